What follows belongs to an exercise in optimizing a design on an open flow for small area; a production flow would make more cautious choices.
Where RTL was checked, it was by simulation tests only, not by an equivalence proof against the original.
The runs stand in the order in which they began. Some may have run side by side, so a run need not build on the results above it, and the first need not be the original design.
Some runs may be left out. An edit can pass the tests and still lose a function that they never use.
Only the layout flow was run in runs 1, 4 and 5; the RTL was not checked for function there.
Power and IR drop assume default switching activity.

==> design.v <==
module clk_1s(clk,rst,CP);
input clk,rst;
output reg CP;
reg [27:0]count1s;
parameter  T1=28'd11999999;
always @(posedge clk or negedge rst)
 if (!rst)
	     begin
	     count1s<=28'd0;
	     CP<=1'b0;
	     end
	else  if (count1s==T1)
				begin
				CP<=~CP;
				count1s<=28'd0;
				end
			else  count1s<=count1s+28'b1;
endmodule
module clk_1us(clk,rst,CP,tick);
input clk,rst;
output reg CP;
output tick;
reg [7:0]count1us;
parameter  T1=7'd11;
assign tick = (count1us==T1) && !CP;
always @(posedge clk or negedge rst)
 if (!rst)
       begin
	     count1us<=7'd0;
	     CP<=1'b0;
		 end
	else  if (count1us==T1)
				begin
				CP<=~CP;
				count1us<=7'd0;
				end
			else
			   begin
			   count1us<=count1us+7'b1;
 			end
endmodule
module clk_1ms(clk,rst,CP,tick);
input clk,rst;
output reg CP;
output tick;
reg [27:0]count1ms;
parameter  T1=28'd11999;
assign tick = (count1ms==T1) && !CP;
always @(posedge clk or negedge rst)
 if (!rst)
	     begin
	     count1ms<=28'd0;
	     CP<=1'b0;
	     end
	else  if (count1ms==T1)
				begin
				CP<=~CP;
				count1ms<=28'd0;
				end
			else  count1ms<=count1ms+28'b1;
endmodule
module ds18b20_test(clk,rst,ce,ds_in,ds_out,ds_oe,data,Flag_CmdSET);
input clk;
input rst;
input ce;
input ds_in;
output reg ds_out;
output reg ds_oe;		
output	reg [11:0]data;
output   reg Flag_CmdSET;
reg	[19:0]tempre_temp;
parameter state_0  = 0;
parameter state_1  = 1;
parameter state_2  = 2;  
parameter state_3  = 3;
parameter state_4  = 4;
parameter state_5  = 5;
parameter state_6  = 6;
parameter state_7  = 7;
parameter state_8  = 8;
parameter state_9  = 9;
parameter state_10  = 10;
parameter state_11  = 11;
parameter state_12  = 12;
parameter state_13  = 13;
parameter state_14  = 14;
parameter state_15  = 15;
parameter state_16  = 16;
parameter state_17  = 17;
reg Flag_Rst;         		
reg [4:0] Rststate;       
reg [10:0] CountRstStep;   
task Rst_DS18B20;				
	begin
	 case(Rststate)
	 state_0 :          
			 begin
			  Flag_Rst <= 0;       
			  begin ds_out <= 1; ds_oe <= 1'b1; end       
			  CountRstStep <= 0;		  
			  Rststate <= state_1;
			 end 
	 state_1 :
			 begin
			  begin ds_out <= 0; ds_oe <= 1'b1; end       
			  if(CountRstStep > 600)     
				  begin
					CountRstStep <= 0;    
					Rststate <= state_2;    
				    begin ds_out <= 1; ds_oe <= 1'b1; end      
				  end 
			  else 
				  begin   
					CountRstStep <= CountRstStep + 1'b1; 
					Rststate <= state_1;   
				  end
			 end 
	 state_2 :         
			 begin
				  if(CountRstStep > 60)    
					  begin
						CountRstStep <= 0;    
						Rststate <= state_3;
					  end
				  else
					  begin
						CountRstStep <= CountRstStep +1'b1;
						Rststate <= state_2;   
					  end  
			 end
	 state_3 :
			 begin
			  ds_oe <= 1'b0;       
			  Rststate <= state_4;
			 end
	 state_4 :
			 begin
				  if(CountRstStep > 6) 
					  begin
						CountRstStep <= 0;   
						Rststate <= state_5;
					  end
				  else
					  begin
						CountRstStep <= CountRstStep +1'b1;
						Rststate <= state_4; 
					  end  
			 end
	 state_5 :
			 begin
				  if(ds_in == 1'b0)     
						  begin
							CountRstStep <= 0;
							Rststate <= state_6;    
						  end
				  else
						begin
						CountRstStep <= 0;
						Rststate <= state_9;   
						end
			 end
	 state_6 :
		begin
			if(CountRstStep == 240)			
				  begin
					CountRstStep <= 0;
					Rststate <= state_7;  
				  end
			  else
				  begin
					CountRstStep <= CountRstStep + 1'b1;
					Rststate <= state_6;  
				  end
		end
	 state_7 :
			 begin
			  if(ds_in == 1'b1)
				  begin
					Rststate <= state_8;  
				  end
			  else
				  begin
					Rststate <= state_0;  
				  end
			 end 
	 state_8 :
			 begin
			  Flag_Rst <= 1;      
			  CountRstStep <= 0;
			  begin ds_out <= 1'b1; ds_oe <= 1'b1; end
			  Rststate <= state_0;     
			 end
	state_9 :
			 begin
				if(CountRstStep > 300)
					begin
					 CountRstStep <= 0;
					 Rststate <= state_0;
					end
				else
					begin
					 CountRstStep <= CountRstStep + 1'b1;
					 Rststate <= state_9;
					end 
			end
	 default :
			 begin
			  CountRstStep <= 0;
			  Rststate <= state_0;      
			 end 
	 endcase
	end
endtask 
reg[4:0] i;     				
reg Flag_Write;       		
reg[4:0] WrState;       	
task Write_DS18B20;			
	input [7:0] dcmd;       
	reg	[7:0] indcmd;
	begin	
		 case(WrState)
			 state_0 :
				 begin
					Flag_Write <= 0;      
					WrState <= state_1; 
					indcmd <= dcmd;
					begin ds_out <= 1'b1; ds_oe <= 1'b1; end	
					i <= 0; 
				 end
			 state_1 :
				 begin 
					if(i < 8)
						begin
							wBit_DS18B20(dcmd[i]); 
							if(Flag_wBit)  
								begin
								 i <= i + 1'b1;      
								end
							WrState <= state_1;    
					  end
				  else         
						begin
						WrState <= state_2;    
						i <= 5'd0;
						end 
				 end
			 state_2 :
				begin
				begin ds_out <= 1'b1; ds_oe <= 1'b1; end
				WrState <= state_3;
				end
			 state_3 :
				begin
				WrState <= state_4;
				end
			state_4:
				 begin
				  Flag_Write <= 1'b1;      
				  indcmd <= 0;
				  WrState <= state_0;
				 end
			 default :
				 begin
					Flag_Write <= 1'b0;
					WrState<=state_0;
					Flag_Write <= 1'b0;
				 end
		 endcase
	end
endtask 
reg Flag_wBit;         		
reg[4:0] WriteBitstate;    
reg[7:0] CountWbitStep;    
task wBit_DS18B20;			
input wiBit;          
	begin 
		 case(WriteBitstate)
		 state_0 :
			 begin
			  Flag_wBit <= 1'b0;      
			  begin ds_out <= 1'b0; ds_oe <= 1'b1; end       			  
			  CountWbitStep <= 8'd0;
			  WriteBitstate <= state_1;
			 end 
		 state_1 :
			 begin
			  if(CountWbitStep>15)
				begin
				  CountWbitStep<=8'd0;
				  WriteBitstate <= state_2;
				end
			  else
				begin
					CountWbitStep<=CountWbitStep+1'b1;
					WriteBitstate <= state_1;
				end
			 end 
		 state_2 :
			 begin
				if(wiBit)
					begin
					begin ds_out <= 1; ds_oe <= 1'b1; end
					WriteBitstate <= state_3;
					end
				else
					begin
					begin ds_out <= 0; ds_oe <= 1'b1; end
					WriteBitstate <= state_3;
					end
			 end
		 state_3 :
				begin
				  if(CountWbitStep >= 60)     
					  begin
						CountWbitStep <= 0;
						WriteBitstate <= state_4;
					  end
				  else
					  begin
						CountWbitStep <= CountWbitStep + 1'b1; 
						WriteBitstate <= state_3;
					  end				  
				end 
		 state_4 :
			 begin
			 begin ds_out <= 1; ds_oe <= 1'b1; end
			 WriteBitstate <= state_5;
			 end
		 state_5 :
			 begin
			  if(CountWbitStep >= 3)     
				  begin
					CountWbitStep <= 0;
					WriteBitstate <= state_6;
				  end
			  else
				  begin
					CountWbitStep <= CountWbitStep + 1'b1;
					WriteBitstate <= state_5;
				  end
			 end 
		 state_6 :         
			 begin
			  Flag_wBit <= 1;    
			  CountWbitStep <= 0;
			  WriteBitstate <= state_0;
			 end
		 default :
			 begin
			  Flag_wBit <= 0;
			  CountWbitStep <= 0;
			  WriteBitstate <= state_0; 
			 end 
		endcase
	end
endtask
reg[3:0] j;
reg[7:0] ResultDS18B20; 	
reg Flag_Read;         		
reg [15:0] Readstate;      
task Read_DS18B20;					
	begin
		 case(Readstate)
			 state_0 :
				 begin
				  Flag_Read <= 0;      
				  Readstate <= state_1;
				  j <= 0;
				 end
			 state_1 :
				 begin
					  rBit_DS18B20;
					  if(Flag_rBit)
						  begin
								if(temp)
								begin
								ResultDS18B20 = ResultDS18B20 | 8'b10000000;
								end
								if(j < 7)
									begin
									 ResultDS18B20 = ResultDS18B20 >> 1; 
									 j <= j + 1'b1;
									 Readstate <= state_1;
									end 
								else
									begin
									 Readstate <= state_2;   
									 j <= 0;
									end   
						  end
					  else Readstate <= state_1;  
				 end
			 state_2 : 
				 begin
				  Flag_Read <= 1;       
				  Readstate <= state_0;
				 end
			 default : 
				 begin
				  Flag_Read <= 0;
				  Readstate <= state_0;
				 end
		 endcase
	end 
endtask  
reg Flag_rBit,temp;       
reg[15:0] ReadBitstate;   
reg[15:0] CountRbitStep;    
task rBit_DS18B20;			
	begin
		 case(ReadBitstate)
				 state_0 :
					 begin
					  Flag_rBit <= 1'b0;      
					  begin ds_out <= 1'b0; ds_oe <= 1'b1; end      
					  CountRbitStep <= 16'd0;
					  ReadBitstate <= state_1;
					 end
				 state_1 :
					 begin
						if(CountRbitStep >= 2)   
							begin
							begin ds_out <= 1'b1; ds_oe <= 1'b1; end     
							CountRbitStep <= 0;		
							ReadBitstate <= state_2;			
							end
						else
							begin
							CountRbitStep <= CountRbitStep + 1'b1;	
							ReadBitstate <= state_1;
							end  
					 end
				state_2 :
					 begin
					 if(CountRbitStep >= 4)     
							begin	
							ds_oe <= 1'b0;     
							CountRbitStep <= 16'd0; 			
							ReadBitstate <= state_3;
							end
						else
							begin
							CountRbitStep <= CountRbitStep + 1'b1;		
							ReadBitstate <= state_2;
							end  
					 end
				state_3 :
					 begin
						  if(CountRbitStep >= 2)     
							  begin
							  if(ds_in)				
								begin
									temp <= 1'b1;    
									data<=data+1'b1;	
									end
								else 
									begin
									temp <= 1'b0;      
								end
								CountRbitStep <= 16'd0;
								ReadBitstate <= state_4;
							  end
						  else
								  begin
									CountRbitStep <= CountRbitStep + 1'b1;		
									ReadBitstate <= state_3;   
								  end
					 end
				state_4 :
					 begin
					  if(CountRbitStep >= 60)     
						  begin
							CountRbitStep <= 16'd0;
							ReadBitstate <= state_5; 
						  end
					  else
						  begin
							CountRbitStep <= CountRbitStep + 1'b1;
							ReadBitstate <= state_4; 
						  end     
					 end
				state_5 :
					 begin
					  begin ds_out <= 1'b1; ds_oe <= 1'b1; end            
					  Flag_rBit <= 1'b1;       
					  CountRbitStep <= 16'd0;
					  ReadBitstate <= state_0; 
					 end
				default :
					 begin
					  Flag_rBit <= 1'b0;
					  CountRbitStep <= 16'd0;
					  ReadBitstate <= state_0;  
					 end
		 endcase
	end 
endtask 
reg [15:0] CmdSETstate;
reg [15:0] Count65535;
reg [3:0] Count12;
reg [7:0] Resultl,Resulth;
reg	[15:0]Result_all;
task CmdSETDS18B20;			
	begin
		 case(CmdSETstate)			 			 
		 state_0 :
			 begin
			  Flag_CmdSET <= 0;
			  Rst_DS18B20;
			  if(!Flag_Rst)	  
				  begin
				  CmdSETstate <= state_0;
				  end			  
			  else 
				begin
				CmdSETstate <= state_1;
				end
			 end
		 state_1 :
			 begin
			  Write_DS18B20(8'hCC);
			  if(!Flag_Write)CmdSETstate <= state_1;
			  else CmdSETstate <= state_2;
			 end
		 state_2 : 
			 begin
			  Write_DS18B20(8'h44);
			  if(!Flag_Write)CmdSETstate <= state_2;
			  else CmdSETstate <= state_3;
			 end
		 state_3 :														
		 begin														
			  if(Count65535 == 16'd249)									
				  begin
					Count65535 <= 0;
					CmdSETstate <= state_4;
				  end
			  else
				  begin
					Count65535 <= Count65535 + 1'b1;
					CmdSETstate <= state_3;
				  end    
			 end
		 state_4 :
			 begin
			  if(Count12 == 13)
				  begin
					Count12 <= 0;
					CmdSETstate <= state_5;
				  end
			  else
			  begin
				Count12 <= Count12 + 1'b1;
				CmdSETstate <= state_3;
			  end   
			 end  
		 state_5 :
			 begin
				Rst_DS18B20;
				if(!Flag_Rst)
					CmdSETstate <= state_5;
				else 
					begin
					CmdSETstate <= state_6;
					end
			 end		 
		 state_6 :
			 begin
			  Write_DS18B20(8'hcc);
			  if(!Flag_Write)CmdSETstate <= state_6;
			  else CmdSETstate <= state_7;
			 end 
		 state_7 : 
			 begin
				Write_DS18B20(8'hbe);
			  if(!Flag_Write)CmdSETstate <= state_7;
			  else CmdSETstate <= state_8;
			 end 
		 state_8 :
			 begin		
			  Read_DS18B20;
			  if(!Flag_Read)CmdSETstate <= state_8;
			  else
				  begin
					Resultl = ResultDS18B20;
				   ResultDS18B20 <= 8'b00000000;
					CmdSETstate <= state_9;
				  end 
			 end  
		 state_9 :
			 begin
			  Read_DS18B20;
			  if(!Flag_Read)CmdSETstate <= state_9;
			  else
			  begin
				Resulth = ResultDS18B20;
				ResultDS18B20 <= 8'b00000000;
				CmdSETstate <= state_10;
			  end 
			 end  
		 state_10 :
			 begin
			  Result_all=Resulth;
			  Result_all=Result_all<<8;
			  Result_all=Result_all|Resultl;
			  tempre_temp=Result_all;
			  tempre_temp=tempre_temp*10;		
			  data<=tempre_temp/16;
			  CmdSETstate <= state_11;
			 end 
		 state_11 : 
			 begin
			  Flag_CmdSET <= 1;
			  CmdSETstate <= state_0;
			 end
		 default :
			 begin
			  Flag_CmdSET <= 0;
			  CmdSETstate <= state_0; 
			 end
		 endcase
	end
endtask
always@(posedge clk or negedge rst)
begin
	if(!rst)
	begin
		data <= 12'd0;
		tempre_temp <= 20'd0;
		Flag_Rst <= 1'b0;
		Rststate <= 5'd0;
		CountRstStep <= 11'd0;
		i <= 5'd0;
		Flag_Write <= 1'b0;
		WrState <= 5'd0;
		Flag_wBit <= 1'b0;
		WriteBitstate <= 5'd0;
		CountWbitStep <= 8'd0;
		j <= 4'd0;
		ResultDS18B20 <= 8'd0;
		Flag_Read <= 1'b0;
		Readstate <= 16'd0;
		Flag_rBit <= 1'b0;
		temp <= 1'b0;
		ReadBitstate <= 16'd0;
		CountRbitStep <= 16'd0;
		CmdSETstate <= 16'd0;
		Count65535 <= 16'd0;
		Count12 <= 4'd0;
		Resultl <= 8'd0;
		Resulth <= 8'd0;
		Result_all <= 16'd0;
		Flag_CmdSET <= 1'b0;
		ds_out <= 1'b1;
		ds_oe <= 1'b0;
	end
	else if(ce)
	CmdSETDS18B20;
end
endmodule
module key_rc(clk,rst,ce,key1,key2,key3,key1_out,key2_out,key3_out);
input		clk;
input		rst;
input		ce;				
input		key1;
input		key2;
input		key3;
output	reg	key1_out;
output	reg	key2_out;
output	reg	key3_out;
parameter state_0  = 0;
parameter state_1  = 1;
parameter state_2  = 2;
parameter state_3  = 3;
parameter state_4  = 4;
parameter state_5  = 5;
parameter state_6  = 6;
parameter state_7  = 7;
parameter state_8  = 8;
parameter state_9  = 9;
reg	[3:0]key_state;  
reg	[7:0]key_count;
reg	[2:0]key_value;
always @(posedge clk or negedge rst)
	if(!rst)
	begin
		key1_out<=1'b0;
		key2_out<=1'b0;
		key3_out<=1'b0;
		key_state<=4'd0;
		key_count<=8'd0;
		key_value<=3'd0;
	end
	else if(ce)
	begin
		case(key_state)
		 state_0 :          
				 begin
				 if(key1&key2&key3)
						key_state<=state_0;
					 else					 
						key_state<=state_1;
				 end 
		 state_1 :
				 begin
					if(key_count > 20) 
						begin
						 key_count <= 0;
						 key_state <= state_2;
						end
					else
						begin
						 key_count <= key_count + 1'b1;			
						 key_state <= state_1;
						end 
				 end 
		 state_2 :         
				 begin
					if(key1&key2&key3)   
						key_state<=state_0;
					 else					 
						key_state<=state_3;
				 end
		 state_3 :
				 begin
					if		 ((!key1)&key2&key3)
						key_value<=2'd1;
					else if(key1&(!key2)&key3)
						key_value<=2'd2;
					else if(key1&key2&(!key3))
						key_value<=2'd3;
					key_state<=state_4;
				 end
		 state_4 :					
				begin
					if(!(key1&key2&key3)) 
							key_state<=state_4;
					else					 
							key_state<=state_5;
				end
		state_5 :
				 begin
					if		 (1==key_value)
						key1_out<=1'b1;
					else if(2==key_value)
						key2_out<=1'b1;
					else if(3==key_value)
						key3_out<=1'b1;
					key_value<=2'd0;			
					key_state<=state_6;
				 end
		state_6 :
				 begin
					key_state<=state_7;		
				 end
		state_7 :
				 begin
					if(key_count > 2)
						begin
						 key_count <= 0;
						 key_state <= state_8;
						end
					else
						begin
						 key_count <= key_count + 1'b1;
						 key_state <= state_7;
						end 
				end
		 state_8 :
				 begin
						key1_out<=1'b0;
						key2_out<=1'b0;
						key3_out<=1'b0;
						key_state<=state_9;
				 end
		 state_9 :
				 begin
					key_state<=state_0;
				 end	
		default :
				 begin
					key_state<=state_0;  
				 end 
		endcase
	end
endmodule 
module	data_change(clk,rst,key1_in,key2_in,key3_in,data_warn,show_flag,flash_flag);
input	clk;
input	rst;
input	key1_in;
input	key2_in;
input	key3_in;
output	reg [11:0]data_warn;
output	reg show_flag;
output	reg	[2:0]flash_flag;
wire	ev3 = key3_in &&(!key1_in);
wire	ev1 = key1_in &&(!key3_in);
reg	ev3_d, ev2_d, ev1_d;
wire	rise3 = ev3 && !ev3_d;
wire	rise2 = key2_in && !ev2_d;
wire	rise1 = ev1 && !ev1_d;
always @(posedge clk or negedge rst)
	if(!rst)
		begin
		ev3_d<=1'b0;
		ev2_d<=1'b0;
		ev1_d<=1'b0;
		end
	else
		begin
		ev3_d<=ev3;
		ev2_d<=key2_in;
		ev1_d<=ev1;
		end
always @(posedge clk or negedge rst)
	if(!rst)
	show_flag<=1'b0;
	else if(rise3)
	begin
	show_flag<=~show_flag;
	end
always @(posedge clk or negedge rst)
	if(!rst)
	data_warn<=12'd200;
	else if(rise2)
	begin
	if(show_flag)
		begin
		case(flash_flag)
		2'd0:
				begin
					if(data_warn%10==9)
						data_warn<=data_warn-12'd9;
					else
					data_warn<=data_warn+12'd1;
				end
			2'd1:
				begin
					if(data_warn/10%10==9)
						data_warn<=data_warn-12'd90;
					else
					data_warn<=data_warn+12'd10;
				end
			2'd2:
				begin
					if(data_warn/100==9)
						data_warn<=data_warn-12'd900;
					else
					data_warn<=data_warn+12'd100;
				end
			endcase
		end
	end
always @(posedge clk or negedge rst)
	if(!rst)
	flash_flag<=3'b0;
	else if(rise1)
	begin
	if(show_flag)
		begin
			begin
			if(flash_flag==2)
			flash_flag<=3'b0;
			else
			flash_flag<=flash_flag+3'd1;
			end
		end
	end
endmodule
module led_show(clk,rst,ce,flash_flag,show_flag,clk_1ms,cs,data_warn,data_show,data,sta_p1,sta_p2,p_data,i_data,d_data,pid_show,pid_lock);
input		clk;
input		rst;
input		ce;
input		clk_1ms;			
input		show_flag;		
input		[2:0]flash_flag;
input		[11:0]data_show;			
input		[11:0]data_warn;	
input    [9:0]p_data;
input    [9:0]i_data;
input    [9:0]d_data;
input    [1:0]pid_show;		
output	reg[3:0]cs;			
output	reg[7:0]data;		
output   reg[7:0]sta_p1;
output   reg[7:0]sta_p2;
output   reg pid_lock;
parameter	SEG_NUM0	=8'hC0,		
				SEG_NUM1	=8'hF9,		
				SEG_NUM2	=8'hA4,	
				SEG_NUM3	=8'hB0,	
				SEG_NUM4	=8'h99,	
				SEG_NUM5	=8'h92,	
				SEG_NUM6	=8'h82,	
				SEG_NUM7	=8'hF8,	
				SEG_NUM8	=8'h80,	
				SEG_NUM9	=8'h90,	
				SEG_DU   =8'hFF,	
				SEG_C    =8'hFF,	
				SEG_P    =8'h8C,                                                                                          
				SEG_I    =8'hCF,  
				SEG_D    =8'hA1,  
				SEG_NULL =8'hFF;			
reg			[2:0]cs_count;			
reg			[3:0]data_in;			
reg			[9:0]flash_count;		
reg			flash_single_flag;
reg         [9:0]pid_count; 
reg         [3:0]sta_p1_in;
reg         [3:0]sta_p2_in;
reg         [7:0]data_dp;
always@(posedge clk or negedge rst)
	if(!rst)
	begin
		cs=4'd0;
		data=8'd0;
		sta_p1=8'd0;
		sta_p2=8'd0;
		pid_lock<=1'b0;
		cs_count<=3'd0;
		data_in=4'd0;
		flash_count<=10'd0;
		flash_single_flag<=1'b0;
		pid_count<=10'd0;
		sta_p1_in<=4'd0;
		sta_p2_in<=4'd0;
	end
	else if(ce)
	begin
	if(pid_show==2'b00 && pid_lock==1'b0)
		  begin
				if(!show_flag)		
					begin
						if(cs_count==2)
							cs_count<=0;
						else
							cs_count<=cs_count+8'd1;
						data_dp=data+8'h80;
						case(cs_count[2:0])
						3'd0:
							begin
							cs[3:0]=8'b0111;						
							data_in[3:0]=data_show/100;		
							if(data_in==0) 
							begin
								data_in=8'd10;
							end
							end 
						3'd1:			
							begin
							cs[3:0]=8'b1011;											
							data_in[3:0]=data_show/10%10;	
							end 
						3'd2:
							begin	
							cs[3:0]=8'b1101;						
							data_in[3:0]=data_show%10;		
							end
						default:data_in[3:0]=0;
						endcase
						case(data_in[3:0])
							8'd0:data[7:0]=SEG_NUM0;
							8'd1:data[7:0]=SEG_NUM1;
							8'd2:data[7:0]=SEG_NUM2;
							8'd3:data[7:0]=SEG_NUM3;
							8'd4:data[7:0]=SEG_NUM4;
							8'd5:data[7:0]=SEG_NUM5;
							8'd6:data[7:0]=SEG_NUM6;
							8'd7:data[7:0]=SEG_NUM7;
							8'd8:data[7:0]=SEG_NUM8;
							8'd9:data[7:0]=SEG_NUM9;
							8'd10:data[7:0]=SEG_NULL;
							default:data[7:0]=0;
						endcase
						if(cs_count==1)
							data=data_dp;
					end
				else					
					begin
						if(flash_count==10'd500)  
							begin
							flash_count<=0;
							flash_single_flag<=~flash_single_flag;
							end
						else
							flash_count<=flash_count+1'b1;
						case(cs_count[2:0])
						3'd0:
							begin
							if((flash_flag==2)&&(!flash_single_flag))
							cs[3:0]=8'b1111;
							else
							cs[3:0]=8'b0111;						
							data_in[3:0]=data_warn/100;		
							if(data_in==0) 
							begin
							   data_in=8'd10;
							end
							end 
						3'd1:			
							begin
							if((flash_flag==1)&&(!flash_single_flag))
							cs[3:0]=8'b1111;
							else
							cs[3:0]=8'b1011;												
							data_in[3:0]=data_warn/10%10;	
							end 
						3'd2:
							begin
							if((flash_flag==0)&&(!flash_single_flag))
							cs[3:0]=8'b1111;
							else
							cs[3:0]=8'b1101;						
							data_in[3:0]=data_warn%10;		
							end
						default:data_in[3:0]=0;
						endcase
						case(data_in[3:0])
							8'd0:data[7:0]=SEG_NUM0;
							8'd1:data[7:0]=SEG_NUM1;
							8'd2:data[7:0]=SEG_NUM2;
							8'd3:data[7:0]=SEG_NUM3;
							8'd4:data[7:0]=SEG_NUM4;
							8'd5:data[7:0]=SEG_NUM5;
							8'd6:data[7:0]=SEG_NUM6;
							8'd7:data[7:0]=SEG_NUM7;
							8'd8:data[7:0]=SEG_NUM8;
							8'd9:data[7:0]=SEG_NUM9;
							8'd10:data[7:0]=SEG_NULL;
							default:data[7:0]=0;
						endcase
						if(cs_count==2)
							cs_count<=0;
						else
							cs_count<=cs_count+8'd1;
				 		if(cs_count==1)
							data=data+8'h80;		
					end
					sta_p1[7:0]=SEG_DU;
					sta_p2[7:0]=SEG_C;
			end
	else 
		  begin
		   case(pid_show[1:0])
		   2'd1:
		      begin
		         cs[3:0]=8'b0111;					
				   data[7:0]=SEG_P;
				   sta_p1_in[3:0]<=p_data/10;
				   sta_p2_in[3:0]<=p_data%10;
		      end
		   2'd2:
		      begin
		         cs[3:0]=8'b0111;					
				   data[7:0]=SEG_I;
				   sta_p1_in[3:0]<=i_data/10;
				   sta_p2_in[3:0]<=i_data%10;
		      end
		   2'd3:
		      begin
		         cs[3:0]=8'b0111;					
				   data[7:0]=SEG_D;
				   sta_p1_in[3:0]<=d_data/10;
				   sta_p2_in[3:0]<=d_data%10;
		      end			
		   endcase
			case(sta_p1_in[3:0])
					8'd0:sta_p1[7:0]=SEG_NUM0;
					8'd1:sta_p1[7:0]=SEG_NUM1;
					8'd2:sta_p1[7:0]=SEG_NUM2;
					8'd3:sta_p1[7:0]=SEG_NUM3;
					8'd4:sta_p1[7:0]=SEG_NUM4;
					8'd5:sta_p1[7:0]=SEG_NUM5;
					8'd6:sta_p1[7:0]=SEG_NUM6;
					8'd7:sta_p1[7:0]=SEG_NUM7;
					8'd8:sta_p1[7:0]=SEG_NUM8;
					8'd9:sta_p1[7:0]=SEG_NUM9;
					default:sta_p1[7:0]=0;
				endcase
			case(sta_p2_in[3:0])
					8'd0:sta_p2[7:0]=SEG_NUM0;
					8'd1:sta_p2[7:0]=SEG_NUM1;
					8'd2:sta_p2[7:0]=SEG_NUM2;
					8'd3:sta_p2[7:0]=SEG_NUM3;
					8'd4:sta_p2[7:0]=SEG_NUM4;
					8'd5:sta_p2[7:0]=SEG_NUM5;
					8'd6:sta_p2[7:0]=SEG_NUM6;
					8'd7:sta_p2[7:0]=SEG_NUM7;
					8'd8:sta_p2[7:0]=SEG_NUM8;
					8'd9:sta_p2[7:0]=SEG_NUM9;
					default:sta_p2[7:0]=0;
				endcase
			if(pid_count==10'd1000)   
		   	begin
				   pid_count<=0;
					pid_lock<=0;
				end
			else
			   begin
					pid_count<=pid_count+1'b1;
					pid_lock<=1;
				end
		end	
	end		
endmodule
module work_unity(clk,rst,ce,data_changing,data_warn,ds_data,data_get_complete,p_para,i_para,d_para,heater_open,fan_open,work_c,high_len);
input clk;
input rst;
input ce;
input data_changing;  
input [11:0]data_warn;		
input	[11:0]ds_data;  		
input data_get_complete;	
input [9:0]p_para;			
input [9:0]i_para;
input [9:0]d_para;
output reg heater_open;   
output reg fan_open;      
output reg work_c;       
output reg signed[15:0]high_len;	
parameter state_0  = 0;
parameter state_1  = 1;
parameter state_2  = 2;
parameter state_3  = 3;
parameter state_4  = 4;
parameter state_5  = 5;
parameter state_6  = 6;
parameter state_7  = 7;
parameter state_8  = 8;
parameter state_9  = 9;
parameter state_10  = 10;
parameter state_11  = 11;
parameter state_12  = 12;
parameter state_13  = 13;
parameter state_14  = 14;
parameter state_15  = 15;
reg signed[15:0]hter_error;   
reg signed[15:0]hter_perror; 	
reg signed[15:0]hter_esum;    
reg signed[15:0]hter_d;
reg signed[15:0]hl;
reg [3:0]contCMD;
reg [15:0]Count20000;
reg [11:0]Count1000;
reg [3:0]Count50;
reg [11:0]cont_fin;
reg [3:0]judge;
always @(posedge clk or negedge rst)
begin
   if(!rst)
   begin
	    heater_open<=0;
	    fan_open<=0;
		 contCMD<=0;
		 work_c<=0;
		 hter_error=0;
		 hter_perror=0;
		 hter_esum=0;
		 hter_d=0;
		 high_len<=0;
		 judge<=0;
   end
   else if(!ce)
   begin
   end
   else if(!data_changing) 
	begin
      temp_cont;      
   end
	else					
	begin			
	    heater_open<=0;
		 contCMD<=0;
		 work_c<=0;
		 hter_error=0;
		 hter_perror=0;
		 hter_esum=0;
		 hter_d=0;
		 high_len<=0;
	end
end
task heater_get;
begin
	hter_perror=hter_error;
	if(data_warn>ds_data)
		hter_error=data_warn-ds_data;
	else
	   begin
		    hter_error=ds_data-data_warn;
          hter_error=hter_error*(-1);			 
		end
	if(hter_error<0)
	   begin
	      high_len<=0;
	   end
	else if(hter_error>0)
	      high_len<=1000;
			else
				begin	
				if(hter_error>=2)
					begin
						hter_esum=hter_error+hter_esum;
						end
				hter_d=hter_error-hter_perror;
				hl=hter_error*p_para+hter_esum*i_para/3+hter_d*d_para*100;
				if(hl>1000)
					begin
						hl=15'd1000;
					end
				else if(hl<0)
						begin	   
							hl=15'd0;
						end
				high_len<=hl;
			end
end
endtask
task temp_cont;
begin
      case(contCMD)
		state_0:
		begin
		   work_c<=0;
			fan_open<=0;
			if(data_warn>(ds_data+12'd10)||ds_data>(data_warn+12'd10)) contCMD<=state_1;
		end
		state_1:
		begin
		   work_c<=1;
		   if(ds_data==data_warn) contCMD<=state_2;
			heater_get;
		   if(ds_data>data_warn+1)
         begin		
 	   	   fan_open<=1;
				heater_open<=0;
         end
			else 
			    begin
			       fan_open<=0;
					 heater_open<=1;
			    end
		end
		state_2:
		begin
		   if(ds_data==data_warn)
			   begin
				   if(judge==16)
					   contCMD<=state_3;
					else
					   judge<=judge+1;
			   end
			else
			   begin
			      contCMD<=state_1;
			   end
		end
		state_3:
		begin
		   if(ds_data==data_warn)
			   begin
				   contCMD<=state_0;
					work_c<=0;
			   end
			else
			   begin
			      contCMD<=state_1;
			   end
		end
		endcase
end
endtask
endmodule 
module heatercontrol(clk,rst,ce,heater_open,high_len,heater_con);
input clk;
input rst;
input ce;
input heater_open;
input signed[15:0]high_len;
output reg heater_con;
reg [15:0]point_now;
always @(posedge clk or negedge rst)
begin
   if(!rst)
      begin
         heater_con<=1'b0;
         point_now<=16'd0;
      end
   else if(ce)
   begin
   if(heater_open==1)
      begin
	       if(point_now<high_len)
				begin
		        point_now<=point_now+16'd1;
		        heater_con<=1;
				end
	       else if(point_now<16'd1010)
		        begin
                 heater_con<=0;
				     point_now<=point_now+16'd1;
              end
		    else
	           begin
	              heater_con<=1;
				     point_now<=16'd0;
				  end
      end
	else
	   begin
			heater_con<=0;
	   end
   end
end
endmodule
module pid_parameter(clk,rst,ce,change_p,k_p,k_i,k_d,p_pa,i_pa,d_pa,pid_show);
input clk;
input rst;
input ce;
input change_p;
input k_p;
input k_i;
input k_d;
output reg [9:0]p_pa;
output reg [9:0]i_pa;
output reg [9:0]d_pa;
output reg [1:0]pid_show; 
parameter state_0  = 0;
parameter state_1  = 1;
parameter state_2  = 2;
parameter state_3  = 3;
parameter state_4  = 4;
parameter state_5  = 5;
parameter state_6  = 6;
parameter state_7  = 7;
parameter state_8  = 8;
parameter state_9  = 9;
reg	[3:0]key_state;
reg	[7:0]key_count;
reg	[2:0]key_value;
always @(posedge clk or negedge rst)
   if(!rst)
   begin
		p_pa<=10'd70;
		i_pa<=10'd10;
		d_pa<=10'd4;
		pid_show<=2'd0;
		key_state<=4'd0;
		key_count<=8'd0;
		key_value<=3'd0;
   end
   else if(ce && (~change_p))
   begin
		case(key_state)
		 state_0 :          
				 begin
					 if(k_p&k_i&k_d)
						key_state<=state_0;
					 else					
						key_state<=state_1;
				 end 
		 state_1 :
				 begin
					if(key_count > 20)
						begin
						 key_count <= 0;
						 key_state <= state_2;
						end
					else
						begin
						 key_count <= key_count + 1'b1;
						 key_state <= state_1;
						end 
				 end 
		 state_2 :         
				 begin
					if(k_p&k_i&k_d) 
						key_state<=state_0;
					 else					 
						key_state<=state_3;
				 end
		 state_3 :
				 begin
					if		 ((!k_p)&k_i&k_d)
						key_value<=2'd1;
					else if(k_p&(!k_i)&k_d)
						key_value<=2'd2;	
					else if(k_p&k_i&(!k_d))
						key_value<=2'd3;
					key_state<=state_4;
				 end
		 state_4 :						 
				begin
					if(!(k_p&k_i&k_d)) 
							key_state<=state_4;
					else					
							key_state<=state_5;
				end
		state_5 :
				 begin
					case(key_value[2:0])
					1:begin
					   if(p_pa==99)
						begin
						   p_pa<=0;
						end
    					p_pa<=p_pa+1;
						pid_show<=1;
					end
					2:begin
					   if(i_pa==99)
						begin
						   i_pa<=0;
						end
				   	i_pa<=i_pa+1;
						pid_show<=2;
					end
					3:begin
					   if(d_pa==99)
						begin
						   d_pa<=0;
						end
						d_pa<=d_pa+1;
					   pid_show<=3;
					end
	            endcase				
					key_value<=2'd0;	
					key_state<=state_6;
				 end
		state_6 :
				 begin
					key_state<=state_7;
				 end
		state_7 :
				 begin
					if(key_count > 20)
						begin
						 key_count <= 0;
						 key_state <= state_8;
						end
					else
						begin
						 key_count <= key_count + 1'b1;
						 key_state <= state_7;
						end 
				end
		 state_8 :
				 begin
				   pid_show<=0;
					key_state<=state_9;
				 end	
		 state_9 :
				 begin
					key_state<=state_0;
				 end	
		default :
				 begin
					key_state<=state_0;
				 end 
		endcase
	end
endmodule 
module Tempreture(clk,rst,ds_in,ds_out,ds_oe,led,cs,key1,key2,key3,key_p,key_i,key_d,static_p1,static_p2,work_status,show_flag_wire,heater_status,fan_status,heater_control,loopfin);
input		key1,key2,key3,key_p,key_i,key_d;
input		rst;
input		clk;
input		ds_in;
output	ds_out;
output	ds_oe;
output	[3:0]cs;
output	[7:0]led;
output   [7:0]static_p1;
output   [7:0]static_p2;
output   work_status;
output   show_flag_wire;
output   heater_status;
output   fan_status;
output  heater_control;
output loopfin;
wire clk_1ms_wire;
wire clk_1s_wire;
wire clk_1us_wire;
wire tick_1ms;
wire tick_1us;
wire [11:0]temp_data;
wire	[11:0]data_warn_wire;
wire	[2:0]flash_flag_wire;
wire key1_wire;
wire key2_wire;
wire key3_wire;
wire [15:0]mid_point;
wire [6:0]P_PARA;
wire [6:0]I_PARA;
wire [6:0]D_PARA;
wire [1:0]pid_show_wire;
wire pid_lock_wire;
reg loopfin_d;
always @(posedge clk or negedge rst)
	if(!rst)
		loopfin_d<=1'b0;
	else
		loopfin_d<=loopfin;
wire loopfin_rise = loopfin && !loopfin_d;
clk_1s U0(
			.clk(clk),
			.rst(rst),
			.CP(clk_1s_wire)
			);
clk_1us U1(
			.clk(clk),
			.rst(rst),
			.CP(clk_1us_wire),
			.tick(tick_1us)
			);
clk_1ms U2(
			.clk(clk),
			.rst(rst),
			.CP(clk_1ms_wire),
			.tick(tick_1ms)
			);
ds18b20_test U3(
				.clk(clk),
				.rst(rst),
				.ce(tick_1us),
				.ds_in(ds_in),
				.ds_out(ds_out),
				.ds_oe(ds_oe),
				.data(temp_data),
				.Flag_CmdSET(loopfin)
				);
key_rc	U4(
			.clk(clk),
			.rst(rst),
			.ce(tick_1ms),
			.key1(key1),
			.key2(key2),
			.key3(key3),
			.key1_out(key1_wire),
			.key2_out(key2_wire),
			.key3_out(key3_wire)
			);
data_change	U5(
				.clk(clk),
				.rst(rst),
				.key1_in(key1_wire),
				.key2_in(key2_wire),
				.key3_in(key3_wire),
				.data_warn(data_warn_wire),
				.show_flag(show_flag_wire),
				.flash_flag(flash_flag_wire)
				);
led_show	U6(
			.clk(clk),
			.rst(rst),
			.ce(tick_1ms),
			.flash_flag(flash_flag_wire),
			.show_flag(show_flag_wire),
			.clk_1ms(clk_1ms_wire),
			.cs(cs),
			.data_warn(data_warn_wire),
			.data_show(temp_data),
			.data(led),
			.sta_p1(static_p1),
			.sta_p2(static_p2),
			.p_data({3'b000,P_PARA}),
			.i_data({3'b000,I_PARA}),
			.d_data({3'b000,D_PARA}),
         .pid_show(pid_show_wire),
			.pid_lock(pid_lock_wire)
			);
work_unity U7(
			.clk(clk),
			.rst(rst),
			.ce(loopfin_rise),
			.data_changing(show_flag_wire),
			.data_warn(data_warn_wire),
			.ds_data(temp_data),
			.data_get_complete(loopfin),
			.p_para({3'b000,P_PARA}),
			.i_para({3'b000,I_PARA}),
			.d_para({3'b000,D_PARA}),
			.heater_open(heater_status),
			.fan_open(fan_status),
			.work_c(work_status),
			.high_len(mid_point)
			);
heatercontrol U8(
         .clk(clk),
			.rst(rst),
			.ce(tick_1us),
			.heater_open(heater_status),
			.high_len(mid_point),
			.heater_con(heater_control)
			);
wire [9:0]p_pa_full;
wire [9:0]i_pa_full;
wire [9:0]d_pa_full;
assign P_PARA = p_pa_full[6:0];
assign I_PARA = i_pa_full[6:0];
assign D_PARA = d_pa_full[6:0];
pid_parameter U9(
			.clk(clk),
			.rst(rst),
			.ce(tick_1ms),
			.change_p(show_flag_wire),
			.k_p(key_p),
			.k_i(key_i),
			.k_d(key_d),
			.p_pa(p_pa_full),
			.i_pa(i_pa_full),
			.d_pa(d_pa_full),
         .pid_show(pid_show_wire)
			);
endmodule
==> run.sh <==
#!/bin/bash
# synth_recipe.tcl (not shown) runs the flow's synth.tcl, then flattens the netlist and writes it again
# the make line also repeats each setting of config.mk as NAME=value (left out here)
make -C /OpenROAD-flow-scripts/flow DESIGN_CONFIG=/design/flow/config.mk WORK_HOME=/design/flow/orfs CLKGATE_MAP_FILE= SYNTH_SCRIPT=/design/flow/synth_recipe.tcl finish
==> config.mk <==
export PLATFORM = sky130hd
export DESIGN_NAME = Tempreture
export DESIGN_NICKNAME = Tempreture
export VERILOG_FILES = /design/flow/design.v
export SDC_FILE = /design/flow/constraint.sdc
export NUM_CORES = 4
export LEC_CHECK = 0
export CAP_MARGIN = 20
export CORE_MARGIN = 2
export CORE_UTILIZATION = 30
export SLEW_MARGIN = 20
==> constraint.sdc <==
create_clock -name core_clock -period 25.0 [get_ports {clk}]
set_input_delay 5.0000 -clock core_clock [delete_from_list [all_inputs] [get_ports {clk}]]
set_output_delay 5.0000 -clock core_clock [all_outputs]
set_load 0.01 [all_outputs]
==> flow_summary.ini, run 1 <==
[route]
ant_nets = 0
routed_wl_um = 140000
via_per_inst = 5.53
vias = 44700
drtIter0Drc = 3659
drcViolationCount = 0
firstDrtPassIters = 6
wl_per_cell_um = 17.4

[clocking]
cts_tree = yes
clkTransAtPathRegs_ps = 60
cts_hold_buf = 0
ctsLongestPathBuffers = 3
insertion_delay_ps = 620
htreeDepth = 2
cts_root_buf = clkbuf_16
clock-sinks = 367
numCtsBuffers = 44

[floorplanning]
chipHeight_um = 404
die_area_mm2 = 0.163
num_io_pins = 45
core_area_mm2 = 0.159
dieWidth_um = 404
num_rows = 146
start_util_pct = 30.2

[critical_path]
start_kind = flip-flop
slowest_stage = a2111oi_0
crit_path_end_kind = flip-flop
crit_family = compound AO/OA/AOI/OAI gates
crit_type = flip-flop to flip-flop
required_ps = 25530
cp_max_fo = 25
crit_buf_inv = 11
slowest_delay_ps = 990
arrival_ps = 23440

[yosys]
yosys_warnings = 11
ys.flop_type = dfrtp_1
synth-edff-count = 0
synth_seq_cells = 367
yosysSeqAreaShare_pct = 19.2
syn_avg_cell_area_um2 = 7.86
async_flop_share_pct = 100
synth_nets = 6651
synth_cells = 6096
synth_area_mm2 = 0.0479
ys_types = 131

[sta]
worst_pin_slew_ps = 1060
setup_viol = 0
slew_viol_final = 0
period_share_pct = 91.6
finalHoldViolCount = 0
rsz0062_at_grt = no
max_freq_ghz = 0.0437
fin_crit_ps = 22900
final.setup_skew_ps = 56.4
setup_tns_ps = 0
relSlewSlack_pct = 27.5

[place]
port_buffers = 44
dp_hpwl_um = 105000
place_congestion = 0.930

[finish]
nets = 6532
fillerInstances = 16600
syn_to_final_growth_pct = 8.72
n_antenna_cell = 0
final_layout_size_suffix_gt1_share_pct = 5.72

[grt]
grt_overflow = 0
antenna_found_initial = 1
grt_pass1_vias = 42500
track_usage_pct = 16.7
grt_max_degree = 79
grt_pass1_wl_um = 229000

[outcome]
status = complete, no violations

[min_path]
hold_class = flip-flop to flip-flop

[run]
drv_cap = 0
==> per-stage QoR <==
step           instances  area, um2  hold WS (ps)  utilization (%)  worst slack, ps
6_report            8084      52100           469             32.9             2100
5_1_grt             8084      52100           487             32.9             4.52
4_1_cts             8081      52000           476             32.8              788
3_5_place_dp        8000      50500           462             31.8              875
3_3_place_gp        8000      50400           457             31.8             1310
2_1_floorplan       6096      47900           381                -             3360
==> synth_stat cells (19+ instances only) <==
cell type,count,area [um2]
a21o_1,118,886
a31oi_1,89,557
nor2b_1,144,901
and3_1,70,438
mux2i_1,82,821
and2_1,134,838
fa_1,207,4140
o311ai_0,22,193
a211oi_1,47,353
a21oi_1,382,1910
or3_1,41,257
clkbuf_1,248,931
nand4_1,75,469
nand3_1,175,876
o31ai_1,65,488
mux2_2,30,338
nor2_1,469,1760
o21a_1,38,285
o21ai_0,436,2180
dfrtp_1,357,8930
nor3_1,143,716
o21bai_1,49,368
xor2_1,109,955
o21ai_1,23,115
buf_1,23,86.3
ha_1,339,4240
or4_1,21,158
nand2b_1,101,632
a22oi_1,30,225
nand2_1,643,2410
or2_2,19,119
a22o_1,35,307
inv_1,374,1400
o211ai_1,51,383
nor4_1,54,338
o2111ai_1,20,175
o22ai_1,36,225
xnor2_1,303,2650
a221oi_1,19,166
o221ai_1,20,175
a311oi_1,25,219
==> registers in the layout, indices dropped and copies added, names as in the netlist, 10 cells and up <==
register          cells
U2.count1ms          28
U3.Count65535        16
U3.CountRbitStep     16
U3.CountRstStep      11
U3.data              12
U5.data_warn         12
U6.flash_count       10
U6.pid_count         10
U7.high_len          15
U7.hter_error        14
U7.hter_esum         16
U8.point_now         16
==> final timing paths <==
check	end	cells past startpoint	slack, ps	startpoint
max in group asynchronous	U3.data[4]	3	18590	rst
max reg2reg	U7.high_len[8]	89	2100	U3.data[2]
min in group asynchronous	U2.count1ms[0]	1	4280	rst
max	U7.high_len[8]	89	2100	U3.data[2]
min reg2reg	U3.Count65535[15]	1	470	U3.Count65535[15]
min	U3.Count65535[15]	1	470	U3.Count65535[15]
==> metal layers <==
| layer | track usage (%) | wire, um | part of all wire (%) |
|---|---|---|---|
| met1 | 23.9 | 66300 | 47 |
| met2 | 27.2 | 64400 | 46 |
| met3 | 1.71 | 7410 | 5.3 |
| met4 | 3.33 | 2370 | 1.7 |
| met5 | 0 | 0 | 0 |
==> worst register-to-register path: cells and delay by family, from the launching register on <==
kind	cells	cell delay, ps
AO/OA/AOI/OAI	40	9940
adder cells (fa/ha/maj)	12	5210
AND/OR/NAND/NOR	15	3670
XOR/XNOR	9	1670
buffers and inverters	11	1060
multiplexers	2	930
flip-flops	1	350
==> cell type report <==
| class | instances | area, um2 | share of cell area (%) |
|---|---|---|---|
| clock buffer | 59 | 1230 | 2.36 |
| clock inverter | 22 | 338 | 0.648 |
| multi-input combinational | 5042 | 36200 | 69.4 |
| inverter | 386 | 1450 | 2.78 |
| tap | 2072 | 2590 | 4.97 |
| sequential | 367 | 9200 | 17.6 |
| timing repair buffer | 136 | 1140 | 2.19 |
==> what timing repair did <==
action | in CTS | in global routing
gates resized for setup | 0 | 9
setup buffers | 0 | 3
endpoints found under the setup margin | 0 | 10
endpoints found under the hold margin | 0 | 0
==> layout by cell type (no fill, tap or decap), drive strengths merged, types with 93 or more instances in the layout <==
| master | netlist | final |
|---|---|---|
| a21o | 118 | 118 |
| a21oi | 391 | 391 |
| and2 | 135 | 135 |
| buf | 52 | 93 |
| dfrtp | 357 | 357 |
| fa | 207 | 207 |
| ha | 339 | 339 |
| inv | 380 | 384 |
| nand2 | 648 | 648 |
| nand2b | 101 | 101 |
| nand3 | 176 | 176 |
| nor2 | 469 | 469 |
| nor2b | 144 | 144 |
| nor3 | 148 | 148 |
| o21ai | 464 | 464 |
| xnor2 | 308 | 308 |
| xor2 | 110 | 110 |
==> logic make-up (layout without fill, tap and decap cells) <==
logic type                 after synthesis  in the layout  share of synthesized area, %
AOI/OAI and AO/OA                     1763           1763                          24.6
xor gates and xnor gates               418            418                          7.73
adders and majority gates              564            564                          17.9
buffers and inverters                  687            603                          5.55
DFF                                    367            367                          19.2
muxes                                  113            113                          2.45
and+or+nand+nor                       2184           2184                          22.6
Power of run 1 is not shown: the default activity estimate is doubtful for this run.
==> run 2, diff against run 1 <==
==> design.v (replaced) <==
module clk_1us(clk,rst,cnt,half,tick);
input clk,rst;
output reg [3:0]cnt;
output reg half;
output tick;
assign tick = (cnt==4'd11) && !half;
always @(posedge clk or negedge rst)
	if (!rst)
		begin
		cnt<=4'd0;
		half<=1'b0;
		end
	else if (cnt==4'd11)
		begin
		half<=~half;
		cnt<=4'd0;
		end
	else
		cnt<=cnt+4'd1;
endmodule
module clk_1ms(clk,rst,p23,p0,tick,post);
input clk,rst;
input p23;
input p0;
output tick;
output post;
reg [9:0]cnt;
assign tick = p23 && (cnt==10'd0);
assign post = p0 && (cnt==10'd999);
always @(posedge clk or negedge rst)
	if (!rst)
		cnt<=10'd499;
	else if (p23)
		begin
		if (cnt==10'd0)
			cnt<=10'd999;
		else
			cnt<=cnt-10'd1;
		end
endmodule
module ds18b20_test(clk,rst,ce,ds_in,ds_out,ds_oe,data,Flag_CmdSET);
input clk;
input rst;
input ce;
input ds_in;
output reg ds_out;
output reg ds_oe;
output	reg [11:0]data;
output   reg Flag_CmdSET;
parameter state_0  = 0;
parameter state_1  = 1;
parameter state_2  = 2;
parameter state_3  = 3;
parameter state_4  = 4;
parameter state_5  = 5;
parameter state_6  = 6;
parameter state_7  = 7;
parameter state_8  = 8;
parameter state_9  = 9;
parameter state_10  = 10;
parameter state_11  = 11;
reg [11:0] cnt;
reg [12:0] sr;
reg b1, b2, cy;
wire [1:0] s5 = ds_in + b2 + cy;
reg Flag_Rst;
reg [3:0] Rststate;
task Rst_DS18B20;
	begin
	 case(Rststate)
	 state_0 :
			 begin
			  Flag_Rst <= 0;
			  ds_out <= 1; ds_oe <= 1'b1;
			  cnt <= 0;
			  Rststate <= state_1;
			 end
	 state_1 :
			 begin
			  ds_out <= 0; ds_oe <= 1'b1;
			  if(cnt > 600)
				  begin
					cnt <= 0;
					Rststate <= state_2;
					ds_out <= 1; ds_oe <= 1'b1;
				  end
			  else
				  begin
					cnt <= cnt + 1'b1;
					Rststate <= state_1;
				  end
			 end
	 state_2 :
			 begin
				  if(cnt > 60)
					  begin
						cnt <= 0;
						Rststate <= state_3;
					  end
				  else
					  begin
						cnt <= cnt +1'b1;
						Rststate <= state_2;
					  end
			 end
	 state_3 :
			 begin
			  ds_oe <= 1'b0;
			  Rststate <= state_4;
			 end
	 state_4 :
			 begin
				  if(cnt > 6)
					  begin
						cnt <= 0;
						Rststate <= state_5;
					  end
				  else
					  begin
						cnt <= cnt +1'b1;
						Rststate <= state_4;
					  end
			 end
	 state_5 :
			 begin
				  cnt <= 0;
				  if(ds_in == 1'b0)
						Rststate <= state_6;
				  else
						Rststate <= state_9;
			 end
	 state_6 :
		begin
			if(cnt == 240)
				  begin
					cnt <= 0;
					Rststate <= state_7;
				  end
			  else
				  begin
					cnt <= cnt + 1'b1;
					Rststate <= state_6;
				  end
		end
	 state_7 :
			 begin
			  if(ds_in == 1'b1)
					Rststate <= state_8;
			  else
					Rststate <= state_0;
			 end
	 state_8 :
			 begin
			  Flag_Rst <= 1;
			  cnt <= 0;
			  ds_out <= 1'b1; ds_oe <= 1'b1;
			  Rststate <= state_0;
			 end
	state_9 :
			 begin
				if(cnt > 300)
					begin
					 cnt <= 0;
					 Rststate <= state_0;
					end
				else
					begin
					 cnt <= cnt + 1'b1;
					 Rststate <= state_9;
					end
			end
	 default :
			 begin
			  cnt <= 0;
			  Rststate <= state_0;
			 end
	 endcase
	end
endtask
reg[3:0] i;
reg Flag_Write;
reg[2:0] WrState;
task Write_DS18B20;
	input [7:0] dcmd;
	begin
		 case(WrState)
			 state_0 :
				 begin
					Flag_Write <= 0;
					WrState <= state_1;
					ds_out <= 1'b1; ds_oe <= 1'b1;
					i <= 0;
				 end
			 state_1 :
				 begin
					if(!i[3])
						begin
							wBit_DS18B20(dcmd[i[2:0]]);
							if(Flag_wBit)
								i <= i + 1'b1;
							WrState <= state_1;
						end
					else
						begin
						WrState <= state_2;
						i <= 4'd0;
						end
				 end
			 state_2 :
				begin
				ds_out <= 1'b1; ds_oe <= 1'b1;
				WrState <= state_3;
				end
			 state_3 :
				begin
				WrState <= state_4;
				end
			state_4:
				 begin
				  Flag_Write <= 1'b1;
				  WrState <= state_0;
				 end
			 default :
				 begin
					Flag_Write <= 1'b0;
					WrState<=state_0;
				 end
		 endcase
	end
endtask
reg Flag_wBit;
reg[2:0] WriteBitstate;
task wBit_DS18B20;
input wiBit;
	begin
		 case(WriteBitstate)
		 state_0 :
			 begin
			  Flag_wBit <= 1'b0;
			  ds_out <= 1'b0; ds_oe <= 1'b1;
			  cnt <= 0;
			  WriteBitstate <= state_1;
			 end
		 state_1 :
			 begin
			  if(cnt>15)
				begin
				  cnt<=0;
				  WriteBitstate <= state_2;
				end
			  else
				begin
					cnt<=cnt+1'b1;
					WriteBitstate <= state_1;
				end
			 end
		 state_2 :
			 begin
				ds_out <= wiBit; ds_oe <= 1'b1;
				WriteBitstate <= state_3;
			 end
		 state_3 :
				begin
				  if(cnt >= 60)
					  begin
						cnt <= 0;
						WriteBitstate <= state_4;
					  end
				  else
					  begin
						cnt <= cnt + 1'b1;
						WriteBitstate <= state_3;
					  end
				end
		 state_4 :
			 begin
			 ds_out <= 1; ds_oe <= 1'b1;
			 WriteBitstate <= state_5;
			 end
		 state_5 :
			 begin
			  if(cnt >= 3)
				  begin
					cnt <= 0;
					WriteBitstate <= state_6;
				  end
			  else
				  begin
					cnt <= cnt + 1'b1;
					WriteBitstate <= state_5;
				  end
			 end
		 state_6 :
			 begin
			  Flag_wBit <= 1;
			  cnt <= 0;
			  WriteBitstate <= state_0;
			 end
		 default :
			 begin
			  Flag_wBit <= 0;
			  cnt <= 0;
			  WriteBitstate <= state_0;
			 end
		endcase
	end
endtask
reg[2:0] j;
reg Flag_Read;
reg [1:0] Readstate;
task Read_DS18B20;
	begin
		 case(Readstate)
			 state_0 :
				 begin
				  Flag_Read <= 0;
				  Readstate <= state_1;
				  j <= 0;
				 end
			 state_1 :
				 begin
					  rBit_DS18B20;
					  if(Flag_rBit)
						  begin
								if(j != 3'd7)
									begin
									 j <= j + 1'b1;
									 Readstate <= state_1;
									end
								else
									begin
									 Readstate <= state_2;
									 j <= 0;
									end
						  end
					  else Readstate <= state_1;
				 end
			 state_2 :
				 begin
				  Flag_Read <= 1;
				  Readstate <= state_0;
				 end
			 default :
				 begin
				  Flag_Read <= 0;
				  Readstate <= state_0;
				 end
		 endcase
	end
endtask
reg Flag_rBit;
reg[2:0] ReadBitstate;
task rBit_DS18B20;
	begin
		 case(ReadBitstate)
				 state_0 :
					 begin
					  Flag_rBit <= 1'b0;
					  ds_out <= 1'b0; ds_oe <= 1'b1;
					  cnt <= 0;
					  ReadBitstate <= state_1;
					 end
				 state_1 :
					 begin
						if(cnt >= 2)
							begin
							ds_out <= 1'b1; ds_oe <= 1'b1;
							cnt <= 0;
							ReadBitstate <= state_2;
							end
						else
							begin
							cnt <= cnt + 1'b1;
							ReadBitstate <= state_1;
							end
					 end
				state_2 :
					 begin
					 if(cnt >= 4)
							begin
							ds_oe <= 1'b0;
							cnt <= 0;
							ReadBitstate <= state_3;
							end
						else
							begin
							cnt <= cnt + 1'b1;
							ReadBitstate <= state_2;
							end
					 end
				state_3 :
					 begin
						  if(cnt >= 2)
							  begin
								sr <= {s5[0], sr[12:1]};
								b1 <= ds_in;
								b2 <= b1;
								cy <= s5[1];
								if(ds_in)
									data<=data+1'b1;
								cnt <= 0;
								ReadBitstate <= state_4;
							  end
						  else
								  begin
									cnt <= cnt + 1'b1;
									ReadBitstate <= state_3;
								  end
					 end
				state_4 :
					 begin
					  if(cnt >= 60)
						  begin
							cnt <= 0;
							ReadBitstate <= state_5;
						  end
					  else
						  begin
							cnt <= cnt + 1'b1;
							ReadBitstate <= state_4;
						  end
					 end
				state_5 :
					 begin
					  ds_out <= 1'b1; ds_oe <= 1'b1;
					  Flag_rBit <= 1'b1;
					  cnt <= 0;
					  ReadBitstate <= state_0;
					 end
				default :
					 begin
					  Flag_rBit <= 1'b0;
					  cnt <= 0;
					  ReadBitstate <= state_0;
					 end
		 endcase
	end
endtask
reg [3:0] CmdSETstate;
task CmdSETDS18B20;
	begin
		 case(CmdSETstate)
		 state_0 :
			 begin
			  Flag_CmdSET <= 0;
			  Rst_DS18B20;
			  if(Flag_Rst)
				CmdSETstate <= state_1;
			 end
		 state_1 :
			 begin
			  Write_DS18B20(8'hCC);
			  if(Flag_Write) CmdSETstate <= state_2;
			 end
		 state_2 :
			 begin
			  Write_DS18B20(8'h44);
			  if(Flag_Write) CmdSETstate <= state_3;
			 end
		 state_3 :
		 begin
			  if(cnt == 12'd3513)
				  begin
					cnt <= 0;
					CmdSETstate <= state_5;
				  end
			  else
					cnt <= cnt + 1'b1;
			 end
		 state_5 :
			 begin
				Rst_DS18B20;
				if(Flag_Rst)
					CmdSETstate <= state_6;
			 end
		 state_6 :
			 begin
			  Write_DS18B20(8'hcc);
			  if(Flag_Write) CmdSETstate <= state_7;
			 end
		 state_7 :
			 begin
				Write_DS18B20(8'hbe);
			  if(Flag_Write) CmdSETstate <= state_8;
			 end
		 state_8 :
			 begin
			  Read_DS18B20;
			  if(Flag_Read) CmdSETstate <= state_9;
			 end
		 state_9 :
			 begin
			  Read_DS18B20;
			  if(Flag_Read) CmdSETstate <= state_10;
			 end
		 state_10 :
			 begin
			  data<=sr[11:0];
			  b1<=1'b0;
			  b2<=1'b0;
			  cy<=1'b0;
			  CmdSETstate <= state_11;
			 end
		 state_11 :
			 begin
			  Flag_CmdSET <= 1;
			  CmdSETstate <= state_0;
			 end
		 default :
			 begin
			  Flag_CmdSET <= 0;
			  CmdSETstate <= state_0;
			 end
		 endcase
	end
endtask
always@(posedge clk or negedge rst)
begin
	if(!rst)
	begin
		data <= 12'd0;
		Flag_Rst <= 1'b0;
		Rststate <= 4'd0;
		cnt <= 12'd0;
		i <= 4'd0;
		Flag_Write <= 1'b0;
		WrState <= 3'd0;
		Flag_wBit <= 1'b0;
		WriteBitstate <= 3'd0;
		j <= 3'd0;
		sr <= 13'd0;
		b1 <= 1'b0;
		b2 <= 1'b0;
		cy <= 1'b0;
		Flag_Read <= 1'b0;
		Readstate <= 2'd0;
		Flag_rBit <= 1'b0;
		ReadBitstate <= 3'd0;
		CmdSETstate <= 4'd0;
		Flag_CmdSET <= 1'b0;
		ds_out <= 1'b1;
		ds_oe <= 1'b0;
	end
	else if(ce)
	CmdSETDS18B20;
end
endmodule
module key_rc(clk,rst,ce,post,key1,key2,key3,rise1,rise2,rise3);
input		clk;
input		rst;
input		ce;
input		post;
input		key1;
input		key2;
input		key3;
output	rise1;
output	rise2;
output	rise3;
reg	[3:0]key_state;
reg	[4:0]key_count;
reg	[1:0]key_value;
wire none = key1&key2&key3;
wire first6 = post && (key_state==4'd6);
assign rise1 = first6 && (key_value==2'd1);
assign rise2 = first6 && (key_value==2'd2);
assign rise3 = first6 && (key_value==2'd3);
always @(posedge clk or negedge rst)
	if(!rst)
	begin
		key_state<=4'd0;
		key_count<=5'd0;
		key_value<=2'd0;
	end
	else if(ce)
	begin
		case(key_state)
		4'd0: if(!none) key_state<=4'd1;
		4'd1:
			if(key_count > 20)
				begin
				 key_count <= 0;
				 key_state <= 4'd2;
				end
			else
				 key_count <= key_count + 1'b1;
		4'd2: key_state <= none ? 4'd0 : 4'd3;
		4'd3:
			begin
				if		 ((!key1)&key2&key3)
					key_value<=2'd1;
				else if(key1&(!key2)&key3)
					key_value<=2'd2;
				else if(key1&key2&(!key3))
					key_value<=2'd3;
				else
					key_value<=2'd0;
				key_state<=4'd4;
			end
		4'd4: if(none) key_state<=4'd5;
		4'd7:
			if(key_count > 2)
				begin
				 key_count <= 0;
				 key_state <= 4'd8;
				end
			else
				 key_count <= key_count + 1'b1;
		4'd9: key_state<=4'd0;
		default: key_state<=key_state+4'd1;
		endcase
	end
endmodule
module	data_change(clk,rst,rise1,rise2,rise3,dw_h,dw_t,dw_u,show_flag,flash_flag);
input	clk;
input	rst;
input	rise1;
input	rise2;
input	rise3;
output	reg [3:0]dw_h;
output	reg [3:0]dw_t;
output	reg [3:0]dw_u;
output	reg show_flag;
output	reg	[1:0]flash_flag;
always @(posedge clk or negedge rst)
	if(!rst)
	show_flag<=1'b0;
	else if(rise3)
	show_flag<=~show_flag;
always @(posedge clk or negedge rst)
	if(!rst)
		begin
		dw_h<=4'd2;
		dw_t<=4'd0;
		dw_u<=4'd0;
		end
	else if(rise2 && show_flag)
		case(flash_flag)
		2'd0: dw_u <= (dw_u==4'd9) ? 4'd0 : dw_u+4'd1;
		2'd1: dw_t <= (dw_t==4'd9) ? 4'd0 : dw_t+4'd1;
		2'd2: dw_h <= (dw_h==4'd9) ? 4'd0 : dw_h+4'd1;
		default: ;
		endcase
always @(posedge clk or negedge rst)
	if(!rst)
	flash_flag<=2'b0;
	else if(rise1 && show_flag)
	flash_flag <= (flash_flag==2'd2) ? 2'd0 : flash_flag+2'd1;
endmodule
module led_show(clk,rst,ce,ph_cnt,ph_half,flash_flag,show_flag,cs,dw_h,dw_t,dw_u,data_show,data,sta_p1,sta_p2,p_data,i_data,d_data,pid_show);
input		clk;
input		rst;
input		ce;
input		[3:0]ph_cnt;
input		ph_half;
input		show_flag;
input		[1:0]flash_flag;
input		[11:0]data_show;
input		[3:0]dw_h;
input		[3:0]dw_t;
input		[3:0]dw_u;
input    [6:0]p_data;
input    [6:0]i_data;
input    [6:0]d_data;
input    [1:0]pid_show;
output	reg[3:0]cs;
output	reg[7:0]data;
output   reg[7:0]sta_p1;
output   reg[7:0]sta_p2;
function [7:0] seg;
	input [3:0] v;
	case(v)
		4'd0:seg=8'hC0;
		4'd1:seg=8'hF9;
		4'd2:seg=8'hA4;
		4'd3:seg=8'hB0;
		4'd4:seg=8'h99;
		4'd5:seg=8'h92;
		4'd6:seg=8'h82;
		4'd7:seg=8'hF8;
		4'd8:seg=8'h80;
		4'd9:seg=8'h90;
		default:seg=8'h00;
	endcase
endfunction
reg			pid_lock;
reg			[1:0]cs_count;
reg			[8:0]flash_count;
reg			flash_single_flag;
reg         [9:0]pid_count;
reg         [3:0]sta_p1_in;
reg         [3:0]sta_p2_in;
wire pid_mode = (pid_show!=2'b00) || pid_lock;
wire [6:0] pid_sel = (pid_show==2'd1) ? p_data : (pid_show==2'd2) ? i_data : d_data;
wire [11:0] x = pid_mode ? {5'b00000,pid_sel} : data_show;
wire xb = x[4'd11-ph_cnt];
wire first = (ph_cnt==4'd0);
reg [3:0] r1, r2;
reg [2:0] q2;
wire [3:0] r1_in = first ? 4'd0 : r1;
wire [3:0] r2_in = first ? 4'd0 : r2;
wire [2:0] q2_in = first ? 3'd0 : q2;
wire [4:0] t1 = {r1_in,xb};
wire qb1 = (t1 >= 5'd10);
wire [3:0] r1_nx = qb1 ? t1-5'd10 : t1[3:0];
wire [4:0] t2 = {r2_in,qb1};
wire qb2 = (t2 >= 5'd10);
wire [3:0] r2_nx = qb2 ? t2-5'd10 : t2[3:0];
wire [3:0] q2_nx = {q2_in,qb2};
always @(posedge clk)
	begin
	r1 <= r1_nx;
	r2 <= r2_nx;
	q2 <= q2_nx[2:0];
	end
wire [3:0] t_u = r1_nx;
wire [3:0] t_h = q2_nx;
wire [3:0] pid_tens = r2_nx + (q2_nx[0] ? 4'd10 : 4'd0);
wire [3:0] hund = show_flag ? dw_h : t_h;
wire [7:0] seg_h = (hund==4'd0 || hund==4'd10) ? 8'hFF : seg(hund);
always@(posedge clk or negedge rst)
	if(!rst)
	begin
		cs<=4'd0;
		data<=8'd0;
		sta_p1<=8'd0;
		sta_p2<=8'd0;
		pid_lock<=1'b0;
		cs_count<=2'd0;
		flash_count<=9'd0;
		flash_single_flag<=1'b0;
		pid_count<=10'd0;
		sta_p1_in<=4'd0;
		sta_p2_in<=4'd0;
	end
	else if(ce)
	begin
	if(!pid_mode)
		begin
			cs_count <= (cs_count==2'd2) ? 2'd0 : cs_count+2'd1;
			if(show_flag)
				begin
				if(flash_count==9'd500)
					begin
					flash_count<=0;
					flash_single_flag<=~flash_single_flag;
					end
				else
					flash_count<=flash_count+1'b1;
				end
			case(cs_count)
			2'd0:
				begin
				cs <= (show_flag && flash_flag==2'd2 && !flash_single_flag) ? 4'b1111 : 4'b0111;
				data <= seg_h;
				end
			2'd1:
				begin
				cs <= (show_flag && flash_flag==2'd1 && !flash_single_flag) ? 4'b1111 : 4'b1011;
				data <= show_flag ? (seg(dw_t) ^ 8'h80) : (data ^ 8'h80);
				end
			default:
				begin
				cs <= (show_flag && flash_flag==2'd0 && !flash_single_flag) ? 4'b1111 : 4'b1101;
				data <= seg(show_flag ? dw_u : t_u);
				end
			endcase
			sta_p1<=8'hFF;
			sta_p2<=8'hFF;
		end
	else
		begin
		case(pid_show)
		2'd1: begin cs<=4'b0111; data<=8'h8C; end
		2'd2: begin cs<=4'b0111; data<=8'hCF; end
		2'd3: begin cs<=4'b0111; data<=8'hA1; end
		default: ;
		endcase
		if(pid_show!=2'd0)
			begin
			sta_p1_in<=pid_tens;
			sta_p2_in<=t_u;
			end
		sta_p1<=seg(sta_p1_in);
		sta_p2<=seg(sta_p2_in);
		if(pid_count==10'd1000)
			begin
			pid_count<=0;
			pid_lock<=0;
			end
		else
			begin
			pid_count<=pid_count+1'b1;
			pid_lock<=1;
			end
		end
	end
endmodule
module work_unity(clk,rst,ce,ph_cnt,ph_half,data_changing,dw_h,dw_t,dw_u,ds_data,d_para,heater_open,fan_open,work_c,hl4);
input clk;
input rst;
input ce;
input [3:0]ph_cnt;
input ph_half;
input data_changing;
input [3:0]dw_h;
input [3:0]dw_t;
input [3:0]dw_u;
input	[11:0]ds_data;
input [6:0]d_para;
output reg heater_open;
output reg fan_open;
output reg work_c;
output reg [7:0]hl4;
reg [1:0]contCMD;
reg [12:0]nerr;		 
wire [9:0] dw = dw_h*7'd100 + dw_t*4'd10 + dw_u;
wire [12:0] nd = {1'b0,ds_data} - {3'b000,dw};	 
wire nd_pos = !nd[12] && (nd != 13'd0);
wire eq = (nd == 13'd0);
wire hot = !nd[12] && (nd > 13'd1);
wire far = nd[12] ? (nd < 13'h1FF6) : (nd > 13'd10);
wire [11:0] m = d_para * 5'd25;
wire mb = m[4'd11-ph_cnt];
wire start = (ph_cnt==4'd0) && !ph_half;
reg [13:0] acc;
wire [13:0] addend = mb ? {nerr[12],nerr} : 14'd0;
always @(posedge clk)
	acc <= (start ? 14'd0 : {acc[12:0],1'b0}) + addend;
wire [7:0] hl_d = acc[13] ? 8'd0 : (acc > 14'd250) ? 8'd250 : acc[7:0];
always @(posedge clk or negedge rst)
begin
	if(!rst)
	begin
		heater_open<=0;
		fan_open<=0;
		contCMD<=0;
		work_c<=0;
		nerr<=0;
		hl4<=0;
	end
	else if(ce)
	begin
	if(!data_changing)
		case(contCMD)
		2'd0:
			begin
			work_c<=0;
			fan_open<=0;
			if(far) contCMD<=2'd1;
			end
		2'd1:
			begin
			work_c<=1;
			if(eq) contCMD<=2'd2;
			nerr<=nd;
			if(nd_pos)
				hl4<=0;
			else if(!eq)
				hl4<=8'd250;
			else
				hl4<=hl_d;
			fan_open<=hot;
			heater_open<=!hot;
			end
		2'd2:
			if(!eq) contCMD<=2'd1;
		default: ;
		endcase
	else
		begin
		heater_open<=0;
		contCMD<=0;
		work_c<=0;
		nerr<=0;
		hl4<=0;
		end
	end
end
endmodule
module heatercontrol(clk,rst,ce,heater_open,hl4,heater_con);
input clk;
input rst;
input ce;
input heater_open;
input [7:0]hl4;
output reg heater_con;
reg [9:0]point_now;
always @(posedge clk or negedge rst)
begin
   if(!rst)
      begin
         heater_con<=1'b0;
         point_now<=10'd0;
      end
   else if(ce)
   begin
   if(heater_open)
      begin
	       if(point_now[9:2]<hl4)
				begin
		        point_now<=point_now+10'd1;
		        heater_con<=1;
				end
	       else if(point_now<10'd1010)
		        begin
                 heater_con<=0;
				     point_now<=point_now+10'd1;
              end
		    else
	           begin
	              heater_con<=1;
				     point_now<=10'd0;
				  end
      end
	else
			heater_con<=0;
   end
end
endmodule
module pid_parameter(clk,rst,ce,change_p,k_p,k_i,k_d,p_pa,i_pa,d_pa,pid_show);
input clk;
input rst;
input ce;
input change_p;
input k_p;
input k_i;
input k_d;
output reg [6:0]p_pa;
output reg [6:0]i_pa;
output reg [6:0]d_pa;
output reg [1:0]pid_show;
reg	[3:0]key_state;
reg	[4:0]key_count;
reg	[1:0]key_value;
wire none = k_p&k_i&k_d;
always @(posedge clk or negedge rst)
   if(!rst)
   begin
		p_pa<=7'd70;
		i_pa<=7'd10;
		d_pa<=7'd4;
		pid_show<=2'd0;
		key_state<=4'd0;
		key_count<=5'd0;
		key_value<=2'd0;
   end
   else if(ce && (~change_p))
   begin
		case(key_state)
		4'd0: if(!none) key_state<=4'd1;
		4'd1:
			if(key_count > 20)
				begin
				 key_count <= 0;
				 key_state <= 4'd2;
				end
			else
				 key_count <= key_count + 1'b1;
		4'd2: key_state <= none ? 4'd0 : 4'd3;
		4'd3:
			begin
				if		 ((!k_p)&k_i&k_d)
					key_value<=2'd1;
				else if(k_p&(!k_i)&k_d)
					key_value<=2'd2;
				else if(k_p&k_i&(!k_d))
					key_value<=2'd3;
				key_state<=4'd4;
			end
		4'd4: if(none) key_state<=4'd5;
		4'd5:
			begin
				case(key_value)
				2'd1: begin p_pa<=p_pa+1'b1; pid_show<=2'd1; end
				2'd2: begin i_pa<=i_pa+1'b1; pid_show<=2'd2; end
				2'd3: begin d_pa<=d_pa+1'b1; pid_show<=2'd3; end
				default: ;
				endcase
				key_value<=2'd0;
				key_state<=4'd6;
			end
		4'd6: key_state<=4'd7;
		4'd7:
			if(key_count > 20)
				begin
				 key_count <= 0;
				 key_state <= 4'd8;
				end
			else
				 key_count <= key_count + 1'b1;
		4'd8:
			begin
				pid_show<=2'd0;
				key_state<=4'd9;
			end
		default: key_state<=4'd0;
		endcase
	end
endmodule
module Tempreture(clk,rst,ds_in,ds_out,ds_oe,led,cs,key1,key2,key3,key_p,key_i,key_d,static_p1,static_p2,work_status,show_flag_wire,heater_status,fan_status,heater_control,loopfin);
input		key1,key2,key3,key_p,key_i,key_d;
input		rst;
input		clk;
input		ds_in;
output	ds_out;
output	ds_oe;
output	[3:0]cs;
output	[7:0]led;
output   [7:0]static_p1;
output   [7:0]static_p2;
output   work_status;
output   show_flag_wire;
output   heater_status;
output   fan_status;
output  heater_control;
output loopfin;
wire [3:0]us_cnt;
wire us_half;
wire tick_1us;
wire tick_1ms;
wire [11:0]temp_data;
wire [3:0]dw_h, dw_t, dw_u;
wire [1:0]flash_flag_wire;
wire rise1, rise2, rise3;
wire post_1ms;
wire [7:0]hl4;
wire [6:0]P_PARA;
wire [6:0]I_PARA;
wire [6:0]D_PARA;
wire [1:0]pid_show_wire;
wire loopfin_rise = loopfin && us_half && (us_cnt==4'd0);
clk_1us U1(
			.clk(clk),
			.rst(rst),
			.cnt(us_cnt),
			.half(us_half),
			.tick(tick_1us)
			);
clk_1ms U2(
			.clk(clk),
			.rst(rst),
			.p23(us_half && (us_cnt==4'd11)),
			.p0(!us_half && (us_cnt==4'd0)),
			.tick(tick_1ms),
			.post(post_1ms)
			);
ds18b20_test U3(
				.clk(clk),
				.rst(rst),
				.ce(tick_1us),
				.ds_in(ds_in),
				.ds_out(ds_out),
				.ds_oe(ds_oe),
				.data(temp_data),
				.Flag_CmdSET(loopfin)
				);
key_rc	U4(
			.clk(clk),
			.rst(rst),
			.ce(tick_1ms),
			.post(post_1ms),
			.key1(key1),
			.key2(key2),
			.key3(key3),
			.rise1(rise1),
			.rise2(rise2),
			.rise3(rise3)
			);
data_change	U5(
				.clk(clk),
				.rst(rst),
				.rise1(rise1),
				.rise2(rise2),
				.rise3(rise3),
				.dw_h(dw_h),
				.dw_t(dw_t),
				.dw_u(dw_u),
				.show_flag(show_flag_wire),
				.flash_flag(flash_flag_wire)
				);
led_show	U6(
			.clk(clk),
			.rst(rst),
			.ce(tick_1ms),
			.ph_cnt(us_cnt),
			.ph_half(us_half),
			.flash_flag(flash_flag_wire),
			.show_flag(show_flag_wire),
			.cs(cs),
			.dw_h(dw_h),
			.dw_t(dw_t),
			.dw_u(dw_u),
			.data_show(temp_data),
			.data(led),
			.sta_p1(static_p1),
			.sta_p2(static_p2),
			.p_data(P_PARA),
			.i_data(I_PARA),
			.d_data(D_PARA),
			.pid_show(pid_show_wire)
			);
work_unity U7(
			.clk(clk),
			.rst(rst),
			.ce(loopfin_rise),
			.ph_cnt(us_cnt),
			.ph_half(us_half),
			.data_changing(show_flag_wire),
			.dw_h(dw_h),
			.dw_t(dw_t),
			.dw_u(dw_u),
			.ds_data(temp_data),
			.d_para(D_PARA),
			.heater_open(heater_status),
			.fan_open(fan_status),
			.work_c(work_status),
			.hl4(hl4)
			);
heatercontrol U8(
			.clk(clk),
			.rst(rst),
			.ce(tick_1us),
			.heater_open(heater_status),
			.hl4(hl4),
			.heater_con(heater_control)
			);
pid_parameter U9(
			.clk(clk),
			.rst(rst),
			.ce(tick_1ms),
			.change_p(show_flag_wire),
			.k_p(key_p),
			.k_i(key_i),
			.k_d(key_d),
			.p_pa(P_PARA),
			.i_pa(I_PARA),
			.d_pa(D_PARA),
			.pid_show(pid_show_wire)
			);
endmodule
--- a/config.mk
+++ b/config.mk
@@ -5,6 +5,7 @@
 export SDC_FILE = /design/flow/constraint.sdc
 export NUM_CORES = 4
 export LEC_CHECK = 0
+export ABC_AREA = 1
 export CAP_MARGIN = 20
 export CORE_MARGIN = 2
 export CORE_UTILIZATION = 30
==> run 2 against run 1 <==
  * Still clean
  * Global-route usage shrank 2.7 points
  * Sequential share of layout area grew 15 points
  * Register-to-register slack gained 17000 ps
  * Highest routed layer unchanged
  * Critical path type is now flip-flop to primary output
  * Sequential cell count shrank 97
  * Final cell count shrank 61%
  * Critical endpoint is now show_flag_wire
  * Count of clock-buffer cells in the layout shrank 9
  * Clock skew shrank 31 ps
  * Worst hold slack lost 39 ps
  * Synthesized cell count shrank 62%
  * First-iteration DRC count shrank 72%
  * Fmax grew to 3.4 times the previous value
  * Via count shrank 67%
==> flow_summary.ini, run 2 <==
[sta]
worst_pin_slew_ps = 959
rsz0062_at_grt = no
fin_crit_ps = 6770
fin_hold_ws_ps = 430
setup_tns_ps = 0
slew_viol_final = 0
setup_viol = 0
final.setup_skew_ps = 24.9
fin_ws_ps = 18230
period_share_pct = 27.1
max_freq_ghz = 0.148
finalHoldViolCount = 0
relSlewSlack_pct = 36.0

[route]
drtIter0Drc = 1022
vias = 15000
via_per_inst = 4.71
drcViolationCount = 0
firstDrtPassIters = 7
routed_wl_um = 42300
ant_nets = 0
wl_per_cell_um = 13.3

[grt]
grt_max_degree = 108
track_usage_pct = 14.0
antenna_found_initial = 0
grt_pass1_wl_um = 71400
grt_overflow = 0
grt_pass1_vias = 14400

[yosys]
yosysMostFrequentCell = inv_1
yosys.area.top_type_share_pct = 32.2
async_flop_share_pct = 90.7
synth_commonest_cells = inv_1, nand2_1, dfrtp_1
synth_area_leaders = dfrtp_1, ha_1, inv_1, nand2_1, o21ai_0
synth_area_mm2 = 0.0179
synth_cells = 2321
synth_area_leader_cell = dfrtp_1
synth_seq_cells = 270
ys.flop_type = dfrtp_1
yosysSeqAreaShare_pct = 37.2
synth-edff-count = 0
syn_avg_cell_area_um2 = 7.70
yosys_warnings = 9
ys_types = 69
synth_nets = 2485

[place]
place_congestion = 0.868
dp_slack_ps = 18240
place_area_mm2 = 0.0192
port_buffers = 44
dp_hpwl_um = 31400

[clocking]
clock-sinks = 270
post_cts_resized = 0
ctsLongestPathBuffers = 3
clkTransAtPathRegs_ps = 60
htreeDepth = 2
cts_tree = yes
numCtsBuffers = 35
cts_root_buf = clkbuf_16
cts_hold_buf = 0
insertion_delay_ps = 550
postCtsSetupBuffers = 0

[finish]
final_cell_mix = inv_1, nand2_1, dfrtp_1
n_antenna_cell = 0
final_layout_size_suffix_gt1_share_pct = 6.78
largest_reg_flops = 14
mostFrequentLayoutCell = inv_1
nets = 2540
reg.largest.list = U7.acc: 14 flops, U3.sr: 13 flops, U7.nerr: 13 flops
syn_to_final_growth_pct = 14.2
regMostFlops = U7.acc
final_area_mm2 = 0.0204
fillerInstances = 6095

[floorplanning]
start_util_pct = 30.3
num_io_pins = 45
core_area_mm2 = 0.0590
chipHeight_um = 248
dieWidth_um = 248
die_area_mm2 = 0.0616
num_rows = 89

[critical_path]
reg2reg_depth = 39
crit_family = buffers and inverters
crit_path_end_kind = primary output
slowest_delay_ps = 600
cp_max_fo = 20
slowest_stage = clkdlybuf4s50_1
required_ps = 20000
path_cells = buf_4, clkdlybuf4s50_1
arrival_ps = 1770
start_kind = flip-flop
crit_buf_inv = 2
cp_num_cells = 2
crit_type = flip-flop to primary output

[min_path]
hold_class = flip-flop to flip-flop
min_path_cells = 2

[run]
drv_cap = 0

[outcome]
status = complete, no violations
## run 2: metal layers
layer | GRT usage (%) | routed length (um)
met1 | 18.6 | 20100
met2 | 23.5 | 19600
met5 | 0 | 0
met3 | 2.25 | 1620
met4 | 3.82 | 951
## run 2: logic make-up after synthesis
family,count (synthesis),share of synthesized area (%)
AO/OA/AOI/OAI,447,14.7
flip-flops,270,37.2
AND/OR/NAND/NOR,921,23.1
adder cells (fa/ha/maj),155,11.3
XOR/XNOR,77,3.77
buffers and inverters,445,9.53
multiplexers,6,0.371
## run 2: per-stage QoR
| stage | cells | util [%] |
|---|---|---|
| floorplan | 2321 | - |
| global placement | 3112 | 32.5 |
| detailed placement | 3112 | 32.5 |
| CTS | 3176 | 34.6 |
| global route | 3176 | 34.6 |
| finish | 3176 | 34.6 |
## run 2: worst paths after layout
kind | from | end | slack [ps]
worst max-delay path | U5.show_flag | show_flag_wire | 18230
worst min-delay path | U6.q2[0] | U6.q2[1] | 430
worst max register to register | U9.d_pa[2] | U7.acc[13] | 18980
worst min register to register | U6.q2[0] | U6.q2[1] | 430
max in group asynchronous | rst | U4.key_count[2] | 18990
min in group asynchronous | rst | U9.key_state[0] | 4530
## run 2: area by class of cell
type | count | area, um2 | area share (%)
Clock buffer | 50 | 962 | 4.71
Inverter | 412 | 1550 | 7.58
Multi-Input combinational cell | 1606 | 9530 | 46.7
Sequential cell | 270 | 6650 | 32.6
Clock inverter | 14 | 264 | 1.29
Timing Repair Buffer | 51 | 498 | 2.44
Tap cell | 773 | 967 | 4.74
## run 2: worst register-to-register path, delay by kind of cell, from the launching register on
family	cells	cell delay (ps)
adder cells (fa/ha/maj)	6	2000
XOR/XNOR	1	150
buffers and inverters	5	240
AND/OR/NAND/NOR	18	1730
flip-flops	1	580
AO/OA/AOI/OAI	9	1240
Power of run 2 is not shown: the default activity estimate is doubtful for this run.
==> run 3, diff against run 2 <==
--- a/config.mk
+++ b/config.mk
@@ -8,5 +8,7 @@
 export ABC_AREA = 1
 export CAP_MARGIN = 20
 export CORE_MARGIN = 2
-export CORE_UTILIZATION = 30
+export CORE_UTILIZATION = 60
+export CTS_BUF_LIST = sky130_fd_sc_hd__clkbuf_4 sky130_fd_sc_hd__clkbuf_2
+export PLACE_DENSITY = 0.7
 export SLEW_MARGIN = 20
==> run 3 against run 2 <==
  * Critical path type unchanged
  * Critical endpoint is now ds_out
  * Routed wire length shrank 2.0%
  * Non-clock buffer count grew 1
  * Synthesized cell count is the same
==> flow_summary.ini, run 3 <==
[route]
drtIter0Drc = 909
met1_length_um = 19400
ant_nets = 0
vias = 15600
routed_wl_um = 41400
drcViolationCount = 0
wl_met3_um = 2040
firstDrtPassIters = 5
routed.top_layer = met5
via_per_inst = 5.44
route.met2.wl_um = 19000
wl_per_cell_um = 14.4

[sta]
slew_viol_final = 0
worst_pin_slew_ps = 988
period_share_pct = 27.0
relSlewSlack_pct = 34.1
rsz0062_at_grt = no
final.setup_skew_ps = 66.6
finalHoldViolCount = 0
max_freq_ghz = 0.148
setup_viol = 0
setup_tns_ps = 0
fin_crit_ps = 6740

[floorplanning]
dieWidth_um = 177
num_io_pins = 45
chipHeight_um = 177
die_area_mm2 = 0.0312
start_util_pct = 60.7
num_rows = 63
core_area_mm2 = 0.0295

[yosys]
yosys.area.top_type_share_pct = 32.2
async_flop_share_pct = 90.7
syn_avg_cell_area_um2 = 7.70
synth_nets = 2485
synth_area_leader_cell = dfrtp_1
synth_commonest_cells = inv_1, nand2_1, dfrtp_1
ys_types = 69
yosys_warnings = 9
synth_seq_cells = 270
yosysMostFrequentCell = inv_1
yosysSeqAreaShare_pct = 37.2
synth-edff-count = 0
synth_area_mm2 = 0.0179
synth_area_leaders = dfrtp_1, ha_1, inv_1, nand2_1, o21ai_0
ys.flop_type = dfrtp_1
synth_cells = 2321

[critical_path]
reg2reg_depth = 39
start_kind = flip-flop
cp_num_cells = 1
crit_path_end_kind = primary output
crit_family = flip-flops
crit_buf_inv = 1
slowest_delay_ps = 520
slowest_stage = dfstp_2
cp_max_fo = 2
arrival_ps = 1740
required_ps = 20000
crit_type = flip-flop to primary output
path_cells = clkdlybuf4s50_1

[grt]
track_usage_pct = 27.3
antenna_found_initial = 2
grt_pass1_vias = 15200
grt_pass1_wl_um = 70700
grt_max_degree = 118
grt_overflow = 0

[finish]
largest_reg_flops = 14
reg.largest.list = U7.acc: 14 flops, U3.sr: 13 flops, U7.nerr: 13 flops
multi_input_area_mm2 = 0.00953
seq_area_mm2 = 0.00665
regMostFlops = U7.acc
final_layout_size_suffix_gt1_share_pct = 9.52
final_cell_mix = inv_1, nand2_1, dfrtp_1
nets = 2581
fillerInstances = 2627
mostFrequentLayoutCell = inv_1
syn_to_final_growth_pct = 10.3

[clocking]
ctsLongestPathBuffers = 3
cts_hold_buf = 0
cts_root_buf = clkbuf_4
numCtsBuffers = 75
postCtsSetupBuffers = 0
htreeDepth = 3
cts_tree = yes
post_cts_resized = 0
clkTransAtPathRegs_ps = 70
insertion_delay_ps = 720
clock-sinks = 270

[run]
drv_cap = 0

[place]
place_congestion = 0.883
dp_hpwl_um = 30900
port_buffers = 44

[outcome]
status = complete, no violations

[min_path]
min_path_cells = 2
hold_class = flip-flop to flip-flop
## run 3: kinds of logic (layout without fill, tap and decap cells)
kind of cell / count (synthesis) / count (layout) / share of synthesized area [%]
simple gates: 921 / 921 / 23.1
compound gates: 447 / 447 / 14.7
buf+inv: 445 / 603 / 9.53
flops: 270 / 270 / 37.2
fa+ha+maj: 155 / 155 / 11.3
xor+xnor: 77 / 77 / 3.77
mux: 6 / 6 / 0.371
other cells: 0 / 3 / 0
## run 3: worst paths after layout
check | slack [ps] | start | endpoint
setup / recovery | 18260 | U3.ds_out | ds_out
hold / removal | 420 | U6.q2[0] | U6.q2[1]
setup reg to reg | 18960 | U9.d_pa[2] | U7.acc[13]
hold reg to reg | 420 | U6.q2[0] | U6.q2[1]
max in group asynchronous | 19190 | rst | U6.sta_p2_in[2]
min in group asynchronous | 4320 | rst | U6.sta_p2[7]
## run 3: stage by stage
| stage | instances | hold slack, ps | cell area (um2) | worst slack, ps | util [%] |
|---|---|---|---|---|---|
| CTS | 2869 | 412 | 19700 | 18210 | 66.9 |
| detailed placement | 2730 | 428 | 18700 | 18280 | 63.5 |
| floorplan | 2321 | 405 | 17900 | 19040 | - |
| finish | 2872 | 425 | 19700 | 18260 | 66.9 |
| global route | 2872 | 438 | 19700 | 18200 | 66.9 |
| global placement | 2730 | 418 | 18700 | 18340 | 63.5 |
## run 3: layer usage
layer | up-vias | track usage, %
met5 | - | 0
li1 | 7866 | -
met4 | 2 | 8.92
met1 | 7326 | 37.4
met3 | 81 | 4.60
met2 | 347 | 44.2
## run 3: layout make-up
| class | count | area share (%) |
|---|---|---|
| Antenna cell | 3 | 0.0381 |
| Clock buffer | 112 | 4.26 |
| Clock inverter | 27 | 0.793 |
| Inverter | 412 | 7.84 |
| Multi-Input combinational cell | 1606 | 48.3 |
| Sequential cell | 270 | 33.7 |
| Tap cell | 390 | 2.47 |
| Timing Repair Buffer | 52 | 2.56 |
## run 3: tightest hold or removal path, cell delays in order, from the launching register on
cell,delay (ps)
dfxtp_1,300
inv_1,60
nor2_1,40
Power of run 3 is not shown: the default activity estimate is doubtful for this run.
==> run 4, diff against run 3 <==
==> design.v (replaced) <==
module clk_1us(clk,rst,cnt,half,tick);
input clk,rst;
output reg [3:0]cnt;
output reg half;
output tick;
wire wrap = cnt[3] && cnt[1] && cnt[0];		 
assign tick = wrap && !half;
always @(posedge clk or negedge rst)
	if (!rst)
		begin
		cnt<=4'd0;
		half<=1'b0;
		end
	else
		begin
		half<=half^wrap;
		cnt<=wrap ? 4'd0 : {cnt[3]^(cnt[2]&cnt[1]&cnt[0]), cnt[2]^(cnt[1]&cnt[0]), cnt[1]^cnt[0], ~cnt[0]};
		end
endmodule
module clk_1ms(clk,rst,p23,p0,tick,post);
input clk,rst;
input p23;
input p0;
output tick;
output post;
reg [9:0]cnt;
reg [9:0]dec;
reg b;
integer k;
always @*
	begin
	b = p23;
	for (k=0;k<10;k=k+1)
		begin
		dec[k] = cnt[k]^b;
		b = b & ~cnt[k];
		end
	end
wire zero = (cnt==10'd0);
assign tick = p23 && zero;
assign post = p0 && ((cnt & 10'd999)==10'd999);
always @(posedge clk or negedge rst)
	if (!rst)
		cnt<=10'd499;
	else
		cnt<=tick ? 10'd999 : dec;
endmodule
module ds18b20_test(clk,rst,ce,ds_in,ds_out,ds_oe,data,Flag_CmdSET);
input clk;
input rst;
input ce;
input ds_in;
output reg ds_out;
output reg ds_oe;
output	reg [11:0]data;
output   reg Flag_CmdSET;
parameter state_0  = 0;
parameter state_1  = 1;
parameter state_2  = 2;
parameter state_3  = 3;
parameter state_4  = 4;
parameter state_5  = 5;
parameter state_6  = 6;
parameter state_7  = 7;
parameter state_8  = 8;
parameter state_9  = 9;
parameter state_10  = 10;
parameter state_11  = 11;
reg [11:0] cnt;
reg [12:0] sr;
reg b1, b2, cy;
wire s5_sum = ds_in ^ b2 ^ cy;
wire s5_cy = (ds_in & b2) | (cy & (ds_in ^ b2));
reg cnt_clr, cnt_inc;
reg i_clr, i_inc;
reg data_inc, data_load;
reg sample;
function has;		 
input [11:0] c;
input [11:0] k;
has = ((c & k) == k);
endfunction
reg Flag_Rst;
reg [3:0] Rststate;
task Rst_DS18B20;
	begin
	 case(Rststate)
	 state_0 :
			 begin
			  Flag_Rst <= 0;
			  ds_out <= 1; ds_oe <= 1'b1;
			  cnt_clr = 1;
			  Rststate <= state_1;
			 end
	 state_1 :
			 begin
			  ds_out <= 0; ds_oe <= 1'b1;
			  if(has(cnt,12'd601))
				  begin
					cnt_clr = 1;
					Rststate <= state_2;
					ds_out <= 1; ds_oe <= 1'b1;
				  end
			  else
					cnt_inc = 1;
			 end
	 state_2 :
			 begin
				  if(has(cnt,12'd61))
					  begin
						cnt_clr = 1;
						Rststate <= state_3;
					  end
				  else
						cnt_inc = 1;
			 end
	 state_3 :
			 begin
			  ds_oe <= 1'b0;
			  Rststate <= state_4;
			 end
	 state_4 :
			 begin
				  if(has(cnt,12'd7))
					  begin
						cnt_clr = 1;
						Rststate <= state_5;
					  end
				  else
						cnt_inc = 1;
			 end
	 state_5 :
			 begin
				  cnt_clr = 1;
				  if(ds_in == 1'b0)
						Rststate <= state_6;
				  else
						Rststate <= state_9;
			 end
	 state_6 :
		begin
			if(has(cnt,12'd240))
				  begin
					cnt_clr = 1;
					Rststate <= state_7;
				  end
			  else
					cnt_inc = 1;
		end
	 state_7 :
			 begin
			  if(ds_in == 1'b1)
					Rststate <= state_8;
			  else
					Rststate <= state_0;
			 end
	 state_8 :
			 begin
			  Flag_Rst <= 1;
			  cnt_clr = 1;
			  ds_out <= 1'b1; ds_oe <= 1'b1;
			  Rststate <= state_0;
			 end
	 default :	 
			 begin
				if(has(cnt,12'd301))
					begin
					 cnt_clr = 1;
					 Rststate <= state_0;
					end
				else
					 cnt_inc = 1;
			end
	 endcase
	end
endtask
reg[3:0] i;
reg Flag_Write;
reg[2:0] WrState;
task Write_DS18B20;
	input [7:0] dcmd;
	begin
		 case(WrState)
			 state_0 :
				 begin
					Flag_Write <= 0;
					WrState <= state_1;
					ds_out <= 1'b1; ds_oe <= 1'b1;
					i_clr = 1;
				 end
			 state_1 :
				 begin
					if(!i[3])
						begin
							wBit_DS18B20(dcmd[i[2:0]]);
							if(Flag_wBit)
								i_inc = 1;
						end
					else
						begin
						WrState <= state_2;
						i_clr = 1;
						end
				 end
			 state_2 :
				begin
				ds_out <= 1'b1; ds_oe <= 1'b1;
				WrState <= state_3;
				end
			 state_3 :
				begin
				WrState <= state_4;
				end
			default:	 
				 begin
				  Flag_Write <= 1'b1;
				  WrState <= state_0;
				 end
		 endcase
	end
endtask
reg Flag_wBit;
reg[2:0] WriteBitstate;
task wBit_DS18B20;
input wiBit;
	begin
		 case(WriteBitstate)
		 state_0 :
			 begin
			  Flag_wBit <= 1'b0;
			  ds_out <= 1'b0; ds_oe <= 1'b1;
			  cnt_clr = 1;
			  WriteBitstate <= state_1;
			 end
		 state_1 :
			 begin
			  if(has(cnt,12'd16))
				begin
				  cnt_clr = 1;
				  WriteBitstate <= state_2;
				end
			  else
					cnt_inc = 1;
			 end
		 state_2 :
			 begin
				ds_out <= wiBit; ds_oe <= 1'b1;
				WriteBitstate <= state_3;
			 end
		 state_3 :
				begin
				  if(has(cnt,12'd60))
					  begin
						cnt_clr = 1;
						WriteBitstate <= state_4;
					  end
				  else
						cnt_inc = 1;
				end
		 state_4 :
			 begin
			 ds_out <= 1; ds_oe <= 1'b1;
			 WriteBitstate <= state_5;
			 end
		 state_5 :
			 begin
			  if(has(cnt,12'd3))
				  begin
					cnt_clr = 1;
					WriteBitstate <= state_6;
				  end
			  else
					cnt_inc = 1;
			 end
		 default :	 
			 begin
			  Flag_wBit <= 1;
			  cnt_clr = 1;
			  WriteBitstate <= state_0;
			 end
		endcase
	end
endtask
reg Flag_Read;
reg [1:0] Readstate;
task Read_DS18B20;
	begin
		 case(Readstate)
			 state_0 :
				 begin
				  Flag_Read <= 0;
				  Readstate <= state_1;
				  i_clr = 1;
				 end
			 state_1 :
				 begin
					  rBit_DS18B20;
					  if(Flag_rBit)
						  begin
								if(i[2:0] != 3'd7)
									i_inc = 1;
								else
									begin
									 Readstate <= state_2;
									 i_clr = 1;
									end
						  end
				 end
			 default :	 
				 begin
				  Flag_Read <= 1;
				  Readstate <= state_0;
				 end
		 endcase
	end
endtask
reg Flag_rBit;
reg[2:0] ReadBitstate;
task rBit_DS18B20;
	begin
		 case(ReadBitstate)
				 state_0 :
					 begin
					  Flag_rBit <= 1'b0;
					  ds_out <= 1'b0; ds_oe <= 1'b1;
					  cnt_clr = 1;
					  ReadBitstate <= state_1;
					 end
				 state_1 :
					 begin
						if(has(cnt,12'd2))
							begin
							ds_out <= 1'b1; ds_oe <= 1'b1;
							cnt_clr = 1;
							ReadBitstate <= state_2;
							end
						else
							cnt_inc = 1;
					 end
				state_2 :
					 begin
					 if(has(cnt,12'd4))
							begin
							ds_oe <= 1'b0;
							cnt_clr = 1;
							ReadBitstate <= state_3;
							end
						else
							cnt_inc = 1;
					 end
				state_3 :
					 begin
						  if(has(cnt,12'd2))
							  begin
								sample = 1;
								data_inc = ds_in;
								cnt_clr = 1;
								ReadBitstate <= state_4;
							  end
						  else
								cnt_inc = 1;
					 end
				state_4 :
					 begin
					  if(has(cnt,12'd60))
						  begin
							cnt_clr = 1;
							ReadBitstate <= state_5;
						  end
					  else
							cnt_inc = 1;
					 end
				default :	 
					 begin
					  ds_out <= 1'b1; ds_oe <= 1'b1;
					  Flag_rBit <= 1'b1;
					  cnt_clr = 1;
					  ReadBitstate <= state_0;
					 end
		 endcase
	end
endtask
reg [3:0] CmdSETstate;
task CmdSETDS18B20;
	begin
		 case(CmdSETstate)
		 state_0 :
			 begin
			  Flag_CmdSET <= 0;
			  Rst_DS18B20;
			  if(Flag_Rst)
				CmdSETstate <= state_1;
			 end
		 state_1 :
			 begin
			  Write_DS18B20(8'hCC);
			  if(Flag_Write) CmdSETstate <= state_2;
			 end
		 state_2 :
			 begin
			  Write_DS18B20(8'h44);
			  if(Flag_Write) CmdSETstate <= state_3;
			 end
		 state_3 :
			 begin
			  if(has(cnt,12'd3513))
				  begin
					cnt_clr = 1;
					CmdSETstate <= state_5;
				  end
			  else
					cnt_inc = 1;
			 end
		 state_5 :
			 begin
				Rst_DS18B20;
				if(Flag_Rst)
					CmdSETstate <= state_6;
			 end
		 state_6 :
			 begin
			  Write_DS18B20(8'hcc);
			  if(Flag_Write) CmdSETstate <= state_7;
			 end
		 state_7 :
			 begin
				Write_DS18B20(8'hbe);
			  if(Flag_Write) CmdSETstate <= state_8;
			 end
		 state_8 :
			 begin
			  Read_DS18B20;
			  if(Flag_Read) CmdSETstate <= state_9;
			 end
		 state_9 :
			 begin
			  Read_DS18B20;
			  if(Flag_Read) CmdSETstate <= state_10;
			 end
		 state_10 :
			 begin
			  data_load = 1;
			  CmdSETstate <= state_11;
			 end
		 default :	 
			 begin
			  Flag_CmdSET <= 1;
			  CmdSETstate <= state_0;
			 end
		 endcase
	end
endtask
reg [11:0] cnt_nx;
reg [11:0] data_nx;
reg c;
integer k;
always@(posedge clk or negedge rst)
begin
	if(!rst)
	begin
		data <= 12'd0;
		Flag_Rst <= 1'b0;
		Rststate <= 4'd0;
		cnt <= 12'd0;
		i <= 4'd0;
		Flag_Write <= 1'b0;
		WrState <= 3'd0;
		Flag_wBit <= 1'b0;
		WriteBitstate <= 3'd0;
		Flag_Read <= 1'b0;
		Readstate <= 2'd0;
		Flag_rBit <= 1'b0;
		ReadBitstate <= 3'd0;
		CmdSETstate <= 4'd0;
		Flag_CmdSET <= 1'b0;
		ds_out <= 1'b1;
		ds_oe <= 1'b0;
		b1 <= 1'b0;
		b2 <= 1'b0;
		cy <= 1'b0;
	end
	else
	begin
		cnt_clr = 0; cnt_inc = 0;
		i_clr = 0; i_inc = 0;
		data_inc = 0; data_load = 0;
		sample = 0;
		if(ce)
			CmdSETDS18B20;
		c = cnt_inc;
		for (k=0;k<12;k=k+1)
			begin
			cnt_nx[k] = cnt[k]^c;
			c = c & cnt[k];
			end
		cnt <= cnt_clr ? 12'd0 : cnt_nx;
		if(i_clr)
			i <= 4'd0;
		else if(i_inc)
			i <= {i[3]^(i[2]&i[1]&i[0]), i[2]^(i[1]&i[0]), i[1]^i[0], ~i[0]};
		c = data_inc;
		for (k=0;k<12;k=k+1)
			begin
			data_nx[k] = data[k]^c;
			c = c & data[k];
			end
		data <= data_load ? sr[11:0] : data_nx;
		if(sample)
			begin
			b1 <= ds_in;
			b2 <= b1;
			cy <= s5_cy;
			end
		else if(data_load)
			begin
			b1 <= 1'b0;
			b2 <= 1'b0;
			cy <= 1'b0;
			end
	end
end
always@(posedge clk)
	if(ce && CmdSETstate[3] && !CmdSETstate[1] && Readstate==2'd1 && ReadBitstate==3'd3 && has(cnt,12'd2))
		sr <= {s5_sum, sr[12:1]};
endmodule
module key_rc(clk,rst,ce,post,key1,key2,key3,rise1,rise2,rise3);
input		clk;
input		rst;
input		ce;
input		post;
input		key1;
input		key2;
input		key3;
output	rise1;
output	rise2;
output	rise3;
reg	[5:0]pos;
reg	[1:0]key_value;
wire none = key1&key2&key3;
wire at0  = (pos==6'd0);
wire at23 = (pos==6'd23);
wire at24 = (pos==6'd24);
wire at25 = (pos==6'd25);
wire at27 = (pos==6'd27);
wire at33 = pos[5] & pos[0];		 
wire first6 = post && at27;
assign rise1 = first6 && (key_value==2'd1);
assign rise2 = first6 && (key_value==2'd2);
assign rise3 = first6 && (key_value==2'd3);
wire clr = ce && ((at23 && none) || at33);
wire adv = ce && !(at0 && none) && !(at25 && !none) && !(at23 && none) && !at33;
reg [5:0] pos_inc;
reg c;
integer k;
always @*
	begin
	c = adv;
	for (k=0;k<6;k=k+1)
		begin
		pos_inc[k] = pos[k]^c;
		c = c & pos[k];
		end
	end
always @(posedge clk or negedge rst)
	if(!rst)
	begin
		pos<=6'd0;
		key_value<=2'd0;
	end
	else
	begin
		pos <= clr ? 6'd0 : pos_inc;
		if(ce && at24)
			begin
			if		 ((!key1)&key2&key3)
				key_value<=2'd1;
			else if(key1&(!key2)&key3)
				key_value<=2'd2;
			else if(key1&key2&(!key3))
				key_value<=2'd3;
			else
				key_value<=2'd0;
			end
	end
endmodule
module	data_change(clk,rst,rise1,rise2,rise3,dw_h,dw_t,dw_u,show_flag,flash_flag);
input	clk;
input	rst;
input	rise1;
input	rise2;
input	rise3;
output	reg [3:0]dw_h;
output	reg [3:0]dw_t;
output	reg [3:0]dw_u;
output	reg show_flag;
output	reg	[1:0]flash_flag;
function [3:0] dnext;
input [3:0] d;
dnext = (d[3] & d[0]) ? 4'd0 : {d[3]^(d[2]&d[1]&d[0]), d[2]^(d[1]&d[0]), d[1]^d[0], ~d[0]};
endfunction
always @(posedge clk or negedge rst)
	if(!rst)
	show_flag<=1'b0;
	else if(rise3)
	show_flag<=~show_flag;
always @(posedge clk or negedge rst)
	if(!rst)
		begin
		dw_h<=4'd2;
		dw_t<=4'd0;
		dw_u<=4'd0;
		end
	else if(rise2 && show_flag)
		case(flash_flag)
		2'd0: dw_u <= dnext(dw_u);
		2'd1: dw_t <= dnext(dw_t);
		2'd2: dw_h <= dnext(dw_h);
		default: ;
		endcase
always @(posedge clk or negedge rst)
	if(!rst)
	flash_flag<=2'b0;
	else if(rise1 && show_flag)
	flash_flag <= {flash_flag[0], ~flash_flag[1] & ~flash_flag[0]};
endmodule
module led_show(clk,rst,ce,ph_cnt,flash_flag,show_flag,cs,dw_h,dw_t,dw_u,data_show,data,sta_p1,sta_p2,pid_sel,pid_show);
input		clk;
input		rst;
input		ce;
input		[3:0]ph_cnt;
input		show_flag;
input		[1:0]flash_flag;
input		[11:0]data_show;
input		[3:0]dw_h;
input		[3:0]dw_t;
input		[3:0]dw_u;
input    [6:0]pid_sel;
input    [1:0]pid_show;
output	reg[3:0]cs;
output	[7:0]data;
output   [7:0]sta_p1;
output   [7:0]sta_p2;
function [6:0] seg7;
	input [3:0] v;
	case(v)
		4'd0:seg7=7'h40;
		4'd1:seg7=7'h79;
		4'd2:seg7=7'h24;
		4'd3:seg7=7'h30;
		4'd4:seg7=7'h19;
		4'd5:seg7=7'h12;
		4'd6:seg7=7'h02;
		4'd7:seg7=7'h78;
		4'd9:seg7=7'h10;
		4'd10:seg7=7'h7F;
		4'd11:seg7=7'h0C;
		4'd12:seg7=7'h4F;
		4'd13:seg7=7'h21;
		default:seg7=7'h00;
	endcase
endfunction
function [7:0] seg8;
	input [3:0] v;
	case(v)
		4'd0:seg8=8'hC0;
		4'd1:seg8=8'hF9;
		4'd2:seg8=8'hA4;
		4'd3:seg8=8'hB0;
		4'd4:seg8=8'h99;
		4'd5:seg8=8'h92;
		4'd6:seg8=8'h82;
		4'd7:seg8=8'hF8;
		4'd8:seg8=8'h80;
		4'd9:seg8=8'h90;
		4'd15:seg8=8'hFF;
		default:seg8=8'h00;
	endcase
endfunction
reg			[3:0]led_code;
reg			led_b7;
reg			[3:0]p1_code;
reg			[3:0]p2_code;
reg			[1:0]cs_count;
reg			[8:0]flash_count;
reg			flash_single_flag;
reg         [9:0]pid_count;
reg         [3:0]sta_p1_in;
reg         [3:0]sta_p2_in;
assign data = {led_b7, seg7(led_code)};
assign sta_p1 = seg8(p1_code);
assign sta_p2 = seg8(p2_code);
wire pid_lock = (pid_count!=10'd0);
wire pid_mode = (pid_show!=2'b00) || pid_lock;
wire [11:0] x = pid_mode ? {5'b00000,pid_sel} : data_show;
wire xb = x[4'd11-ph_cnt];
wire first = (ph_cnt==4'd0);
reg [3:0] r1, r2;
reg [2:0] q2;
wire [3:0] r1_in = first ? 4'd0 : r1;
wire [3:0] r2_in = first ? 4'd0 : r2;
wire [2:0] q2_in = first ? 3'd0 : q2;
function [4:0] dstep;		 
input [3:0] r;
input b;
begin
	case(r)
	4'd5: dstep = {1'b1, 3'd0, b};
	4'd6: dstep = {1'b1, 3'd1, b};
	4'd7: dstep = {1'b1, 3'd2, b};
	4'd8: dstep = {1'b1, 3'd3, b};
	4'd9: dstep = {1'b1, 3'd4, b};
	default: dstep = {1'b0, r[2:0], b};
	endcase
end
endfunction
wire [4:0] st1 = dstep(r1_in, xb);
wire qb1 = st1[4];
wire [3:0] r1_nx = st1[3:0];
wire [4:0] st2 = dstep(r2_in, qb1);
wire qb2 = st2[4];
wire [3:0] r2_nx = st2[3:0];
wire [3:0] q2_nx = {q2_in,qb2};
always @(posedge clk)
	begin
	r1 <= r1_nx;
	r2 <= r2_nx;
	q2 <= q2_nx[2:0];
	end
wire [3:0] t_u = r1_nx;
wire [3:0] t_h = q2_nx;
wire [3:0] pid_tens = q2_nx[0] ? {1'b1, r2_nx[1], ~r2_nx[1], r2_nx[0]} : r2_nx;
wire [3:0] hund = show_flag ? dw_h : t_h;
wire hund_blank = (hund==4'd0 || hund==4'd10);
wire hund_digit = !hund[3] || (!hund[2] && !hund[1]);
wire flash_en = ce && !pid_mode && show_flag;
wire flash_wrap = ((flash_count & 9'd500)==9'd500);
wire pid_en = ce && pid_mode;
wire pid_wrap = ((pid_count & 10'd1000)==10'd1000);
reg [8:0] fc_inc;
reg [9:0] pc_inc;
reg c;
integer k;
always @*
	begin
	c = flash_en;
	for (k=0;k<9;k=k+1)
		begin
		fc_inc[k] = flash_count[k]^c;
		c = c & flash_count[k];
		end
	c = pid_en;
	for (k=0;k<10;k=k+1)
		begin
		pc_inc[k] = pid_count[k]^c;
		c = c & pid_count[k];
		end
	end
always@(posedge clk or negedge rst)
	if(!rst)
		begin
		flash_count<=9'd0;
		pid_count<=10'd0;
		end
	else
		begin
		flash_count <= (flash_en && flash_wrap) ? 9'd0 : fc_inc;
		pid_count <= (pid_en && pid_wrap) ? 10'd0 : pc_inc;
		end
always@(posedge clk or negedge rst)
	if(!rst)
	begin
		cs<=4'd0;
		led_code<=4'd8;
		led_b7<=1'b0;
		p1_code<=4'd10;
		p2_code<=4'd10;
		cs_count<=2'd0;
		flash_single_flag<=1'b0;
		sta_p1_in<=4'd0;
		sta_p2_in<=4'd0;
	end
	else if(ce)
	begin
	if(!pid_mode)
		begin
			cs_count <= {cs_count[0], ~cs_count[1] & ~cs_count[0]};
			if(show_flag)
				begin
				if(flash_wrap)
					flash_single_flag<=~flash_single_flag;
				end
			case(cs_count)
			2'd0:
				begin
				cs <= (show_flag && flash_flag==2'd2 && !flash_single_flag) ? 4'b1111 : 4'b0111;
				led_code <= hund_blank ? 4'd10 : hund_digit ? hund : 4'd8;
				led_b7 <= hund_blank || hund_digit;
				end
			2'd1:
				begin
				cs <= (show_flag && flash_flag==2'd1 && !flash_single_flag) ? 4'b1111 : 4'b1011;
				if(show_flag)
					begin
					led_code <= dw_t;
					led_b7 <= 1'b0;
					end
				else
					led_b7 <= ~led_b7;
				end
			default:
				begin
				cs <= (show_flag && flash_flag==2'd0 && !flash_single_flag) ? 4'b1111 : 4'b1101;
				led_code <= show_flag ? dw_u : t_u;
				led_b7 <= 1'b1;
				end
			endcase
			p1_code<=4'd15;
			p2_code<=4'd15;
		end
	else
		begin
		case(pid_show)
		2'd1: begin cs<=4'b0111; led_code<=4'd11; led_b7<=1'b1; end
		2'd2: begin cs<=4'b0111; led_code<=4'd12; led_b7<=1'b1; end
		2'd3: begin cs<=4'b0111; led_code<=4'd13; led_b7<=1'b1; end
		default: ;
		endcase
		if(pid_show!=2'd0)
			begin
			sta_p1_in<=pid_tens;
			sta_p2_in<=t_u;
			end
		p1_code<=sta_p1_in;
		p2_code<=sta_p2_in;
		end
	end
endmodule
module work_unity(clk,rst,ce,ph_cnt,ph_half,data_changing,dw_h,dw_t,dw_u,ds_data,d_para,heater_open,fan_open,work_c,hl4);
input clk;
input rst;
input ce;
input [3:0]ph_cnt;
input ph_half;
input data_changing;
input [3:0]dw_h;
input [3:0]dw_t;
input [3:0]dw_u;
input	[11:0]ds_data;
input [6:0]d_para;
output reg heater_open;
output reg fan_open;
output reg work_c;
output reg [7:0]hl4;
function [13:0] add14;
input [13:0] a;
input [13:0] b;
input ci;
reg c;
integer k;
begin
	c = ci;
	for (k=0;k<14;k=k+1)
		begin
		add14[k] = a[k]^b[k]^c;
		c = (a[k]&b[k]) | (c&(a[k]^b[k]));
		end
end
endfunction
reg [1:0]contCMD;
reg [12:0]nerr;		 
reg [9:0] h100;
always @*
	case(dw_h)
	4'd1: h100 = 10'd100;
	4'd2: h100 = 10'd200;
	4'd3: h100 = 10'd300;
	4'd4: h100 = 10'd400;
	4'd5: h100 = 10'd500;
	4'd6: h100 = 10'd600;
	4'd7: h100 = 10'd700;
	4'd8: h100 = 10'd800;
	4'd9: h100 = 10'd900;
	default: h100 = 10'd0;
	endcase
wire [13:0] tu = add14({7'd0,dw_t,3'b000}, {9'd0,dw_t,1'b0}, 1'b0);		 
wire [13:0] tu2 = add14(tu, {10'd0,dw_u}, 1'b0);					 
wire [13:0] dw = add14({4'd0,h100}, tu2, 1'b0);
wire [13:0] nd14 = add14({2'b00,ds_data}, ~dw, 1'b1);			 
wire [12:0] nd = nd14[12:0];		 
wire eq = (nd == 13'd0);
wire nd_pos = !nd[12] && !eq;
wire hot = !nd[12] && (|nd[11:1]);
wire ge11 = (|nd[11:4]) || (nd[3] && (nd[2] || (nd[1] && nd[0])));
wire ge_m10 = (&nd[11:4]) && (nd[3:0] >= 4'd6);	 
wire far = nd[12] ? !ge_m10 : ge11;
wire [13:0] d3 = add14({6'd0,d_para,1'b0}, {7'd0,d_para}, 1'b0);	 
wire [13:0] m14 = add14({d3[10:0],3'b000}, {7'd0,d_para}, 1'b0);	 
wire [11:0] m = m14[11:0];
wire mb = m[4'd11-ph_cnt];
wire start = (ph_cnt==4'd0) && !ph_half;
reg [13:0] acc;
wire [13:0] addend = mb ? {nerr[12],nerr} : 14'd0;
always @(posedge clk)
	acc <= add14(start ? 14'd0 : {acc[12:0],1'b0}, addend, 1'b0);
wire gt250 = (|acc[12:8]) || ((&acc[7:3]) && (acc[2] || (acc[1] && acc[0])));
wire [7:0] hl_d = acc[13] ? 8'd0 : gt250 ? 8'd250 : acc[7:0];
always @(posedge clk or negedge rst)
begin
	if(!rst)
	begin
		heater_open<=0;
		fan_open<=0;
		contCMD<=0;
		work_c<=0;
		nerr<=0;
		hl4<=0;
	end
	else if(ce)
	begin
	if(!data_changing)
		case(contCMD)
		2'd0:
			begin
			work_c<=0;
			fan_open<=0;
			if(far) contCMD<=2'd1;
			end
		2'd1:
			begin
			work_c<=1;
			if(eq) contCMD<=2'd2;
			nerr<=nd;
			if(nd_pos)
				hl4<=0;
			else if(!eq)
				hl4<=8'd250;
			else
				hl4<=hl_d;
			fan_open<=hot;
			heater_open<=!hot;
			end
		2'd2:
			if(!eq) contCMD<=2'd1;
		default: ;
		endcase
	else
		begin
		heater_open<=0;
		contCMD<=0;
		work_c<=0;
		nerr<=0;
		hl4<=0;
		end
	end
end
endmodule
module heatercontrol(clk,rst,ce,heater_open,hl4,heater_con);
input clk;
input rst;
input ce;
input heater_open;
input [7:0]hl4;
output reg heater_con;
reg [9:0]point_now;
reg lt;
reg [9:0] pn_inc;
reg c;
integer k;
always @*
	begin
	lt = 1'b0;		 
	for (k=0;k<8;k=k+1)
		lt = (~point_now[k+2] & hl4[k]) | (~(point_now[k+2]^hl4[k]) & lt);
	end
wire lt1010 = ((point_now & 10'd1010) != 10'd1010);
wire run = ce && heater_open;
wire step = lt || lt1010;
always @*
	begin
	c = run && step;
	for (k=0;k<10;k=k+1)
		begin
		pn_inc[k] = point_now[k]^c;
		c = c & point_now[k];
		end
	end
always @(posedge clk or negedge rst)
begin
   if(!rst)
      begin
         heater_con<=1'b0;
         point_now<=10'd0;
      end
   else
      begin
      point_now <= (run && !step) ? 10'd0 : pn_inc;
      if(ce)
         heater_con <= heater_open && (lt || !lt1010);
      end
end
endmodule
module pid_parameter(clk,rst,ce,change_p,k_p,k_i,k_d,d_pa,sel,pid_show);
input clk;
input rst;
input ce;
input change_p;
input k_p;
input k_i;
input k_d;
output reg [6:0]d_pa;
output [6:0]sel;
output [1:0]pid_show;
reg [6:0]p_pa;
reg [6:0]i_pa;
reg	[5:0]pos;
reg	[1:0]key_value;
wire none = k_p&k_i&k_d;
wire at0  = (pos==6'd0);
wire at23 = (pos==6'd23);
wire at24 = (pos==6'd24);
wire at25 = (pos==6'd25);
wire at26 = (pos==6'd26);
wire at51 = (pos==6'd51);
wire in6to8 = (pos>=6'd27) && (pos<=6'd50);
assign sel = (key_value==2'd1) ? p_pa : (key_value==2'd2) ? i_pa : d_pa;
assign pid_show = in6to8 ? key_value : 2'd0;
wire en = ce && !change_p;
wire clr = en && ((at23 && none) || at51);
wire adv = en && !(at0 && none) && !(at25 && !none) && !(at23 && none) && !at51;
reg [5:0] pos_inc;
reg [6:0] sel_inc;
reg c;
integer k;
always @*
	begin
	c = adv;
	for (k=0;k<6;k=k+1)
		begin
		pos_inc[k] = pos[k]^c;
		c = c & pos[k];
		end
	c = 1'b1;
	for (k=0;k<7;k=k+1)
		begin
		sel_inc[k] = sel[k]^c;
		c = c & sel[k];
		end
	end
always @(posedge clk or negedge rst)
   if(!rst)
   begin
		p_pa<=7'd70;
		i_pa<=7'd10;
		d_pa<=7'd4;
		pos<=6'd0;
		key_value<=2'd0;
   end
   else
   begin
		pos <= clr ? 6'd0 : pos_inc;
		if(en && at24)
			begin
			if		 ((!k_p)&k_i&k_d)
				key_value<=2'd1;
			else if(k_p&(!k_i)&k_d)
				key_value<=2'd2;
			else if(k_p&k_i&(!k_d))
				key_value<=2'd3;
			else
				key_value<=2'd0;
			end
		if(en && at26)
			case(key_value)
			2'd1: p_pa<=sel_inc;
			2'd2: i_pa<=sel_inc;
			2'd3: d_pa<=sel_inc;
			default: ;
			endcase
	end
endmodule
module Tempreture(clk,rst,ds_in,ds_out,ds_oe,led,cs,key1,key2,key3,key_p,key_i,key_d,static_p1,static_p2,work_status,show_flag_wire,heater_status,fan_status,heater_control,loopfin);
input		key1,key2,key3,key_p,key_i,key_d;
input		rst;
input		clk;
input		ds_in;
output	ds_out;
output	ds_oe;
output	[3:0]cs;
output	[7:0]led;
output   [7:0]static_p1;
output   [7:0]static_p2;
output   work_status;
output   show_flag_wire;
output   heater_status;
output   fan_status;
output  heater_control;
output loopfin;
wire [3:0]us_cnt;
wire us_half;
wire tick_1us;
wire tick_1ms;
wire [11:0]temp_data;
wire [3:0]dw_h, dw_t, dw_u;
wire [1:0]flash_flag_wire;
wire rise1, rise2, rise3;
wire post_1ms;
wire [7:0]hl4;
wire [6:0]PID_SEL;
wire [6:0]D_PARA;
wire [1:0]pid_show_wire;
wire loopfin_rise = loopfin && us_half && (us_cnt==4'd0);
clk_1us U1(
			.clk(clk),
			.rst(rst),
			.cnt(us_cnt),
			.half(us_half),
			.tick(tick_1us)
			);
clk_1ms U2(
			.clk(clk),
			.rst(rst),
			.p23(us_half && (us_cnt==4'd11)),
			.p0(!us_half && (us_cnt==4'd0)),
			.tick(tick_1ms),
			.post(post_1ms)
			);
ds18b20_test U3(
				.clk(clk),
				.rst(rst),
				.ce(tick_1us),
				.ds_in(ds_in),
				.ds_out(ds_out),
				.ds_oe(ds_oe),
				.data(temp_data),
				.Flag_CmdSET(loopfin)
				);
key_rc	U4(
			.clk(clk),
			.rst(rst),
			.ce(tick_1ms),
			.post(post_1ms),
			.key1(key1),
			.key2(key2),
			.key3(key3),
			.rise1(rise1),
			.rise2(rise2),
			.rise3(rise3)
			);
data_change	U5(
				.clk(clk),
				.rst(rst),
				.rise1(rise1),
				.rise2(rise2),
				.rise3(rise3),
				.dw_h(dw_h),
				.dw_t(dw_t),
				.dw_u(dw_u),
				.show_flag(show_flag_wire),
				.flash_flag(flash_flag_wire)
				);
led_show	U6(
			.clk(clk),
			.rst(rst),
			.ce(tick_1ms),
			.ph_cnt(us_cnt),
			.flash_flag(flash_flag_wire),
			.show_flag(show_flag_wire),
			.cs(cs),
			.dw_h(dw_h),
			.dw_t(dw_t),
			.dw_u(dw_u),
			.data_show(temp_data),
			.data(led),
			.sta_p1(static_p1),
			.sta_p2(static_p2),
			.pid_sel(PID_SEL),
			.pid_show(pid_show_wire)
			);
work_unity U7(
			.clk(clk),
			.rst(rst),
			.ce(loopfin_rise),
			.ph_cnt(us_cnt),
			.ph_half(us_half),
			.data_changing(show_flag_wire),
			.dw_h(dw_h),
			.dw_t(dw_t),
			.dw_u(dw_u),
			.ds_data(temp_data),
			.d_para(D_PARA),
			.heater_open(heater_status),
			.fan_open(fan_status),
			.work_c(work_status),
			.hl4(hl4)
			);
heatercontrol U8(
			.clk(clk),
			.rst(rst),
			.ce(tick_1us),
			.heater_open(heater_status),
			.hl4(hl4),
			.heater_con(heater_control)
			);
pid_parameter U9(
			.clk(clk),
			.rst(rst),
			.ce(tick_1ms),
			.change_p(show_flag_wire),
			.k_p(key_p),
			.k_i(key_i),
			.k_d(key_d),
			.d_pa(D_PARA),
			.sel(PID_SEL),
			.pid_show(pid_show_wire)
			);
endmodule
--- a/config.mk
+++ b/config.mk
@@ -9,6 +9,8 @@
 export CAP_MARGIN = 20
 export CORE_MARGIN = 2
 export CORE_UTILIZATION = 60
-export CTS_BUF_LIST = sky130_fd_sc_hd__clkbuf_4 sky130_fd_sc_hd__clkbuf_2
+export CTS_BUF_LIST = sky130_fd_sc_hd__clkbuf_4
+export CTS_CLUSTER_DIAMETER = 50
+export CTS_CLUSTER_SIZE = 8
 export PLACE_DENSITY = 0.7
 export SLEW_MARGIN = 20
==> run 4 against run 3 <==
  * Non-clock buffer count down 3
  * First-iteration DRC count down 15%
  * Critical path depth grew 31
  * Synthesized area fell by 17%
  * Via count shrank 25%
  * Final cell count is 23% lower
  * Clock skew decreased by 21 ps
  * Die area decreased by 16%
==> flow_summary.ini, run 4 <==
[route]
vias = 11700
wl_per_cell_um = 13.9
drtIter0Drc = 773
drcViolationCount = 0
firstDrtPassIters = 5
ant_nets = 0
via_per_inst = 5.27
routed_wl_um = 30800

[clocking]
postCtsSetupBuffers = 0
numCtsBuffers = 39
clock-sinks = 247
clkTransAtPathRegs_ps = 100
htreeDepth = 2
cts_root_buf = clkbuf_4
insertion_delay_ps = 650
cts_tree = yes
post_cts_resized = 0
cts_hold_buf = 0
ctsLongestPathBuffers = 3

[finish]
final_cell_mix = nand2_1, inv_1, dfrtp_1
reg.largest.list = U7.acc: 14 flops, U3.sr: 13 flops, U7.nerr: 13 flops
syn_to_final_growth_pct = 8.51
regMostFlops = U7.acc
largest_reg_flops = 14
mostFrequentLayoutCell = nand2_1
nets = 2050
final_layout_size_suffix_gt1_share_pct = 7.07
final_core_util_pct = 66.5
final_area_mm2 = 0.0162

[sta]
relSlewSlack_pct = 36.8
period_share_pct = 35.6
max_freq_ghz = 0.112
slew_viol_final = 0
finalHoldViolCount = 0
rsz0062_at_grt = no
worst_pin_slew_ps = 948
fin_crit_ps = 8890
setup_tns_ps = 0
setup_viol = 0
final.setup_skew_ps = 45.1

[floorplanning]
chipHeight_um = 162
dieWidth_um = 162
core_area_mm2 = 0.0243
die_area_mm2 = 0.0261
num_rows = 57
start_util_pct = 61.3
num_io_pins = 45

[grt]
grt_overflow = 0
antenna_found_initial = 1
track_usage_pct = 24.7
grt_pass1_wl_um = 53700
grt_pass1_vias = 11400
grt_max_degree = 77

[place]
port_buffers = 44
place_area_mm2 = 0.0156
place_congestion = 0.877
dp_hpwl_um = 23000

[yosys]
ys.flop_type = dfrtp_1
yosys.area.top_type_share_pct = 31.7
synth_area_leader_cell = dfrtp_1
synth-edff-count = 13
synth_commonest_cells = nand2_1, inv_1, dfrtp_1
async_flop_share_pct = 84.6
synth_area_mm2 = 0.0149
synth_seq_cells = 247
synth_nets = 1990
synth_area_leaders = dfrtp_1, ha_1, nand2_1, inv_1, fa_1
yosysMostFrequentCell = nand2_1
yosysSeqAreaShare_pct = 41.2
yosys_warnings = 9
ys_types = 62
synth_cells = 1804
syn_avg_cell_area_um2 = 8.26

[critical_path]
crit_type = flip-flop to flip-flop
required_ps = 25540
cp_max_fo = 11
setup.worst_path.start = U9.d_pa[2]
slowest_stage = dfstp_2
arrival_ps = 9430
crit_path_end_kind = flip-flop
slowest_delay_ps = 560
r2r-start = U9.d_pa[2]
start_kind = flip-flop
crit_top_cell = fa_1

[min_path]
hold_class = flip-flop to flip-flop
holdCritStartpoint = U6.q2[0]

[outcome]
status = complete, no violations

[run]
drv_cap = 0
-- run 4: per-stage QoR --
step           std cells  setup slack (ps)  hold slack, ps
5_1_grt             2220             15580             458
6_report            2220             16110             432
2_1_floorplan       1804             16450             400
3_5_place_dp        2147             16100             406
4_1_cts             2218             16100             433
3_3_place_gp        2147             16230             403
-- run 4: path summary, 6_finish.rpt --
| kind | end | slack (ps) | cells after the start |
|---|---|---|---|
| setup / recovery | U7.acc[13] | 16110 | 32 |
| setup reg to reg | U7.acc[13] | 16110 | 32 |
| hold / removal | U6.q2[1] | 430 | 2 |
| min in group asynchronous | U8.point_now[8] | 4340 | 1 |
| max in group asynchronous | U6.led_code[2] | 19210 | 2 |
| hold reg to reg | U6.q2[1] | 430 | 2 |
-- run 4: kinds of logic (layout without fill, tap and decap cells) --
group                      count (synthesis)  in the layout  synth area share [%]
other                                      0              2                     0
DFF                                      247            247                  41.2
buffers and inverters                    375            465                  9.69
AOI/OAI and AO/OA                        292            292                  10.9
adders and majority gates                177            177                  16.9
xor gates and xnor gates                  18             18                  1.06
and+or+nand+nor                          695            695                  20.2
-- run 4: final cells by class --
cell class,instances,area [um2]
antenna,2,5.00
timing repair buffer,49,482
clock buffer,64,480
tap,324,405
fill,2114,8150
clock inverter,7,33.8
inverter,345,1300
sequential,247,6150
multi-input combinational,1182,7320
-- run 4: routing by layer --
layer	track usage (%)	part of all wire, %	up-vias
met5	0	0	-
met4	5.40	1.6	0
met3	3.80	4.7	43
met2	40.3	46	226
met1	35.3	48	5480
li1	-	-	5952
-- run 4: critical path, delay by kind of cell, from the launching register on --
kind,cells,cell delay (ps)
DFF,1,560
and+or+nand+nor,3,430
xor gates and xnor gates,2,320
adders and majority gates,18,6570
buffers and inverters,7,700
AOI/OAI and AO/OA,2,220
Power of run 4 is not shown: the default activity estimate is doubtful for this run.
==> run 5, diff against run 4 <==
--- a/config.mk
+++ b/config.mk
@@ -9,8 +9,8 @@
 export CAP_MARGIN = 20
 export CORE_MARGIN = 2
 export CORE_UTILIZATION = 60
-export CTS_BUF_LIST = sky130_fd_sc_hd__clkbuf_4
-export CTS_CLUSTER_DIAMETER = 50
-export CTS_CLUSTER_SIZE = 8
+export CTS_BUF_LIST = sky130_fd_sc_hd__clkbuf_16
+export CTS_CLUSTER_DIAMETER = 80
+export CTS_CLUSTER_SIZE = 20
 export PLACE_DENSITY = 0.7
 export SLEW_MARGIN = 20
==> run 5 against run 4 <==
  * Worst hold slack gained 1.6 ps
  * Non-clock buffer count did not move
  * First-iteration DRC count decreased by 3.2%
  * Global-route usage shrank 0.38 points
  * Worst setup slack got worse by 54 ps
  * Register-to-register slack got worse by 50 ps
  * Critical path depth did not move
  * Routed wire length down 0.84%
  * Clock skew shrank 26 ps
  * Via count shrank 1.3%
  * Sequential share of layout area is 0.11 points higher
  * Cell area down 0.29%
  * Highest routed layer unchanged
==> flow_summary.ini, run 5 <==
[critical_path]
regToRegEndpoint = U7.acc[13]
r2r-start = U9.d_pa[2]
crit_end = U7.acc[13]
setup.worst_path.start = U9.d_pa[2]
crit_path_end_kind = flip-flop
crit_type = flip-flop to flip-flop
slowest_stage = dfstp_2
rrSetupSlack_ps = 16050
reg2reg_depth = 32
crit_top_cell = fa_1
cp_max_fo = 11
start_kind = flip-flop
arrival_ps = 9350
slowest_delay_ps = 560
required_ps = 25400

[finish]
largest_reg_flops = 14
n_antenna_cell = 0
reg.largest.list = U7.acc: 14 flops, U3.sr: 13 flops, U7.nerr: 13 flops
mostFrequentLayoutCell = nand2_1
regMostFlops = U7.acc
nets = 2027
multi_input_area_mm2 = 0.00732
final_core_util_pct = 66.3
fillerInstances = 2094
final_layout_size_suffix_gt1_share_pct = 4.59
syn_to_final_growth_pct = 8.20
seq_area_mm2 = 0.00615
final_cell_mix = nand2_1, inv_1, dfrtp_1

[clocking]
insertion_delay_ps = 500
ctsLongestPathBuffers = 3
post_cts_resized = 0
cts_tree = yes
cts_hold_buf = 0
postCtsSetupBuffers = 0
cts_root_buf = clkbuf_16
numCtsBuffers = 16
clkTransAtPathRegs_ps = 90
htreeDepth = 1
clock-sinks = 247

[grt]
grt_pass1_wl_um = 53100
antenna_found_initial = 0
grt_overflow = 0
grt_pass1_vias = 11200
grt_max_degree = 77
track_usage_pct = 24.3

[sta]
setup_tns_ps = 0
relSlewSlack_pct = 36.7
rsz0062_at_grt = no
worst_pin_slew_ps = 950
fin_crit_ps = 8950
max_freq_ghz = 0.112
final.setup_skew_ps = 19.5
period_share_pct = 35.8
slew_viol_final = 0
setup_viol = 0
fin_ws_ps = 16050
finalHoldViolCount = 0

[route]
drtIter0Drc = 748
via_per_inst = 5.31
routed_wl_um = 30500
firstDrtPassIters = 5
ant_nets = 0
wl_per_cell_um = 14.0
vias = 11500
drcViolationCount = 0

[yosys]
synth_commonest_cells = nand2_1, inv_1, dfrtp_1
ys_types = 62
synth_cells = 1804
syn_avg_cell_area_um2 = 8.26
yosysMostFrequentCell = nand2_1
async_flop_share_pct = 84.6
synth_area_mm2 = 0.0149
synth_nets = 1990
synth_seq_cells = 247
ys.flop_type = dfrtp_1
yosysSeqAreaShare_pct = 41.2
synth-edff-count = 13
yosys.area.top_type_share_pct = 31.7
yosys_warnings = 9
synth_area_leader_cell = dfrtp_1
synth_area_leaders = dfrtp_1, ha_1, nand2_1, inv_1, fa_1

[floorplanning]
dieWidth_um = 162
die_area_mm2 = 0.0261
core_area_mm2 = 0.0243
start_util_pct = 61.3
num_io_pins = 45
chipHeight_um = 162
num_rows = 57

[min_path]
hold_class = flip-flop to flip-flop
holdCritStartpoint = U6.q2[0]

[place]
dp_slack_ps = 16100
port_buffers = 44
place_congestion = 0.877
dp_hpwl_um = 23000

[outcome]
status = complete, no violations

[run]
drv_cap = 0
[run 5: through the flow]
| step | std cells | instance area, um2 | hold WS, ps |
|---|---|---|---|
| 2_1_floorplan | 1804 | 14900 | 400 |
| 6_report | 2175 | 16100 | 433 |
| 3_3_place_gp | 2147 | 15600 | 403 |
| 4_1_cts | 2175 | 16100 | 433 |
| 3_5_place_dp | 2147 | 15600 | 406 |
| 5_1_grt | 2175 | 16100 | 452 |
[run 5: how the worst min path moves through the flow]
stage                      endpoint  slack [ps]  cells past startpoint
after floorplan           U3.sr[11]         400                      0
after global placement    U3.sr[11]         400                      0
after detailed placement  U3.sr[11]         410                      0
after CTS                  U6.q2[1]         430                      2
after global routing      U3.sr[11]         450                      0
final                      U6.q2[1]         430                      2
[run 5: area by class of cell]
cell class | count | share of cell area [%]
flip-flops and latches | 247 | 38.1
clock buffers | 17 | 2.64
repair buffers | 49 | 2.99
multi-input cells | 1182 | 45.4
inverters | 345 | 8.06
well taps | 324 | 2.51
clock inverters | 11 | 0.295
[run 5: cells by family after synthesis]
logic type,Yosys count,synth area share (%)
buffers and inverters,375,9.69
DFF,247,41.2
xor gates and xnor gates,18,1.06
AOI/OAI and AO/OA,292,10.9
and+or+nand+nor,695,20.2
adders and majority gates,177,16.9
[run 5: critical path, delay by kind of cell (launching register included)]
kind,cells,cell delay [ps]
flip-flops,1,560
AO/OA/AOI/OAI,2,220
buffers and inverters,7,710
adder cells (fa/ha/maj),18,6620
AND/OR/NAND/NOR,3,410
XOR/XNOR,2,330
[run 5: per-layer routing]
layer / global-route usage (%) / up-vias / wire (um)
li1: - / 5869 / -
met1: 35.4 / 5459 / 14900
met2: 40.1 / 185 / 14000
met3: 2.85 / 34 / 1070
met4: 4.30 / 0 / 465
met5: 0 / - / 0
Power of run 5 is not shown: the default activity estimate is doubtful for this run.
==> run 6, diff against run 5 <==
--- a/design.v
+++ b/design.v
@@ -692,7 +692,22 @@
 wire pid_lock = (pid_count!=10'd0);
 wire pid_mode = (pid_show!=2'b00) || pid_lock;
 wire [11:0] x = pid_mode ? {5'b00000,pid_sel} : data_show;
-wire xb = x[4'd11-ph_cnt];
+reg xb;		 
+always @*
+	case(ph_cnt)
+	4'd0: xb = x[11];
+	4'd1: xb = x[10];
+	4'd2: xb = x[9];
+	4'd3: xb = x[8];
+	4'd4: xb = x[7];
+	4'd5: xb = x[6];
+	4'd6: xb = x[5];
+	4'd7: xb = x[4];
+	4'd8: xb = x[3];
+	4'd9: xb = x[2];
+	4'd10: xb = x[1];
+	default: xb = x[0];
+	endcase
 wire first = (ph_cnt==4'd0);
 reg [3:0] r1, r2;
 reg [2:0] q2;
@@ -896,7 +911,22 @@
 wire [13:0] d3 = add14({6'd0,d_para,1'b0}, {7'd0,d_para}, 1'b0);	 
 wire [13:0] m14 = add14({d3[10:0],3'b000}, {7'd0,d_para}, 1'b0);	 
 wire [11:0] m = m14[11:0];
-wire mb = m[4'd11-ph_cnt];
+reg mb;		 
+always @*
+	case(ph_cnt)
+	4'd0: mb = m[11];
+	4'd1: mb = m[10];
+	4'd2: mb = m[9];
+	4'd3: mb = m[8];
+	4'd4: mb = m[7];
+	4'd5: mb = m[6];
+	4'd6: mb = m[5];
+	4'd7: mb = m[4];
+	4'd8: mb = m[3];
+	4'd9: mb = m[2];
+	4'd10: mb = m[1];
+	default: mb = m[0];
+	endcase
 wire start = (ph_cnt==4'd0) && !ph_half;
 reg [13:0] acc;
 wire [13:0] addend = mb ? {nerr[12],nerr} : 14'd0;
==> run 6 against run 5 <==
  * Final cell count grew 0.37%
  * First-iteration DRC count decreased by 6.4%
  * Synthesized cell count grew 0.17%
  * Clock skew decreased by 7.0 ps
  * Synthesized area rose by 0.77%
  * Core utilization increased by 0.17 points
  * Critical path type unchanged
==> flow_summary.ini, run 6 <==
[outcome]
status = complete, no violations

[route]
drcViolationCount = 0
vias = 11500
via_per_inst = 5.26
drtIter0Drc = 700
wl_per_cell_um = 14.1
ant_nets = 0
firstDrtPassIters = 5
routed_wl_um = 30700

[finish]
mostFrequentLayoutCell = nand2_1
fillerInstances = 2091
reg.largest.list = U7.acc: 14 flops, U3.sr: 13 flops, U7.nerr: 13 flops
syn_to_final_growth_pct = 8.27
largest_reg_flops = 14
final_cell_mix = nand2_1, inv_1, dfrtp_1
n_antenna_cell = 0
final_layout_size_suffix_gt1_share_pct = 5.76
nets = 2035
regMostFlops = U7.acc

[critical_path]
crit_path_end_kind = flip-flop
crit_family = adder cells
regToRegEndpoint = U7.acc[13]
start_kind = flip-flop
crit_end = U7.acc[13]
required_ps = 25390
cp_max_fo = 12
crit_top_cell = fa_1
slowest_stage = fa_1
crit_type = flip-flop to flip-flop
crit_buf_inv = 4
reg2reg_depth = 32
r2r-start = U9.d_pa[0]
rrSetupSlack_ps = 16280
slowest_delay_ps = 480
setup.worst_path.start = U9.d_pa[0]
arrival_ps = 9110
cp_num_cells = 32

[floorplanning]
num_rows = 57
chipHeight_um = 162
core_area_mm2 = 0.0245
num_io_pins = 45
die_area_mm2 = 0.0263
start_util_pct = 61.4
dieWidth_um = 162

[sta]
worst_pin_slew_ps = 907
rsz0062_at_grt = no
finalHoldViolCount = 0
slew_viol_final = 0
max_freq_ghz = 0.115
setup_tns_ps = 0
fin_crit_ps = 8720
final.setup_skew_ps = 12.5
relSlewSlack_pct = 39.5
period_share_pct = 34.9
setup_viol = 0

[yosys]
synth_area_mm2 = 0.0150
synth_commonest_cells = nand2_1, inv_1, dfrtp_1
synth_area_leaders = dfrtp_1, ha_1, nand2_1, inv_1, fa_1
ys_types = 72
synth_nets = 1993
ys.flop_type = dfrtp_1
yosys_warnings = 9
yosysMostFrequentCell = nand2_1
synth_cells = 1807
synth-edff-count = 13
synth_seq_cells = 247
async_flop_share_pct = 84.6
yosys.area.top_type_share_pct = 31.5
syn_avg_cell_area_um2 = 8.31
yosysSeqAreaShare_pct = 40.9
synth_area_leader_cell = dfrtp_1

[clocking]
cts_hold_buf = 0
clkTransAtPathRegs_ps = 80
post_cts_resized = 0
cts_tree = yes
cts_root_buf = clkbuf_16
numCtsBuffers = 16
ctsLongestPathBuffers = 3
insertion_delay_ps = 500
htreeDepth = 1
postCtsSetupBuffers = 0
clock-sinks = 247

[place]
port_buffers = 44
place_congestion = 0.922
dp_hpwl_um = 23500

[grt]
grt_pass1_wl_um = 52900
grt_pass1_vias = 11300
track_usage_pct = 24.4
grt_max_degree = 80
grt_overflow = 0
antenna_found_initial = 0

[min_path]
hold_class = flip-flop to flip-flop
holdCritStartpoint = U3.sr[12]

[run]
drv_cap = 0
[run 6: cell count changes after synthesis, moves of 6 or more]
| cell | previous run | this run |
|---|---|---|
| a21oi_1 | 69 | 51 |
| o22ai_1 | 17 | 11 |
| nor2_1 | 168 | 149 |
| o21ai_1 | 13 | 1 |
| nand3_1 | 78 | 72 |
| o21ai_0 | 144 | 132 |
| nand2_1 | 344 | 402 |
[run 6: worst register-to-register path, delay by kind of cell (launching register included)]
family,cells,cell delay [ps]
compound gates,1,40
xor+xnor,2,310
fa+ha+maj,20,6920
buf+inv,4,270
flops,1,420
simple gates,5,640
[run 6: cells by family (layout without fill, tap and decap cells)]
| logic type | after synthesis | count (layout) | synth area share (%) |
|---|---|---|---|
| mux | 2 | 2 | 0.142 |
| buf+inv | 364 | 416 | 9.33 |
| xor+xnor | 18 | 18 | 1.10 |
| compound gates | 258 | 258 | 10.1 |
| flops | 247 | 247 | 40.9 |
| simple gates | 741 | 741 | 21.6 |
| fa+ha+maj | 177 | 177 | 16.8 |
[run 6: how the worst min path moves through the flow]
stage | endpoint | depth (start not counted)
3_3_place_gp | U3.sr[11] | 0
2_1_floorplan | U3.sr[11] | 0
3_5_place_dp | U3.sr[11] | 0
5_1_grt | U6.q2[2] | 2
6_report | U3.sr[11] | 0
4_1_cts | U6.q2[2] | 2
[run 6: through the flow]
step / cell area (um2) / hold WS (ps) / utilization, % / instances / setup WS [ps]
2_1_floorplan: 15000 / 400 / - / 1807 / 16860
6_report: 16300 / 433 / 66.5 / 2183 / 16280
4_1_cts: 16300 / 435 / 66.4 / 2183 / 16280
3_5_place_dp: 15800 / 407 / 64.5 / 2155 / 16280
5_1_grt: 16300 / 450 / 66.5 / 2183 / 15760
3_3_place_gp: 15800 / 409 / 64.5 / 2155 / 16480
[run 6: final cells by class]
class | count | area, um2 | area share [%]
flip-flops and latches | 247 | 6150 | 37.8
clock inverters | 11 | 43.8 | 0.269
inverters | 339 | 1280 | 7.86
well taps | 324 | 405 | 2.49
repair buffers | 49 | 485 | 2.99
multi-input cells | 1196 | 7470 | 46.0
clock buffers | 17 | 425 | 2.62
[run 6: routing by layer]
metal | part of all wire [%] | vias to the layer above | global-route usage [%]
met4 | 2.4 | 0 | 6.11
met2 | 47 | 181 | 42.0
met3 | 3.2 | 54 | 2.22
met1 | 47 | 5387 | 33.5
li1 | - | 5864 | -
met5 | 0 | - | 0
Power of run 6 is not shown: the default activity estimate is doubtful for this run.
==> run 7, diff against run 6 <==
==> flow/run.sh (new file) <==
#!/bin/bash
# The standard layout (bash standard.sh: ORFS from the standard synthesis to
# finish) with two changes made through ORFS's own variables:
# - port buffers are the smallest buffer (buf_1) instead of the one ORFS picks;
# - clock tree synthesis inserts no dummy loads.
set -euo pipefail
export BUFFER_PORTS_ARGS="-buffer_cell sky130_fd_sc_hd__buf_1"
export CTS_ARGS="-sink_clustering_enable -repair_clock_nets -dont_use_dummy_load -sink_clustering_size 20 -sink_clustering_max_diameter 80 -buf_list sky130_fd_sc_hd__clkbuf_16"
bash standard.sh > standard_flow.log 2>&1
==> standard.sh (new file) <==
#!/bin/bash
# synth_recipe.tcl (not shown) runs the flow's synth.tcl, then flattens the netlist and writes it again
# the make line also repeats each setting of config.mk as NAME=value (left out here)
make -C /OpenROAD-flow-scripts/flow DESIGN_CONFIG=/design/flow/config.mk WORK_HOME=/design/flow/orfs CLKGATE_MAP_FILE= SYNTH_SCRIPT=/design/flow/synth_recipe.tcl "${@:-finish}"
removed: run.sh
==> run 7 against run 6 <==
  * Still clean
  * Count of clock-buffer cells in the layout down 1
  * Die area unchanged
  * Routed wire length down 0.52%
  * Sequential share of layout area up 0.80 points
  * Cell area down 2.1%
  * Critical endpoint unchanged
  * Largest cell class unchanged
  * Highest routed layer unchanged
==> flow_summary.ini, run 7 <==
[outcome]
status = complete, no violations

[finish]
n_antenna_cell = 0
final_cell_mix = nand2_1, inv_1, dfrtp_1
regMostFlops = U7.acc
fillerInstances = 2142
reg.largest.list = U7.acc: 14 flops, U3.sr: 13 flops, U7.nerr: 13 flops
nets = 2035
mostFrequentLayoutCell = nand2_1
largest_reg_flops = 14
multi_input_area_mm2 = 0.00747
final_layout_size_suffix_gt1_share_pct = 5.63
syn_to_final_growth_pct = 6.04
seq_area_mm2 = 0.00615

[floorplanning]
die_area_mm2 = 0.0263
num_rows = 57
core_area_mm2 = 0.0245
dieWidth_um = 162
start_util_pct = 61.4
chipHeight_um = 162
num_io_pins = 45

[clocking]
numCtsBuffers = 16
postCtsSetupBuffers = 0
cts_hold_buf = 0
post_cts_resized = 0
htreeDepth = 1
clock-sinks = 247
ctsLongestPathBuffers = 3
clkTransAtPathRegs_ps = 80
cts_root_buf = clkbuf_16
cts_tree = yes
insertion_delay_ps = 500

[min_path]
hold_class = flip-flop to flip-flop
min_path_cells = 2
holdCritStartpoint = U6.q2[1]
hold_end = U6.q2[2]

[yosys]
synth_seq_cells = 247
yosys_warnings = 9
synth_area_mm2 = 0.0150
synth_area_leader_cell = dfrtp_1
ys_types = 72
synth_area_leaders = dfrtp_1, ha_1, nand2_1, inv_1, fa_1
synth-edff-count = 13
synth_commonest_cells = nand2_1, inv_1, dfrtp_1
yosysSeqAreaShare_pct = 40.9
synth_cells = 1807
syn_avg_cell_area_um2 = 8.31
yosys.area.top_type_share_pct = 31.5
yosysMostFrequentCell = nand2_1
ys.flop_type = dfrtp_1
async_flop_share_pct = 84.6
synth_nets = 1993

[critical_path]
crit_top_cell = fa_1
regToRegEndpoint = U7.acc[13]
slowest_stage = fa_1
start_kind = flip-flop
rrSetupSlack_ps = 16210
crit_type = flip-flop to flip-flop
arrival_ps = 9170
crit_path_end_kind = flip-flop
cp_max_fo = 12
reg2reg_depth = 30
r2r-start = U9.d_pa[0]
required_ps = 25380
slowest_delay_ps = 480

[run]
drv_cap = 0

[sta]
fin_crit_ps = 8790
fin_hold_ws_ps = 429
slew_viol_final = 0
final.setup_skew_ps = 33.5
finalHoldViolCount = 0
relSlewSlack_pct = 43.8
setup_tns_ps = 0
max_freq_ghz = 0.114
rsz0062_at_grt = no
setup_viol = 0
period_share_pct = 35.2
worst_pin_slew_ps = 843

[route]
ant_nets = 0
drcViolationCount = 0
via_per_inst = 5.31
wl_per_cell_um = 14.1
vias = 11500
routed_wl_um = 30600
firstDrtPassIters = 6
drtIter0Drc = 676

[grt]
grt_overflow = 0
antenna_found_initial = 0
track_usage_pct = 24.3
grt_max_degree = 151
grt_pass1_vias = 11300
grt_pass1_wl_um = 52700

[place]
port_buffers = 44
place_congestion = 0.900
dp_hpwl_um = 23500
[run 7: cell count changes in the layout (fill, tap and decap cells not counted), sizes merged]
cell           previous run  this run
clkbuf                   18        17
buf                       5        48
inv                     345       339
clkdlybuf4s50            43         0
clkinv                    5         0
[run 7: logic make-up (layout without fill, tap and decap cells)]
group                    Yosys count  after routing  synth area share, %
XOR/XNOR                          18             18                 1.10
multiplexers                       2              2                0.142
AND/OR/NAND/NOR                  741            741                 21.6
flip-flops                       247            247                 40.9
AO/OA/AOI/OAI                    258            258                 10.1
buffers and inverters            364            404                 9.33
adder cells (fa/ha/maj)          177            177                 16.8
[run 7: worst max-delay path by stage]
| stage | start | endpoint | slack (ps) |
|---|---|---|---|
| after floorplan | U9.d_pa[2] | U7.acc[13] | 16860 |
| after global placement | U9.d_pa[2] | U7.acc[13] | 16470 |
| after detailed placement | U9.d_pa[2] | U7.acc[13] | 16220 |
| after CTS | U9.d_pa[0] | U7.acc[13] | 16220 |
| after global routing | U9.d_pa[2] | U7.acc[13] | 15840 |
| final | U9.d_pa[0] | U7.acc[13] | 16210 |
[run 7: cell type report]
| type | instances | area share [%] |
|---|---|---|
| multi-input combinational | 1196 | 46.9 |
| sequential | 247 | 38.6 |
| inverter | 339 | 8.02 |
| tap | 324 | 2.55 |
| clock buffer | 16 | 2.51 |
| timing repair buffer | 49 | 1.38 |
[run 7: critical path: cells and delay by family (launching register included)]
kind                       cells  cell delay [ps]
adders and majority gates     20             7060
and+or+nand+nor                5              690
DFF                            1              420
buffers and inverters          2              150
xor gates and xnor gates       2              300
AOI/OAI and AO/OA              1               40
[run 7: per-layer routing]
layer  GRT usage, %  part of all wire [%]  wire length (um)  up-vias
met3           2.48                   3.9              1200       53
li1               -                     -                 -     5864
met4           5.87                   2.1               647        0
met2           42.1                    48             14800      225
met1           33.2                    46             13900     5395
met5              0                     0                 0        -
[run 7: through the flow]
| stage | util (%) | instance area (um2) | std cells | setup slack, ps |
|---|---|---|---|---|
| after floorplan | - | 15000 | 1807 | 16860 |
| after global placement | 63.5 | 15500 | 2155 | 16470 |
| after detailed placement | 63.5 | 15500 | 2155 | 16220 |
| after CTS | 65.1 | 15900 | 2171 | 16220 |
| after global routing | 65.1 | 15900 | 2171 | 15840 |
| final | 65.1 | 15900 | 2171 | 16210 |
Power of run 7 is not shown: the default activity estimate is doubtful for this run.
==> run 8, diff against run 7 <==
--- a/design.v
+++ b/design.v
@@ -943,7 +943,6 @@
 		contCMD<=0;
 		work_c<=0;
 		nerr<=0;
-		hl4<=0;
 	end
 	else if(ce)
 	begin
@@ -960,12 +959,6 @@
 			work_c<=1;
 			if(eq) contCMD<=2'd2;
 			nerr<=nd;
-			if(nd_pos)
-				hl4<=0;
-			else if(!eq)
-				hl4<=8'd250;
-			else
-				hl4<=hl_d;
 			fan_open<=hot;
 			heater_open<=!hot;
 			end
@@ -979,10 +972,12 @@
 		contCMD<=0;
 		work_c<=0;
 		nerr<=0;
-		hl4<=0;
 		end
 	end
 end
+always @(posedge clk)
+	if(ce && !data_changing && contCMD==2'd1)
+		hl4 <= nd_pos ? 8'd0 : !eq ? 8'd250 : hl_d;
 endmodule
 module heatercontrol(clk,rst,ce,heater_open,hl4,heater_con);
 input clk;
==> flow/run.sh (replaced) <==
#!/bin/bash
# The standard layout (bash standard.sh: ORFS from the standard synthesis to
# finish) with two changes made through ORFS's own variables:
# - port buffers are the smallest buffer (buf_1) instead of the one ORFS picks;
# - clock tree synthesis inserts no dummy loads.
set -euo pipefail
export BUFFER_PORTS_ARGS="-buffer_cell sky130_fd_sc_hd__buf_1"
export CTS_ARGS="-sink_clustering_enable -repair_clock_nets -dont_use_dummy_load -sink_clustering_size 8 -sink_clustering_max_diameter 50 -buf_list sky130_fd_sc_hd__clkbuf_4"
bash standard.sh > standard_flow.log 2>&1
--- a/config.mk
+++ b/config.mk
@@ -9,8 +9,5 @@
 export CAP_MARGIN = 20
 export CORE_MARGIN = 2
 export CORE_UTILIZATION = 60
-export CTS_BUF_LIST = sky130_fd_sc_hd__clkbuf_16
-export CTS_CLUSTER_DIAMETER = 80
-export CTS_CLUSTER_SIZE = 20
 export PLACE_DENSITY = 0.7
 export SLEW_MARGIN = 20
==> run 8 against run 7 <==
  * Die area is 0.81% lower
  * Sequential share of layout area up 0.87 points
  * Synthesized area is 0.83% lower
  * Non-clock buffer count shrank 1
  * Fmax down 0.21%
  * Highest routed layer unchanged
  * Critical path type unchanged
  * Global-route usage grew 0.41 points
  * First-iteration DRC count grew 6.1%
  * Still clean
  * Critical path depth grew 1
  * Worst setup slack got worse by 18 ps
  * Clock skew up 12 ps
==> flow_summary.ini, run 8 <==
[route]
wl_per_cell_um = 14.4
firstDrtPassIters = 6
met1_length_um = 14900
via_per_inst = 5.39
wl_met3_um = 1480
vias = 11500
ant_nets = 0
drcViolationCount = 0
drtIter0Drc = 717
routed.top_layer = met4
routed_wl_um = 30600
route.met2.wl_um = 13500

[critical_path]
cp_max_fo = 12
regToRegEndpoint = U7.acc[13]
crit_top_cell = fa_1
reg2reg_depth = 31
crit_path_end_kind = flip-flop
crit_type = flip-flop to flip-flop
slowest_delay_ps = 540
slowest_stage = dfstp_2
start_kind = flip-flop
rrSetupSlack_ps = 16190
required_ps = 25520
r2r-start = U9.d_pa[2]
arrival_ps = 9340

[floorplanning]
chipHeight_um = 162
start_util_pct = 61.2
num_io_pins = 45
dieWidth_um = 162
core_area_mm2 = 0.0243
num_rows = 57
die_area_mm2 = 0.0261

[sta]
worst_pin_slew_ps = 942
period_share_pct = 35.3
relSlewSlack_pct = 37.2
fin_crit_ps = 8810
final.setup_skew_ps = 45.8
slew_viol_final = 0
finalHoldViolCount = 0
max_freq_ghz = 0.113
setup_viol = 0
rsz0062_at_grt = no
setup_tns_ps = 0

[yosys]
synth_nets = 1922
yosys_warnings = 9
synth_area_mm2 = 0.0149
synth_seq_cells = 247
yosysSeqAreaShare_pct = 41.5
async_flop_share_pct = 81.4
yosysMostFrequentCell = nand2_1
ys.flop_type = dfrtp_1
yosys.area.top_type_share_pct = 30.4
synth-edff-count = 21
ys_types = 60
synth_area_leaders = dfrtp_1, ha_1, nand2_1, inv_1, fa_1
syn_avg_cell_area_um2 = 8.58
synth_area_leader_cell = dfrtp_1
synth_cells = 1736
synth_commonest_cells = nand2_1, inv_1, dfrtp_1

[clocking]
insertion_delay_ps = 650
cts_root_buf = clkbuf_4
postCtsSetupBuffers = 0
clock-sinks = 247
post_cts_resized = 0
cts_tree = yes
cts_hold_buf = 0
numCtsBuffers = 38
ctsLongestPathBuffers = 3
clkTransAtPathRegs_ps = 90
htreeDepth = 2

[grt]
grt_overflow = 0
grt_pass1_vias = 11100
antenna_found_initial = 1
grt_max_degree = 75
grt_pass1_wl_um = 53200
track_usage_pct = 24.7

[min_path]
hold_end = U3.sr[11]
hold_class = flip-flop to flip-flop
holdCritStartpoint = U3.sr[12]
min_path_cells = 0

[finish]
reg.largest.list = U7.acc: 14 flops, U3.sr: 13 flops, U7.nerr: 13 flops
final_layout_size_suffix_gt1_share_pct = 7.83
nets = 1989
mostFrequentLayoutCell = nand2_1
syn_to_final_growth_pct = 5.26
largest_reg_flops = 14
regMostFlops = U7.acc
final_cell_mix = nand2_1, inv_1, dfrtp_1

[place]
place_congestion = 0.882
port_buffers = 44
dp_hpwl_um = 23100

[run]
drv_cap = 0

[outcome]
status = complete, no violations
==> run 8: cell type report <==
cell class	instances	area, um2
fillers	2116	8650
multi-input cells	1147	7390
flip-flops and latches	247	6190
inverters	321	1210
well taps	324	405
clock buffers	38	285
repair buffers	48	199
diodes	1	2.50
==> run 8: worst max-delay path: cells and delay by family, from the launching register on <==
kind / cells / cell delay (ps)
AOI/OAI and AO/OA: 1 / 50
xor gates and xnor gates: 1 / 150
adders and majority gates: 18 / 6720
buffers and inverters: 4 / 490
DFF: 1 / 540
and+or+nand+nor: 7 / 750
==> run 8: worst max-delay path by stage <==
stage | from | end | slack, ps | depth (start not counted)
final | U9.d_pa[2] | U7.acc[13] | 16190 | 31
after global routing | U9.d_pa[0] | U7.acc[13] | 15760 | 32
after CTS | U9.d_pa[2] | U7.acc[13] | 16210 | 31
after detailed placement | U9.d_pa[2] | U7.acc[13] | 16250 | 31
after global placement | U9.d_pa[2] | U7.acc[13] | 16410 | 31
after floorplan | U9.d_pa[2] | U7.acc[13] | 16750 | 32
==> run 8: cells by family (layout without fill, tap and decap cells) <==
| family | after synthesis | count (layout) | synth area share, % |
|---|---|---|---|
| AOI/OAI and AO/OA | 268 | 268 | 10.2 |
| xor gates and xnor gates | 21 | 21 | 1.29 |
| adders and majority gates | 177 | 177 | 16.9 |
| buffers and inverters | 342 | 407 | 8.89 |
| DFF | 247 | 247 | 41.5 |
| muxes | 13 | 13 | 0.966 |
| other | 0 | 1 | 0 |
| and+or+nand+nor | 668 | 668 | 20.2 |
==> run 8: per-stage QoR <==
stage	utilization [%]	hold slack [ps]	setup slack (ps)	std cells	instance area, um2
after floorplan	-	400	16750	1736	14900
after CTS	64.4	425	16210	2125	15700
final	64.4	424	16190	2126	15700
after global routing	64.4	438	15760	2126	15700
after global placement	63.3	404	16410	2087	15400
after detailed placement	63.3	406	16250	2087	15400
==> run 8: routing by layer <==
metal  up-vias  track usage (%)
li1       5740                -
met5         -                0
met1      5428             36.9
met3        47             3.49
met4         0             6.29
met2       240             38.3
Power of run 8 is not shown: the default activity estimate is doubtful for this run.
==> run 9, diff against run 8 <==
--- a/config.mk
+++ b/config.mk
@@ -5,7 +5,7 @@
 export SDC_FILE = /design/flow/constraint.sdc
 export NUM_CORES = 4
 export LEC_CHECK = 0
-export ABC_AREA = 1
+export ABC_AREA = 0
 export CAP_MARGIN = 20
 export CORE_MARGIN = 2
 export CORE_UTILIZATION = 60
==> run 9 against run 8 <==
  * Sequential share of layout area increased by 0.55 points
  * Core utilization decreased by 0.70 points
  * Worst setup slack got worse by 350 ps
  * Count of clock-buffer cells in the layout unchanged
  * Sequential cell count unchanged
  * Clock skew decreased by 18 ps
  * Non-clock buffer count increased by 5
  * Synthesized cell count decreased by 16%
  * Via count decreased by 7.4%
  * Synthesized area decreased by 0.83%
  * Critical path type unchanged
  * Critical endpoint unchanged
==> flow_summary.ini, run 9 <==
[yosys]
synth_compound_area_share_pct = 12.3
async_flop_share_pct = 81.4
yosys.area.top_type_share_pct = 30.7
synth-xor-area-share_pct = 1.66
synth_area_mm2 = 0.0148
synth_seq_cells = 247
ys_types = 80
synth_top_family_by_area = adder cells
synth_cells = 1463
yosysSeqAreaShare_pct = 41.9
yosys_warnings = 9
synth_commonest_cells = dfrtp_1, nand2_1, ha_1
synth_mux_area_share_pct = 5.22
yosys.area_share.simple_pct = 17.0
synth_nets = 1649
ys.flop_type = dfrtp_1
synth_area_leader_cell = dfrtp_1
yosysMostFrequentCell = dfrtp_1
synth_area_leaders = dfrtp_1, ha_1, fa_1, edfxtp_1, nand2_1
synth_fa_ha_area_share_pct = 17.1
syn_avg_cell_area_um2 = 10.1
synth-edff-count = 21

[clocking]
clkTransAtPathRegs_ps = 100
clock-sinks = 247
cts_hold_buf = 0
post_cts_resized = 0
cts_tree = yes
insertion_delay_ps = 620
numCtsBuffers = 38
ctsLongestPathBuffers = 3
postCtsSetupBuffers = 0
htreeDepth = 2
cts_root_buf = clkbuf_4

[outcome]
status = complete, no violations

[route]
wl_per_cell_um = 16.2
drtIter0Drc = 651
via_per_inst = 5.82
routed_wl_um = 29600
vias = 10600
drcViolationCount = 0
firstDrtPassIters = 6
ant_nets = 0

[critical_path]
crit_path_end_kind = flip-flop
crit_top_cell = fa_1
crit_type = flip-flop to flip-flop
slowest_stage = dfstp_2
cp_max_fo = 13
required_ps = 25510
crit_buf_inv = 3
start_kind = flip-flop
slowest_delay_ps = 570
arrival_ps = 9670
crit_family = adder cells

[min_path]
hold_class = flip-flop to flip-flop

[grt]
grt_overflow = 0
grt_pass1_vias = 10400
track_usage_pct = 23.6
grt_max_degree = 62
antenna_found_initial = 1
grt_pass1_wl_um = 50700

[sta]
worst_pin_slew_ps = 1060
setup_tns_ps = 0
relSlewSlack_pct = 29.2
fin_crit_ps = 9160
slew_viol_final = 0
final.setup_skew_ps = 28.2
finalHoldViolCount = 0
setup_viol = 0
rsz0062_at_grt = no
period_share_pct = 36.7
fin_ws_ps = 15840
fin_hold_ws_ps = 434
max_freq_ghz = 0.109

[finish]
final_cell_mix = dfrtp_1, nand2_1, ha_1
final_area_mm2 = 0.0155
nets = 1684
mostFrequentLayoutCell = dfrtp_1
regMostFlops = U7.acc
final_layout_size_suffix_gt1_share_pct = 9.02
reg.largest.list = U7.acc: 14 flops, U3.sr: 13 flops, U7.nerr: 13 flops
syn_to_final_growth_pct = 4.68
fillerInstances = 2036
largest_reg_flops = 14

[floorplanning]
core_area_mm2 = 0.0242
num_rows = 57
dieWidth_um = 161
start_util_pct = 60.9
chipHeight_um = 161
die_area_mm2 = 0.0259
num_io_pins = 45

[run]
drv_cap = 0

[place]
port_buffers = 44
dp_slack_ps = 15820
place_congestion = 0.869
place_area_mm2 = 0.0152
dp_hpwl_um = 21800
[run 9: final cells by class]
cell class	count	area [um2]	share of cell area, %
clock buffers	38	285	1.85
flip-flops and latches	247	6190	40.0
inverters	125	469	3.04
multi-input cells	1033	7870	50.9
repair buffers	53	236	1.53
diodes	1	2.50	0.0162
well taps	324	405	2.62
[run 9: final timing paths]
| path | slack [ps] | cells after the start | startpoint | end |
|---|---|---|---|---|
| worst max-delay path | 15840 | 29 | U9.d_pa[2] | U7.acc[13] |
| worst min-delay path | 430 | 0 | U3.sr[12] | U3.sr[11] |
| worst max register to register | 15840 | 29 | U9.d_pa[2] | U7.acc[13] |
| worst min register to register | 430 | 0 | U3.sr[12] | U3.sr[11] |
| max in group asynchronous | 18810 | 3 | rst | U6.flash_count[0] |
| min in group asynchronous | 4370 | 1 | rst | U8.point_now[7] |
[run 9: stage by stage]
step,instances,utilization (%)
final,1821,63.7
after floorplan,1463,-
after global routing,1821,63.7
after detailed placement,1782,62.6
after global placement,1782,62.6
after CTS,1820,63.7
[run 9: routing by layer]
layer / routed length, um / vias to the layer above / track usage (%) / share of wire, %
met4: 428 / 0 / 5.24 / 1.4
met3: 1250 / 41 / 3.72 / 4.2
met2: 13300 / 207 / 36.6 / 45
met5: 0 / - / 0 / 0
li1: - / 5202 / - / -
met1: 14600 / 5156 / 35.4 / 49
[run 9: cells by family after synthesis]
kind of cell / Yosys count
adders and majority gates: 177
DFF: 247
and+or+nand+nor: 483
xor gates and xnor gates: 28
muxes: 64
AOI/OAI and AO/OA: 281
buffers and inverters: 183
[run 9: worst register-to-register path: cells and delay by family, from the launching register on]
kind / cells / cell delay [ps]
compound gates: 3 / 850
xor+xnor: 2 / 310
fa+ha+maj: 19 / 6760
buf+inv: 3 / 200
flops: 1 / 570
simple gates: 2 / 380
Power of run 9 is not shown: the default activity estimate is doubtful for this run.
==> run 10, diff against run 9 <==
--- a/design.v
+++ b/design.v
@@ -623,11 +623,13 @@
 	else if(rise1 && show_flag)
 	flash_flag <= {flash_flag[0], ~flash_flag[1] & ~flash_flag[0]};
 endmodule
-module led_show(clk,rst,ce,ph_cnt,flash_flag,show_flag,cs,dw_h,dw_t,dw_u,data_show,data,sta_p1,sta_p2,pid_sel,pid_show);
+module led_show(clk,rst,ce,ph_cnt,div_q,div_nx,flash_flag,show_flag,cs,dw_h,dw_t,dw_u,data_show,data,sta_p1,sta_p2,pid_sel,pid_show);
 input		clk;
 input		rst;
 input		ce;
 input		[3:0]ph_cnt;
+input		[10:0]div_q;		 
+output	[10:0]div_nx;		 
 input		show_flag;
 input		[1:0]flash_flag;
 input		[11:0]data_show;
@@ -709,8 +711,9 @@
 	default: xb = x[0];
 	endcase
 wire first = (ph_cnt==4'd0);
-reg [3:0] r1, r2;
-reg [2:0] q2;
+wire [3:0] r1 = div_q[3:0];
+wire [3:0] r2 = div_q[7:4];
+wire [2:0] q2 = div_q[10:8];
 wire [3:0] r1_in = first ? 4'd0 : r1;
 wire [3:0] r2_in = first ? 4'd0 : r2;
 wire [2:0] q2_in = first ? 3'd0 : q2;
@@ -735,12 +738,7 @@
 wire qb2 = st2[4];
 wire [3:0] r2_nx = st2[3:0];
 wire [3:0] q2_nx = {q2_in,qb2};
-always @(posedge clk)
-	begin
-	r1 <= r1_nx;
-	r2 <= r2_nx;
-	q2 <= q2_nx[2:0];
-	end
+assign div_nx = {q2_nx[2:0], r2_nx, r1_nx};
 wire [3:0] t_u = r1_nx;
 wire [3:0] t_h = q2_nx;
 wire [3:0] pid_tens = q2_nx[0] ? {1'b1, r2_nx[1], ~r2_nx[1], r2_nx[0]} : r2_nx;
@@ -850,12 +848,14 @@
 		end
 	end
 endmodule
-module work_unity(clk,rst,ce,ph_cnt,ph_half,data_changing,dw_h,dw_t,dw_u,ds_data,d_para,heater_open,fan_open,work_c,hl4);
+module work_unity(clk,rst,ce,ph_cnt,ph_half,div_nx,div_q,data_changing,dw_h,dw_t,dw_u,ds_data,d_para,heater_open,fan_open,work_c,hl4);
 input clk;
 input rst;
 input ce;
 input [3:0]ph_cnt;
 input ph_half;
+input [10:0]div_nx;		 
+output [10:0]div_q;		 
 input data_changing;
 input [3:0]dw_h;
 input [3:0]dw_t;
@@ -930,8 +930,10 @@
 wire start = (ph_cnt==4'd0) && !ph_half;
 reg [13:0] acc;
 wire [13:0] addend = mb ? {nerr[12],nerr} : 14'd0;
+wire [13:0] acc_nx = add14(start ? 14'd0 : {acc[12:0],1'b0}, addend, 1'b0);
 always @(posedge clk)
-	acc <= add14(start ? 14'd0 : {acc[12:0],1'b0}, addend, 1'b0);
+	acc <= {acc_nx[13:11], ph_half ? div_nx : acc_nx[10:0]};
+assign div_q = acc[10:0];
 wire gt250 = (|acc[12:8]) || ((&acc[7:3]) && (acc[2] || (acc[1] && acc[0])));
 wire [7:0] hl_d = acc[13] ? 8'd0 : gt250 ? 8'd250 : acc[7:0];
 always @(posedge clk or negedge rst)
@@ -1129,6 +1131,7 @@
 wire [1:0]flash_flag_wire;
 wire rise1, rise2, rise3;
 wire post_1ms;
+wire [10:0]div_q, div_nx;
 wire [7:0]hl4;
 wire [6:0]PID_SEL;
 wire [6:0]D_PARA;
@@ -1188,6 +1191,8 @@
 			.rst(rst),
 			.ce(tick_1ms),
 			.ph_cnt(us_cnt),
+			.div_q(div_q),
+			.div_nx(div_nx),
 			.flash_flag(flash_flag_wire),
 			.show_flag(show_flag_wire),
 			.cs(cs),
@@ -1207,6 +1212,8 @@
 			.ce(loopfin_rise),
 			.ph_cnt(us_cnt),
 			.ph_half(us_half),
+			.div_nx(div_nx),
+			.div_q(div_q),
 			.data_changing(show_flag_wire),
 			.dw_h(dw_h),
 			.dw_t(dw_t),
==> run 10 against run 9 <==
  * Die area shrank 0.15%
  * Worst setup slack gained 720 ps
  * Via count shrank 0.40%
  * Critical path depth grew 1
  * First-iteration DRC count grew 12%
  * Clock skew grew 40 ps
  * Fmax grew 8.5%
  * Core utilization shrank 0.34 points
  * Synthesized area shrank 0.15%
  * Still clean
  * Global-route usage grew 0.92 points
  * Count of clock-buffer cells in the layout is the same
  * Cell area shrank 0.53%
==> flow_summary.ini, run 10 <==
[clocking]
cts_tree = yes
cts_root_buf = clkbuf_4
cts_hold_buf = 0
ctsLongestPathBuffers = 3
post_cts_resized = 0
clock-sinks = 236
insertion_delay_ps = 650
numCtsBuffers = 38
clkTransAtPathRegs_ps = 90
htreeDepth = 2
postCtsSetupBuffers = 0

[yosys]
ys.flop_type = dfrtp_1
synth_commonest_cells = dfrtp_1, ha_1, nand2_1
synth_area_leaders = dfrtp_1, ha_1, fa_1, edfxtp_1, dfstp_2
synth_compound_area_share_pct = 14.5
synth-edff-count = 21
yosysSeqAreaShare_pct = 40.5
syn_avg_cell_area_um2 = 10.2
yosys_warnings = 9
yosys.area_share.simple_pct = 15.4
synth_seq_cells = 236
synth_area_mm2 = 0.0147
synth_fa_ha_area_share_pct = 17.1
synth_area_leader_cell = dfrtp_1
async_flop_share_pct = 85.2
yosys.area.top_type_share_pct = 30.7
ys_types = 94
synth_cells = 1440
synth-xor-area-share_pct = 1.77
yosysMostFrequentCell = dfrtp_1
synth_mux_area_share_pct = 5.81
synth_nets = 1626
synth_top_family_by_area = adder cells

[floorplanning]
core_area_mm2 = 0.0242
start_util_pct = 60.8
die_area_mm2 = 0.0258
num_rows = 57
num_io_pins = 45
chipHeight_um = 161
dieWidth_um = 161

[critical_path]
crit_end = U7.acc[13]
slowest_delay_ps = 540
rrSetupSlack_ps = 16550
cp_num_cells = 30
slowest_stage = dfstp_2
required_ps = 25540
r2r-start = U9.d_pa[2]
start_kind = flip-flop
crit_path_end_kind = flip-flop
crit_buf_inv = 4
crit_type = flip-flop to flip-flop
crit_top_cell = fa_1
cp_max_fo = 13
crit_family = adder cells
reg2reg_depth = 30
regToRegEndpoint = U7.acc[13]
setup.worst_path.start = U9.d_pa[2]
arrival_ps = 8990

[finish]
final_cell_mix = dfrtp_1, ha_1, nand2_1
fillerInstances = 2090
final_layout_size_suffix_gt1_share_pct = 10.0
syn_to_final_growth_pct = 4.28
nets = 1651
mostFrequentLayoutCell = dfrtp_1
regMostFlops = U7.acc
largest_reg_flops = 14
reg.largest.list = U7.acc: 14 flops, U3.sr: 13 flops, U7.nerr: 13 flops

[sta]
fin_crit_ps = 8450
setup_viol = 0
period_share_pct = 33.8
final.setup_skew_ps = 68.2
fin_hold_ws_ps = 423
finalHoldViolCount = 0
slew_viol_final = 0
max_freq_ghz = 0.118
worst_pin_slew_ps = 978
rsz0062_at_grt = no
setup_tns_ps = 0
relSlewSlack_pct = 34.8

[route]
via_per_inst = 5.91
routed_wl_um = 30600
wl_per_cell_um = 17.1
ant_nets = 0
vias = 10600
firstDrtPassIters = 8
drcViolationCount = 0
drtIter0Drc = 732

[grt]
antenna_found_initial = 1
track_usage_pct = 24.5
grt_max_degree = 77
grt_pass1_wl_um = 52000
grt_overflow = 0
grt_pass1_vias = 10600

[run]
drv_cap = 0

[min_path]
hold_class = flip-flop to flip-flop

[place]
port_buffers = 44
dp_hpwl_um = 22100
place_congestion = 0.857

[outcome]
status = complete, no violations
## run 10: changes by cell type in the layout (fill, tap and decap cells not counted), sizes merged, moves of 6 or more
| cell | change |
|---|---|
| nand2 | -25 |
| dfxtp | -11 |
| inv | -13 |
| o31ai | +6 |
| o21a | +7 |
| nor4 | +7 |
| o21ai | +15 |
| and2 | +13 |
| nor3 | -12 |
| a21boi | +10 |
| mux2i | +12 |
| nor2b | -14 |
| nor2 | -19 |
## run 10: metal layers
layer / track usage (%) / wire length, um / vias to the layer above
li1: - / - / 5147
met1: 34.5 / 14600 / 5177
met2: 40.2 / 14200 / 185
met3: 3.49 / 1140 / 55
met4: 6.78 / 657 / 0
met5: 0 / 0 / -
## run 10: worst min path at each step
stage	slack, ps	depth (start not counted)	to	startpoint
floorplan	400	0	U3.sr[11]	U3.sr[12]
global placement	400	0	U3.sr[11]	U3.sr[12]
detailed placement	410	0	U3.sr[11]	U3.sr[12]
global route	420	0	U3.sr[11]	U3.sr[12]
finish	420	0	U3.sr[11]	U3.sr[12]
CTS	420	0	U3.sr[11]	U3.sr[12]
## run 10: cell families (layout without fill, tap and decap cells)
group / Yosys count / count (layout)
AOI/OAI and AO/OA: 318 / 318
muxes: 73 / 73
and+or+nand+nor: 427 / 427
xor gates and xnor gates: 29 / 29
other: 0 / 1
DFF: 236 / 236
adders and majority gates: 177 / 177
buffers and inverters: 180 / 203
## run 10: cell type report
cell class / instances / area (um2) / share of cell area, %
Multi-Input combinational cell: 1024 / 8060 / 52.4
Clock buffer: 38 / 285 / 1.86
Inverter: 113 / 424 / 2.76
Sequential cell: 236 / 5970 / 38.8
Timing Repair Buffer: 52 / 229 / 1.49
Tap cell: 324 / 405 / 2.64
Antenna cell: 1 / 2.50 / 0.0163
## run 10: stage by stage
stage	worst slack [ps]	instances	instance area (um2)	util, %
after floorplan	16940	1440	14700	-
after global placement	16730	1749	15100	62.2
after global routing	16170	1788	15400	63.4
after CTS	16550	1787	15400	63.4
final	16550	1788	15400	63.4
after detailed placement	16540	1749	15100	62.2
Power of run 10 is not shown: the default activity estimate is doubtful for this run.
==> run 11, diff against run 10 <==
==> flow/run.sh (replaced) <==
#!/bin/bash
# The standard layout (bash standard.sh: ORFS from the standard synthesis to
# finish) with two changes made through ORFS's own variables:
# - port buffers are the smallest buffer (buf_1) instead of the one ORFS picks;
# - clock tree synthesis inserts no dummy loads.
set -euo pipefail
export BUFFER_PORTS_ARGS="-buffer_cell sky130_fd_sc_hd__buf_1"
export CTS_ARGS="-sink_clustering_enable -repair_clock_nets -dont_use_dummy_load -sink_clustering_size 16 -sink_clustering_max_diameter 60 -buf_list sky130_fd_sc_hd__clkbuf_8"
bash standard.sh > standard_flow.log 2>&1
==> run 11 against run 10 <==
  * Synthesized area unchanged
  * Routed wire length shrank 0.96%
  * Synthesized cell count stayed put
  * Sequential share of layout area is 0.14 points lower
  * Largest cell class unchanged
  * Global-route usage decreased by 0.39 points
  * Count of clock-buffer cells in the layout decreased by 13
  * Highest routed layer unchanged
==> flow_summary.ini, run 11 <==
[outcome]
status = complete, no violations

[sta]
period_share_pct = 33.8
finalHoldViolCount = 0
setup_viol = 0
setup_tns_ps = 0
fin_crit_ps = 8440
slew_viol_final = 0
final.setup_skew_ps = 67.1
worst_pin_slew_ps = 980
relSlewSlack_pct = 34.7
max_freq_ghz = 0.118
fin_hold_ws_ps = 410
rsz0062_at_grt = no

[floorplanning]
core_area_mm2 = 0.0242
num_rows = 57
dieWidth_um = 161
die_area_mm2 = 0.0258
chipHeight_um = 161
num_io_pins = 45
start_util_pct = 60.8

[critical_path]
crit_path_end_kind = flip-flop
crit_family = adder cells
crit_buf_inv = 4
arrival_ps = 8910
slowest_delay_ps = 540
crit_top_cell = fa_1
crit_type = flip-flop to flip-flop
required_ps = 25470
slowest_stage = dfstp_2
start_kind = flip-flop
cp_max_fo = 13

[grt]
grtUsageMet2_pct = 40.4
grt_pass1_wl_um = 51600
busiest_layer = met2
antenna_found_initial = 0
grt_max_degree = 77
grt_util_met3_pct = 2.71
grt_use_met1_pct = 34.6
grt_pass1_vias = 10500
track_usage_pct = 24.2
grt_overflow = 0

[clocking]
post_cts_resized = 0
htreeDepth = 1
postCtsSetupBuffers = 0
clock-sinks = 236
cts_hold_buf = 0
clkTransAtPathRegs_ps = 100
ctsLongestPathBuffers = 3
insertion_delay_ps = 570
cts_root_buf = clkbuf_8
numCtsBuffers = 25
cts_tree = yes

[finish]
final_layout_size_suffix_gt1_share_pct = 9.24
syn_to_final_growth_pct = 4.66
nets = 1638
mostFrequentLayoutCell = dfrtp_1
largest_reg_flops = 14
final_cell_mix = dfrtp_1, ha_1, nand2_1
reg.largest.list = U7.acc: 14 flops, U3.sr: 13 flops, U7.nerr: 13 flops
regMostFlops = U7.acc
final_area_mm2 = 0.0154
n_antenna_cell = 0

[route]
drtIter0Drc = 771
wl_per_cell_um = 17.1
ant_nets = 0
routed_wl_um = 30300
via_per_inst = 5.94
firstDrtPassIters = 5
drcViolationCount = 0
vias = 10500

[yosys]
async_flop_share_pct = 85.2
synth_cells = 1440
syn_avg_cell_area_um2 = 10.2
synth_area_leader_cell = dfrtp_1
synth_area_mm2 = 0.0147
synth_seq_cells = 236
synth-edff-count = 21
yosys.area.top_type_share_pct = 30.7
yosysSeqAreaShare_pct = 40.5
synth_area_leaders = dfrtp_1, ha_1, fa_1, edfxtp_1, dfstp_2
ys.flop_type = dfrtp_1
synth_nets = 1626
ys_types = 94
yosysMostFrequentCell = dfrtp_1
synth_commonest_cells = dfrtp_1, ha_1, nand2_1
yosys_warnings = 9

[place]
dp_hpwl_um = 22100
place_congestion = 0.857
port_buffers = 44
place_area_mm2 = 0.0151

[min_path]
hold_class = flip-flop to flip-flop

[run]
drv_cap = 0
## run 11: path summary, 6_finish.rpt
check / start / to / slack (ps) / cells past startpoint
max: U9.d_pa[2] / U7.acc[13] / 16560 / 30
min: U3.sr[12] / U3.sr[11] / 410 / 0
max reg2reg: U9.d_pa[2] / U7.acc[13] / 16560 / 30
min reg2reg: U3.sr[12] / U3.sr[11] / 410 / 0
max in group asynchronous: rst / U5.dw_t[0] / 18100 / 3
min in group asynchronous: rst / U8.point_now[0] / 4520 / 1
## run 11: cells by family after synthesis
family | after synthesis | synth area share (%)
AND/OR/NAND/NOR | 427 | 15.4
AO/OA/AOI/OAI | 318 | 14.5
flip-flops | 236 | 40.5
buffers and inverters | 180 | 4.90
adder cells (fa/ha/maj) | 177 | 17.1
multiplexers | 73 | 5.81
XOR/XNOR | 29 | 1.77
## run 11: per-layer routing
layer	routed length, um	share of wire [%]	vias up
met3	1230	4.0	36
met5	0	0	-
met4	439	1.5	0
met2	14200	47	220
li1	-	-	5102
met1	14400	47	5172
## run 11: cell type report
type,count,area (um2)
Multi-Input combinational cell,1024,8060
Timing Repair Buffer,52,229
Clock buffer,25,344
Sequential cell,236,5970
Fill cell,2082,8820
Tap cell,324,405
Inverter,113,424
## run 11: stage by stage
step | worst slack (ps) | util (%) | std cells
after floorplan | 16940 | - | 1440
after global placement | 16730 | 62.2 | 1749
after detailed placement | 16540 | 62.2 | 1749
after CTS | 16580 | 63.6 | 1774
after global routing | 16200 | 63.6 | 1774
final | 16560 | 63.6 | 1774
Power of run 11 is not shown: the default activity estimate is doubtful for this run.
==> run 12, diff against run 11 <==
--- a/design.v
+++ b/design.v
@@ -80,116 +80,96 @@
 input [11:0] k;
 has = ((c & k) == k);
 endfunction
-reg Flag_Rst;
-reg [3:0] Rststate;
+reg [3:0] A;
+reg [2:0] B;
+reg fp;
+reg [3:0] i;
+wire Flag_Rst = (A==4'd10);
+wire Flag_Write = (A==4'd5);
+wire Flag_wBit = (B==3'd7);
+wire Flag_Read = (A==4'd3);
+wire Flag_rBit = (B==3'd6);
+reg [3:0] A_nx;
+reg [2:0] B_nx;
 task Rst_DS18B20;
 	begin
-	 case(Rststate)
-	 state_0 :
-			 begin
-			  Flag_Rst <= 0;
-			  ds_out <= 1; ds_oe <= 1'b1;
-			  cnt_clr = 1;
-			  Rststate <= state_1;
-			 end
-	 state_1 :
+	 case(A)
+	 4'd1 :
 			 begin
 			  ds_out <= 0; ds_oe <= 1'b1;
 			  if(has(cnt,12'd601))
 				  begin
 					cnt_clr = 1;
-					Rststate <= state_2;
+					A_nx = 4'd2;
 					ds_out <= 1; ds_oe <= 1'b1;
 				  end
 			  else
 					cnt_inc = 1;
 			 end
-	 state_2 :
-			 begin
-				  if(has(cnt,12'd61))
-					  begin
-						cnt_clr = 1;
-						Rststate <= state_3;
-					  end
-				  else
-						cnt_inc = 1;
-			 end
-	 state_3 :
+	 4'd2 :
+			  if(has(cnt,12'd61))
+				  begin
+					cnt_clr = 1;
+					A_nx = 4'd3;
+				  end
+			  else
+					cnt_inc = 1;
+	 4'd3 :
 			 begin
 			  ds_oe <= 1'b0;
-			  Rststate <= state_4;
-			 end
-	 state_4 :
-			 begin
-				  if(has(cnt,12'd7))
-					  begin
-						cnt_clr = 1;
-						Rststate <= state_5;
-					  end
-				  else
-						cnt_inc = 1;
+			  A_nx = 4'd4;
 			 end
-	 state_5 :
+	 4'd4 :
+			  if(has(cnt,12'd7))
+				  begin
+					cnt_clr = 1;
+					A_nx = 4'd5;
+				  end
+			  else
+					cnt_inc = 1;
+	 4'd5 :
 			 begin
-				  cnt_clr = 1;
-				  if(ds_in == 1'b0)
-						Rststate <= state_6;
-				  else
-						Rststate <= state_9;
+			  cnt_clr = 1;
+			  A_nx = ds_in ? 4'd9 : 4'd6;
 			 end
-	 state_6 :
-		begin
+	 4'd6 :
 			if(has(cnt,12'd240))
 				  begin
 					cnt_clr = 1;
-					Rststate <= state_7;
+					A_nx = 4'd7;
 				  end
 			  else
 					cnt_inc = 1;
-		end
-	 state_7 :
-			 begin
-			  if(ds_in == 1'b1)
-					Rststate <= state_8;
-			  else
-					Rststate <= state_0;
-			 end
-	 state_8 :
+	 4'd7 :
+			  A_nx = ds_in ? 4'd8 : 4'd0;
+	 4'd8 :
 			 begin
-			  Flag_Rst <= 1;
 			  cnt_clr = 1;
 			  ds_out <= 1'b1; ds_oe <= 1'b1;
-			  Rststate <= state_0;
+			  A_nx = 4'd10;
 			 end
+	 4'd9 :
+			if(has(cnt,12'd301))
+				begin
+				 cnt_clr = 1;
+				 A_nx = 4'd0;
+				end
+			else
+				 cnt_inc = 1;
 	 default :	 
 			 begin
-				if(has(cnt,12'd301))
-					begin
-					 cnt_clr = 1;
-					 Rststate <= state_0;
-					end
-				else
-					 cnt_inc = 1;
-			end
+			  ds_out <= 1; ds_oe <= 1'b1;
+			  cnt_clr = 1;
+			  A_nx = 4'd1;
+			 end
 	 endcase
 	end
 endtask
-reg[3:0] i;
-reg Flag_Write;
-reg[2:0] WrState;
 task Write_DS18B20;
 	input [7:0] dcmd;
 	begin
-		 case(WrState)
-			 state_0 :
-				 begin
-					Flag_Write <= 0;
-					WrState <= state_1;
-					ds_out <= 1'b1; ds_oe <= 1'b1;
-					i_clr = 1;
-				 end
-			 state_1 :
-				 begin
+		 case(A)
+			 4'd1 :
 					if(!i[3])
 						begin
 							wBit_DS18B20(dcmd[i[2:0]]);
@@ -198,101 +178,83 @@
 						end
 					else
 						begin
-						WrState <= state_2;
+						A_nx = 4'd2;
 						i_clr = 1;
 						end
-				 end
-			 state_2 :
+			 4'd2 :
 				begin
 				ds_out <= 1'b1; ds_oe <= 1'b1;
-				WrState <= state_3;
+				A_nx = 4'd3;
 				end
-			 state_3 :
-				begin
-				WrState <= state_4;
-				end
-			default:	 
+			 4'd3 :
+				A_nx = 4'd4;
+			 4'd4:
+				A_nx = 4'd5;
+			 default :	 
 				 begin
-				  Flag_Write <= 1'b1;
-				  WrState <= state_0;
+					A_nx = 4'd1;
+					ds_out <= 1'b1; ds_oe <= 1'b1;
+					i_clr = 1;
 				 end
 		 endcase
 	end
 endtask
-reg Flag_wBit;
-reg[2:0] WriteBitstate;
 task wBit_DS18B20;
 input wiBit;
 	begin
-		 case(WriteBitstate)
-		 state_0 :
-			 begin
-			  Flag_wBit <= 1'b0;
-			  ds_out <= 1'b0; ds_oe <= 1'b1;
-			  cnt_clr = 1;
-			  WriteBitstate <= state_1;
-			 end
-		 state_1 :
-			 begin
+		 case(B)
+		 3'd1 :
 			  if(has(cnt,12'd16))
 				begin
 				  cnt_clr = 1;
-				  WriteBitstate <= state_2;
+				  B_nx = 3'd2;
 				end
 			  else
 					cnt_inc = 1;
-			 end
-		 state_2 :
+		 3'd2 :
 			 begin
 				ds_out <= wiBit; ds_oe <= 1'b1;
-				WriteBitstate <= state_3;
+				B_nx = 3'd3;
 			 end
-		 state_3 :
-				begin
+		 3'd3 :
 				  if(has(cnt,12'd60))
 					  begin
 						cnt_clr = 1;
-						WriteBitstate <= state_4;
+						B_nx = 3'd4;
 					  end
 				  else
 						cnt_inc = 1;
-				end
-		 state_4 :
+		 3'd4 :
 			 begin
 			 ds_out <= 1; ds_oe <= 1'b1;
-			 WriteBitstate <= state_5;
+			 B_nx = 3'd5;
 			 end
-		 state_5 :
-			 begin
+		 3'd5 :
 			  if(has(cnt,12'd3))
 				  begin
 					cnt_clr = 1;
-					WriteBitstate <= state_6;
+					B_nx = 3'd6;
 				  end
 			  else
 					cnt_inc = 1;
+		 3'd6 :
+			 begin
+			  cnt_clr = 1;
+			  B_nx = 3'd7;
 			 end
 		 default :	 
 			 begin
-			  Flag_wBit <= 1;
+			  ds_out <= 1'b0; ds_oe <= 1'b1;
 			  cnt_clr = 1;
-			  WriteBitstate <= state_0;
+			  B_nx = 3'd1;
 			 end
 		endcase
 	end
 endtask
-reg Flag_Read;
-reg [1:0] Readstate;
 task Read_DS18B20;
 	begin
-		 case(Readstate)
-			 state_0 :
-				 begin
-				  Flag_Read <= 0;
-				  Readstate <= state_1;
-				  i_clr = 1;
-				 end
-			 state_1 :
+		 case(A)
+			 4'd1 :
 				 begin
 					  rBit_DS18B20;
 					  if(Flag_rBit)
@@ -301,81 +263,71 @@
 									i_inc = 1;
 								else
 									begin
-									 Readstate <= state_2;
+									 A_nx = 4'd2;
 									 i_clr = 1;
 									end
 						  end
 				 end
+			 4'd2 :
+				  A_nx = 4'd3;
 			 default :	 
 				 begin
-				  Flag_Read <= 1;
-				  Readstate <= state_0;
+				  A_nx = 4'd1;
+				  i_clr = 1;
 				 end
 		 endcase
 	end
 endtask
-reg Flag_rBit;
-reg[2:0] ReadBitstate;
 task rBit_DS18B20;
 	begin
-		 case(ReadBitstate)
-				 state_0 :
-					 begin
-					  Flag_rBit <= 1'b0;
-					  ds_out <= 1'b0; ds_oe <= 1'b1;
-					  cnt_clr = 1;
-					  ReadBitstate <= state_1;
-					 end
-				 state_1 :
-					 begin
+		 case(B)
+				 3'd1 :
 						if(has(cnt,12'd2))
 							begin
 							ds_out <= 1'b1; ds_oe <= 1'b1;
 							cnt_clr = 1;
-							ReadBitstate <= state_2;
+							B_nx = 3'd2;
 							end
 						else
 							cnt_inc = 1;
-					 end
-				state_2 :
-					 begin
+				3'd2 :
 					 if(has(cnt,12'd4))
 							begin
 							ds_oe <= 1'b0;
 							cnt_clr = 1;
-							ReadBitstate <= state_3;
+							B_nx = 3'd3;
 							end
 						else
 							cnt_inc = 1;
-					 end
-				state_3 :
-					 begin
+				3'd3 :
 						  if(has(cnt,12'd2))
 							  begin
 								sample = 1;
 								data_inc = ds_in;
 								cnt_clr = 1;
-								ReadBitstate <= state_4;
+								B_nx = 3'd4;
 							  end
 						  else
 								cnt_inc = 1;
-					 end
-				state_4 :
-					 begin
+				3'd4 :
 					  if(has(cnt,12'd60))
 						  begin
 							cnt_clr = 1;
-							ReadBitstate <= state_5;
+							B_nx = 3'd5;
 						  end
 					  else
 							cnt_inc = 1;
+				3'd5 :
+					 begin
+					  ds_out <= 1'b1; ds_oe <= 1'b1;
+					  cnt_clr = 1;
+					  B_nx = 3'd6;
 					 end
 				default :	 
 					 begin
-					  ds_out <= 1'b1; ds_oe <= 1'b1;
-					  Flag_rBit <= 1'b1;
+					  ds_out <= 1'b0; ds_oe <= 1'b1;
 					  cnt_clr = 1;
-					  ReadBitstate <= state_0;
+					  B_nx = 3'd1;
 					 end
 		 endcase
 	end
@@ -389,7 +341,11 @@
 			  Flag_CmdSET <= 0;
 			  Rst_DS18B20;
 			  if(Flag_Rst)
+				begin
 				CmdSETstate <= state_1;
+				if(fp)
+					A_nx = 4'd0;		 
+				end
 			 end
 		 state_1 :
 			 begin
@@ -425,7 +381,16 @@
 		 state_7 :
 			 begin
 				Write_DS18B20(8'hbe);
-			  if(Flag_Write) CmdSETstate <= state_8;
+			  if(Flag_Write)
+				begin
+				CmdSETstate <= state_8;
+				if(fp)
+					begin		 
+					A_nx = 4'd0;
+					B_nx = 3'd0;
+					fp <= 1'b0;
+					end
+				end
 			 end
 		 state_8 :
 			 begin
@@ -459,18 +424,11 @@
 	if(!rst)
 	begin
 		data <= 12'd0;
-		Flag_Rst <= 1'b0;
-		Rststate <= 4'd0;
+		A <= 4'd0;
+		B <= 3'd0;
+		fp <= 1'b1;
 		cnt <= 12'd0;
 		i <= 4'd0;
-		Flag_Write <= 1'b0;
-		WrState <= 3'd0;
-		Flag_wBit <= 1'b0;
-		WriteBitstate <= 3'd0;
-		Flag_Read <= 1'b0;
-		Readstate <= 2'd0;
-		Flag_rBit <= 1'b0;
-		ReadBitstate <= 3'd0;
 		CmdSETstate <= 4'd0;
 		Flag_CmdSET <= 1'b0;
 		ds_out <= 1'b1;
@@ -485,8 +443,12 @@
 		i_clr = 0; i_inc = 0;
 		data_inc = 0; data_load = 0;
 		sample = 0;
+		A_nx = A;
+		B_nx = B;
 		if(ce)
 			CmdSETDS18B20;
+		A <= A_nx;
+		B <= B_nx;
 		c = cnt_inc;
 		for (k=0;k<12;k=k+1)
 			begin
@@ -520,7 +482,7 @@
 	end
 end
 always@(posedge clk)
-	if(ce && CmdSETstate[3] && !CmdSETstate[1] && Readstate==2'd1 && ReadBitstate==3'd3 && has(cnt,12'd2))
+	if(ce && CmdSETstate[3] && !CmdSETstate[1] && A==4'd1 && B==3'd3 && has(cnt,12'd2))
 		sr <= {s5_sum, sr[12:1]};
 endmodule
 module key_rc(clk,rst,ce,post,key1,key2,key3,rise1,rise2,rise3);
==> flow/run.sh (replaced) <==
#!/bin/bash
# The standard layout (bash standard.sh: ORFS from the standard synthesis to
# finish) with two changes made through ORFS's own variables:
# - port buffers are the smallest buffer (buf_1) instead of the one ORFS picks;
# - clock tree synthesis inserts no dummy loads.
set -euo pipefail
export BUFFER_PORTS_ARGS="-buffer_cell sky130_fd_sc_hd__buf_1"
export CTS_ARGS="-sink_clustering_enable -repair_clock_nets -dont_use_dummy_load -sink_clustering_size 8 -sink_clustering_max_diameter 50 -buf_list sky130_fd_sc_hd__clkbuf_4"
bash standard.sh > standard_flow.log 2>&1
--- a/config.mk
+++ b/config.mk
@@ -8,6 +8,6 @@
 export ABC_AREA = 0
 export CAP_MARGIN = 20
 export CORE_MARGIN = 2
-export CORE_UTILIZATION = 60
-export PLACE_DENSITY = 0.7
+export CORE_UTILIZATION = 75
+export PLACE_DENSITY = 0.85
 export SLEW_MARGIN = 20
==> run 12 against run 11 <==
  * Largest cell class unchanged
  * Via count increased by 6.4%
  * Sequential share of layout area shrank 1.3 points
  * Critical endpoint unchanged
  * Synthesized cell count rose by 4.1%
  * Worst setup slack got worse by 58 ps
  * Still clean
  * Highest routed layer unchanged
  * Core utilization rose by 15 points
  * Fmax decreased by 0.69%
  * Cell area fell by 1.6%
==> flow_summary.ini, run 12 <==
[route]
vias = 11200
firstDrtPassIters = 6
drcViolationCount = 0
via_per_inst = 6.31
drtIter0Drc = 814
routed_wl_um = 31800
ant_nets = 0
wl_per_cell_um = 17.9

[power]
p_leak_nw = 7.45
power.density_mw_per_mm2 = 37.9
power.total_mw = 0.575
vdd_drop_max_v = 0.0000425

[yosys]
async_flop_share_pct = 84.4
synth_area_leaders = dfrtp_1, ha_1, fa_1, nand2_1, edfxtp_1
synth_mux_area_share_pct = 5.04
synth-xor-area-share_pct = 1.61
yosys_warnings = 9
yosysSeqAreaShare_pct = 38.6
synth_cells = 1499
synth_commonest_cells = nand2_1, dfrtp_1, ha_1
synth-edff-count = 21
synth_area_leader_cell = dfrtp_1
ys_types = 95
ys.flop_type = dfrtp_1
yosys.area.top_type_share_pct = 28.6
synth_nets = 1686
synth_fa_ha_area_share_pct = 17.3
yosysMostFrequentCell = nand2_1
synth_compound_area_share_pct = 15.0
synth_seq_cells = 224
synth_area_mm2 = 0.0147
syn_avg_cell_area_um2 = 9.80
yosys.area_share.simple_pct = 17.5
synth_top_family_by_area = simple AND/OR/NAND/NOR gates

[min_path]
hold_class = flip-flop to flip-flop

[grt]
grt_max_degree = 70
grt_util_met3_pct = 4.70
grtUsageMet2_pct = 52.2
grt_pass1_vias = 10900
grt_use_met1_pct = 42.1
antenna_found_initial = 1
grt_overflow = 0
grt_pass1_wl_um = 52500
track_usage_pct = 31.8
busiest_layer = met2

[clocking]
cts_hold_buf = 0
htreeDepth = 2
clock-sinks = 224
postCtsSetupBuffers = 0
post_cts_resized = 0
insertion_delay_ps = 640
numCtsBuffers = 35
cts_tree = yes
ctsLongestPathBuffers = 3
clkTransAtPathRegs_ps = 90
cts_root_buf = clkbuf_4

[critical_path]
crit_type = flip-flop to flip-flop
crit_path_end_kind = flip-flop
cp_max_fo = 13
slowest_delay_ps = 450
required_ps = 25500
start_kind = flip-flop
arrival_ps = 9000
slowest_stage = dfrtp_1
crit_top_cell = fa_1

[finish]
syn_to_final_growth_pct = 3.31
reg.largest.list = U7.acc: 14 flops, U3.sr: 13 flops, U7.nerr: 13 flops
largest_reg_flops = 14
nets = 1700
fillerInstances = 1308
regMostFlops = U7.acc
final_layout_size_suffix_gt1_share_pct = 7.54
mostFrequentLayoutCell = nand2_1
final_cell_mix = nand2_1, dfrtp_1, ha_1

[place]
dp_slack_ps = 16630
dp_hpwl_um = 23300
port_buffers = 44
place_congestion = 0.894

[sta]
final.setup_skew_ps = 66.0
setup_viol = 0
max_freq_ghz = 0.118
fin_ws_ps = 16500
worst_pin_slew_ps = 982
setup_tns_ps = 0
fin_crit_ps = 8500
finalHoldViolCount = 0
slew_viol_final = 0
relSlewSlack_pct = 33.9
period_share_pct = 34.0
rsz0062_at_grt = no

[floorplanning]
num_rows = 51
core_area_mm2 = 0.0193
die_area_mm2 = 0.0207
start_util_pct = 76.0
dieWidth_um = 144
chipHeight_um = 144
num_io_pins = 45

[outcome]
status = complete, no violations

[run]
drv_cap = 0
## run 12: changes by cell type after synthesis, sizes merged, moves of 12 or more
cell / change
a21boi: +16
mux2i: +12
nor2b: +18
a21oi: +13
mux2: -21
o21ai: -14
nand2: +52
dfrtp: -13
and2: -18
## run 12: layout make-up
type                    count  area [um2]  share of cell area, %
diodes                      1        2.50                 0.0165
repair buffers             54         244                   1.61
clock buffers              35         263                   1.73
flip-flops and latches    224        5670                   37.3
inverters                 101         379                   2.50
well taps                 265         332                   2.18
multi-input cells        1097        8300                   54.6
## run 12: logic make-up (layout without fill, tap and decap cells)
group	after synthesis	in the layout
buf+inv	178	190
compound gates	331	331
mux	64	64
fa+ha+maj	179	179
simple gates	496	496
flops	224	224
other cells	0	1
xor+xnor	27	27
## run 12: worst max-delay path: cells and delay by family, from the launching register on
family	cells	cell delay (ps)
fa+ha+maj	20	6240
compound gates	3	630
buf+inv	5	500
flops	1	450
xor+xnor	2	300
simple gates	2	210
## run 12: per-stage QoR
step                hold slack, ps  area (um2)  util (%)  cells
floorplan                      400       14700         -   1499
global placement               403       14900      77.2   1741
detailed placement             423       14900      77.2   1741
CTS                            413       15200      78.5   1776
global route                   442       15200      78.5   1777
finish                         418       15200      78.5   1777
## run 12: power by group
group | total [mW] | switching [mW] | internal [mW]
clock | 0.185 | 0.120 | 0.0647
combinational | 0.0206 | 0.0143 | 0.00629
sequential | 0.370 | 0.00270 | 0.367
total | 0.575 | 0.137 | 0.438
## run 12: worst paths after layout
| path | startpoint | to | slack [ps] | cells past startpoint |
|---|---|---|---|---|
| max in group asynchronous | rst | U3.B[1] | 19110 | 2 |
| worst max-delay path | U9.d_pa[0] | U7.acc[13] | 16500 | 32 |
| worst min-delay path | U3.sr[7] | U3.sr[6] | 420 | 0 |
| min in group asynchronous | rst | U6.p1_code[0] | 4480 | 1 |
| worst min register to register | U3.sr[7] | U3.sr[6] | 420 | 0 |
| worst max register to register | U9.d_pa[0] | U7.acc[13] | 16500 | 32 |
## run 12: layer usage
metal | routed length (um) | share of wire [%]
met3 | 1880 | 5.9
met5 | 0 | 0
met1 | 13500 | 42
met4 | 1120 | 3.5
met2 | 15300 | 48
==> run 13, diff against run 12 <==
--- a/config.mk
+++ b/config.mk
@@ -8,6 +8,6 @@
 export ABC_AREA = 0
 export CAP_MARGIN = 20
 export CORE_MARGIN = 2
-export CORE_UTILIZATION = 75
-export PLACE_DENSITY = 0.85
+export CORE_UTILIZATION = 60
+export PLACE_DENSITY = 0.7
 export SLEW_MARGIN = 20
==> run 13 against run 12 <==
  * Via count down 2.2%
  * Global-route usage down 6.2 points
  * Cell area up 0.49%
  * Non-clock buffer count down 2
  * Register-to-register slack better by 220 ps
  * Die area up 24%
  * Combinational power about the same
  * Count of clock-buffer cells in the layout unchanged
  * Sequential cell count unchanged
  * Worst setup slack better by 220 ps
  * Largest cell class unchanged
  * Highest routed layer is now met5
==> flow_summary.ini, run 13 <==
[outcome]
status = complete, no violations

[critical_path]
cp_max_fo = 13
required_ps = 25570
start_kind = flip-flop
slowest_stage = dfstp_2
crit_path_end_kind = flip-flop
crit_family = adder cells
crit_buf_inv = 5
crit_type = flip-flop to flip-flop
slowest_delay_ps = 560
crit_top_cell = fa_1
arrival_ps = 8850

[sta]
fin_crit_ps = 8280
setup_tns_ps = 0
worst_pin_slew_ps = 1070
setup_viol = 0
final.setup_skew_ps = 115
relSlewSlack_pct = 28.4
max_freq_ghz = 0.121
slew_viol_final = 0
period_share_pct = 33.1
finalHoldViolCount = 0
rsz0062_at_grt = no

[route]
routed_wl_um = 32000
wl_per_cell_um = 17.4
drcViolationCount = 0
via_per_inst = 5.97
drtIter0Drc = 798
firstDrtPassIters = 5
vias = 11000
ant_nets = 0

[yosys]
synth_area_leaders = dfrtp_1, ha_1, fa_1, nand2_1, edfxtp_1
ys_types = 95
synth_area_leader_cell = dfrtp_1
yosys.area_share.simple_pct = 17.5
yosys.area.top_type_share_pct = 28.6
synth_fa_ha_area_share_pct = 17.3
synth_commonest_cells = nand2_1, dfrtp_1, ha_1
synth_cells = 1499
synth_seq_cells = 224
async_flop_share_pct = 84.4
yosysMostFrequentCell = nand2_1
yosys_warnings = 9
yosysSeqAreaShare_pct = 38.6
synth-edff-count = 21
synth_area_mm2 = 0.0147
ys.flop_type = dfrtp_1
synth_compound_area_share_pct = 15.0
synth_mux_area_share_pct = 5.04
synth_nets = 1686
synth_top_family_by_area = simple AND/OR/NAND/NOR gates
synth-xor-area-share_pct = 1.61
syn_avg_cell_area_um2 = 9.80

[grt]
track_usage_pct = 25.5
antenna_found_initial = 2
grt_pass1_wl_um = 53900
grt_pass1_vias = 10900
grt_max_degree = 136
grt_overflow = 0

[power]
p_leak_nw = 7.45
vdd_drop_max_v = 0.0000305
power.density_mw_per_mm2 = 37.9
power.total_mw = 0.578

[finish]
regMostFlops = U7.acc
final_layout_size_suffix_gt1_share_pct = 7.42
multi_input_area_mm2 = 0.00830
nets = 1698
mostFrequentLayoutCell = nand2_1
fillerInstances = 2067
seq_area_mm2 = 0.00567
final_cell_mix = nand2_1, dfrtp_1, ha_1
syn_to_final_growth_pct = 3.81
largest_reg_flops = 14
reg.largest.list = U7.acc: 14 flops, U3.sr: 13 flops, U7.nerr: 13 flops

[floorplanning]
die_area_mm2 = 0.0258
dieWidth_um = 161
num_rows = 57
chipHeight_um = 161
num_io_pins = 45
core_area_mm2 = 0.0242
start_util_pct = 60.8

[clocking]
ctsLongestPathBuffers = 3
insertion_delay_ps = 670
clkTransAtPathRegs_ps = 100
htreeDepth = 2
clock-sinks = 224
cts_hold_buf = 0
post_cts_resized = 0
cts_root_buf = clkbuf_4
cts_tree = yes
postCtsSetupBuffers = 0
numCtsBuffers = 35

[place]
place_congestion = 0.881
dp_hpwl_um = 23100
port_buffers = 44

[run]
drv_cap = 0

[min_path]
hold_class = flip-flop to flip-flop
run 13: cells by family (layout without fill, tap and decap cells):
family | after synthesis | count (layout)
simple gates | 496 | 496
compound gates | 331 | 331
flops | 224 | 224
fa+ha+maj | 179 | 179
buf+inv | 178 | 188
mux | 64 | 64
xor+xnor | 27 | 27
other cells | 0 | 2
run 13: power by group:
| group | total (mW) | switching (mW) | leakage [nW] | internal (mW) |
|---|---|---|---|---|
| clock | 0.187 | 0.123 | 0.161 | 0.0646 |
| sequential | 0.370 | 0.00276 | 2.68 | 0.367 |
| combinational | 0.0206 | 0.0142 | 4.61 | 0.00640 |
| total | 0.578 | 0.140 | 7.45 | 0.438 |
run 13: metal layers:
metal	part of all wire, %	routed length, um	vias to the layer above	GRT usage, %
li1	-	-	5291	-
met1	45	14300	5314	34.3
met2	47	15000	275	42.4
met3	4.9	1560	80	3.82
met4	3.5	1110	2	9.42
met5	0.031	10	-	0
run 13: worst paths after layout:
| path | startpoint | to | slack (ps) | cells past startpoint |
|---|---|---|---|---|
| setup / recovery | U9.d_pa[2] | U7.acc[13] | 16720 | 31 |
| setup reg to reg | U9.d_pa[2] | U7.acc[13] | 16720 | 31 |
| max in group asynchronous | rst | U3.ds_oe | 19280 | 2 |
| hold reg to reg | U3.sr[12] | U3.sr[11] | 440 | 0 |
| min in group asynchronous | rst | U6.p1_code[0] | 4410 | 1 |
| hold / removal | U3.sr[12] | U3.sr[11] | 440 | 0 |
run 13: layout make-up:
class / instances / share of cell area [%]
Timing Repair Buffer: 52 / 1.58
Clock buffer: 35 / 1.72
Tap cell: 324 / 2.66
Multi-Input combinational cell: 1097 / 54.4
Antenna cell: 2 / 0.0328
Inverter: 101 / 2.48
Sequential cell: 224 / 37.1
run 13: stage by stage:
stage                     utilization (%)  cell area [um2]  std cells  worst slack, ps  hold WS (ps)
final                                63.1            15300       1835            16720           437
after detailed placement             62.0            15000       1798            16670           417
after CTS                            63.1            15300       1833            16690           441
after floorplan                         -            14700       1499            16820           400
after global routing                 63.1            15300       1835            16280           450
after global placement               62.0            15000       1798            16840           405

==> re-timing with driven ports <==
In the flow no input, the clock included, has a driving cell. The finished layouts below were timed again as built, in two steps.
Step 1 (the two cells are an assumption about what drives the block):
set clk [get_ports {clk}]
set_driving_cell -lib_cell sky130_fd_sc_hd__clkbuf_16 $clk
set_driving_cell -lib_cell sky130_fd_sc_hd__buf_2 [delete_from_list [all_inputs] $clk]
Step 2, shift: input delay + t, output delay - t, t = (earliest + latest rising clock arrival at the registers) / 2. This alone moves slack from input paths to output paths.
Slacks: ideal / step 1 / step 2; pairs: ideal / step 1.
| run | t (ns) | setup slack, ns | clock arrival spread, ns | cell pins on the clock port's net |
|---|---|---|---|---|
| run 1 | 0.673 | 2.098 / 2.098 / 2.098 | 0.060 / 0.060 | 1 |
| run 2 | 0.589 | 18.231 / 18.180 / 18.228 | 0.027 / 0.027 | 1 |
| run 3 | 0.732 | 18.256 / 18.210 / 18.242 | 0.066 / 0.067 | 1 |
| run 4 | 0.668 | 16.107 / 16.107 / 16.107 | 0.050 / 0.050 | 1 |
| run 5 | 0.540 | 16.053 / 16.053 / 16.053 | 0.020 / 0.021 | 1 |
| run 6 | 0.538 | 16.278 / 16.278 / 16.278 | 0.013 / 0.012 | 1 |
| run 7 | 0.536 | 16.205 / 16.205 / 16.205 | 0.033 / 0.034 | 1 |
| run 8 | 0.669 | 16.187 / 16.187 / 16.187 | 0.046 / 0.046 | 1 |
| run 9 | 0.651 | 15.835 / 15.835 / 15.835 | 0.029 / 0.029 | 1 |
| run 10 | 0.663 | 16.550 / 16.550 / 16.550 | 0.069 / 0.068 | 1 |
| run 11 | 0.585 | 16.559 / 16.559 / 16.559 | 0.073 / 0.073 | 1 |
| run 12 | 0.650 | 16.501 / 16.501 / 16.501 | 0.066 / 0.066 | 1 |
| run 13 | 0.658 | 16.718 / 16.718 / 16.718 | 0.117 / 0.116 | 1 |
After both steps every run listed still meets setup and hold. For run 3, which loses most, drivers alone change the setup slack by -0.046 ns; drivers and shift together by -0.014 ns.
